From an optimization exercise on the open Yosys and OpenROAD flow, aimed at small area; shortcuts taken in it are not production practice. At most, simulation tests tie the RTL to the original design; equivalence was not proved. Order is by start time. A run may have started before the one above it ended, and the first run may already hold edits. The series may have gaps, and a smaller design here may also do less where the tests do not look. Function not checked in run 1: the RTL went through the layout flow alone. Power and IR drop assume default switching activity. The clock port is modelled as an ideal driver; clocking choices that lean on that would not hold on a real chip.

===== config.mk =====
export PLATFORM = sky130hd
export DESIGN_NAME = top
export DESIGN_NICKNAME = top
export VERILOG_FILES = /design/flow/design.v
export SDC_FILE = /design/flow/constraint.sdc
export NUM_CORES = 4
export LEC_CHECK = 0
export CAP_MARGIN = 20
export CORE_MARGIN = 2
export CORE_UTILIZATION = 40
export SLEW_MARGIN = 20

===== constraint.sdc =====
create_clock -name core_clock -period 7.5 [get_ports {clk}]
set_input_delay 1.5000 -clock core_clock [delete_from_list [all_inputs] [get_ports {clk}]]
set_output_delay 1.5000 -clock core_clock [all_outputs]
set_load 0.01 [all_outputs]

===== design.v =====
module top #(parameter WIDTH = 32)
(
	input				   clk,
	input				   rst,
	input 				   div_ready,
	input 				   div_datavalid_i,
	input 	   [WIDTH-1:0] div_dividend_i,
	input 	   [WIDTH-1:0] div_divisor_i,
	output reg 		 	   div_doing_o,
	output reg 		 	   div_qrvalid_o,
	output reg [WIDTH-1:0] div_quotient_o,
	output reg [WIDTH-1:0] div_remainder_o
);
reg [2*WIDTH  :0] div_remainder_r 	[WIDTH-1:0];
reg [2*WIDTH-1:0] div_divisor_r   	[WIDTH-1:0];
reg [  WIDTH-1:0] div_quotient_r  	[WIDTH-1:0];
reg               div_data_valid_r 	[WIDTH-1:0];
reg 		 	  div_qrvalid_r;
reg [WIDTH-1:0]   div_quotiento_r;
reg [WIDTH-1:0]   div_remaindero_r;
always @(posedge clk) begin
    if (rst) begin
    	div_doing_o <= 1'b0;
    end
    else if (div_qrvalid_o) begin
      	div_doing_o <= 1'b0;
    end
    else if(div_datavalid_i) begin
      	div_doing_o <= 1'b1;
    end
end
always @(posedge clk ) begin
	if (rst) begin
    	div_quotient_o 	<= 1'b0;
		div_remainder_o	<= 0;
		div_qrvalid_o	<=0;
    end
	else if (div_ready)begin
		div_quotient_o 	<= 1'b0;
		div_remainder_o	<= 0;
		div_qrvalid_o	<=0;
	end
	else if(div_qrvalid_r)begin
		div_quotient_o 	<= div_quotiento_r;
		div_remainder_o	<= div_remaindero_r;
		div_qrvalid_o	<= div_qrvalid_r;
	end
end
genvar div_m_var;
always @ (posedge clk ) begin
	if (rst) begin
		div_remainder_r	[0] <= {2*WIDTH+1{1'b0}};
		div_divisor_r  	[0] <= {2*WIDTH  {1'b0}};
		div_quotient_r 	[0] <= {  WIDTH  {1'b0}};
		div_data_valid_r[0] <=            1'b0  ;
	end else if (div_datavalid_i) begin
		if (|div_divisor_i) begin 
			div_remainder_r	[0] 	<= (div_dividend_i<<1) - (div_divisor_i<<WIDTH);
			div_divisor_r  	[0] 	<= div_divisor_i<<WIDTH;
			div_quotient_r 	[0] 	<= {  WIDTH  {1'b0}};
			div_data_valid_r[0] 	<=            1'b1  ;
		end else begin
			div_remainder_r	[0] 	<= {2*WIDTH+1{1'b0}};
			div_divisor_r  	[0] 	<= {2*WIDTH  {1'b0}};
			div_quotient_r 	[0] 	<= {  WIDTH  {1'b0}};
			div_data_valid_r[0] 	<=            1'b0  ;
		end
	end else begin
		div_remainder_r	[0]		<= {2*WIDTH+1{1'b0}};
		div_divisor_r  	[0]		<= {2*WIDTH  {1'b0}};
		div_quotient_r 	[0]		<= {  WIDTH  {1'b0}};
		div_data_valid_r[0]		<=            1'b0  ;
	end
end
generate
for (div_m_var=1;div_m_var<WIDTH;div_m_var=div_m_var+1) begin: calculate_cycle
	always @ (posedge clk ) begin
		if (rst) begin
			div_remainder_r[div_m_var] 	<= {2*WIDTH+1{1'b0}};
			div_divisor_r  [div_m_var] 	<= {2*WIDTH  {1'b0}};
			div_quotient_r [div_m_var] 	<= {  WIDTH  {1'b0}};
			div_data_valid_r[div_m_var] <=            1'b0  ;
		end else if (div_data_valid_r[div_m_var-1]) begin
			if (div_remainder_r[div_m_var-1][2*WIDTH]) begin 
				div_remainder_r[div_m_var] <= ((div_remainder_r[div_m_var-1]+div_divisor_r[div_m_var-1])<<1) - div_divisor_r[div_m_var-1];
				div_divisor_r  [div_m_var] <= div_divisor_r  [div_m_var-1];
				div_quotient_r [div_m_var] <= div_quotient_r [div_m_var-1]<<1 ;
				div_data_valid_r[div_m_var] <= div_data_valid_r[div_m_var-1];
			end else begin 
				div_remainder_r[div_m_var] <= (div_remainder_r[div_m_var-1]<<1) - div_divisor_r[div_m_var-1];
				div_divisor_r  [div_m_var] <= div_divisor_r  [div_m_var-1];
				div_quotient_r [div_m_var] <= (div_quotient_r [div_m_var-1]<<1) + 1'b1;
				div_data_valid_r[div_m_var] <= div_data_valid_r[div_m_var-1];
			end
		end else begin
			div_remainder_r[div_m_var] <= div_remainder_r[div_m_var-1];
			div_divisor_r  [div_m_var] <= div_divisor_r  [div_m_var-1];
			div_quotient_r [div_m_var] <= div_quotient_r [div_m_var-1];
			div_data_valid_r[div_m_var] <= div_data_valid_r[div_m_var-1];
		end
	end
end
endgenerate
always @ (posedge clk ) begin
	if (rst) begin
		div_remaindero_r <= {WIDTH{1'b0}};
		div_remaindero_r  <= {WIDTH{1'b0}};
		div_qrvalid_r  <=        1'b0  ;
	end else if (div_data_valid_r[WIDTH-1]) begin
		if (div_remainder_r[WIDTH-1][2*WIDTH]) begin
			div_remaindero_r <= (div_remainder_r[WIDTH-1]+div_divisor_r[WIDTH-1])>>WIDTH;
			div_quotiento_r  <= div_quotient_r [WIDTH-1]<<1;
			div_qrvalid_r  <= div_data_valid_r[WIDTH-1];
		end else begin
			div_remaindero_r <= div_remainder_r[WIDTH-1]>>WIDTH;
			div_quotiento_r  <= (div_quotient_r [WIDTH-1]<<1) + 1'b1;
			div_qrvalid_r  <= div_data_valid_r[WIDTH-1];
		end
	end else begin
			div_qrvalid_r  <= div_data_valid_r[WIDTH-1];
	end
end
endmodule

===== run.sh =====
#!/bin/bash
# synth_recipe.tcl (not shown) runs the flow's synth.tcl, then flattens the netlist and writes it again
# the make line also repeats each setting of config.mk as NAME=value (left out here)
make -C /OpenROAD-flow-scripts/flow DESIGN_CONFIG=/design/flow/config.mk WORK_HOME=/design/flow/orfs CLKGATE_MAP_FILE= SYNTH_SCRIPT=/design/flow/synth_recipe.tcl finish

==> run_results.csv, run 1 <==
group,metric,value,unit
route,post_drt_via_cell_ratio,5.321,
synthesis,post_synth_num_cell_types,100,
synthesis,synth_top_cells_by_area,"sky130_fd_sc_hd__dfxtp_1, sky130_fd_sc_hd__ha_1, sky130_fd_sc_hd__mux2i_1",
place,io_buffer_count,133,
clocking,clkSlewWorstSetupHoldPaths,60,ps
layout,layoutNonFillerInstCount,31540,
synthesis,library_cell_with_the_largest_summed_area_after_synthesis,"sky130_fd_sc_hd__dfxtp_1",
synthesis,synth_instances,24530,
synthesis,yosys_register_bits,3235,
setup_path,critical-path-top-cell-by-count,"sky130_fd_sc_hd__a31oi_1",
synthesis,synth.net_count,26650,
layout,nFillCells,51760,
timing,fin_crit,6448,ps
synthesis,post-synth-top-area-fraction,30.76,%
timing,slew_headroom,27.20,%
clocking,ctsResizeCount,0,
timing,finalHoldViolations,0,
route,route.detailed.drc,0,
global_routing,grt_start_max_net_pins,175,
timing,setup_ws,1052,ps
power,power-per-cell-area,174.1,mW/mm2
run,max_cap_viols,0,
route,wl_per_cell,17.20,um
place,dp_hpwl,430100,um
clocking,cts.repair_timing.setup_buffer_count,0,
timing,achievable-frequency,0.1551,GHz
place,dp_cells,30860,
synthesis,synth_sequential_area_ratio,31.22,%
clocking,maximum_count_of_clock_buffers_along_a_single_path,4,
clocking,cts_buffers,361,
route,vias,167800,
setup_path,crit_path_end_kind,"flop",
floorplan,floorplan.initialDensity,40.10,%
synthesis,count_of_flip_flops_with_a_built_in_enable_after_synthesis,32,
setup_path,timing.critical_path.fanout_max,4,
timing,slew_of_the_pin_with_the_lowest_slew_margin,1085,ps
synthesis,avgSynthCellArea,8.499,um2
setup_path,crit_path_start_kind,"flop",
layout,fin_nets,26400,
timing,finalSetupViolCount,0,
power,vdd_drop_max,0.2062,mV
setup_path,cp.arrival,7360,ps
run_status,outcome,"timing/DRC/antenna clean",
clocking,cts.sinks,3235,
place,setup_ws_pre_cts,1086,ps
hold_path,timing.hold.worst.class,"reg -> reg",
timing,timing_max_transition_violations_final,0,
floorplan,dieHeight,725.9,um
place,routabilityCongestion,0.8959,
layout,layout_common_cells,"sky130_fd_sc_hd__nor2_1, sky130_fd_sc_hd__dfxtp_1, sky130_fd_sc_hd__ha_1",
route,drt_wl_total,542300,um
synthesis,post_synth_instance_area,0.2085,mm2
global_routing,global_route_wire_length_before_repair,864600,um
layout,area.growth.synth_to_final,9.886,%
synthesis,ys_dominant_reg_cell,"sky130_fd_sc_hd__dfxtp_1",
global_routing,grt_pass1_vias,163600,
clocking,cts_tree,"built",
clocking,clock_latency,1020,ps
setup_path,required,8410,ps
timing,fin_crit_sh,85.97,%
global_routing,grt_overflow_total,0,
timing,rsz0062_at_grt,"false",
floorplan,placementRows,265,
layout,layout_cell_share_with_drive_strength_beyond_1,6.983,%
floorplan,core_area,0.5199,mm2
setup_path,critical_path.slowest_cell,"sky130_fd_sc_hd__or4b_1",
layout,mostFrequentLayoutCell,"sky130_fd_sc_hd__nor2_1",
floorplan,floorplan.die_area,0.5270,mm2
synthesis,async_sr_flop_fraction,0,%
synthesis,yosys_warnings,5,
route,firstDrtPassIters,6,
global_routing,track_usage,19.65,%
timing,skew,73.09,ps
setup_path,max_stage_delay,550,ps
power,leakagePower,97.84,nW
floorplan,floorplan.io_pins,134,
global_routing,grt_antenna_before_repair,14,
floorplan,width_of_the_die,725.9,um
layout,postLayoutCoreUtil,44.06,%
clocking,cts.root.buffer_cell,"sky130_fd_sc_hd__clkbuf_16",
timing,finalSetupTns,0,ps
route,route.antenna.remaining_nets,0,
clocking,cts_htree_levels,5,
clocking,cts_hold_buf,0,
setup_path,classification_of_the_worst_setup_path,"reg -> reg",
route,first_iter_violations,9080,
==> critical path, delay by kind of cell (launching register included) <==
kind | cells | cell delay, ps
simple gates | 5 | 1260
fa+ha+maj | 3 | 880
compound gates | 13 | 3290
mux | 1 | 270
flops | 1 | 350
buf+inv | 1 | 60
xor+xnor | 2 | 220
==> sequential cells by signal, summed over array words and instances, names as in the netlist <==
name and count:
div_remainder_r 1552, div_remaindero_r 32, div_remainder_o 32, div_data_valid_r 32, div_divisor_r 1024, div_quotient_o 32, div_quotiento_r 32, div_qrvalid_r 1
div_quotient_r 496, div_qrvalid_o 1, div_doing_o 1
==> cells in the mapped netlist, drive strengths merged, types with 276 or more instances <==
master,count
a21o,1043
a21oi,1697
clkbuf,708
dfxtp,3203
ha,1986
inv,1641
mux2,773
mux2i,1671
nand2,1012
nand2b,276
nand3,349
nor2,3878
nor2b,325
nor3,284
o21ai,845
xnor2,1128
xor2,511
==> power by group <==
| part | total, mW | switching (mW) | internal (mW) |
|---|---|---|---|
| Combinational | 3.88 | 2.20 | 1.68 |
| Clock | 18.6 | 7.60 | 11.0 |
| Sequential | 17.5 | 0.137 | 17.3 |
| Total | 39.9 | 9.94 | 30.0 |
==> layer usage <==
metal | global-route usage [%] | wire length [um] | up-vias | share of wire (%)
met4 | 6.200 | 17780 | 2 | 3.3
met2 | 35.17 | 262400 | 2847 | 48
met5 | 0 | 11 | - | 0.0020
met3 | 2.109 | 19490 | 877 | 3.6
li1 | - | - | 85550 | -
met1 | 24.59 | 242700 | 78530 | 45
==> logic make-up after synthesis <==
logic type | after synthesis | synth area share (%)
buffers and inverters | 2506 | 4.515
adder cells (fa/ha/maj) | 2049 | 12.52
XOR/XNOR | 1639 | 6.886
AND/OR/NAND/NOR | 7131 | 15.41
flip-flops | 3235 | 31.22
AO/OA/AOI/OAI | 5524 | 17.24
multiplexers | 2444 | 12.20
==> stage by stage <==
step / hold slack [ps] / power, mW / area [um2]
final: 398.7 / 39.89 / 229100
after global routing: 403.1 / 41.50 / 229100
after CTS: 402.6 / 40.37 / 229000
after detailed placement: 388.7 / 21.66 / 216400
after global placement: 386.9 / 21.65 / 216400
after floorplan: 385.5 / 20.85 / 208500
==> area by class of cell <==
class	instances	area, um2	area share [%]
Sequential cell	3235	65200	28.46
Clock buffer	490	10150	4.430
Tap cell	6942	8686	3.792
Timing Repair Buffer	246	2392	1.044
Inverter	1655	6217	2.714
Multi-Input combinational cell	18790	134000	58.49
Antenna cell	4	10.01	0.004369
Clock inverter	176	2445	1.067
==> final timing paths <==
check                                                       from                           endpoint  depth (start not counted)  slack, ps
worst max-delay path             div_divisor_r[1][32]$_SDFF_PP0_  div_remainder_r[2][64]$_SDFF_PP0_                         25       1050
worst min-delay path            div_quotient_r[31][3]$_SDFF_PP0_       div_quotiento_r[4]$_DFFE_PP_                          0        400
worst max register to register   div_divisor_r[1][32]$_SDFF_PP0_  div_remainder_r[2][64]$_SDFF_PP0_                         25       1050
worst min register to register  div_quotient_r[31][3]$_SDFF_PP0_       div_quotiento_r[4]$_DFFE_PP_                          0        400
## Run 2: large edit since run 1, in outline
design.v: 123 -> 3241 lines; modules unchanged: 0
  top: edited, 123 -> 3241 lines, shown in part
==> module top, changes in run 2, first 52 of 3360 lines <==
@@ -1,123 +1,3241 @@
-module top #(parameter WIDTH = 32)
-(
-	input				   clk,
-	input				   rst,
-	input 				   div_ready,
-	input 				   div_datavalid_i,
-	input 	   [WIDTH-1:0] div_dividend_i,
-	input 	   [WIDTH-1:0] div_divisor_i,
-	output reg 		 	   div_doing_o,
-	output reg 		 	   div_qrvalid_o,
-	output reg [WIDTH-1:0] div_quotient_o,
-	output reg [WIDTH-1:0] div_remainder_o
+module top (
+    input             clk,
+    input             rst,
+    input             div_ready,
+    input             div_datavalid_i,
+    input      [31:0] div_dividend_i,
+    input      [31:0] div_divisor_i,
+    output reg        div_doing_o,
+    output reg        div_qrvalid_o,
+    output reg [31:0] div_quotient_o,
+    output reg [31:0] div_remainder_o
 );
-reg [2*WIDTH  :0] div_remainder_r 	[WIDTH-1:0];
-reg [2*WIDTH-1:0] div_divisor_r   	[WIDTH-1:0];
-reg [  WIDTH-1:0] div_quotient_r  	[WIDTH-1:0];
-reg               div_data_valid_r 	[WIDTH-1:0];
-reg 		 	  div_qrvalid_r;
-reg [WIDTH-1:0]   div_quotiento_r;
-reg [WIDTH-1:0]   div_remaindero_r;
-always @(posedge clk) begin
-    if (rst) begin
-    	div_doing_o <= 1'b0;
+    wire v_in = div_datavalid_i & (|div_divisor_i);
+    wire [0:0] t0 = div_dividend_i[31];
+    wire hi0 = |div_divisor_i[31:1];
+    wire [1:0] c0;
+    wire [0:0] d0;
+    assign c0[0] = 1'b0;
+    assign d0[0] = t0[0] ^ div_divisor_i[0] ^ c0[0];
+    assign c0[1] = (~t0[0] & (div_divisor_i[0] | c0[0])) | (div_divisor_i[0] & c0[0]);
+    wire qb0 = ~c0[1] & ~hi0;
+    wire [0:0] r0 = qb0 ? d0 : t0;
+    wire [30:0] a0 = div_dividend_i[30:0];
+    wire [0:0] q0 = qb0;
+    wire [1:0] t1 = {r0, a0[30]};
+    wire hi1 = |div_divisor_i[31:2];
+    wire [2:0] c1;
+    wire [1:0] d1;
+    assign c1[0] = 1'b0;
==> run 2 against run 1 <==
Compared with the run above: still clean; non-clock buffer count fell by 53; die area fell by 68%; worst setup slack got worse by 480 ps; largest cell class is now flip-flops and latches.
==> run_results.csv, run 2 <==
group,metric,value,unit
setup_path,crit_path_end_kind,"flop",
power,power.switching_fraction,24.23,%
route,vias,39460,
hold_path,timing.hold.worst.class,"reg -> reg",
route,post_drt_via_cell_ratio,4.667,
global_routing,global_route_wire_length_before_repair,201000,um
route,route.detailed.drc,0,
synthesis,post_synth_num_cell_types,89,
clocking,clkSlewWorstSetupHoldPaths,60,ps
power,clockPowerShare,37.6,%
global_routing,grt_overflow_total,0,
synthesis,ys_dominant_reg_cell,"sky130_fd_sc_hd__dfxtp_1",
place,post_dp_cell_area,0.07120,mm2
power,power.share.combinational,11.4,%
timing,rsz0062_at_grt,"false",
setup_path,classification_of_the_worst_setup_path,"reg -> reg",
floorplan,floorplan.io_pins,134,
route,dr.max_layer_used,"met4",
timing,fin_crit_sh,92.33,%
setup_path,crit_path_start_kind,"flop",
synthesis,yosys_warnings,1,
power,seq_power_share,51.0,%
global_routing,grt_antenna_before_repair,0,
floorplan,placementRows,150,
setup_path,cp.arrival,7600,ps
floorplan,core_area,0.1668,mm2
clocking,cts_buffers,188,
clocking,cts.root.buffer_cell,"sky130_fd_sc_hd__clkbuf_16",
layout,area.growth.synth_to_final,16.19,%
clocking,cts.sinks,1955,
synthesis,async_sr_flop_fraction,0,%
route,met3RoutedLength,3928,um
clocking,maximum_count_of_clock_buffers_along_a_single_path,3,
synthesis,synth.net_count,6505,
global_routing,track_usage,14.60,%
route,met1Wirelength,54720,um
route,firstDrtPassIters,5,
timing,finalSetupTns,0,ps
clocking,cts_htree_levels,4,
synthesis,post_synth_instance_area,0.06699,mm2
route,first_iter_violations,1676,
route,met2RoutedLength,60750,um
run_status,outcome,"timing/DRC/antenna clean",
floorplan,floorplan.die_area,0.1708,mm2
place,io_buffer_count,133,
route,route.antenna.remaining_nets,0,
layout,mostFrequentLayoutCell,"sky130_fd_sc_hd__dfxtp_1",
floorplan,dieHeight,413.3,um
layout,layout_common_cells,"sky130_fd_sc_hd__dfxtp_1, sky130_fd_sc_hd__inv_1, sky130_fd_sc_hd__ha_1",
timing,skew,89.25,ps
power,power-per-cell-area,330.4,mW/mm2
setup_path,required,8180,ps
synthesis,avgSynthCellArea,11.51,um2
setup_path,timing.critical_path.fanout_max,21,
timing,finalHoldWorstSlack,289.3,ps
setup_path,crit-reg2reg-launch,"b_s12[0]$_DFF_P_",
power,vdd_drop_max,0.2227,mV
clocking,cts_tree,"built",
setup_path,setup.worst_path.start,"b_s12[0]$_DFF_P_",
power,power.net_switching,6.232,mW
floorplan,floorplan.initialDensity,40.15,%
place,dp_hpwl,93260,um
synthesis,library_cell_with_the_largest_summed_area_after_synthesis,"sky130_fd_sc_hd__dfxtp_1",
layout,layoutNonFillerInstCount,8454,
synthesis,yosys_register_bits,1955,
global_routing,grt_pass1_vias,39420,
layout,fin_nets,6784,
layout,layout_cell_share_with_drive_strength_beyond_1,7.889,%
timing,finalHoldViolations,0,
clocking,cts.repair_timing.setup_buffer_count,0,
timing,achievable-frequency,0.1444,GHz
synthesis,synth_top_cells_by_area,"sky130_fd_sc_hd__dfxtp_1, sky130_fd_sc_hd__ha_1, sky130_fd_sc_hd__fa_1",
place,routabilityCongestion,0.8703,
synthesis,synth_sequential_area_ratio,58.42,%
hold_path,min-delay-start,"a_s7[2]$_DFF_P_",
power,leakagePower,33.93,nW
synthesis,synth_instances,5819,
timing,slew_headroom,31.26,%
route,wl_per_cell,14.62,um
clocking,clock_latency,850,ps
power,internal_power,19.48,mW
synthesis,post-synth-top-area-fraction,58.42,%
timing,timing_max_transition_violations_final,0,
synthesis,top_count_cell_post_synth,"sky130_fd_sc_hd__dfxtp_1",
floorplan,width_of_the_die,413.3,um
route,drt_wl_total,123600,um
run,max_cap_viols,0,
timing,finalSetupViolCount,0,
place,dp_cells,8112,
timing,fin_crit,6925,ps
layout,fin_area,0.07784,mm2
timing,slew_of_the_pin_with_the_lowest_slew_margin,1031,ps
synthesis,count_of_flip_flops_with_a_built_in_enable_after_synthesis,0,
synthesis,post_synth_most_frequent_cells,"sky130_fd_sc_hd__dfxtp_1, sky130_fd_sc_hd__inv_1, sky130_fd_sc_hd__ha_1",
global_routing,grt_start_max_net_pins,128,
## run 2: kinds of logic after synthesis
family,count (synthesis),synth area share (%)
buffers and inverters,601,3.494
DFF,1955,58.42
AOI/OAI and AO/OA,1080,10.18
xor gates and xnor gates,269,3.517
adders and majority gates,618,13.03
muxes,235,3.614
and+or+nand+nor,1061,7.745
## run 2: metrics by stage
stage	utilization, %	total power, mW	setup slack, ps
6_report	46.65	25.72	575.3
5_1_grt	46.65	27.04	71.68
4_1_cts	46.64	26.08	389.0
3_5_place_dp	42.67	16.29	-248.3
3_3_place_gp	42.67	16.17	-207.3
2_1_floorplan	-	15.34	1103
## run 2: metal layers
metal  global-route usage, %  vias to the layer above
met2                   26.08                      585
met1                   17.29                    18300
met5                       0                        -
li1                        -                    20330
met4                   5.693                        0
met3                   2.636                      248
## run 2: final cells by class
cell class	count	area (um2)
clock buffers	255	5369
diodes	1	2.502
well taps	2204	2758
multi-input cells	3263	25590
flip-flops and latches	1955	39140
inverters	497	1866
repair buffers	193	1856
fillers	14910	89010
clock inverters	86	1260
## run 2: worst max-delay path: stages, from the launching register on
cell and delay [ps]:
sky130_fd_sc_hd__dfxtp_1 390, sky130_fd_sc_hd__ha_1 230, sky130_fd_sc_hd__fa_1 430, sky130_fd_sc_hd__a211oi_1 250, sky130_fd_sc_hd__o21bai_1 160, sky130_fd_sc_hd__o211a_1 300, sky130_fd_sc_hd__a311oi_2 530, sky130_fd_sc_hd__nor3b_1 170
sky130_fd_sc_hd__o21ai_2 260, sky130_fd_sc_hd__a31oi_1 230, sky130_fd_sc_hd__a21oi_4 370, sky130_fd_sc_hd__buf_4 410, sky130_fd_sc_hd__mux2i_2 460, sky130_fd_sc_hd__inv_1 80, sky130_fd_sc_hd__ha_1 260, sky130_fd_sc_hd__a21oi_1 190
sky130_fd_sc_hd__nor2_1 70, sky130_fd_sc_hd__nor3b_1 160, sky130_fd_sc_hd__o21ai_0 110, sky130_fd_sc_hd__a21oi_1 210, sky130_fd_sc_hd__o221ai_1 240, sky130_fd_sc_hd__a211o_1 370, sky130_fd_sc_hd__a31o_2 330, sky130_fd_sc_hd__buf_4 230
sky130_fd_sc_hd__nor3b_1 250, sky130_fd_sc_hd__a21oi_1 60
## run 2: power groups by stage
stage | registers [mW] | clock network [mW] | logic, mW
after floorplan | 13.1 | 0 | 2.28
after global placement | 13.3 | 0 | 2.84
after detailed placement | 13.4 | 0 | 2.92
after CTS | 13.2 | 9.97 | 2.94
after global routing | 13.3 | 10.4 | 3.33
final | 13.1 | 9.67 | 2.93
## run 2: timing repair
action / in CTS / in global routing
hold buffers: 0 / 0
resized for setup: 0 / 1
endpoints found under the setup margin: 0 / 1
endpoints found under the hold margin: 0 / 0
## run 2: final timing paths
kind | end | slack, ps | cells past startpoint
worst max-delay path | r_s13[6]$_DFF_P_ | 580 | 25
worst max register to register | r_s13[6]$_DFF_P_ | 580 | 25
worst min register to register | a_s8[2]$_DFF_P_ | 290 | 0
worst min-delay path | a_s8[2]$_DFF_P_ | 290 | 0
==> run 3, diff against run 2 <==
--- a/config.mk
+++ b/config.mk
@@ -7,5 +7,7 @@
 export LEC_CHECK = 0
 export CAP_MARGIN = 20
 export CORE_MARGIN = 2
-export CORE_UTILIZATION = 40
+export CORE_UTILIZATION = 60
+export CTS_BUF_LIST = sky130_fd_sc_hd__clkbuf_8
+export CTS_CLUSTER_SIZE = 30
 export SLEW_MARGIN = 20
==> run 3 against run 2 <==
Compared with the run above: sequential share of layout area grew 0.95 points; cell area is 1.8% lower; register-to-register slack hardly changed; largest cell class unchanged; maximum frequency grew 0.15%; global-route usage increased by 7.0 points; area after synthesis is the same; still clean on timing, DRC and antenna; sequential power is essentially flat.
==> run_results.csv, run 3 <==
group,metric,value,unit
place,dp_cells,7392,
floorplan,floorplan.die_area,0.1143,mm2
global_routing,grt_antenna_before_repair,4,
hold_path,min-delay-start,"x_s29[15]$_DFF_P_",
hold_path,whs_endpoint,"x_s30[15]$_DFF_P_",
setup_path,setup.worst_path.start,"a_s6[15]$_DFF_P_",
timing,finalSetupTns,0,ps
power,power-per-cell-area,324.6,mW/mm2
run_status,outcome,"timing/DRC/antenna clean",
layout,layoutNonFillerInstCount,7923,
hold_path,worst_hold_path.num_cells,0,
power,seq_power_share,53.2,%
synthesis,post_synth_most_frequent_cells,"sky130_fd_sc_hd__dfxtp_1, sky130_fd_sc_hd__inv_1, sky130_fd_sc_hd__ha_1",
power,internal_power,18.71,mW
floorplan,floorplan.io_pins,134,
synthesis,top_count_cell_post_synth,"sky130_fd_sc_hd__dfxtp_1",
clocking,cts_tree,"built",
layout,nFillCells,8247,
global_routing,track_usage,21.58,%
power,clockPowerShare,35.0,%
layout,layout_common_cells,"sky130_fd_sc_hd__dfxtp_1, sky130_fd_sc_hd__inv_1, sky130_fd_sc_hd__ha_1",
setup_path,timing.critical_path.fanout_max,14,
timing,skew,61.21,ps
synthesis,post-synth-top-area-fraction,58.42,%
layout,layout_cell_share_with_drive_strength_beyond_1,9.533,%
place,routabilityCongestion,0.9144,
clocking,cts_htree_levels,5,
route,post_drt_via_cell_ratio,5.058,
route,first_iter_violations,1540,
setup_path,cp.arrival,7670,ps
floorplan,core_area,0.1107,mm2
global_routing,grt_pass1_vias,39920,
setup_path,critical-path-top-cell-by-count,"sky130_fd_sc_hd__a21o_1",
route,route.antenna.remaining_nets,0,
power,leakagePower,34.19,nW
setup_path,r2r_end,"r_s7[16]$_DFF_P_",
clocking,cts.repair_timing.setup_buffer_count,0,
power,power.switching_fraction,24.56,%
clocking,maximum_count_of_clock_buffers_along_a_single_path,4,
timing,finalHoldWorstSlack,268.2,ps
synthesis,synth_instances,5819,
clocking,cts_buffers,312,
timing,fin_crit,6914,ps
synthesis,synth.net_count,6505,
synthesis,async_sr_flop_fraction,0,%
floorplan,width_of_the_die,338.2,um
layout,area.growth.synth_to_final,14.05,%
timing,achievable-frequency,0.1446,GHz
timing,finalHoldViolations,0,
setup_path,classification_of_the_worst_setup_path,"reg -> reg",
synthesis,yosys_register_bits,1955,
synthesis,synth_top_cells_by_area,"sky130_fd_sc_hd__dfxtp_1, sky130_fd_sc_hd__ha_1, sky130_fd_sc_hd__fa_1",
setup_path,max_stage_delay,630,ps
setup_path,crit_path_start_kind,"flop",
setup_path,reg2reg_setup_slack,590,ps
synthesis,yosys_warnings,1,
power,vdd_drop_max,0.2198,mV
layout,mostFrequentLayoutCell,"sky130_fd_sc_hd__dfxtp_1",
place,io_buffer_count,133,
global_routing,grt_overflow_total,0,
route,firstDrtPassIters,5,
layout,register_area,0.03914,mm2
clocking,cts.sinks,1955,
global_routing,global_route_wire_length_before_repair,200800,um
timing,finalSetupViolCount,0,
setup_path,worst-r2r-cell-count,25,
clocking,clkSlewWorstSetupHoldPaths,60,ps
floorplan,placementRows,122,
timing,fin_crit_sh,92.19,%
timing,slew_headroom,36.37,%
route,route.detailed.drc,0,
timing,timing_max_transition_violations_final,0,
route,wl_per_cell,15.44,um
synthesis,synth_sequential_area_ratio,58.42,%
clocking,cts.root.buffer_cell,"sky130_fd_sc_hd__clkbuf_8",
route,vias,40080,
power,power.net_switching,6.090,mW
setup_path,crit-reg2reg-launch,"a_s6[15]$_DFF_P_",
floorplan,dieHeight,338.2,um
synthesis,library_cell_with_the_largest_summed_area_after_synthesis,"sky130_fd_sc_hd__dfxtp_1",
setup_path,critical_path.slowest_cell,"sky130_fd_sc_hd__or3_1",
floorplan,floorplan.initialDensity,60.54,%
run,max_cap_viols,0,
synthesis,ys_dominant_reg_cell,"sky130_fd_sc_hd__dfxtp_1",
route,drt_wl_total,122400,um
layout,fin_nets,6905,
setup_path,crit_path_end_kind,"flop",
timing,slew_of_the_pin_with_the_lowest_slew_margin,930.4,ps
power,power.share.combinational,11.7,%
clocking,clock_latency,930,ps
layout,area_of_combinational_cells_with_multiple_inputs,0.02559,mm2
synthesis,post_synth_instance_area,0.06699,mm2
hold_path,timing.hold.worst.class,"reg -> reg",
synthesis,avgSynthCellArea,11.51,um2
timing,rsz0062_at_grt,"false",
setup_path,required,8250,ps
global_routing,grt_start_max_net_pins,111,
place,dp_hpwl,92580,um
synthesis,post_synth_num_cell_types,89,
layout,postLayoutCoreUtil,69.04,%
synthesis,count_of_flip_flops_with_a_built_in_enable_after_synthesis,0,
-- run 3: cell types whose count changed in the layout (fill, tap and decap cells not counted), moves of 3 or more --
cell,delta
sky130_fd_sc_hd__clkinv_2,+5
sky130_fd_sc_hd__diode_2,+4
sky130_fd_sc_hd__clkbuf_8,+338
sky130_fd_sc_hd__clkinv_4,-5
sky130_fd_sc_hd__bufinv_16,-6
sky130_fd_sc_hd__inv_6,+3
sky130_fd_sc_hd__inv_1,+87
sky130_fd_sc_hd__buf_12,-3
sky130_fd_sc_hd__clkinv_16,-12
sky130_fd_sc_hd__clkbuf_16,-190
sky130_fd_sc_hd__clkbuf_1,-28
sky130_fd_sc_hd__clkinvlp_4,-6
-- run 3: per-stage QoR --
step	worst slack, ps	instance area (um2)	total power, mW
finish	585.7	76410	24.80
global route	112.8	76400	26.15
CTS	406.2	76380	25.13
detailed placement	-95.50	70240	16.33
global placement	-20.18	70230	16.22
floorplan	1103	66990	15.34
-- run 3: power by group through the flow --
stage | combinational (mW) | clock (mW) | sequential (mW)
after global routing | 3.30 | 9.45 | 13.4
after CTS | 2.91 | 8.96 | 13.3
after detailed placement | 2.88 | 0 | 13.4
after global placement | 2.82 | 0 | 13.4
final | 2.91 | 8.69 | 13.2
after floorplan | 2.28 | 0 | 13.1
-- run 3: timing repair --
item	in CTS	in global routing
hold buffers	0	0
resized for setup	0	1
endpoints found under the setup margin	0	1
-- run 3: routing by layer --
layer | wire length, um | global-route usage, % | vias up
li1 | - | - | 20630
met4 | 4271 | 9.245 | 2
met1 | 53600 | 26.45 | 18480
met2 | 58470 | 36.68 | 734
met3 | 5992 | 4.666 | 233
met5 | 13 | 0 | -
-- run 3: how the worst max path moves through the flow --
stage | depth (start not counted) | to | slack (ps)
4_1_cts | 25 | r_s7[16]$_DFF_P_ | 410
2_1_floorplan | 22 | r_s0[1]$_DFF_P_ | 1100
3_5_place_dp | 23 | r_s0[1]$_DFF_P_ | -100
3_3_place_gp | 23 | r_s0[3]$_DFF_P_ | -20
6_report | 25 | r_s7[16]$_DFF_P_ | 590
5_1_grt | 25 | r_s7[16]$_DFF_P_ | 110
-- run 3: cells by family after synthesis --
family                     share of synthesized area (%)
AOI/OAI and AO/OA                                  10.18
xor gates and xnor gates                           3.517
adders and majority gates                          13.03
buffers and inverters                              3.494
DFF                                                58.42
muxes                                              3.614
and+or+nand+nor                                    7.745
-- run 3: worst max-delay path: cells and delay by family, from the launching register on --
family          cells  cell delay, ps
compound gates     14            3410
fa+ha+maj           5            1680
buf+inv             2             120
flops               1             330
mux                 1             260
simple gates        3             970
-- run 3: layout make-up --
class / count / area share [%]
multi-input cells: 3263 / 33.49
clock inverters: 150 / 1.285
flip-flops and latches: 1955 / 51.23
well taps: 1488 / 2.437
inverters: 497 / 2.442
repair buffers: 190 / 2.352
diodes: 5 / 0.01638
clock buffers: 375 / 6.755
==> run 4, diff against run 3 <==
--- a/config.mk
+++ b/config.mk
@@ -8,6 +8,5 @@
 export CAP_MARGIN = 20
 export CORE_MARGIN = 2
 export CORE_UTILIZATION = 60
-export CTS_BUF_LIST = sky130_fd_sc_hd__clkbuf_8
-export CTS_CLUSTER_SIZE = 30
+export CTS_BUF_LIST = sky130_fd_sc_hd__clkbuf_4
 export SLEW_MARGIN = 20
==> run 4 against run 3 <==
Compared with the run above: flip-flop and latch count did not move; worst setup slack got worse by 18 ps; non-clock buffer count did not move; largest power group unchanged; maximum frequency fell by 0.26%; die area did not move; critical path type unchanged; via count rose by 2.3%; clock power fell by 7.4%.
==> run_results.csv, run 4 <==
group,metric,value,unit
run_status,outcome,"timing/DRC/antenna clean",
synthesis,count_of_flip_flops_with_a_built_in_enable_after_synthesis,0,
place,routabilityCongestion,0.9144,
floorplan,placementRows,122,
synthesis,async_sr_flop_fraction,0,%
layout,layout_cell_share_with_drive_strength_beyond_1,13.42,%
layout,fin_nets,7053,
timing,slew_headroom,34.73,%
place,dp_hpwl,92580,um
floorplan,core_area,0.1107,mm2
setup_path,timing.critical_path.max_delay_family,"compound AO/OA/AOI/OAI gates",
synthesis,post_synth_instance_area,0.06699,mm2
route,route.detailed.drc,0,
route,firstDrtPassIters,5,
power,leakagePower,34.15,nW
layout,mostFrequentLayoutCell,"sky130_fd_sc_hd__dfxtp_1",
setup_path,crit_buf_inv,2,
setup_path,crit_path_end_kind,"flop",
global_routing,track_usage,21.78,%
floorplan,width_of_the_die,338.2,um
synthesis,ys_dominant_reg_cell,"sky130_fd_sc_hd__dfxtp_1",
global_routing,grt_overflow_total,0,
power,power.switching_fraction,24.81,%
hold_path,timing.hold.worst.class,"reg -> reg",
synthesis,post_synth_num_cell_types,89,
synthesis,synth_instances,5819,
clocking,clkSlewWorstSetupHoldPaths,60,ps
power,power.net_switching,5.987,mW
floorplan,floorplan.die_area,0.1143,mm2
setup_path,critical_path.slowest_cell,"sky130_fd_sc_hd__or3_1",
global_routing,grt_antenna_before_repair,4,
timing,rsz0062_at_grt,"false",
setup_path,classification_of_the_worst_setup_path,"reg -> reg",
power,vdd_drop_max,0.2340,mV
route,wl_per_cell,14.90,um
timing,timing_max_transition_violations_final,0,
timing,finalHoldViolations,0,
place,setup_ws_pre_cts,-95.50,ps
timing,slew_of_the_pin_with_the_lowest_slew_margin,954.4,ps
clocking,cts_buffers,460,
clocking,maximum_count_of_clock_buffers_along_a_single_path,4,
timing,setup_ws,567.5,ps
clocking,cts_tree,"built",
clocking,cts.root.buffer_cell,"sky130_fd_sc_hd__clkbuf_4",
layout,layoutNonFillerInstCount,8197,
timing,achievable-frequency,0.1442,GHz
floorplan,floorplan.initialDensity,60.54,%
place,dp_cells,7392,
timing,fin_crit_sh,92.43,%
setup_path,crit_path_start_kind,"flop",
route,drt_wl_total,122200,um
run,max_cap_viols,0,
setup_path,critical-path-top-cell-by-count,"sky130_fd_sc_hd__a21o_1",
global_routing,global_route_wire_length_before_repair,202600,um
power,power.share.combinational,12.0,%
floorplan,floorplan.io_pins,134,
power,clockPowerShare,33.3,%
route,first_iter_violations,1552,
synthesis,yosys_register_bits,1955,
place,io_buffer_count,133,
setup_path,reg2reg_setup_slack,570,ps
clocking,clock_latency,1240,ps
synthesis,yosys_warnings,1,
synthesis,top_count_cell_post_synth,"sky130_fd_sc_hd__dfxtp_1",
synthesis,post_synth_most_frequent_cells,"sky130_fd_sc_hd__dfxtp_1, sky130_fd_sc_hd__inv_1, sky130_fd_sc_hd__ha_1",
layout,area.growth.synth_to_final,13.46,%
synthesis,synth_sequential_area_ratio,58.42,%
synthesis,synth_top_cells_by_area,"sky130_fd_sc_hd__dfxtp_1, sky130_fd_sc_hd__ha_1, sky130_fd_sc_hd__fa_1",
route,route.antenna.remaining_nets,0,
layout,nFillCells,8388,
route,post_drt_via_cell_ratio,5.002,
layout,layout_common_cells,"sky130_fd_sc_hd__dfxtp_1, sky130_fd_sc_hd__clkbuf_4, sky130_fd_sc_hd__inv_1",
synthesis,avgSynthCellArea,11.51,um2
power,internal_power,18.15,mW
setup_path,timing.critical_path.fanout_max,14,
setup_path,cp.arrival,7990,ps
global_routing,grt_pass1_vias,41380,
clocking,cts_htree_levels,5,
timing,fin_crit,6933,ps
clocking,cts.repair_timing.setup_buffer_count,0,
synthesis,library_cell_with_the_largest_summed_area_after_synthesis,"sky130_fd_sc_hd__dfxtp_1",
power,seq_power_share,54.6,%
timing,skew,120.2,ps
clocking,cts.sinks,1955,
setup_path,required,8560,ps
global_routing,grt_start_max_net_pins,111,
route,vias,41000,
timing,finalSetupViolCount,0,
synthesis,synth.net_count,6505,
setup_path,max_stage_delay,630,ps
synthesis,post-synth-top-area-fraction,58.42,%
power,power-per-cell-area,317.5,mW/mm2
floorplan,dieHeight,338.2,um
-- run 4: cells by family (layout without fill, tap and decap cells) --
logic type	count (synthesis)	in the layout	share of synthesized area (%)
DFF	1955	1955	58.42
muxes	235	235	3.614
and+or+nand+nor	1061	1061	7.745
buffers and inverters	601	1479	3.494
AOI/OAI and AO/OA	1080	1080	10.18
xor gates and xnor gates	269	269	3.517
other	0	12	0
adders and majority gates	618	618	13.03
-- run 4: power groups by stage --
stage	sequential [mW]	combinational (mW)	clock, mW
6_report	13.2	2.90	8.05
5_1_grt	13.4	3.30	8.95
4_1_cts	13.2	2.90	8.37
3_5_place_dp	13.4	2.88	0
3_3_place_gp	13.4	2.82	0
2_1_floorplan	13.1	2.28	0
-- run 4: what timing repair did --
| action | CTS | global route |
|---|---|---|
| gates resized for setup | 0 | 1 |
| hold buffers | 0 | 0 |
| endpoints found under the setup margin | 0 | 1 |
-- run 4: per-stage QoR --
stage	util [%]	hold slack (ps)	instance area [um2]	setup TNS (ps)	total power, mW
detailed placement	63.47	312.1	70240	-279.6	16.33
global placement	63.46	309.6	70230	-54.86	16.22
global route	68.67	221.1	76000	0	25.64
finish	68.68	249.4	76010	0	24.13
CTS	68.64	220.3	75970	0	24.51
floorplan	-	309.6	66990	0	15.34
-- run 4: final timing paths --
check        depth (start not counted)               from                end
max                                 25   a_s6[15]$_DFF_P_   r_s7[16]$_DFF_P_
min                                  0  q_s12[11]$_DFF_P_  q_s13[13]$_DFF_P_
max reg2reg                         25   a_s6[15]$_DFF_P_   r_s7[16]$_DFF_P_
min reg2reg                          0  q_s12[11]$_DFF_P_  q_s13[13]$_DFF_P_
-- run 4: per-layer routing --
layer	up-vias	track usage [%]	wire length [um]
met2	763	36.70	58430
met1	18810	25.95	53200
met3	228	5.475	6089
met5	-	0	13
li1	21200	-	-
met4	2	10.66	4435
-- run 4: layout make-up --
| type | count | area [um2] | area share (%) |
|---|---|---|---|
| sequential | 1955 | 39140 | 51.49 |
| multi-input combinational | 3263 | 25590 | 33.66 |
| clock buffer | 698 | 5240 | 6.894 |
| inverter | 497 | 1866 | 2.454 |
| tap | 1488 | 1862 | 2.449 |
| timing repair buffer | 190 | 1797 | 2.364 |
| clock inverter | 94 | 490.5 | 0.6453 |
| antenna | 12 | 30.03 | 0.03951 |
==> run 5, diff against run 4 <==
==> flow/run.sh (new file) <==
#!/bin/bash
# Standard layout, with clock tree synthesis told not to add dummy loads and to use larger sink clusters.
set -euo pipefail
export CTS_ARGS="-sink_clustering_enable -repair_clock_nets -dont_use_dummy_load -sink_clustering_size 30 -sink_clustering_max_diameter 120"
bash standard.sh > standard_flow.log 2>&1
==> standard.sh (new file) <==
#!/bin/bash
# synth_recipe.tcl (not shown) runs the flow's synth.tcl, then flattens the netlist and writes it again
# the make line also repeats each setting of config.mk as NAME=value (left out here)
make -C /OpenROAD-flow-scripts/flow DESIGN_CONFIG=/design/flow/config.mk WORK_HOME=/design/flow/orfs CLKGATE_MAP_FILE= SYNTH_SCRIPT=/design/flow/synth_recipe.tcl "${@:-finish}"
--- a/config.mk
+++ b/config.mk
@@ -7,6 +7,5 @@
 export LEC_CHECK = 0
 export CAP_MARGIN = 20
 export CORE_MARGIN = 2
-export CORE_UTILIZATION = 60
-export CTS_BUF_LIST = sky130_fd_sc_hd__clkbuf_4
+export CORE_UTILIZATION = 40
 export SLEW_MARGIN = 20
removed: run.sh
==> run 5 against run 4 <==
Compared with the run above: critical path type unchanged; cell count is 0.11% lower; worst setup slack worse by 22 ps; area after synthesis stayed put; synthesized cell count stayed put; register-to-register slack worse by 20 ps; core utilization is 25 points lower; flip-flop and latch count stayed put; cell area is 3.8% lower; still clean on timing, DRC and antenna.
==> run_results.csv, run 5 <==
group,metric,value,unit
power,power-per-cell-area,283.5,mW/mm2
floorplan,core_area,0.1668,mm2
clocking,clock_latency,740,ps
place,dp_hpwl,93260,um
place,post_dp_cell_area,0.07120,mm2
synthesis,yosys_warnings,1,
floorplan,dieHeight,413.3,um
setup_path,crit-reg2reg-launch,"b_s12[0]$_DFF_P_",
setup_path,critical_path.slowest_cell,"sky130_fd_sc_hd__a311oi_2",
place,dp_cells,8112,
synthesis,synth.net_count,6505,
route,met1Wirelength,54270,um
global_routing,grt_antenna_before_repair,0,
run_status,outcome,"timing/DRC/antenna clean",
floorplan,width_of_the_die,413.3,um
timing,setup_ws,545.8,ps
synthesis,synth_sequential_area_ratio,58.42,%
synthesis,avgSynthCellArea,11.51,um2
clocking,cts.repair_timing.setup_buffer_count,0,
route,route.antenna.remaining_nets,0,
synthesis,post_synth_num_cell_types,89,
hold_path,whs_endpoint,"x_s15[9]$_DFF_P_",
timing,finalSetupViolCount,0,
setup_path,cp.arrival,7520,ps
synthesis,post_synth_instance_area,0.06699,mm2
layout,layout_common_cells,"sky130_fd_sc_hd__dfxtp_1, sky130_fd_sc_hd__inv_1, sky130_fd_sc_hd__ha_1",
clocking,cts_buffers,76,
setup_path,worst-r2r-cell-count,24,
clocking,cts_hold_buf,0,
route,first_iter_violations,1674,
timing,achievable-frequency,0.1438,GHz
layout,mostFrequentLayoutCell,"sky130_fd_sc_hd__dfxtp_1",
timing,timing_max_transition_violations_final,0,
clocking,cts_tree,"built",
layout,layout_cell_share_with_drive_strength_beyond_1,4.278,%
timing,finalSetupTns,0,ps
timing,fin_crit,6954,ps
global_routing,grt_pass1_vias,38090,
timing,finalHoldWorstSlack,283.3,ps
floorplan,placementRows,150,
synthesis,count_of_flip_flops_with_a_built_in_enable_after_synthesis,0,
route,route.detailed.drc,0,
synthesis,post_synth_most_frequent_cells,"sky130_fd_sc_hd__dfxtp_1, sky130_fd_sc_hd__inv_1, sky130_fd_sc_hd__ha_1",
route,met2RoutedLength,59160,um
floorplan,floorplan.initialDensity,40.15,%
synthesis,ys_dominant_reg_cell,"sky130_fd_sc_hd__dfxtp_1",
route,post_drt_via_cell_ratio,4.706,
synthesis,async_sr_flop_fraction,0,%
place,setup_ws_pre_cts,-248.3,ps
synthesis,synth_instances,5819,
route,firstDrtPassIters,5,
hold_path,min-delay-start,"x_s14[9]$_DFF_P_",
timing,finalHoldViolations,0,
timing,slew_of_the_pin_with_the_lowest_slew_margin,1025,ps
synthesis,top_count_cell_post_synth,"sky130_fd_sc_hd__dfxtp_1",
place,io_buffer_count,133,
synthesis,post-synth-top-area-fraction,58.42,%
layout,area.growth.synth_to_final,9.129,%
setup_path,timing.critical_path.fanout_max,21,
clocking,maximum_count_of_clock_buffers_along_a_single_path,3,
layout,insertedDiodeCount,0,
clocking,cts.sinks,1955,
global_routing,track_usage,14.10,%
setup_path,crit_chain,"ha_1 -> fa_1 -> a211oi_1 -> o21bai_1 -> o211a_1 -> a311oi_2 -> nor3b_1 -> o21ai_2 -> a31oi_1 -> a21oi_4 -> buf_4 -> mux2i_2 -> inv_1 -> ha_1 -> a21oi_1 -> nor2_1 -> nor3b_1 -> o21ai_0 -> a21oi_1 -> o221ai_1 -> a211o_1 -> a31o_2 -> buf_4 -> mux2_2",
layout,fin_area,0.07311,mm2
setup_path,r2r_end,"r_s13[8]$_DFF_P_",
layout,postLayoutCoreUtil,43.82,%
route,wl_per_cell,14.69,um
layout,layoutNonFillerInstCount,8188,
setup_path,crit_path_start_kind,"flop",
timing,rsz0062_at_grt,"false",
floorplan,floorplan.die_area,0.1708,mm2
route,met3RoutedLength,3333,um
route,drt_wl_total,120300,um
layout,fin_nets,6672,
setup_path,crit_path_end_kind,"flop",
setup_path,required,8070,ps
place,routabilityCongestion,0.8703,
global_routing,grt_start_max_net_pins,128,
power,vdd_drop_max,0.2173,mV
hold_path,timing.hold.worst.class,"reg -> reg",
global_routing,grt_overflow_total,0,
route,dr.max_layer_used,"met4",
timing,fin_crit_sh,92.72,%
setup_path,reg2reg_setup_slack,550,ps
setup_path,max_stage_delay,570,ps
hold_path,worst_hold_path.num_cells,0,
clocking,cts.root.buffer_cell,"sky130_fd_sc_hd__clkbuf_16",
power,totalPowerFinal,20.73,mW
power,leakagePower,31.66,nW
setup_path,classification_of_the_worst_setup_path,"reg -> reg",
clocking,ctsResizeCount,0,
clocking,clkSlewWorstSetupHoldPaths,120,ps
synthesis,synth_top_cells_by_area,"sky130_fd_sc_hd__dfxtp_1, sky130_fd_sc_hd__ha_1, sky130_fd_sc_hd__fa_1",
synthesis,yosys_register_bits,1955,
route,vias,38540,
run,max_cap_viols,0,
timing,skew,99.98,ps
global_routing,global_route_wire_length_before_repair,195400,um
floorplan,floorplan.io_pins,134,
timing,slew_headroom,31.69,%
synthesis,library_cell_with_the_largest_summed_area_after_synthesis,"sky130_fd_sc_hd__dfxtp_1",
clocking,cts_htree_levels,3,
run 5: cell types whose count changed in the layout (fill, tap and decap cells not counted), sizes merged:
cell	change
clkinvlp	-2
inv	-4
bufinv	-4
buf	+5
clkdlybuf4s50	-1
clkbuf	-623
clkinv	-84
diode	-12
run 5: final cells by class:
class | instances | area, um2
multi-input cells | 3263 | 25590
flip-flops and latches | 1955 | 39140
repair buffers | 193 | 1856
well taps | 2204 | 2758
inverters | 497 | 1866
clock buffers | 76 | 1902
fillers | 15330 | 93740
run 5: cell families (layout without fill, tap and decap cells):
kind of cell | Yosys count | after routing | synth area share [%]
compound gates | 1080 | 1080 | 10.18
flops | 1955 | 1955 | 58.42
xor+xnor | 269 | 269 | 3.517
buf+inv | 601 | 766 | 3.494
mux | 235 | 235 | 3.614
simple gates | 1061 | 1061 | 7.745
fa+ha+maj | 618 | 618 | 13.03
run 5: worst max-delay path by stage:
stage,from,to,depth (start not counted)
4_1_cts,b_s12[0]$_DFF_P_,r_s13[8]$_DFF_P_,24
3_3_place_gp,div_divisor_i[27],r_s0[2]$_DFF_P_,24
5_1_grt,div_divisor_i[27],r_s0[1]$_DFF_P_,24
3_5_place_dp,div_divisor_i[27],r_s0[1]$_DFF_P_,24
2_1_floorplan,div_divisor_i[4],r_s0[1]$_DFF_P_,22
6_report,b_s12[0]$_DFF_P_,r_s13[8]$_DFF_P_,24
run 5: report_power, final:
group | total (mW) | internal, mW | switching (mW)
Clock | 4.72 | 1.83 | 2.89
Sequential | 13.1 | 12.5 | 0.623
Combinational | 2.92 | 1.33 | 1.59
run 5: critical path, delay by kind of cell, from the launching register on:
| kind | cells | cell delay (ps) |
|---|---|---|
| AO/OA/AOI/OAI | 13 | 3560 |
| adder cells (fa/ha/maj) | 3 | 910 |
| buffers and inverters | 3 | 730 |
| flip-flops | 1 | 410 |
| multiplexers | 2 | 780 |
| AND/OR/NAND/NOR | 3 | 410 |
run 5: metal layers:
layer | GRT usage (%) | vias up
met5 | 0 | -
met4 | 4.671 | 0
met3 | 1.698 | 166
met2 | 25.51 | 493
met1 | 17.26 | 17930
li1 | - | 19950
==> run 6, diff against run 5 <==
==> flow/run.sh (replaced) <==
#!/bin/bash
# Standard layout, with clock tree synthesis told not to add dummy loads.
set -euo pipefail
export CTS_ARGS="-sink_clustering_enable -repair_clock_nets -dont_use_dummy_load"
bash standard.sh > standard_flow.log 2>&1
==> run 6 against run 5 <==
Compared with the run above: core utilization is 1.7 points higher; clock skew increased by 16 ps; cell count is 1.4% higher; non-clock buffer count stayed put; sequential power hardly changed; via count increased by 1.8%; largest cell class unchanged; largest power group unchanged.
==> run_results.csv, run 6 <==
group,metric,value,unit
global_routing,global_route_wire_length_before_repair,199400,um
floorplan,floorplan.initialDensity,40.15,%
floorplan,floorplan.io_pins,134,
synthesis,yosys_warnings,1,
power,vdd_drop_max,0.2220,mV
hold_path,timing.hold.worst.class,"reg -> reg",
place,routabilityCongestion,0.8703,
layout,fin_area,0.07592,mm2
clocking,cts_tree,"built",
timing,achievable-frequency,0.1434,GHz
setup_path,reg2reg_setup_slack,530,ps
setup_path,cp.arrival,7600,ps
synthesis,async_sr_flop_fraction,0,%
synthesis,top_count_cell_post_synth,"sky130_fd_sc_hd__dfxtp_1",
clocking,cts_buffers,188,
timing,setup_ws,525.6,ps
synthesis,ys_dominant_reg_cell,"sky130_fd_sc_hd__dfxtp_1",
route,wl_per_cell,14.77,um
setup_path,crit_path_start_kind,"flop",
synthesis,avgSynthCellArea,11.51,um2
timing,timing_max_transition_violations_final,0,
global_routing,grt.met2_usage,25.84,%
setup_path,crit_path_end_kind,"flop",
layout,register_area,0.03914,mm2
global_routing,grt_start_max_net_pins,128,
route,vias,39230,
timing,rsz0062_at_grt,"false",
global_routing,grt_most_used_layer,"met2",
synthesis,post_synth_instance_area,0.06699,mm2
setup_path,required,8130,ps
setup_path,classification_of_the_worst_setup_path,"reg -> reg",
timing,fin_crit,6974,ps
synthesis,synth_sequential_area_ratio,58.42,%
setup_path,worst-r2r-cell-count,25,
layout,layout_cell_share_with_drive_strength_beyond_1,6.037,%
route,first_iter_violations,1656,
layout,layout_common_cells,"sky130_fd_sc_hd__dfxtp_1, sky130_fd_sc_hd__inv_1, sky130_fd_sc_hd__ha_1",
timing,slew_of_the_pin_with_the_lowest_slew_margin,1015,ps
setup_path,max_stage_delay,580,ps
setup_path,critical_path.slowest_cell,"sky130_fd_sc_hd__a311oi_2",
global_routing,grt_antenna_before_repair,0,
floorplan,floorplan.die_area,0.1708,mm2
run,max_cap_viols,0,
hold_path,worst_hold_path.num_cells,0,
synthesis,post-synth-top-area-fraction,58.42,%
place,io_buffer_count,133,
synthesis,post_synth_most_frequent_cells,"sky130_fd_sc_hd__dfxtp_1, sky130_fd_sc_hd__inv_1, sky130_fd_sc_hd__ha_1",
global_routing,grtUsageMet3,2.560,%
synthesis,yosys_register_bits,1955,
power,power-per-cell-area,313.3,mW/mm2
place,post_dp_cell_area,0.07120,mm2
timing,finalSetupViolCount,0,
route,route.antenna.remaining_nets,0,
layout,nFillCells,15060,
synthesis,count_of_flip_flops_with_a_built_in_enable_after_synthesis,0,
clocking,cts.sinks,1955,
floorplan,width_of_the_die,413.3,um
layout,area_of_combinational_cells_with_multiple_inputs,0.02559,mm2
timing,fin_crit_sh,92.99,%
timing,skew,115.8,ps
layout,mostFrequentLayoutCell,"sky130_fd_sc_hd__dfxtp_1",
clocking,cts.repair_timing.setup_buffer_count,0,
clocking,clock_latency,820,ps
clocking,maximum_count_of_clock_buffers_along_a_single_path,3,
layout,area.growth.synth_to_final,13.32,%
setup_path,timing.critical_path.fanout_max,21,
floorplan,core_area,0.1668,mm2
timing,finalSetupTns,0,ps
synthesis,synth_instances,5819,
floorplan,dieHeight,413.3,um
synthesis,synth_top_cells_by_area,"sky130_fd_sc_hd__dfxtp_1, sky130_fd_sc_hd__ha_1, sky130_fd_sc_hd__fa_1",
synthesis,library_cell_with_the_largest_summed_area_after_synthesis,"sky130_fd_sc_hd__dfxtp_1",
synthesis,post_synth_num_cell_types,89,
global_routing,grt_pass1_vias,39230,
layout,fin_nets,6784,
place,setup_ws_pre_cts,-248.3,ps
floorplan,placementRows,150,
route,firstDrtPassIters,5,
run_status,outcome,"timing/DRC/antenna clean",
synthesis,synth.net_count,6505,
layout,postLayoutCoreUtil,45.50,%
global_routing,groute.layer.met1.usage,17.19,%
global_routing,track_usage,14.48,%
place,dp_cells,8112,
clocking,clkSlewWorstSetupHoldPaths,60,ps
layout,layoutNonFillerInstCount,8301,
clocking,cts_htree_levels,4,
route,drt_wl_total,122600,um
route,route.detailed.drc,0,
timing,finalHoldViolations,0,
timing,slew_headroom,32.36,%
place,dp_hpwl,93260,um
power,leakagePower,33.04,nW
clocking,cts.root.buffer_cell,"sky130_fd_sc_hd__clkbuf_16",
global_routing,grt_overflow_total,0,
route,post_drt_via_cell_ratio,4.726,
-- run 6: cell counts after synthesis --
No cell type changed its count.
-- run 6: stage by stage --
stage	hold slack [ps]	total power, mW
after detailed placement	312.1	16.29
after floorplan	309.6	15.34
final	274.2	23.79
after CTS	281.3	24.14
after global placement	309.6	16.17
after global routing	270.6	25.07
-- run 6: final timing paths --
check                          from                end
setup reg to reg   b_s12[0]$_DFF_P_   r_s13[6]$_DFF_P_
hold / removal    x_s16[13]$_DFF_P_  x_s17[13]$_DFF_P_
setup / recovery   b_s12[0]$_DFF_P_   r_s13[6]$_DFF_P_
hold reg to reg   x_s16[13]$_DFF_P_  x_s17[13]$_DFF_P_
-- run 6: cell families (layout without fill, tap and decap cells) --
group	Yosys count	count (layout)	share of synthesized area, %
xor gates and xnor gates	269	269	3.517
DFF	1955	1955	58.42
muxes	235	235	3.614
adders and majority gates	618	618	13.03
AOI/OAI and AO/OA	1080	1080	10.18
other	0	1	0
buffers and inverters	601	878	3.494
and+or+nand+nor	1061	1061	7.745
-- run 6: cell type report --
| cell class | count | area share, % |
|---|---|---|
| sequential | 1955 | 51.56 |
| multi-input combinational | 3263 | 33.71 |
| clock buffer | 188 | 6.197 |
| tap | 2204 | 3.633 |
| inverter | 497 | 2.457 |
| timing repair buffer | 193 | 2.444 |
| antenna | 1 | 0.003296 |
-- run 6: report_power, final --
part | switching [mW] | internal [mW]
registers | 0.627 | 12.5
clock network | 3.39 | 4.36
logic | 1.60 | 1.33
total | 5.61 | 18.2
-- run 6: per-layer routing --
metal / share of wire [%] / wire length, um
met5: 0 / 0
met1: 44 / 53930
met4: 3.3 / 4017
met3: 3.4 / 4185
met2: 49 / 60490
-- run 6: repair_timing --
| item | 4_1_cts | 5_1_grt |
|---|---|---|
| endpoints found under the setup margin | 0 | 1 |
| hold buffers | 0 | 0 |
| resized for setup | 0 | 1 |
| hold endpoints to repair | 0 | 0 |
-- run 6: worst max-delay path: cells and delay by family, from the launching register on --
kind | cells | cell delay, ps
adders and majority gates | 3 | 910
muxes | 1 | 470
and+or+nand+nor | 4 | 660
DFF | 1 | 390
buffers and inverters | 3 | 730
AOI/OAI and AO/OA | 14 | 3660
==> run 7, diff against run 6 <==
==> run.sh (new file) <==
#!/bin/bash
# synth_recipe.tcl (not shown) runs the flow's synth.tcl, then flattens the netlist and writes it again
# the make line also repeats each setting of config.mk as NAME=value (left out here)
make -C /OpenROAD-flow-scripts/flow DESIGN_CONFIG=/design/flow/config.mk WORK_HOME=/design/flow/orfs CLKGATE_MAP_FILE= SYNTH_SCRIPT=/design/flow/synth_recipe.tcl finish
--- a/config.mk
+++ b/config.mk
@@ -8,4 +8,6 @@
 export CAP_MARGIN = 20
 export CORE_MARGIN = 2
 export CORE_UTILIZATION = 40
+export CTS_CLUSTER_DIAMETER = 120
+export CTS_CLUSTER_SIZE = 30
 export SLEW_MARGIN = 20
removed: flow/run.sh
removed: standard.sh
==> run 7 against run 6 <==
Compared with the run above: flip-flop and latch count stayed put; first-iteration DRC count is 4.0% higher; power is 12% lower; routed wire length is 1.8% lower; maximum frequency is 0.72% higher; sequential power hardly changed; via count is 1.7% lower; global-route usage is 0.37 points lower; critical path type unchanged; largest cell class unchanged; highest routed layer unchanged.
==> run_results.csv, run 7 <==
group,metric,value,unit
timing,slew_headroom,31.77,%
synthesis,library_cell_with_the_largest_summed_area_after_synthesis,"sky130_fd_sc_hd__dfxtp_1",
floorplan,width_of_the_die,413.3,um
layout,register_area,0.03914,mm2
power,power-per-cell-area,286.1,mW/mm2
setup_path,crit_path_end_kind,"flop",
clocking,cts_hold_buf,0,
timing,finalHoldViolations,0,
clocking,maximum_count_of_clock_buffers_along_a_single_path,3,
power,totalPowerFinal,21.00,mW
timing,timing_max_transition_violations_final,0,
floorplan,core_area,0.1668,mm2
synthesis,post-synth-top-area-fraction,58.42,%
synthesis,post_synth_num_cell_types,89,
global_routing,track_usage,14.11,%
layout,area_of_combinational_cells_with_multiple_inputs,0.02559,mm2
global_routing,global_route_wire_length_before_repair,195700,um
route,firstDrtPassIters,5,
route,route.detailed.drc,0,
route,drt_wl_total,120400,um
route,first_iter_violations,1723,
clocking,cts_htree_levels,3,
timing,fin_crit,6924,ps
synthesis,post_synth_instance_area,0.06699,mm2
global_routing,grt_antenna_before_repair,0,
run,max_cap_viols,0,
layout,fin_area,0.07340,mm2
synthesis,post_synth_most_frequent_cells,"sky130_fd_sc_hd__dfxtp_1, sky130_fd_sc_hd__inv_1, sky130_fd_sc_hd__ha_1",
route,vias,38570,
place,routabilityCongestion,0.8703,
route,post_drt_via_cell_ratio,4.703,
clocking,clock_latency,740,ps
clocking,cts.root.buffer_cell,"sky130_fd_sc_hd__clkbuf_16",
timing,achievable-frequency,0.1444,GHz
synthesis,synth_sequential_area_ratio,58.42,%
floorplan,placementRows,150,
place,io_buffer_count,133,
timing,fin_crit_sh,92.32,%
floorplan,dieHeight,413.3,um
timing,skew,49.18,ps
setup_path,classification_of_the_worst_setup_path,"reg -> reg",
setup_path,timing.critical_path.fanout_max,21,
floorplan,floorplan.io_pins,134,
route,wl_per_cell,14.68,um
global_routing,grt_overflow_total,0,
clocking,cts_tree,"built",
synthesis,count_of_flip_flops_with_a_built_in_enable_after_synthesis,0,
layout,layout_cell_share_with_drive_strength_beyond_1,4.486,%
global_routing,grt_pass1_vias,38150,
synthesis,synth_top_cells_by_area,"sky130_fd_sc_hd__dfxtp_1, sky130_fd_sc_hd__ha_1, sky130_fd_sc_hd__fa_1",
layout,mostFrequentLayoutCell,"sky130_fd_sc_hd__dfxtp_1",
power,leakagePower,31.79,nW
synthesis,synth_instances,5819,
layout,fin_nets,6672,
floorplan,floorplan.initialDensity,40.15,%
clocking,clkSlewWorstSetupHoldPaths,120,ps
layout,layout_common_cells,"sky130_fd_sc_hd__dfxtp_1, sky130_fd_sc_hd__inv_1, sky130_fd_sc_hd__ha_1",
layout,area.growth.synth_to_final,9.564,%
clocking,cts_buffers,76,
layout,insertedDiodeCount,0,
global_routing,grt_start_max_net_pins,128,
floorplan,floorplan.die_area,0.1708,mm2
synthesis,avgSynthCellArea,11.51,um2
clocking,cts.sinks,1955,
timing,rsz0062_at_grt,"false",
timing,finalSetupViolCount,0,
synthesis,ys_dominant_reg_cell,"sky130_fd_sc_hd__dfxtp_1",
synthesis,async_sr_flop_fraction,0,%
setup_path,required,8120,ps
setup_path,cp.arrival,7540,ps
synthesis,yosys_register_bits,1955,
synthesis,yosys_warnings,1,
hold_path,timing.hold.worst.class,"reg -> reg",
setup_path,crit_path_start_kind,"flop",
synthesis,synth.net_count,6505,
layout,nFillCells,15300,
route,route.antenna.remaining_nets,0,
run_status,outcome,"timing/DRC/antenna clean",
synthesis,top_count_cell_post_synth,"sky130_fd_sc_hd__dfxtp_1",
layout,postLayoutCoreUtil,43.99,%
timing,finalHoldWorstSlack,309.9,ps
timing,slew_of_the_pin_with_the_lowest_slew_margin,1023,ps
power,vdd_drop_max,0.2178,mV
place,dp_hpwl,93260,um
place,post_dp_cell_area,0.07120,mm2
-- run 7: critical path: stages, from the launching register on --
cell and delay (ps):
sky130_fd_sc_hd__dfxtp_1 410, sky130_fd_sc_hd__ha_1 230, sky130_fd_sc_hd__fa_1 430, sky130_fd_sc_hd__a211oi_1 250, sky130_fd_sc_hd__o21bai_1 160, sky130_fd_sc_hd__o211a_1 300
sky130_fd_sc_hd__a311oi_2 540, sky130_fd_sc_hd__nor3b_1 170, sky130_fd_sc_hd__o21ai_2 250, sky130_fd_sc_hd__a31oi_1 230, sky130_fd_sc_hd__a21oi_4 370, sky130_fd_sc_hd__buf_4 410
sky130_fd_sc_hd__mux2i_2 490, sky130_fd_sc_hd__inv_1 90, sky130_fd_sc_hd__ha_1 250, sky130_fd_sc_hd__a21oi_1 180, sky130_fd_sc_hd__nor2_1 70, sky130_fd_sc_hd__nor3b_1 160
sky130_fd_sc_hd__o21ai_0 110, sky130_fd_sc_hd__a21oi_1 210, sky130_fd_sc_hd__o221ai_1 240, sky130_fd_sc_hd__a211o_1 370, sky130_fd_sc_hd__a31o_2 330, sky130_fd_sc_hd__buf_4 230
sky130_fd_sc_hd__nor3b_1 250, sky130_fd_sc_hd__a21oi_1 60
-- run 7: kinds of logic (layout without fill, tap and decap cells) --
group	count (synthesis)	count (layout)	synth area share, %
mux	235	235	3.614
simple gates	1061	1061	7.745
buf+inv	601	779	3.494
fa+ha+maj	618	618	13.03
xor+xnor	269	269	3.517
compound gates	1080	1080	10.18
flops	1955	1955	58.42
-- run 7: repair_timing --
action	CTS	global route
setup buffers	0	0
setup endpoints to repair	0	1
resized for setup	0	1
-- run 7: path summary, 6_finish.rpt --
| path | startpoint | end | slack [ps] | depth (start not counted) |
|---|---|---|---|---|
| max | b_s12[0]$_DFF_P_ | r_s13[6]$_DFF_P_ | 580 | 25 |
| min | a_s8[4]$_DFF_P_ | a_s9[4]$_DFF_P_ | 310 | 0 |
| max reg2reg | b_s12[0]$_DFF_P_ | r_s13[6]$_DFF_P_ | 580 | 25 |
| min reg2reg | a_s8[4]$_DFF_P_ | a_s9[4]$_DFF_P_ | 310 | 0 |
-- run 7: layout make-up --
type	count	area share [%]
inverter	497	2.542
clock buffer	76	2.591
sequential	1955	53.32
timing repair buffer	193	2.528
clock inverter	13	0.3972
tap	2204	3.757
multi-input combinational	3263	34.86
-- run 7: power breakdown --
part / switching (mW) / internal (mW) / leakage (nW) / total, mW
logic: 1.59 / 1.33 / 14.4 / 2.92
clock network: 3.06 / 1.94 / 1.06 / 5.00
registers: 0.624 / 12.5 / 16.3 / 13.1
-- run 7: routing by layer --
metal	part of all wire (%)	track usage, %	vias up
met4	2.8	4.483	0
met1	45	17.27	17900
li1	-	-	19970
met3	3.1	1.884	171
met2	49	25.51	527
met5	0	0	-
-- run 7: per-stage QoR --
stage | worst slack (ps) | cells | TNS [ps]
2_1_floorplan | 1103 | 5819 | 0
3_3_place_gp | -207.3 | 8111 | -761.0
3_5_place_dp | -248.3 | 8112 | -960.8
4_1_cts | 412.2 | 8201 | 0
5_1_grt | 96.51 | 8201 | 0
6_report | 575.6 | 8201 | 0
==> run 8, diff against run 7 <==
--- a/config.mk
+++ b/config.mk
@@ -8,6 +8,6 @@
 export CAP_MARGIN = 20
 export CORE_MARGIN = 2
 export CORE_UTILIZATION = 40
-export CTS_CLUSTER_DIAMETER = 120
-export CTS_CLUSTER_SIZE = 30
+export CTS_CLUSTER_DIAMETER = 100
+export CTS_CLUSTER_SIZE = 24
 export SLEW_MARGIN = 20
==> run 8 against run 7 <==
Compared with the run above: combinational power hardly changed; global-route usage increased by 0.11 points; clock power up 8.4%; area after synthesis is the same; highest routed layer unchanged; hold slack got worse by 8.0 ps.
==> run_results.csv, run 8 <==
group,metric,value,unit
clocking,maximum_count_of_clock_buffers_along_a_single_path,3,
timing,finalSetupTns,0,ps
route,vias,38690,
power,power.share.combinational,13.6,%
layout,area.growth.synth_to_final,10.17,%
power,power.net_switching,5.351,mW
global_routing,grt_most_used_layer,"met2",
global_routing,grt_start_max_net_pins,128,
power,seq_power_share,61.1,%
synthesis,synth_instances,5819,
timing,achievable-frequency,0.1437,GHz
synthesis,async_sr_flop_fraction,0,%
clocking,clkSlewWorstSetupHoldPaths,100,ps
synthesis,synth_sequential_area_ratio,58.42,%
power,leakagePower,31.98,nW
clocking,cts_hold_buf,0,
route,post_drt_via_cell_ratio,4.706,
setup_path,crit_path_end_kind,"flop",
clocking,ctsResizeCount,0,
place,io_buffer_count,133,
timing,slew_of_the_pin_with_the_lowest_slew_margin,1034,ps
global_routing,grtUsageMet3,2.009,%
synthesis,yosys_warnings,1,
setup_path,timing.critical_path.fanout_max,21,
clocking,cts_buffers,93,
synthesis,library_cell_with_the_largest_summed_area_after_synthesis,"sky130_fd_sc_hd__dfxtp_1",
setup_path,cp.arrival,7600,ps
route,firstDrtPassIters,5,
synthesis,count_of_flip_flops_with_a_built_in_enable_after_synthesis,0,
setup_path,classification_of_the_worst_setup_path,"reg -> reg",
floorplan,width_of_the_die,413.3,um
power,power-per-cell-area,290.4,mW/mm2
power,internal_power,16.08,mW
global_routing,groute.layer.met1.usage,17.34,%
global_routing,grt.met2_usage,25.62,%
clocking,cts.sinks,1955,
hold_path,timing.hold.worst.class,"reg -> reg",
synthesis,post_synth_num_cell_types,89,
timing,slew_headroom,31.07,%
route,drt_wl_total,120800,um
layout,layout_cell_share_with_drive_strength_beyond_1,4.737,%
floorplan,floorplan.initialDensity,40.15,%
synthesis,yosys_register_bits,1955,
layout,mostFrequentLayoutCell,"sky130_fd_sc_hd__dfxtp_1",
setup_path,crit_path_start_kind,"flop",
synthesis,ys_dominant_reg_cell,"sky130_fd_sc_hd__dfxtp_1",
run,max_cap_viols,0,
layout,layout_common_cells,"sky130_fd_sc_hd__dfxtp_1, sky130_fd_sc_hd__inv_1, sky130_fd_sc_hd__ha_1",
synthesis,synth.net_count,6505,
clocking,cts_htree_levels,3,
floorplan,floorplan.die_area,0.1708,mm2
synthesis,post-synth-top-area-fraction,58.42,%
clocking,cts_tree,"built",
timing,finalSetupViolCount,0,
synthesis,synth_top_cells_by_area,"sky130_fd_sc_hd__dfxtp_1, sky130_fd_sc_hd__ha_1, sky130_fd_sc_hd__fa_1",
timing,timing_max_transition_violations_final,0,
clocking,clock_latency,780,ps
synthesis,avgSynthCellArea,11.51,um2
timing,skew,54.62,ps
power,totalPowerFinal,21.44,mW
synthesis,post_synth_most_frequent_cells,"sky130_fd_sc_hd__dfxtp_1, sky130_fd_sc_hd__inv_1, sky130_fd_sc_hd__ha_1",
run_status,outcome,"timing/DRC/antenna clean",
power,vdd_drop_max,0.1960,mV
power,power.switching_fraction,24.96,%
floorplan,placementRows,150,
place,dp_hpwl,93260,um
floorplan,core_area,0.1668,mm2
synthesis,post_synth_instance_area,0.06699,mm2
power,clockPowerShare,25.3,%
timing,finalHoldViolations,0,
route,route.detailed.drc,0,
clocking,cts.root.buffer_cell,"sky130_fd_sc_hd__clkbuf_16",
timing,rsz0062_at_grt,"false",
global_routing,grt_pass1_vias,38390,
clocking,cts.repair_timing.setup_buffer_count,0,
global_routing,grt_antenna_before_repair,0,
synthesis,top_count_cell_post_synth,"sky130_fd_sc_hd__dfxtp_1",
global_routing,grt_overflow_total,0,
global_routing,track_usage,14.23,%
floorplan,dieHeight,413.3,um
place,routabilityCongestion,0.8703,
timing,fin_crit,6961,ps
route,route.antenna.remaining_nets,0,
layout,fin_nets,6689,
timing,fin_crit_sh,92.81,%
route,wl_per_cell,14.69,um
setup_path,required,8130,ps
route,first_iter_violations,1692,
floorplan,floorplan.io_pins,134,
global_routing,global_route_wire_length_before_repair,196900,um
==> run 8: area by class of cell <==
cell class,count,area [um2]
Tap cell,2204,2758
Fill cell,15270,93040
Inverter,497,1866
Sequential cell,1955,39140
Clock buffer,97,2352
Multi-Input combinational cell,3263,25590
Timing Repair Buffer,193,1856
Clock inverter,11,245.2
Antenna cell,1,2.502
==> run 8: power groups by stage <==
stage                     combinational (mW)  clock [mW]  sequential [mW]
after detailed placement                2.92           0             13.4
after CTS                               2.94        5.68             13.1
after floorplan                         2.28           0             13.1
final                                   2.92        5.42             13.1
after global placement                  2.84           0             13.3
after global routing                    3.32        6.04             13.3
==> run 8: per-stage QoR <==
step / std cells / setup slack (ps) / utilization, % / hold slack [ps] / instance area, um2
final: 8221 / 539.0 / 44.24 / 301.8 / 73810
after global routing: 8220 / 60.15 / 44.24 / 295.2 / 73810
after CTS: 8220 / 370.2 / 44.23 / 291.6 / 73790
after detailed placement: 8112 / -248.3 / 42.67 / 312.1 / 71200
after global placement: 8111 / -207.3 / 42.67 / 309.6 / 71190
after floorplan: 5819 / 1103 / - / 309.6 / 66990
==> run 8: final timing paths <==
kind / endpoint / startpoint / slack (ps) / cells after the start
max: r_s13[6]$_DFF_P_ / b_s12[0]$_DFF_P_ / 540 / 25
min: x_s16[9]$_DFF_P_ / x_s15[9]$_DFF_P_ / 300 / 0
max reg2reg: r_s13[6]$_DFF_P_ / b_s12[0]$_DFF_P_ / 540 / 25
min reg2reg: x_s16[9]$_DFF_P_ / x_s15[9]$_DFF_P_ / 300 / 0
==> run 8: critical path, stage by stage (launching register included) <==
cell	delay, ps
sky130_fd_sc_hd__dfxtp_1	410
sky130_fd_sc_hd__ha_1	230
sky130_fd_sc_hd__fa_1	430
sky130_fd_sc_hd__a211oi_1	260
sky130_fd_sc_hd__o21bai_1	170
sky130_fd_sc_hd__o211a_1	300
sky130_fd_sc_hd__a311oi_2	540
sky130_fd_sc_hd__nor3b_1	180
sky130_fd_sc_hd__o21ai_2	260
sky130_fd_sc_hd__a31oi_1	230
sky130_fd_sc_hd__a21oi_4	360
sky130_fd_sc_hd__buf_4	410
sky130_fd_sc_hd__mux2i_2	470
sky130_fd_sc_hd__inv_1	80
sky130_fd_sc_hd__ha_1	250
sky130_fd_sc_hd__a21oi_1	190
sky130_fd_sc_hd__nor2_1	70
sky130_fd_sc_hd__nor3b_1	160
sky130_fd_sc_hd__o21ai_0	110
sky130_fd_sc_hd__a21oi_1	210
sky130_fd_sc_hd__o221ai_1	240
sky130_fd_sc_hd__a211o_1	370
sky130_fd_sc_hd__a31o_2	330
sky130_fd_sc_hd__buf_4	230
sky130_fd_sc_hd__nor3b_1	250
sky130_fd_sc_hd__a21oi_1	60
==> run 8: logic make-up (layout without fill, tap and decap cells) <==
family,count (synthesis),count (layout),synth area share [%]
other cells,0,1,0
mux,235,235,3.614
xor+xnor,269,269,3.517
fa+ha+maj,618,618,13.03
compound gates,1080,1080,10.18
flops,1955,1955,58.42
buf+inv,601,798,3.494
simple gates,1061,1061,7.745
==> run 8: metal layers <==
| layer | wire (um) | share of wire (%) |
|---|---|---|
| met3 | 3615 | 3.0 |
| met1 | 54380 | 45 |
| met5 | 0 | 0 |
| met4 | 3462 | 2.9 |
| met2 | 59350 | 49 |
==> run 9, diff against run 8 <==
--- a/design.v
+++ b/design.v
@@ -7,8 +7,8 @@
     input      [31:0] div_divisor_i,
     output reg        div_doing_o,
     output reg        div_qrvalid_o,
-    output reg [31:0] div_quotient_o,
-    output reg [31:0] div_remainder_o
+    output     [31:0] div_quotient_o,
+    output     [31:0] div_remainder_o
 );
     wire v_in = div_datavalid_i & (|div_divisor_i);
     wire [0:0] t0 = div_dividend_i[31];
@@ -125,6 +125,7 @@
     wire hi6 = |b_s1[31:7];
     wire [6:0] g6 = ~t6 & b_s1[6:0];
     wire [6:0] p6 = ~(t6 ^ b_s1[6:0]);
+    wire [6:0] po6 = ~t6 | b_s1[6:0];
     wire G6_0 = g6[1] | (p6[1] & g6[0]);
     wire P6_0 = p6[1] & p6[0];
     wire G6_1 = g6[3] | (p6[3] & g6[2]);
@@ -161,6 +162,7 @@
     wire hi7 = |b_s1[31:8];
     wire [7:0] g7 = ~t7 & b_s1[7:0];
     wire [7:0] p7 = ~(t7 ^ b_s1[7:0]);
+    wire [7:0] po7 = ~t7 | b_s1[7:0];
     wire G7_0 = g7[1] | (p7[1] & g7[0]);
     wire P7_0 = p7[1] & p7[0];
     wire G7_1 = g7[3] | (p7[3] & g7[2]);
@@ -211,6 +213,7 @@
     wire hi8 = |b_s2[31:9];
     wire [8:0] g8 = ~t8 & b_s2[8:0];
     wire [8:0] p8 = ~(t8 ^ b_s2[8:0]);
+    wire [8:0] po8 = ~t8 | b_s2[8:0];
     wire G8_0 = g8[1] | (p8[1] & g8[0]);
     wire P8_0 = p8[1] & p8[0];
     wire G8_1 = g8[3] | (p8[3] & g8[2]);
@@ -257,6 +260,7 @@
     wire hi9 = |b_s2[31:10];
     wire [9:0] g9 = ~t9 & b_s2[9:0];
     wire [9:0] p9 = ~(t9 ^ b_s2[9:0]);
+    wire [9:0] po9 = ~t9 | b_s2[9:0];
     wire G9_0 = g9[1] | (p9[1] & g9[0]);
     wire P9_0 = p9[1] & p9[0];
     wire G9_1 = g9[3] | (p9[3] & g9[2]);
@@ -315,6 +319,7 @@
     wire hi10 = |b_s3[31:11];
     wire [10:0] g10 = ~t10 & b_s3[10:0];
     wire [10:0] p10 = ~(t10 ^ b_s3[10:0]);
+    wire [10:0] po10 = ~t10 | b_s3[10:0];
     wire G10_0 = g10[1] | (p10[1] & g10[0]);
     wire P10_0 = p10[1] & p10[0];
     wire G10_1 = g10[3] | (p10[3] & g10[2]);
@@ -371,6 +376,7 @@
     wire hi11 = |b_s3[31:12];
     wire [11:0] g11 = ~t11 & b_s3[11:0];
     wire [11:0] p11 = ~(t11 ^ b_s3[11:0]);
+    wire [11:0] po11 = ~t11 | b_s3[11:0];
     wire G11_0 = g11[1] | (p11[1] & g11[0]);
     wire P11_0 = p11[1] & p11[0];
     wire G11_1 = g11[3] | (p11[3] & g11[2]);
@@ -441,6 +447,7 @@
     wire hi12 = |b_s4[31:13];
     wire [12:0] g12 = ~t12 & b_s4[12:0];
     wire [12:0] p12 = ~(t12 ^ b_s4[12:0]);
+    wire [12:0] po12 = ~t12 | b_s4[12:0];
     wire G12_0 = g12[1] | (p12[1] & g12[0]);
     wire P12_0 = p12[1] & p12[0];
     wire G12_1 = g12[3] | (p12[3] & g12[2]);
@@ -509,6 +516,7 @@
     wire hi13 = |b_s4[31:14];
     wire [13:0] g13 = ~t13 & b_s4[13:0];
     wire [13:0] p13 = ~(t13 ^ b_s4[13:0]);
+    wire [13:0] po13 = ~t13 | b_s4[13:0];
     wire G13_0 = g13[1] | (p13[1] & g13[0]);
     wire P13_0 = p13[1] & p13[0];
     wire G13_1 = g13[3] | (p13[3] & g13[2]);
@@ -591,6 +599,7 @@
     wire hi14 = |b_s5[31:15];
     wire [14:0] g14 = ~t14 & b_s5[14:0];
     wire [14:0] p14 = ~(t14 ^ b_s5[14:0]);
+    wire [14:0] po14 = ~t14 | b_s5[14:0];
     wire G14_0 = g14[1] | (p14[1] & g14[0]);
     wire P14_0 = p14[1] & p14[0];
     wire G14_1 = g14[3] | (p14[3] & g14[2]);
@@ -673,6 +682,7 @@
     wire hi15 = |b_s5[31:16];
     wire [15:0] g15 = ~t15 & b_s5[15:0];
     wire [15:0] p15 = ~(t15 ^ b_s5[15:0]);
+    wire [15:0] po15 = ~t15 | b_s5[15:0];
     wire G15_0 = g15[1] | (p15[1] & g15[0]);
     wire P15_0 = p15[1] & p15[0];
     wire G15_1 = g15[3] | (p15[3] & g15[2]);
@@ -771,6 +781,7 @@
     wire hi16 = |b_s6[31:17];
     wire [16:0] g16 = ~t16 & b_s6[16:0];
     wire [16:0] p16 = ~(t16 ^ b_s6[16:0]);
+    wire [16:0] po16 = ~t16 | b_s6[16:0];
     wire G16_0 = g16[1] | (p16[1] & g16[0]);
     wire P16_0 = p16[1] & p16[0];
     wire G16_1 = g16[3] | (p16[3] & g16[2]);
@@ -865,6 +876,7 @@
     wire hi17 = |b_s6[31:18];
     wire [17:0] g17 = ~t17 & b_s6[17:0];
     wire [17:0] p17 = ~(t17 ^ b_s6[17:0]);
+    wire [17:0] po17 = ~t17 | b_s6[17:0];
     wire G17_0 = g17[1] | (p17[1] & g17[0]);
     wire P17_0 = p17[1] & p17[0];
     wire G17_1 = g17[3] | (p17[3] & g17[2]);
@@ -971,6 +983,7 @@
     wire hi18 = |b_s7[31:19];
     wire [18:0] g18 = ~t18 & b_s7[18:0];
     wire [18:0] p18 = ~(t18 ^ b_s7[18:0]);
+    wire [18:0] po18 = ~t18 | b_s7[18:0];
     wire G18_0 = g18[1] | (p18[1] & g18[0]);
     wire P18_0 = p18[1] & p18[0];
     wire G18_1 = g18[3] | (p18[3] & g18[2]);
@@ -1075,6 +1088,7 @@
     wire hi19 = |b_s7[31:20];
     wire [19:0] g19 = ~t19 & b_s7[19:0];
     wire [19:0] p19 = ~(t19 ^ b_s7[19:0]);
+    wire [19:0] po19 = ~t19 | b_s7[19:0];
     wire G19_0 = g19[1] | (p19[1] & g19[0]);
     wire P19_0 = p19[1] & p19[0];
     wire G19_1 = g19[3] | (p19[3] & g19[2]);
@@ -1193,6 +1207,7 @@
     wire hi20 = |b_s8[31:21];
     wire [20:0] g20 = ~t20 & b_s8[20:0];
     wire [20:0] p20 = ~(t20 ^ b_s8[20:0]);
+    wire [20:0] po20 = ~t20 | b_s8[20:0];
     wire G20_0 = g20[1] | (p20[1] & g20[0]);
     wire P20_0 = p20[1] & p20[0];
     wire G20_1 = g20[3] | (p20[3] & g20[2]);
@@ -1309,6 +1324,7 @@
     wire hi21 = |b_s8[31:22];
     wire [21:0] g21 = ~t21 & b_s8[21:0];
     wire [21:0] p21 = ~(t21 ^ b_s8[21:0]);
+    wire [21:0] po21 = ~t21 | b_s8[21:0];
     wire G21_0 = g21[1] | (p21[1] & g21[0]);
     wire P21_0 = p21[1] & p21[0];
     wire G21_1 = g21[3] | (p21[3] & g21[2]);
@@ -1439,6 +1455,7 @@
     wire hi22 = |b_s9[31:23];
     wire [22:0] g22 = ~t22 & b_s9[22:0];
     wire [22:0] p22 = ~(t22 ^ b_s9[22:0]);
+    wire [22:0] po22 = ~t22 | b_s9[22:0];
     wire G22_0 = g22[1] | (p22[1] & g22[0]);
     wire P22_0 = p22[1] & p22[0];
     wire G22_1 = g22[3] | (p22[3] & g22[2]);
@@ -1569,6 +1586,7 @@
     wire hi23 = |b_s9[31:24];
     wire [23:0] g23 = ~t23 & b_s9[23:0];
     wire [23:0] p23 = ~(t23 ^ b_s9[23:0]);
+    wire [23:0] po23 = ~t23 | b_s9[23:0];
     wire G23_0 = g23[1] | (p23[1] & g23[0]);
     wire P23_0 = p23[1] & p23[0];
     wire G23_1 = g23[3] | (p23[3] & g23[2]);
@@ -1715,6 +1733,7 @@
     wire hi24 = |b_s10[31:25];
     wire [24:0] g24 = ~t24 & b_s10[24:0];
     wire [24:0] p24 = ~(t24 ^ b_s10[24:0]);
+    wire [24:0] po24 = ~t24 | b_s10[24:0];
     wire G24_0 = g24[1] | (p24[1] & g24[0]);
     wire P24_0 = p24[1] & p24[0];
     wire G24_1 = g24[3] | (p24[3] & g24[2]);
@@ -1859,6 +1878,7 @@
     wire hi25 = |b_s10[31:26];
     wire [25:0] g25 = ~t25 & b_s10[25:0];
     wire [25:0] p25 = ~(t25 ^ b_s10[25:0]);
+    wire [25:0] po25 = ~t25 | b_s10[25:0];
     wire G25_0 = g25[1] | (p25[1] & g25[0]);
     wire P25_0 = p25[1] & p25[0];
     wire G25_1 = g25[3] | (p25[3] & g25[2]);
@@ -2017,6 +2037,7 @@
     wire hi26 = |b_s11[31:27];
     wire [26:0] g26 = ~t26 & b_s11[26:0];
     wire [26:0] p26 = ~(t26 ^ b_s11[26:0]);
+    wire [26:0] po26 = ~t26 | b_s11[26:0];
     wire G26_0 = g26[1] | (p26[1] & g26[0]);
     wire P26_0 = p26[1] & p26[0];
     wire G26_1 = g26[3] | (p26[3] & g26[2]);
@@ -2175,6 +2196,7 @@
     wire hi27 = |b_s11[31:28];
     wire [27:0] g27 = ~t27 & b_s11[27:0];
     wire [27:0] p27 = ~(t27 ^ b_s11[27:0]);
+    wire [27:0] po27 = ~t27 | b_s11[27:0];
     wire G27_0 = g27[1] | (p27[1] & g27[0]);
     wire P27_0 = p27[1] & p27[0];
     wire G27_1 = g27[3] | (p27[3] & g27[2]);
@@ -2349,6 +2371,7 @@
     wire hi28 = |b_s12[31:29];
     wire [28:0] g28 = ~t28 & b_s12[28:0];
     wire [28:0] p28 = ~(t28 ^ b_s12[28:0]);
+    wire [28:0] po28 = ~t28 | b_s12[28:0];
     wire G28_0 = g28[1] | (p28[1] & g28[0]);
     wire P28_0 = p28[1] & p28[0];
     wire G28_1 = g28[3] | (p28[3] & g28[2]);
@@ -2523,6 +2546,7 @@
     wire hi29 = |b_s12[31:30];
     wire [29:0] g29 = ~t29 & b_s12[29:0];
     wire [29:0] p29 = ~(t29 ^ b_s12[29:0]);
+    wire [29:0] po29 = ~t29 | b_s12[29:0];
     wire G29_0 = g29[1] | (p29[1] & g29[0]);
     wire P29_0 = p29[1] & p29[0];
     wire G29_1 = g29[3] | (p29[3] & g29[2]);
@@ -2713,6 +2737,7 @@
     wire hi30 = |b_s13[31:31];
     wire [30:0] g30 = ~t30 & b_s13[30:0];
     wire [30:0] p30 = ~(t30 ^ b_s13[30:0]);
+    wire [30:0] po30 = ~t30 | b_s13[30:0];
     wire G30_0 = g30[1] | (p30[1] & g30[0]);
     wire P30_0 = p30[1] & p30[0];
     wire G30_1 = g30[3] | (p30[3] & g30[2]);
@@ -2905,6 +2930,7 @@
     wire hi31 = 1'b0;
     wire [31:0] g31 = ~t31 & b_s13[31:0];
     wire [31:0] p31 = ~(t31 ^ b_s13[31:0]);
+    wire [31:0] po31 = ~t31 | b_s13[31:0];
     wire G31_0 = g31[1] | (p31[1] & g31[0]);
     wire P31_0 = p31[1] & p31[0];
     wire G31_1 = g31[3] | (p31[3] & g31[2]);
@@ -3211,25 +3237,27 @@
     reg [32:0] x_s32;
     reg [4:0] lm_s32;
     always @(posedge clk) begin x_s32 <= x_s31; lm_s32 <= lm_s31; end
-    wire [31:0] th, qf, rf;
-    genvar ui;
-    generate for (ui = 0; ui < 32; ui = ui + 1) begin : up
-        assign th[ui] = (ui <= lm_s32);
-        assign rf[ui] = x_s32[32-ui] & th[ui];
-        if (ui == 0) begin : u0 assign qf[ui] = x_s32[0]; end
-        else begin : un assign qf[ui] = x_s32[ui] & ~th[32-ui]; end
-    end endgenerate
+    reg [32:0] x_o;
+    reg [4:0] lm_o;
     always @(posedge clk) begin
         if (rst | div_ready) begin
-            div_qrvalid_o   <= 1'b0;
-            div_quotient_o  <= 32'd0;
-            div_remainder_o <= 32'd0;
+            div_qrvalid_o <= 1'b0;
+            x_o           <= 33'd0;
+            lm_o          <= 5'd0;
         end else if (v_s32) begin
-            div_qrvalid_o   <= 1'b1;
-            div_quotient_o  <= qf;
-            div_remainder_o <= rf;
+            div_qrvalid_o <= 1'b1;
+            x_o           <= x_s32;
+            lm_o          <= lm_s32;
         end
     end
+    wire [31:0] th;
+    genvar ui;
+    generate for (ui = 0; ui < 32; ui = ui + 1) begin : up
+        assign th[ui] = (ui <= lm_o);
+        assign div_remainder_o[ui] = x_o[32-ui] & th[ui];
+        if (ui == 0) begin : u0 assign div_quotient_o[ui] = x_o[0]; end
+        else begin : un assign div_quotient_o[ui] = x_o[ui] & ~th[32-ui]; end
+    end endgenerate
     always @(posedge clk) begin
         if (rst)
             div_doing_o <= 1'b0;
--- a/config.mk
+++ b/config.mk
@@ -8,6 +8,6 @@
 export CAP_MARGIN = 20
 export CORE_MARGIN = 2
 export CORE_UTILIZATION = 40
-export CTS_CLUSTER_DIAMETER = 100
-export CTS_CLUSTER_SIZE = 24
+export CTS_CLUSTER_DIAMETER = 120
+export CTS_CLUSTER_SIZE = 30
 export SLEW_MARGIN = 20
==> run 9 against run 8 <==
Compared with the run above: sequential share of layout area is 0.080 points higher; routed wire length is 0.86% lower; worst setup slack better by 0.65 ps; clock skew shrank 19 ps; die area fell by 1.1%; core utilization fell by 0.063 points; largest cell class unchanged.
==> run_results.csv, run 9 <==
group,metric,value,unit
setup_path,max_stage_delay,440,ps
synthesis,post_synth_most_frequent_cells,"sky130_fd_sc_hd__dfxtp_1, sky130_fd_sc_hd__ha_1, sky130_fd_sc_hd__inv_1",
synthesis,top_count_cell_post_synth,"sky130_fd_sc_hd__dfxtp_1",
layout,nFillCells,15210,
synthesis,synth_sequential_area_ratio,58.32,%
setup_path,crit_buf_inv,7,
synthesis,avgSynthCellArea,11.51,um2
setup_path,crit_path_end_kind,"flop",
layout,layout_cell_share_with_drive_strength_beyond_1,4.735,%
route,drt_wl_total,119800,um
timing,finalSetupViolCount,0,
clocking,cts_htree_levels,3,
setup_path,crit_path_start_kind,"flop",
layout,mostFrequentLayoutCell,"sky130_fd_sc_hd__dfxtp_1",
setup_path,cp.arrival,7580,ps
layout,fin_nets,6631,
synthesis,synth_instances,5751,
floorplan,dieHeight,410.9,um
setup_path,required,8120,ps
synthesis,synth_top_cells_by_area,"sky130_fd_sc_hd__dfxtp_1, sky130_fd_sc_hd__ha_1, sky130_fd_sc_hd__fa_1",
timing,fin_crit,6960,ps
floorplan,placementRows,149,
route,route.detailed.drc,0,
clocking,cts_buffers,75,
timing,skew,35.80,ps
timing,finalHoldViolations,0,
clocking,cts.sinks,1929,
global_routing,grt_start_max_net_pins,40,
layout,layout_common_cells,"sky130_fd_sc_hd__dfxtp_1, sky130_fd_sc_hd__ha_1, sky130_fd_sc_hd__inv_1",
global_routing,grt_antenna_before_repair,6,
clocking,maximum_count_of_clock_buffers_along_a_single_path,3,
floorplan,core_area,0.1646,mm2
route,first_iter_violations,1598,
layout,insertedDiodeCount,0,
timing,fin_crit_sh,92.80,%
synthesis,count_of_flip_flops_with_a_built_in_enable_after_synthesis,0,
power,power-per-cell-area,284.2,mW/mm2
clocking,ctsResizeCount,0,
floorplan,floorplan.die_area,0.1688,mm2
route,route.antenna.remaining_nets,0,
synthesis,async_sr_flop_fraction,0,%
clocking,cts.root.buffer_cell,"sky130_fd_sc_hd__clkbuf_16",
place,dp_cells,8057,
setup_path,timing.critical_path.fanout_max,36,
synthesis,library_cell_with_the_largest_summed_area_after_synthesis,"sky130_fd_sc_hd__dfxtp_1",
place,dp_hpwl,94210,um
timing,slew_of_the_pin_with_the_lowest_slew_margin,937.2,ps
synthesis,post_synth_instance_area,0.06622,mm2
timing,slew_headroom,37.45,%
timing,timing_max_transition_violations_final,0,
place,post_dp_cell_area,0.07057,mm2
global_routing,grt_overflow_total,0,
synthesis,yosys_register_bits,1929,
synthesis,post_synth_num_cell_types,89,
hold_path,timing.hold.worst.class,"reg -> reg",
setup_path,timing.critical_path.max_delay_family,"compound AO/OA/AOI/OAI gates",
setup_path,critical_path.slowest_cell,"sky130_fd_sc_hd__a31oi_1",
global_routing,grt_pass1_vias,38010,
clocking,cts.repair_timing.setup_buffer_count,0,
synthesis,yosys_warnings,1,
layout,area.growth.synth_to_final,9.810,%
clocking,clock_latency,730,ps
route,vias,38150,
synthesis,ys_dominant_reg_cell,"sky130_fd_sc_hd__dfxtp_1",
setup_path,classification_of_the_worst_setup_path,"reg -> reg",
timing,finalHoldWorstSlack,318.9,ps
run,max_cap_viols,0,
clocking,cts_hold_buf,0,
place,routabilityCongestion,0.8654,
clocking,cts_tree,"built",
clocking,clkSlewWorstSetupHoldPaths,110,ps
synthesis,synth.net_count,6437,
setup_path,critical-path-top-cell-by-count,"sky130_fd_sc_hd__buf_4",
layout,layoutNonFillerInstCount,8145,
run_status,outcome,"timing/DRC/antenna clean",
floorplan,width_of_the_die,410.9,um
route,post_drt_via_cell_ratio,4.684,
power,leakagePower,31.59,nW
route,wl_per_cell,14.70,um
place,io_buffer_count,133,
global_routing,track_usage,14.28,%
global_routing,global_route_wire_length_before_repair,196700,um
route,firstDrtPassIters,5,
synthesis,post-synth-top-area-fraction,58.32,%
timing,rsz0062_at_grt,"false",
floorplan,floorplan.initialDensity,40.23,%
power,vdd_drop_max,0.1683,mV
layout,fin_area,0.07272,mm2
floorplan,floorplan.io_pins,134,
timing,achievable-frequency,0.1437,GHz
run 9: per-layer routing:
layer / global-route usage (%) / share of wire [%] / up-vias
li1: - / - / 19710
met1: 17.62 / 45 / 17810
met2: 25.84 / 49 / 478
met3: 2.022 / 3.2 / 155
met4: 3.898 / 2.2 / 0
met5: 0 / 0 / -
run 9: metrics by stage:
stage | worst slack (ps) | power [mW] | utilization (%) | TNS (ps)
finish | 539.7 | 20.66 | 44.17 | 0
global route | 16.82 | 21.87 | 44.17 | 0
CTS | 383.7 | 20.98 | 44.16 | 0
detailed placement | 3.888 | 16.09 | 42.87 | 0
global placement | -4.555 | 15.96 | 42.87 | -7.058
floorplan | 1103 | 15.13 | - | 0
run 9: worst paths after layout:
path                    startpoint                to  slack (ps)  depth (start not counted)
setup / recovery  a_s11[5]$_DFF_P_  r_s12[4]$_DFF_P_         540                         27
hold / removal    a_s2[20]$_DFF_P_  a_s3[20]$_DFF_P_         320                          0
setup reg to reg  a_s11[5]$_DFF_P_  r_s12[4]$_DFF_P_         540                         27
hold reg to reg   a_s2[20]$_DFF_P_  a_s3[20]$_DFF_P_         320                          0
run 9: final cells by class:
type / instances / area (um2) / area share (%)
Timing Repair Buffer: 214 / 2014 / 2.770
Sequential cell: 1929 / 38620 / 53.11
Tap cell: 2189 / 2739 / 3.766
Multi-Input combinational cell: 3242 / 25410 / 34.95
Inverter: 483 / 1813 / 2.493
Clock buffer: 75 / 1877 / 2.581
Clock inverter: 13 / 241.5 / 0.3321
run 9: cells by family (layout without fill, tap and decap cells):
family / Yosys count / count (layout) / share of synthesized area [%]
buffers and inverters: 580 / 785 / 3.435
xor gates and xnor gates: 284 / 284 / 3.756
adders and majority gates: 618 / 618 / 13.18
DFF: 1929 / 1929 / 58.32
and+or+nand+nor: 1048 / 1048 / 7.596
muxes: 226 / 226 / 3.503
AOI/OAI and AO/OA: 1066 / 1066 / 10.21
run 9: power breakdown:
group          total [mW]  internal [mW]  switching [mW]
Sequential           12.9           12.3           0.593
Combinational        2.92           1.31            1.60
Clock                4.85           1.88            2.97
Total                20.7           15.5            5.17
run 9: worst register-to-register path, delay by kind of cell (launching register included):
| family | cells | cell delay, ps |
|---|---|---|
| compound gates | 15 | 4120 |
| buf+inv | 7 | 1010 |
| fa+ha+maj | 3 | 930 |
| mux | 1 | 380 |
| flops | 1 | 340 |
| simple gates | 1 | 110 |
==> run 10, diff against run 9 <==
--- a/config.mk
+++ b/config.mk
@@ -8,6 +8,6 @@
 export CAP_MARGIN = 20
 export CORE_MARGIN = 2
 export CORE_UTILIZATION = 40
-export CTS_CLUSTER_DIAMETER = 120
-export CTS_CLUSTER_SIZE = 30
+export CTS_CLUSTER_DIAMETER = 100
+export CTS_CLUSTER_SIZE = 24
 export SLEW_MARGIN = 20
==> run 10 against run 9 <==
Compared with the run above: via count increased by 0.33%; non-clock buffer count unchanged; register-to-register slack got worse by 40 ps; sequential power about the same; critical path depth unchanged; first-iteration DRC count decreased by 4.2%; routed wire length increased by 0.47%; critical endpoint unchanged; largest power group unchanged.
==> run_results.csv, run 10 <==
group,metric,value,unit
layout,layout_cell_share_with_drive_strength_beyond_1,5.051,%
timing,slew_headroom,37.56,%
clocking,cts_tree,"built",
layout,layout_common_cells,"sky130_fd_sc_hd__dfxtp_1, sky130_fd_sc_hd__ha_1, sky130_fd_sc_hd__inv_1",
timing,finalSetupViolCount,0,
setup_path,crit_path_end_kind,"flop",
synthesis,library_cell_with_the_largest_summed_area_after_synthesis,"sky130_fd_sc_hd__dfxtp_1",
synthesis,post-synth-top-area-fraction,58.32,%
synthesis,avgSynthCellArea,11.51,um2
power,leakagePower,31.86,nW
synthesis,top_count_cell_post_synth,"sky130_fd_sc_hd__dfxtp_1",
power,vdd_drop_max,0.2001,mV
synthesis,synth.net_count,6437,
setup_path,timing.critical_path.max_delay_family,"compound AO/OA/AOI/OAI gates",
synthesis,async_sr_flop_fraction,0,%
layout,insertedDiodeCount,0,
clocking,maximum_count_of_clock_buffers_along_a_single_path,3,
timing,timing_max_transition_violations_final,0,
route,route.antenna.remaining_nets,0,
route,route.detailed.drc,0,
synthesis,yosys_warnings,1,
run_status,outcome,"timing/DRC/antenna clean",
place,routabilityCongestion,0.8654,
global_routing,grt_pass1_vias,38290,
synthesis,synth_sequential_area_ratio,58.32,%
place,dp_hpwl,94210,um
setup_path,required,8130,ps
floorplan,floorplan.io_pins,134,
global_routing,track_usage,14.38,%
setup_path,crit_buf_inv,7,
place,io_buffer_count,133,
floorplan,placementRows,149,
clocking,cts_buffers,93,
floorplan,dieHeight,410.9,um
timing,rsz0062_at_grt,"false",
synthesis,ys_dominant_reg_cell,"sky130_fd_sc_hd__dfxtp_1",
clocking,cts.root.buffer_cell,"sky130_fd_sc_hd__clkbuf_16",
floorplan,floorplan.die_area,0.1688,mm2
synthesis,yosys_register_bits,1929,
floorplan,width_of_the_die,410.9,um
clocking,cts.sinks,1929,
synthesis,synth_instances,5751,
timing,fin_crit,7004,ps
timing,fin_crit_sh,93.39,%
layout,fin_nets,6649,
timing,achievable-frequency,0.1428,GHz
route,wl_per_cell,14.73,um
power,power-per-cell-area,290.4,mW/mm2
setup_path,crit_path_start_kind,"flop",
clocking,clock_latency,760,ps
clocking,clkSlewWorstSetupHoldPaths,100,ps
setup_path,cp.arrival,7630,ps
setup_path,max_stage_delay,450,ps
setup_path,critical_path.slowest_cell,"sky130_fd_sc_hd__a31oi_1",
route,post_drt_via_cell_ratio,4.687,
global_routing,grt_antenna_before_repair,5,
layout,nFillCells,15120,
route,first_iter_violations,1531,
route,firstDrtPassIters,5,
layout,mostFrequentLayoutCell,"sky130_fd_sc_hd__dfxtp_1",
layout,postLayoutCoreUtil,44.52,%
timing,finalHoldViolations,0,
setup_path,critical-path-top-cell-by-count,"sky130_fd_sc_hd__buf_4",
clocking,cts_htree_levels,3,
synthesis,post_synth_most_frequent_cells,"sky130_fd_sc_hd__dfxtp_1, sky130_fd_sc_hd__ha_1, sky130_fd_sc_hd__inv_1",
synthesis,post_synth_instance_area,0.06622,mm2
layout,area.growth.synth_to_final,10.66,%
run,max_cap_viols,0,
setup_path,classification_of_the_worst_setup_path,"reg -> reg",
global_routing,grt_start_max_net_pins,40,
route,vias,38280,
setup_path,timing.critical_path.fanout_max,36,
timing,slew_of_the_pin_with_the_lowest_slew_margin,935.6,ps
floorplan,floorplan.initialDensity,40.23,%
route,drt_wl_total,120300,um
floorplan,core_area,0.1646,mm2
synthesis,post_synth_num_cell_types,89,
clocking,cts_hold_buf,0,
timing,finalSetupTns,0,ps
synthesis,count_of_flip_flops_with_a_built_in_enable_after_synthesis,0,
global_routing,grt_overflow_total,0,
hold_path,timing.hold.worst.class,"reg -> reg",
timing,skew,72.22,ps
global_routing,global_route_wire_length_before_repair,197800,um
synthesis,synth_top_cells_by_area,"sky130_fd_sc_hd__dfxtp_1, sky130_fd_sc_hd__ha_1, sky130_fd_sc_hd__fa_1",
## run 10: layout make-up
type / instances / area (um2) / share of cell area (%)
flip-flops and latches: 1929 / 38620 / 52.70
well taps: 2189 / 2739 / 3.737
clock buffers: 96 / 2349 / 3.205
multi-input cells: 3242 / 25410 / 34.67
clock inverters: 15 / 340.3 / 0.4644
inverters: 483 / 1813 / 2.474
repair buffers: 214 / 2014 / 2.749
## run 10: path summary, 6_finish.rpt
path         cells after the start             start  slack (ps)               end
max                             27  a_s11[5]$_DFF_P_         500  r_s12[4]$_DFF_P_
min                              0  x_s16[1]$_DFF_P_         280  x_s17[1]$_DFF_P_
min reg2reg                      0  x_s16[1]$_DFF_P_         280  x_s17[1]$_DFF_P_
max reg2reg                     27  a_s11[5]$_DFF_P_         500  r_s12[4]$_DFF_P_
## run 10: through the flow
step | total power [mW] | cell area (um2) | hold slack [ps] | setup WS [ps] | std cells
after floorplan | 15.13 | 66220 | 309.6 | 1103 | 5751
final | 21.28 | 73280 | 284.5 | 495.9 | 8168
after CTS | 21.60 | 73260 | 273.4 | 377.6 | 8168
after global placement | 15.96 | 70570 | 309.6 | -4.555 | 8057
after global routing | 22.51 | 73280 | 270.4 | 11.97 | 8168
after detailed placement | 16.09 | 70570 | 312.1 | 3.888 | 8057
## run 10: cells by family after synthesis
logic type | after synthesis | synth area share [%]
buf+inv | 580 | 3.435
simple gates | 1048 | 7.596
xor+xnor | 284 | 3.756
flops | 1929 | 58.32
mux | 226 | 3.503
compound gates | 1066 | 10.21
fa+ha+maj | 618 | 13.18
## run 10: power by group
part	internal [mW]	total [mW]	switching [mW]
Combinational	1.31	2.92	1.61
Clock	2.34	5.46	3.11
Sequential	12.3	12.9	0.594
Total	16.0	21.3	5.32
## run 10: timing repair
| action | 4_1_cts | 5_1_grt |
|---|---|---|
| hold endpoints to repair | 0 | 0 |
| resized for setup | 0 | 4 |
| setup endpoints to repair | 0 | 27 |
| setup buffers | 0 | 0 |
## run 10: per-layer routing
layer	GRT usage, %	up-vias	share of wire [%]
li1	-	19770	-
met1	17.64	17840	45
met2	25.95	495	49
met3	2.095	177	3.3
met4	4.241	0	2.4
met5	0	-	0
==> run 11, diff against run 10 <==
--- a/config.mk
+++ b/config.mk
@@ -8,6 +8,6 @@
 export CAP_MARGIN = 20
 export CORE_MARGIN = 2
 export CORE_UTILIZATION = 40
-export CTS_CLUSTER_DIAMETER = 100
-export CTS_CLUSTER_SIZE = 24
+export CTS_CLUSTER_DIAMETER = 70
+export CTS_CLUSTER_SIZE = 30
 export SLEW_MARGIN = 20
==> run 11 against run 10 <==
Compared with the run above: still clean; combinational power barely moved; cell area rose by 1.7%; register-to-register slack improved by 140 ps; sequential power barely moved; non-clock buffer count did not move; sequential share of layout area fell by 0.90 points; global-route usage barely moved; flip-flop and latch count did not move; maximum frequency rose by 2.1%; cell count rose by 0.81%; critical endpoint is now x_s14[13]$_DFF_P_; highest routed layer unchanged.
==> run_results.csv, run 11 <==
group,metric,value,unit
run_status,outcome,"timing/DRC/antenna clean",
synthesis,count_of_flip_flops_with_a_built_in_enable_after_synthesis,0,
timing,fin_crit,6860,ps
layout,fin_nets,6663,
timing,timing_max_transition_violations_final,0,
floorplan,floorplan.die_area,0.1688,mm2
setup_path,worst-r2r-cell-count,23,
place,io_buffer_count,133,
hold_path,worst_hold_path.num_cells,0,
setup_path,crit_path_end_kind,"flop",
clocking,cts_htree_levels,3,
layout,nFillCells,15040,
clocking,clock_latency,800,ps
power,power.net_switching,5.995,mW
global_routing,track_usage,14.37,%
layout,mostFrequentLayoutCell,"sky130_fd_sc_hd__dfxtp_1",
timing,finalSetupTns,0,ps
power,power.share.combinational,13.0,%
clocking,cts.sinks,1929,
synthesis,yosys_warnings,1,
place,dp_hpwl,94210,um
synthesis,yosys_register_bits,1929,
hold_path,timing.hold.worst.class,"reg -> reg",
layout,area.growth.synth_to_final,12.58,%
clocking,cts.repair_timing.setup_buffer_count,0,
global_routing,grt_overflow_total,0,
power,seq_power_share,57.1,%
setup_path,crit_chain,"ha_1 -> inv_1 -> fa_1 -> nor2b_1 -> o31a_1 -> o41ai_4 -> o2111ai_2 -> a211oi_4 -> o32ai_2 -> a31o_2 -> buf_4 -> mux2i_1 -> ha_1 -> o21ai_0 -> nor2_1 -> or4_1 -> a221o_1 -> a21oi_2 -> o31a_2 -> nor3_4 -> o211a_1 -> nor4_1 -> a21oi_1",
layout,insertedDiodeCount,0,
timing,achievable-frequency,0.1458,GHz
power,clockPowerShare,29.9,%
timing,finalSetupViolCount,0,
route,route.antenna.remaining_nets,0,
global_routing,grt_antenna_before_repair,6,
setup_path,classification_of_the_worst_setup_path,"reg -> reg",
floorplan,placementRows,149,
power,power-per-cell-area,302.7,mW/mm2
setup_path,crit-reg2reg-launch,"b_s13[0]$_DFF_P_",
timing,slew_headroom,37.40,%
timing,skew,93.57,ps
power,power.switching_fraction,26.57,%
floorplan,floorplan.initialDensity,40.23,%
setup_path,cp.arrival,7510,ps
clocking,cts.root.buffer_cell,"sky130_fd_sc_hd__clkbuf_16",
run,max_cap_viols,0,
power,vdd_drop_max,0.2447,mV
setup_path,crit_path_start_kind,"flop",
layout,layout_common_cells,"sky130_fd_sc_hd__dfxtp_1, sky130_fd_sc_hd__ha_1, sky130_fd_sc_hd__inv_1",
clocking,ctsResizeCount,0,
timing,finalHoldViolations,0,
power,leakagePower,32.44,nW
synthesis,synth.net_count,6437,
place,post_dp_cell_area,0.07057,mm2
synthesis,post_synth_most_frequent_cells,"sky130_fd_sc_hd__dfxtp_1, sky130_fd_sc_hd__ha_1, sky130_fd_sc_hd__inv_1",
floorplan,core_area,0.1646,mm2
timing,fin_crit_sh,91.46,%
timing,slew_of_the_pin_with_the_lowest_slew_margin,938.0,ps
synthesis,synth_top_cells_by_area,"sky130_fd_sc_hd__dfxtp_1, sky130_fd_sc_hd__ha_1, sky130_fd_sc_hd__fa_1",
setup_path,timing.critical_path.max_delay_family,"compound AO/OA/AOI/OAI gates",
synthesis,post_synth_instance_area,0.06622,mm2
setup_path,critical_path.slowest_cell,"sky130_fd_sc_hd__a31o_2",
setup_path,crit_buf_inv,2,
setup_path,r2r_end,"x_s14[13]$_DFF_P_",
power,internal_power,16.57,mW
clocking,cts_hold_buf,0,
synthesis,ys_dominant_reg_cell,"sky130_fd_sc_hd__dfxtp_1",
hold_path,min-delay-start,"q_s12[2]$_DFF_P_",
synthesis,post_synth_num_cell_types,89,
route,firstDrtPassIters,5,
setup_path,reg2reg_setup_slack,640,ps
synthesis,library_cell_with_the_largest_summed_area_after_synthesis,"sky130_fd_sc_hd__dfxtp_1",
route,drt_wl_total,120500,um
place,routabilityCongestion,0.8654,
global_routing,global_route_wire_length_before_repair,198100,um
route,post_drt_via_cell_ratio,4.669,
route,route.detailed.drc,0,
synthesis,synth_sequential_area_ratio,58.32,%
floorplan,dieHeight,410.9,um
synthesis,post-synth-top-area-fraction,58.32,%
route,vias,38440,
floorplan,width_of_the_die,410.9,um
clocking,maximum_count_of_clock_buffers_along_a_single_path,3,
layout,layout_cell_share_with_drive_strength_beyond_1,6.121,%
synthesis,avgSynthCellArea,11.51,um2
global_routing,grt_pass1_vias,38410,
hold_path,whs_endpoint,"q_s13[4]$_DFF_P_",
clocking,cts_tree,"built",
floorplan,floorplan.io_pins,134,
global_routing,grt_start_max_net_pins,40,
route,first_iter_violations,1572,
synthesis,async_sr_flop_fraction,0,%
timing,rsz0062_at_grt,"false",
setup_path,required,8150,ps
route,wl_per_cell,14.64,um
setup_path,critical-path-top-cell-by-count,"sky130_fd_sc_hd__ha_1",
layout,fin_area,0.07455,mm2
clocking,cts_buffers,107,
setup_path,max_stage_delay,510,ps
synthesis,synth_instances,5751,
clocking,clkSlewWorstSetupHoldPaths,100,ps
synthesis,top_count_cell_post_synth,"sky130_fd_sc_hd__dfxtp_1",
setup_path,timing.critical_path.fanout_max,14,
## run 11: metrics by stage
step / power, mW / cells / hold WS, ps / utilization, % / setup WS (ps)
2_1_floorplan: 15.13 / 5751 / 309.6 / - / 1103
3_3_place_gp: 15.96 / 8057 / 309.6 / 42.87 / -4.555
3_5_place_dp: 16.09 / 8057 / 312.1 / 42.87 / 3.888
4_1_cts: 22.89 / 8234 / 246.1 / 45.27 / 355.2
5_1_grt: 23.81 / 8234 / 265.2 / 45.29 / 5.494
6_report: 22.56 / 8234 / 256.7 / 45.29 / 640.4
## run 11: metal layers
layer | vias to the layer above | part of all wire (%) | global-route usage, %
met5 | - | 0 | 0
met2 | 501 | 49 | 25.87
met1 | 17900 | 45 | 17.69
li1 | 19860 | - | -
met4 | 0 | 2.5 | 4.443
met3 | 192 | 3.3 | 1.950
## run 11: area by class of cell
cell class | count | area, um2 | area share (%)
inverters | 483 | 1813 | 2.432
clock buffers | 110 | 2709 | 3.634
flip-flops and latches | 1929 | 38620 | 51.80
well taps | 2189 | 2739 | 3.674
multi-input cells | 3242 | 25410 | 34.09
repair buffers | 214 | 2014 | 2.702
clock inverters | 67 | 1244 | 1.668
## run 11: worst max path at each step
stage,startpoint,to,slack (ps),cells past startpoint
floorplan,div_divisor_i[4],r_s0[1]$_DFF_P_,1100,22
global placement,div_divisor_i[27],r_s0[1]$_DFF_P_,-5,24
detailed placement,div_divisor_i[27],r_s0[3]$_DFF_P_,4,24
CTS,a_s11[5]$_DFF_P_,r_s12[4]$_DFF_P_,360,27
global route,b_s9[0]$_DFF_P_,r_s10[16]$_DFF_P_,5,24
finish,b_s13[0]$_DFF_P_,x_s14[13]$_DFF_P_,640,23
## run 11: logic make-up after synthesis
logic type,synth area share (%)
compound gates,10.21
flops,58.32
xor+xnor,3.756
buf+inv,3.435
simple gates,7.596
mux,3.503
fa+ha+maj,13.18
## run 11: power groups by stage
stage,Combinational (mW),Clock (mW),Sequential (mW)
global route,3.31,7.39,13.1
detailed placement,2.91,0,13.2
global placement,2.84,0,13.1
finish,2.92,6.75,12.9
floorplan,2.25,0,12.9
CTS,2.93,7.02,12.9
==> run 12, diff against run 11 <==
--- a/config.mk
+++ b/config.mk
@@ -8,6 +8,6 @@
 export CAP_MARGIN = 20
 export CORE_MARGIN = 2
 export CORE_UTILIZATION = 40
-export CTS_CLUSTER_DIAMETER = 70
-export CTS_CLUSTER_SIZE = 30
+export CTS_CLUSTER_DIAMETER = 110
+export CTS_CLUSTER_SIZE = 28
 export SLEW_MARGIN = 20
==> run 12 against run 11 <==
Compared with the run above: cell count is 0.95% lower; area after synthesis is the same; combinational power barely moved; largest cell class unchanged; highest routed layer unchanged.
==> run_results.csv, run 12 <==
group,metric,value,unit
route,route.detailed.drc,0,
clocking,cts_tree,"built",
setup_path,crit_path_start_kind,"flop",
setup_path,crit_buf_inv,7,
place,io_buffer_count,133,
synthesis,synth.net_count,6437,
floorplan,floorplan.die_area,0.1688,mm2
synthesis,count_of_flip_flops_with_a_built_in_enable_after_synthesis,0,
layout,fin_area,0.07292,mm2
synthesis,yosys_register_bits,1929,
floorplan,floorplan.io_pins,134,
layout,fin_nets,6637,
synthesis,yosys_warnings,1,
synthesis,synth_sequential_area_ratio,58.32,%
route,first_iter_violations,1640,
setup_path,classification_of_the_worst_setup_path,"reg -> reg",
synthesis,post_synth_most_frequent_cells,"sky130_fd_sc_hd__dfxtp_1, sky130_fd_sc_hd__ha_1, sky130_fd_sc_hd__inv_1",
run,max_cap_viols,0,
timing,fin_crit,7021,ps
setup_path,timing.critical_path.fanout_max,36,
timing,slew_headroom,37.53,%
route,drt_wl_total,120000,um
floorplan,core_area,0.1646,mm2
clocking,cts.sinks,1929,
timing,slew_of_the_pin_with_the_lowest_slew_margin,936.1,ps
clocking,cts_hold_buf,0,
clocking,clkSlewWorstSetupHoldPaths,110,ps
synthesis,synth-simple-area-share,7.596,%
place,post_dp_cell_area,0.07057,mm2
clocking,ctsResizeCount,0,
floorplan,width_of_the_die,410.9,um
global_routing,grt_pass1_vias,38130,
synthesis,synth_top_cells_by_area,"sky130_fd_sc_hd__dfxtp_1, sky130_fd_sc_hd__ha_1, sky130_fd_sc_hd__fa_1",
route,route.antenna.remaining_nets,0,
route,post_drt_via_cell_ratio,4.682,
setup_path,max_stage_delay,460,ps
setup_path,critical-path-top-cell-by-count,"sky130_fd_sc_hd__buf_4",
synthesis,post_synth_num_cell_types,89,
route,firstDrtPassIters,6,
layout,insertedDiodeCount,0,
synthesis,synth_instances,5751,
place,dp_hpwl,94210,um
timing,fin_crit_sh,93.61,%
timing,timing_max_transition_violations_final,0,
route,wl_per_cell,14.71,um
setup_path,crit_path_end_kind,"flop",
synthesis,post_synth_instance_area,0.06622,mm2
power,vdd_drop_max,0.1968,mV
synthesis,synth-xor-area-share,3.756,%
timing,finalHoldViolations,0,
global_routing,global_route_wire_length_before_repair,197300,um
place,routabilityCongestion,0.8654,
synthesis,synth-compound-area-share,10.21,%
run_status,outcome,"timing/DRC/antenna clean",
synthesis,top_count_cell_post_synth,"sky130_fd_sc_hd__dfxtp_1",
synthesis,async_sr_flop_fraction,0,%
floorplan,dieHeight,410.9,um
synthesis,synth_fa_ha_area_share,13.18,%
layout,layout_cell_share_with_drive_strength_beyond_1,4.877,%
synthesis,ys_dominant_reg_cell,"sky130_fd_sc_hd__dfxtp_1",
synthesis,avgSynthCellArea,11.51,um2
synthesis,library_cell_with_the_largest_summed_area_after_synthesis,"sky130_fd_sc_hd__dfxtp_1",
timing,achievable-frequency,0.1424,GHz
floorplan,placementRows,149,
synthesis,post-synth-top-area-fraction,58.32,%
power,power-per-cell-area,286.4,mW/mm2
timing,skew,54.62,ps
floorplan,floorplan.initialDensity,40.23,%
timing,finalSetupViolCount,0,
timing,finalHoldWorstSlack,312.7,ps
synthesis,dominant_combinational_cell_family_by_area_after_synthesis,"adder cells",
global_routing,grt_antenna_before_repair,6,
power,leakagePower,31.67,nW
timing,rsz0062_at_grt,"false",
clocking,maximum_count_of_clock_buffers_along_a_single_path,3,
setup_path,timing.critical_path.max_delay_family,"compound AO/OA/AOI/OAI gates",
layout,area.growth.synth_to_final,10.12,%
global_routing,grt_start_max_net_pins,40,
clocking,cts_buffers,81,
layout,layout_common_cells,"sky130_fd_sc_hd__dfxtp_1, sky130_fd_sc_hd__ha_1, sky130_fd_sc_hd__inv_1",
route,vias,38180,
hold_path,timing.hold.worst.class,"reg -> reg",
global_routing,grt_overflow_total,0,
clocking,cts.root.buffer_cell,"sky130_fd_sc_hd__clkbuf_16",
global_routing,track_usage,14.32,%
layout,mostFrequentLayoutCell,"sky130_fd_sc_hd__dfxtp_1",
setup_path,cp.arrival,7620,ps
clocking,cts_htree_levels,3,
clocking,cts.repair_timing.setup_buffer_count,0,
synthesis,muxShareOfSynthArea,3.503,%
clocking,clock_latency,730,ps
setup_path,required,8100,ps
setup_path,critical_path.slowest_cell,"sky130_fd_sc_hd__a31oi_1",
[run 12: metal layers]
metal	global-route usage, %	vias to the layer above	routed length [um]	part of all wire, %
met3	1.984	164	3611	3.0
met5	0	-	0	0
met4	4.076	0	2822	2.4
met2	25.82	476	59010	49
li1	-	19750	-	-
met1	17.71	17800	54550	45
[run 12: layout make-up]
class                   count  area (um2)
fillers                 15180       91690
clock inverters            16       291.5
repair buffers            214        2014
inverters                 483        1813
flip-flops and latches   1929       38620
clock buffers              83        2034
well taps                2189        2739
multi-input cells        3242       25410
[run 12: where the power goes]
part / switching [mW] / internal, mW / leakage [nW]
Clock: 3.04 / 2.03 / 1.10
Combinational: 1.61 / 1.31 / 14.4
Sequential: 0.595 / 12.3 / 16.1
Total: 5.24 / 15.6 / 31.7
[run 12: logic make-up (layout without fill, tap and decap cells)]
family / after synthesis / count (layout)
DFF: 1929 / 1929
and+or+nand+nor: 1048 / 1048
buffers and inverters: 580 / 796
AOI/OAI and AO/OA: 1066 / 1066
muxes: 226 / 226
adders and majority gates: 618 / 618
xor gates and xnor gates: 284 / 284
[run 12: final timing paths]
path                          from                to  slack (ps)  cells after the start
hold reg to reg   a_s3[11]$_DFF_P_  a_s4[11]$_DFF_P_         310                      0
setup reg to reg  a_s11[5]$_DFF_P_  r_s12[4]$_DFF_P_         480                     27
setup / recovery  a_s11[5]$_DFF_P_  r_s12[4]$_DFF_P_         480                     27
hold / removal    a_s3[11]$_DFF_P_  a_s4[11]$_DFF_P_         310                      0
[run 12: through the flow]
step	TNS, ps	utilization (%)	cells	setup WS [ps]	total power, mW
after floorplan	0	-	5751	1103	15.13
after global placement	-7.058	42.87	8057	-4.555	15.96
after detailed placement	0	42.87	8057	3.888	16.09
after CTS	0	44.28	8156	375.4	21.20
after global routing	0	44.30	8156	5.413	22.10
final	0	44.30	8156	479.1	20.88
==> run 13, diff against run 12 <==
--- a/config.mk
+++ b/config.mk
@@ -7,7 +7,7 @@
 export LEC_CHECK = 0
 export CAP_MARGIN = 20
 export CORE_MARGIN = 2
-export CORE_UTILIZATION = 40
-export CTS_CLUSTER_DIAMETER = 110
-export CTS_CLUSTER_SIZE = 28
+export CORE_UTILIZATION = 60
+export CTS_CLUSTER_DIAMETER = 100
+export CTS_CLUSTER_SIZE = 24
 export SLEW_MARGIN = 20
==> run 13 against run 12 <==
Compared with the run above: still clean; cell area shrank 1.1%; critical path depth shrank 1; cell count shrank 8.7%; routed wire length grew 0.19%; critical path type unchanged; highest routed layer unchanged.
==> run_results.csv, run 13 <==
group,metric,value,unit
setup_path,cp.arrival,7540,ps
timing,slew_of_the_pin_with_the_lowest_slew_margin,991.2,ps
power,internal_power,15.91,mW
synthesis,post-synth-top-area-fraction,58.32,%
setup_path,crit_path_end_kind,"flop",
floorplan,placementRows,121,
floorplan,floorplan.initialDensity,60.67,%
setup_path,classification_of_the_worst_setup_path,"reg -> reg",
global_routing,grtUsageMet3,3.529,%
synthesis,count_of_flip_flops_with_a_built_in_enable_after_synthesis,0,
floorplan,floorplan.io_pins,134,
route,route.detailed.drc,0,
synthesis,yosys_register_bits,1929,
timing,slew_headroom,33.85,%
synthesis,post_synth_most_frequent_cells,"sky130_fd_sc_hd__dfxtp_1, sky130_fd_sc_hd__ha_1, sky130_fd_sc_hd__inv_1",
place,setup_ws_pre_cts,-136.2,ps
route,vias,38360,
synthesis,ys_dominant_reg_cell,"sky130_fd_sc_hd__dfxtp_1",
clocking,ctsResizeCount,0,
global_routing,grt_start_max_net_pins,40,
synthesis,synth.net_count,6437,
clocking,cts.repair_timing.setup_buffer_count,0,
floorplan,dieHeight,336.2,um
setup_path,crit-reg2reg-launch,"a_s9[9]$_DFF_P_",
power,power.share.combinational,13.8,%
setup_path,required,8120,ps
hold_path,min-delay-start,"q_s12[10]$_DFF_P_",
layout,layout_cell_share_with_drive_strength_beyond_1,4.945,%
timing,finalSetupTns,0,ps
layout,mostFrequentLayoutCell,"sky130_fd_sc_hd__dfxtp_1",
route,first_iter_violations,1845,
power,power-per-cell-area,293.1,mW/mm2
power,power.switching_fraction,24.74,%
synthesis,library_cell_with_the_largest_summed_area_after_synthesis,"sky130_fd_sc_hd__dfxtp_1",
clocking,clock_latency,700,ps
timing,skew,20.88,ps
power,clockPowerShare,24.9,%
synthesis,synth_instances,5751,
route,route.antenna.remaining_nets,0,
global_routing,groute.layer.met1.usage,27.73,%
setup_path,setup.worst_path.start,"a_s9[9]$_DFF_P_",
hold_path,worst_hold_path.num_cells,0,
timing,rsz0062_at_grt,"false",
layout,nFillCells,8495,
run,max_cap_viols,0,
clocking,cts_tree,"built",
clocking,cts.root.buffer_cell,"sky130_fd_sc_hd__clkbuf_16",
timing,timing_max_transition_violations_final,0,
global_routing,grt_most_used_layer,"met2",
clocking,cts_buffers,91,
place,routabilityCongestion,0.9276,
setup_path,worst-r2r-cell-count,26,
setup_path,crit_path_start_kind,"flop",
route,post_drt_via_cell_ratio,5.153,
synthesis,post_synth_instance_area,0.06622,mm2
layout,register_area,0.03862,mm2
global_routing,global_route_wire_length_before_repair,194300,um
layout,area.growth.synth_to_final,8.946,%
synthesis,post_synth_num_cell_types,89,
floorplan,core_area,0.1092,mm2
synthesis,synth_top_cells_by_area,"sky130_fd_sc_hd__dfxtp_1, sky130_fd_sc_hd__ha_1, sky130_fd_sc_hd__fa_1",
global_routing,grt_antenna_before_repair,2,
global_routing,grt_overflow_total,0,
synthesis,async_sr_flop_fraction,0,%
timing,finalHoldViolations,0,
clocking,cts_hold_buf,0,
global_routing,grt.met2_usage,37.11,%
place,io_buffer_count,133,
run_status,outcome,"timing/DRC/antenna clean",
clocking,cts_htree_levels,3,
layout,postLayoutCoreUtil,66.09,%
timing,finalSetupViolCount,0,
synthesis,top_count_cell_post_synth,"sky130_fd_sc_hd__dfxtp_1",
timing,fin_crit_sh,92.25,%
floorplan,floorplan.die_area,0.1130,mm2
global_routing,grt_pass1_vias,37760,
synthesis,avgSynthCellArea,11.51,um2
route,drt_wl_total,120200,um
synthesis,synth_sequential_area_ratio,58.32,%
floorplan,width_of_the_die,336.2,um
route,firstDrtPassIters,5,
route,wl_per_cell,16.15,um
timing,fin_crit,6919,ps
global_routing,track_usage,21.49,%
layout,fin_nets,6641,
layout,layout_common_cells,"sky130_fd_sc_hd__dfxtp_1, sky130_fd_sc_hd__ha_1, sky130_fd_sc_hd__inv_1",
clocking,cts.sinks,1929,
place,dp_hpwl,93480,um
synthesis,yosys_warnings,1,
layout,area_of_combinational_cells_with_multiple_inputs,0.02541,mm2
clocking,maximum_count_of_clock_buffers_along_a_single_path,3,
timing,setup_ws,581.0,ps
clocking,clkSlewWorstSetupHoldPaths,90,ps
power,power.net_switching,5.232,mW
power,vdd_drop_max,0.2694,mV
setup_path,timing.critical_path.fanout_max,30,
timing,achievable-frequency,0.1445,GHz
hold_path,timing.hold.worst.class,"reg -> reg",
power,seq_power_share,61.3,%
power,leakagePower,31.75,nW
## run 13: cell counts after synthesis
No cell type changed its count.
## run 13: layout make-up
cell class | count | share of cell area (%)
tap | 1476 | 2.560
clock buffer | 95 | 3.248
clock inverter | 9 | 0.2671
timing repair buffer | 208 | 2.653
multi-input combinational | 3242 | 35.22
antenna | 3 | 0.01041
sequential | 1929 | 53.53
inverter | 483 | 2.513
## run 13: cells by family after synthesis
family | Yosys count | synth area share (%)
compound gates | 1066 | 10.21
xor+xnor | 284 | 3.756
fa+ha+maj | 618 | 13.18
buf+inv | 580 | 3.435
flops | 1929 | 58.32
mux | 226 | 3.503
simple gates | 1048 | 7.596
## run 13: path summary, 6_finish.rpt
check | to | slack [ps]
max | r_s10[9]$_DFF_P_ | 580
min | q_s13[12]$_DFF_P_ | 320
max reg2reg | r_s10[9]$_DFF_P_ | 580
min reg2reg | q_s13[12]$_DFF_P_ | 320
## run 13: power groups by stage
stage                     Clock (mW)  Combinational (mW)  Sequential, mW
after global routing            5.83                3.31            13.2
final                           5.27                2.92            13.0
after CTS                       5.46                2.91            13.0
after floorplan                    0                2.25            12.9
after global placement             0                2.84            13.2
after detailed placement           0                2.89            13.2
## run 13: metrics by stage
stage	cell area [um2]	instances	power (mW)	hold slack [ps]
floorplan	66220	5751	15.13	309.6
global placement	69570	7338	15.99	309.5
detailed placement	69570	7338	16.11	312.1
CTS	72110	7442	21.39	314.8
global route	72140	7442	22.30	322.8
finish	72150	7445	21.14	317.2
## run 13: metal layers
layer  share of wire (%)  wire [um]
met1                  45      54510
met2                  48      57210
met3                 4.5       5374
met4                 2.6       3128
met5                   0          0
## run 13: critical path, stage by stage (launching register included)
cell,delay [ps]
sky130_fd_sc_hd__dfxtp_1,350
sky130_fd_sc_hd__inv_1,50
sky130_fd_sc_hd__ha_1,200
sky130_fd_sc_hd__fa_1,430
sky130_fd_sc_hd__a211oi_1,250
sky130_fd_sc_hd__o21bai_1,160
sky130_fd_sc_hd__o2111ai_1,360
sky130_fd_sc_hd__a2111oi_2,170
sky130_fd_sc_hd__o32a_1,450
sky130_fd_sc_hd__a221oi_2,360
sky130_fd_sc_hd__a21oi_2,170
sky130_fd_sc_hd__buf_4,250
sky130_fd_sc_hd__nor2_1,120
sky130_fd_sc_hd__a21o_1,150
sky130_fd_sc_hd__inv_1,60
sky130_fd_sc_hd__ha_1,290
sky130_fd_sc_hd__a211oi_1,360
sky130_fd_sc_hd__o21ai_1,200
sky130_fd_sc_hd__a221oi_2,370
sky130_fd_sc_hd__o21ai_1,220
sky130_fd_sc_hd__a211oi_1,410
sky130_fd_sc_hd__o21bai_1,160
sky130_fd_sc_hd__a21o_1,250
sky130_fd_sc_hd__a211oi_4,250
sky130_fd_sc_hd__buf_4,350
sky130_fd_sc_hd__buf_4,210
sky130_fd_sc_hd__mux2i_1,210
==> run 14, diff against run 13 <==
==> flow/run.sh (new file) <==
#!/bin/bash
# The standard layout (standard.sh, which runs the standard synthesis and ORFS
# unchanged) with two placement/CTS options set through ORFS's own variables:
#  - every input and output port still gets its own buffer, but a buf_1 rather
#    than the larger default cell (the resizer may still upsize it);
#  - clock tree synthesis adds no dummy loads.
# make's full output goes to standard_flow.log; ORFS keeps each step's log
# under orfs/logs.
set -euo pipefail
export BUFFER_PORTS_ARGS="-inputs -outputs -buffer_cell sky130_fd_sc_hd__buf_1"
export CTS_ARGS="-sink_clustering_enable -repair_clock_nets -dont_use_dummy_load -sink_clustering_size 24 -sink_clustering_max_diameter 100"
bash standard.sh > standard_flow.log 2>&1
==> standard.sh (new file) <==
#!/bin/bash
# synth_recipe.tcl (not shown) runs the flow's synth.tcl, then flattens the netlist and writes it again
# the make line also repeats each setting of config.mk as NAME=value (left out here)
make -C /OpenROAD-flow-scripts/flow DESIGN_CONFIG=/design/flow/config.mk WORK_HOME=/design/flow/orfs CLKGATE_MAP_FILE= SYNTH_SCRIPT=/design/flow/synth_recipe.tcl "${@:-finish}"
--- a/config.mk
+++ b/config.mk
@@ -7,7 +7,7 @@
 export LEC_CHECK = 0
 export CAP_MARGIN = 20
 export CORE_MARGIN = 2
-export CORE_UTILIZATION = 60
+export CORE_UTILIZATION = 40
 export CTS_CLUSTER_DIAMETER = 100
 export CTS_CLUSTER_SIZE = 24
 export SLEW_MARGIN = 20
removed: run.sh
==> run 14 against run 13 <==
Compared with the run above: flip-flop and latch count is the same; clock power down 4%; area after synthesis did not move; clock skew grew 110 ps; core utilization shrank 22 points; cell count is 9.1% higher; register-to-register slack got worse by 110 ps; maximum frequency down 1.5%; power fell by 1.5%; sequential power about the same; largest power group unchanged; die area grew 49%; via count decreased by 0.40%.
==> run_results.csv, run 14 <==
group,metric,value,unit
global_routing,grt.met2_usage,25.17,%
clocking,cts.sinks,1929,
route,route.detailed.drc,0,
timing,fin_crit,7027,ps
setup_path,crit_path_end_kind,"flop",
synthesis,yosys_warnings,1,
setup_path,crit-reg2reg-launch,"b_s13[1]$_DFF_P_",
timing,achievable-frequency,0.1423,GHz
power,power.share.combinational,13.6,%
global_routing,track_usage,14.17,%
power,power.switching_fraction,24.42,%
synthesis,count_of_flip_flops_with_a_built_in_enable_after_synthesis,0,
clocking,cts_buffers,91,
run,max_cap_viols,0,
setup_path,cp.arrival,7590,ps
floorplan,dieHeight,410.9,um
synthesis,post-synth-top-area-fraction,58.32,%
power,leakagePower,31.24,nW
setup_path,required,8060,ps
synthesis,synth.net_count,6437,
place,dp_hpwl,93040,um
route,drt_wl_total,118800,um
route,wl_per_cell,14.62,um
hold_path,whs_endpoint,"x_s23[28]$_DFF_P_",
run_status,outcome,"timing/DRC/antenna clean",
setup_path,r2r_end,"x_s14[24]$_DFF_P_",
synthesis,post_synth_most_frequent_cells,"sky130_fd_sc_hd__dfxtp_1, sky130_fd_sc_hd__ha_1, sky130_fd_sc_hd__inv_1",
route,first_iter_violations,1637,
global_routing,grt_most_used_layer,"met2",
hold_path,min-delay-start,"x_s22[28]$_DFF_P_",
synthesis,avgSynthCellArea,11.51,um2
global_routing,grt_start_max_net_pins,40,
setup_path,timing.critical_path.fanout_max,19,
synthesis,ys_dominant_reg_cell,"sky130_fd_sc_hd__dfxtp_1",
clocking,cts_htree_levels,3,
layout,layout_common_cells,"sky130_fd_sc_hd__dfxtp_1, sky130_fd_sc_hd__ha_1, sky130_fd_sc_hd__inv_1",
place,routabilityCongestion,0.8519,
place,io_buffer_count,133,
clocking,maximum_count_of_clock_buffers_along_a_single_path,3,
floorplan,floorplan.io_pins,134,
layout,nFillCells,15250,
global_routing,groute.layer.met1.usage,17.52,%
place,dp_cells,8030,
timing,finalSetupViolCount,0,
timing,finalSetupTns,0,ps
timing,slew_headroom,34.52,%
synthesis,async_sr_flop_fraction,0,%
layout,insertedDiodeCount,0,
setup_path,classification_of_the_worst_setup_path,"reg -> reg",
layout,fin_nets,6621,
synthesis,post_synth_num_cell_types,89,
setup_path,crit_path_start_kind,"flop",
clocking,clock_latency,770,ps
clocking,cts_hold_buf,0,
clocking,clkSlewWorstSetupHoldPaths,90,ps
layout,layout_cell_share_with_drive_strength_beyond_1,4.349,%
floorplan,floorplan.initialDensity,40.23,%
global_routing,global_route_wire_length_before_repair,195100,um
timing,fin_crit_sh,93.70,%
timing,finalHoldViolations,0,
power,totalPowerFinal,20.83,mW
setup_path,reg2reg_setup_slack,470,ps
power,seq_power_share,62.0,%
power,internal_power,15.74,mW
timing,timing_max_transition_violations_final,0,
timing,slew_of_the_pin_with_the_lowest_slew_margin,979.1,ps
setup_path,worst-r2r-cell-count,21,
floorplan,placementRows,149,
route,firstDrtPassIters,6,
hold_path,timing.hold.worst.class,"reg -> reg",
global_routing,grt_overflow_total,0,
floorplan,width_of_the_die,410.9,um
floorplan,floorplan.die_area,0.1688,mm2
clocking,cts_tree,"built",
timing,skew,126.0,ps
timing,rsz0062_at_grt,"false",
synthesis,synth_top_cells_by_area,"sky130_fd_sc_hd__dfxtp_1, sky130_fd_sc_hd__ha_1, sky130_fd_sc_hd__fa_1",
layout,layoutNonFillerInstCount,8122,
power,power.net_switching,5.085,mW
layout,mostFrequentLayoutCell,"sky130_fd_sc_hd__dfxtp_1",
synthesis,post_synth_instance_area,0.06622,mm2
synthesis,yosys_register_bits,1929,
clocking,cts.root.buffer_cell,"sky130_fd_sc_hd__clkbuf_16",
route,post_drt_via_cell_ratio,4.704,
power,clockPowerShare,24.4,%
synthesis,top_count_cell_post_synth,"sky130_fd_sc_hd__dfxtp_1",
global_routing,grt_pass1_vias,38070,
hold_path,worst_hold_path.num_cells,0,
global_routing,grt_antenna_before_repair,3,
layout,area.growth.synth_to_final,8.465,%
route,route.antenna.remaining_nets,0,
synthesis,synth_sequential_area_ratio,58.32,%
floorplan,core_area,0.1646,mm2
power,vdd_drop_max,0.2577,mV
route,vias,38210,
global_routing,grtUsageMet3,2.129,%
power,power-per-cell-area,289.9,mW/mm2
synthesis,synth_instances,5751,
synthesis,library_cell_with_the_largest_summed_area_after_synthesis,"sky130_fd_sc_hd__dfxtp_1",
-- run 14: cell type report --
type                            instances  area (um2)  area share [%]
Multi-Input combinational cell       3242       25410           35.38
Timing Repair Buffer                  188       967.2           1.347
Sequential cell                      1929       38620           53.77
Clock buffer                           91        2277           3.170
Tap cell                             2189        2739           3.813
Inverter                              483        1813           2.524
-- run 14: metal layers --
layer	vias up	share of wire [%]	routed length [um]
li1	19680	-	-
met1	17820	46	54040
met2	521	48	57430
met3	185	3.3	3899
met4	2	2.8	3369
met5	-	0.011	13
-- run 14: how the worst max path moves through the flow --
stage                           start           endpoint  cells past startpoint
finish               b_s13[1]$_DFF_P_  x_s14[24]$_DFF_P_                     21
global route         a_s11[5]$_DFF_P_  r_s12[19]$_DFF_P_                     26
CTS                   b_s9[0]$_DFF_P_  r_s10[16]$_DFF_P_                     24
detailed placement  div_divisor_i[27]    r_s0[1]$_DFF_P_                     23
global placement    div_divisor_i[27]    r_s0[1]$_DFF_P_                     23
floorplan            div_divisor_i[4]    r_s0[1]$_DFF_P_                     22
-- run 14: timing repair --
item	in CTS	in global routing
setup buffers	0	0
gates resized for setup	0	6
hold endpoints to repair	0	0
setup endpoints to repair	0	38
-- run 14: cell families (layout without fill, tap and decap cells) --
group / count (synthesis) / count (layout) / share of synthesized area [%]
DFF: 1929 / 1929 / 58.32
AOI/OAI and AO/OA: 1066 / 1066 / 10.21
xor gates and xnor gates: 284 / 284 / 3.756
and+or+nand+nor: 1048 / 1048 / 7.596
adders and majority gates: 618 / 618 / 13.18
buffers and inverters: 580 / 762 / 3.435
muxes: 226 / 226 / 3.503
-- run 14: power by group through the flow --
| stage | logic (mW) | clock network [mW] | registers (mW) |
|---|---|---|---|
| 3_3_place_gp | 2.75 | 0 | 13.1 |
| 5_1_grt | 3.22 | 5.69 | 13.1 |
| 6_report | 2.83 | 5.08 | 12.9 |
| 3_5_place_dp | 2.81 | 0 | 13.2 |
| 4_1_cts | 2.84 | 5.34 | 13.0 |
| 2_1_floorplan | 2.25 | 0 | 12.9 |
-- run 14: stage by stage --
stage               setup WS [ps]  hold slack (ps)  utilization [%]  cell area [um2]
finish                      472.8            242.5            43.63            71830
global route                59.17            232.7            43.63            71830
CTS                         333.7            225.8            43.61            71790
detailed placement          28.13            312.1            42.23            69510
global placement            157.4            309.6            42.23            69510
floorplan                    1103            309.6                -            66220
-- run 14: worst max-delay path: stages, from the launching register on --
cell,delay (ps)
sky130_fd_sc_hd__dfxtp_1,380
sky130_fd_sc_hd__inv_1,110
sky130_fd_sc_hd__fa_1,510
sky130_fd_sc_hd__nor2b_1,200
sky130_fd_sc_hd__o31a_1,210
sky130_fd_sc_hd__o41ai_4,100
sky130_fd_sc_hd__o2111ai_2,390
sky130_fd_sc_hd__a211oi_4,170
sky130_fd_sc_hd__o32ai_2,440
sky130_fd_sc_hd__a31o_2,630
sky130_fd_sc_hd__mux2i_1,630
sky130_fd_sc_hd__ha_1,210
sky130_fd_sc_hd__o21a_1,110
sky130_fd_sc_hd__o31ai_1,110
sky130_fd_sc_hd__a211oi_1,450
sky130_fd_sc_hd__a221o_1,280
sky130_fd_sc_hd__a21oi_2,110
sky130_fd_sc_hd__o31a_2,400
sky130_fd_sc_hd__nor3_4,310
sky130_fd_sc_hd__o211a_1,540
sky130_fd_sc_hd__nor3_1,130
sky130_fd_sc_hd__or3_1,360
==> run 15, diff against run 14 <==
--- a/config.mk
+++ b/config.mk
@@ -7,7 +7,7 @@
 export LEC_CHECK = 0
 export CAP_MARGIN = 20
 export CORE_MARGIN = 2
-export CORE_UTILIZATION = 40
+export CORE_UTILIZATION = 60
 export CTS_CLUSTER_DIAMETER = 100
 export CTS_CLUSTER_SIZE = 24
 export SLEW_MARGIN = 20
==> run 15 against run 14 <==
Compared with the run above: cell area is 1.0% lower; flip-flop and latch count stayed put; register-to-register slack worse by 70 ps; critical endpoint is now r_s9[0]$_DFF_P_; still clean; cell count is 8.5% lower.
==> run_results.csv, run 15 <==
group,metric,value,unit
run_status,outcome,"timing/DRC/antenna clean",
route,first_iter_violations,1756,
synthesis,post_synth_instance_area,0.06622,mm2
global_routing,grt_start_max_net_pins,40,
clocking,cts.root.buffer_cell,"sky130_fd_sc_hd__clkbuf_16",
floorplan,floorplan.io_pins,134,
route,route.detailed.drc,0,
synthesis,yosys_warnings,1,
timing,achievable-frequency,0.1410,GHz
layout,layout_cell_share_with_drive_strength_beyond_1,4.671,%
synthesis,synth_sequential_area_ratio,58.32,%
synthesis,muxShareOfSynthArea,3.503,%
layout,insertedDiodeCount,0,
layout,layout_common_cells,"sky130_fd_sc_hd__dfxtp_1, sky130_fd_sc_hd__ha_1, sky130_fd_sc_hd__inv_1",
clocking,clock_latency,680,ps
timing,slew_headroom,21.56,%
route,firstDrtPassIters,5,
timing,finalSetupViolCount,0,
floorplan,floorplan.die_area,0.1130,mm2
route,drt_wl_total,119900,um
synthesis,synth_instances,5751,
timing,skew,46.79,ps
global_routing,grt_overflow_total,0,
layout,fin_nets,6640,
place,dp_hpwl,93530,um
run,max_cap_viols,0,
setup_path,timing.critical_path.fanout_max,28,
floorplan,dieHeight,336.2,um
setup_path,crit-reg2reg-launch,"b_s8[0]$_DFF_P_",
floorplan,width_of_the_die,336.2,um
timing,fin_crit,7095,ps
timing,fin_crit_sh,94.60,%
synthesis,synth_top_cells_by_area,"sky130_fd_sc_hd__dfxtp_1, sky130_fd_sc_hd__ha_1, sky130_fd_sc_hd__fa_1",
timing,slew_of_the_pin_with_the_lowest_slew_margin,1169,ps
power,power.net_switching,5.117,mW
global_routing,global_route_wire_length_before_repair,193200,um
setup_path,worst-r2r-cell-count,21,
synthesis,synth_fa_ha_area_share,13.18,%
route,post_drt_via_cell_ratio,5.155,
place,io_buffer_count,133,
layout,area.growth.synth_to_final,7.329,%
hold_path,timing.hold.worst.class,"reg -> reg",
power,vdd_drop_max,0.2374,mV
layout,mostFrequentLayoutCell,"sky130_fd_sc_hd__dfxtp_1",
global_routing,track_usage,21.38,%
clocking,clkSlewWorstSetupHoldPaths,90,ps
setup_path,reg2reg_setup_slack,410,ps
setup_path,cp.arrival,7670,ps
power,power.share.combinational,13.9,%
setup_path,required,8070,ps
timing,rsz0062_at_grt,"false",
power,leakagePower,31.33,nW
layout,postLayoutCoreUtil,65.11,%
timing,finalSetupTns,0,ps
setup_path,classification_of_the_worst_setup_path,"reg -> reg",
hold_path,min-delay-start,"a_s3[14]$_DFF_P_",
route,vias,38290,
setup_path,r2r_end,"r_s9[0]$_DFF_P_",
clocking,cts_tree,"built",
power,power.switching_fraction,24.45,%
timing,finalHoldViolations,0,
global_routing,grt_antenna_before_repair,1,
hold_path,whs_endpoint,"a_s4[14]$_DFF_P_",
synthesis,post-synth-top-area-fraction,58.32,%
hold_path,worst_hold_path.num_cells,0,
timing,finalHoldWorstSlack,283.5,ps
clocking,cts_htree_levels,3,
synthesis,post_synth_num_cell_types,89,
synthesis,dominant_combinational_cell_family_by_area_after_synthesis,"adder cells",
synthesis,count_of_flip_flops_with_a_built_in_enable_after_synthesis,0,
power,internal_power,15.81,mW
clocking,cts.repair_timing.setup_buffer_count,0,
synthesis,avgSynthCellArea,11.51,um2
synthesis,synth-compound-area-share,10.21,%
timing,setup_ws,405.4,ps
synthesis,synth.net_count,6437,
power,totalPowerFinal,20.93,mW
floorplan,core_area,0.1092,mm2
synthesis,ys_dominant_reg_cell,"sky130_fd_sc_hd__dfxtp_1",
floorplan,placementRows,121,
synthesis,post_synth_most_frequent_cells,"sky130_fd_sc_hd__dfxtp_1, sky130_fd_sc_hd__ha_1, sky130_fd_sc_hd__inv_1",
clocking,cts_buffers,92,
synthesis,library_cell_with_the_largest_summed_area_after_synthesis,"sky130_fd_sc_hd__dfxtp_1",
synthesis,yosys_register_bits,1929,
synthesis,async_sr_flop_fraction,0,%
route,wl_per_cell,16.14,um
synthesis,top_count_cell_post_synth,"sky130_fd_sc_hd__dfxtp_1",
clocking,maximum_count_of_clock_buffers_along_a_single_path,3,
clocking,cts.sinks,1929,
timing,timing_max_transition_violations_final,0,
place,setup_ws_pre_cts,178.6,ps
synthesis,synth-xor-area-share,3.756,%
floorplan,floorplan.initialDensity,60.67,%
setup_path,crit_path_end_kind,"flop",
place,routabilityCongestion,0.9236,
route,route.antenna.remaining_nets,0,
setup_path,crit_path_start_kind,"flop",
synthesis,synth-simple-area-share,7.596,%
global_routing,grt_pass1_vias,37250,
power,clockPowerShare,24.3,%
power,power-per-cell-area,294.4,mW/mm2
power,seq_power_share,61.9,%
[run 15: cell type report]
cell class                      count  area (um2)
Clock buffer                       92        2302
Timing Repair Buffer              206        1097
Multi-Input combinational cell   3242       25400
Sequential cell                  1929       38620
Inverter                          483        1813
Fill cell                        8558       38080
Tap cell                         1476        1847
[run 15: what timing repair did]
action,in CTS,in global routing
endpoints found under the setup margin,0,55
endpoints found under the hold margin,0,0
gates resized for setup,0,6
hold buffers,0,0
[run 15: worst max-delay path by stage]
stage | start | endpoint | slack (ps)
2_1_floorplan | div_divisor_i[4] | r_s0[1]$_DFF_P_ | 1100
3_3_place_gp | div_divisor_i[19] | r_s0[2]$_DFF_P_ | 350
3_5_place_dp | div_divisor_i[19] | r_s0[1]$_DFF_P_ | 180
4_1_cts | a_s9[9]$_DFF_P_ | r_s10[16]$_DFF_P_ | 330
5_1_grt | a_s8[11]$_DFF_P_ | r_s9[0]$_DFF_P_ | 8
6_report | b_s8[0]$_DFF_P_ | r_s9[0]$_DFF_P_ | 410
[run 15: through the flow]
step | std cells | area (um2)
finish | 7428 | 71070
global route | 7428 | 71070
floorplan | 5751 | 66220
detailed placement | 7336 | 68750
global placement | 7336 | 68750
CTS | 7428 | 71050
[run 15: logic make-up (layout without fill, tap and decap cells)]
| logic type | count (synthesis) | count (layout) |
|---|---|---|
| mux | 226 | 226 |
| compound gates | 1066 | 1066 |
| simple gates | 1048 | 1048 |
| flops | 1929 | 1929 |
| buf+inv | 580 | 781 |
| fa+ha+maj | 618 | 618 |
| xor+xnor | 284 | 284 |
[run 15: worst max-delay path: stages, from the launching register on]
cell	delay, ps
sky130_fd_sc_hd__dfxtp_1	400
sky130_fd_sc_hd__ha_1	230
sky130_fd_sc_hd__fa_1	420
sky130_fd_sc_hd__a211o_1	330
sky130_fd_sc_hd__a2111oi_4	410
sky130_fd_sc_hd__o311a_1	280
sky130_fd_sc_hd__nor2_1	90
sky130_fd_sc_hd__a221o_1	390
sky130_fd_sc_hd__and4_4	220
sky130_fd_sc_hd__o41a_2	680
sky130_fd_sc_hd__a21oi_1	400
sky130_fd_sc_hd__fa_1	300
sky130_fd_sc_hd__a211oi_1	100
sky130_fd_sc_hd__o21a_1	230
sky130_fd_sc_hd__nor3_1	360
sky130_fd_sc_hd__o31ai_1	170
sky130_fd_sc_hd__a21boi_0	560
sky130_fd_sc_hd__a31oi_1	280
sky130_fd_sc_hd__o21ai_1	500
sky130_fd_sc_hd__nand2_1	90
sky130_fd_sc_hd__buf_4	270
sky130_fd_sc_hd__a21oi_1	260
[run 15: power by group through the flow]
stage,Combinational [mW],Sequential (mW),Clock (mW)
2_1_floorplan,2.25,12.9,0
3_3_place_gp,2.82,13.2,0
3_5_place_dp,2.87,13.2,0
4_1_cts,2.89,13.0,5.26
5_1_grt,3.28,13.2,5.62
6_report,2.90,12.9,5.08
[run 15: layer usage]
metal | vias up | global-route usage [%] | wire length [um]
li1 | 19760 | - | -
met1 | 17780 | 27.85 | 54840
met2 | 579 | 37.13 | 57140
met3 | 173 | 3.304 | 4958
met4 | 0 | 5.505 | 2972
met5 | - | 0 | 0
==> run 16, diff against run 15 <==
==> flow/run.sh (replaced) <==
#!/bin/bash
# The standard layout (standard.sh, which runs the standard synthesis and ORFS
# unchanged) with two placement/CTS options set through ORFS's own variables:
#  - every input and output port still gets its own buffer, but a buf_1 rather
#    than the larger default cell (the resizer may still upsize it);
#  - clock tree synthesis adds no dummy loads;
#  - after global routing, gates with positive slack are downsized (RECOVER_POWER).
# make's full output goes to standard_flow.log; ORFS keeps each step's log
# under orfs/logs.
set -euo pipefail
export BUFFER_PORTS_ARGS="-inputs -outputs -buffer_cell sky130_fd_sc_hd__buf_1"
export RECOVER_POWER=100
export CTS_ARGS="-sink_clustering_enable -repair_clock_nets -dont_use_dummy_load -sink_clustering_size 24 -sink_clustering_max_diameter 100"
bash standard.sh > standard_flow.log 2>&1
==> run 16 against run 15 <==
Compared with the run above: now fails the layout checks on max-capacitance violations, max-slew violations; area after synthesis did not move; cell area fell by 0.14%; worst setup slack got worse by 97 ps; global-route usage did not move; cell count barely moved; clock power barely moved.
==> run_results.csv, run 16 <==
group,metric,value,unit
synthesis,synth-simple-area-share,7.596,%
place,routabilityCongestion,0.9236,
route,post_drt_via_cell_ratio,5.157,
setup_path,crit_path_end_kind,"flop",
synthesis,avgSynthCellArea,11.51,um2
clocking,cts.root.buffer_cell,"sky130_fd_sc_hd__clkbuf_16",
synthesis,count_of_flip_flops_with_a_built_in_enable_after_synthesis,0,
synthesis,synth_instances,5751,
global_routing,grt_start_max_net_pins,40,
setup_path,cp.arrival,7750,ps
layout,layout_common_cells,"sky130_fd_sc_hd__dfxtp_1, sky130_fd_sc_hd__ha_1, sky130_fd_sc_hd__inv_1",
floorplan,floorplan.die_area,0.1130,mm2
clocking,cts_hold_buf,0,
synthesis,async_sr_flop_fraction,0,%
hold_path,min-delay-start,"lm_s14[0]$_SDFF_PP1_",
route,first_iter_violations,1774,
global_routing,grt_overflow_total,0,
place,io_buffer_count,133,
setup_path,reg2reg_setup_slack,310,ps
route,route.antenna.remaining_nets,0,
layout,mostFrequentLayoutCell,"sky130_fd_sc_hd__dfxtp_1",
route,vias,38310,
clocking,cts.sinks,1929,
timing,skew,51.71,ps
timing,finalSetupViolCount,0,
layout,layout_cell_share_with_drive_strength_beyond_1,4.284,%
layout,postLayoutCoreUtil,65.02,%
floorplan,placementRows,121,
floorplan,floorplan.initialDensity,60.67,%
clocking,cts_buffers,92,
setup_path,r2r_end,"x_s14[19]$_DFF_P_",
power,leakagePower,31.24,nW
global_routing,global_route_wire_length_before_repair,193200,um
synthesis,post_synth_most_frequent_cells,"sky130_fd_sc_hd__dfxtp_1, sky130_fd_sc_hd__ha_1, sky130_fd_sc_hd__inv_1",
timing,timing_max_transition_violations_final,57,
global_routing,grt_antenna_before_repair,2,
synthesis,synth-xor-area-share,3.756,%
floorplan,width_of_the_die,336.2,um
timing,fin_crit_sh,95.89,%
route,wl_per_cell,16.14,um
synthesis,library_cell_with_the_largest_summed_area_after_synthesis,"sky130_fd_sc_hd__dfxtp_1",
power,totalPowerFinal,20.91,mW
timing,slew_of_the_pin_with_the_lowest_slew_margin,2616,ps
clocking,ctsResizeCount,0,
hold_path,worst_hold_path.num_cells,0,
global_routing,track_usage,21.38,%
power,vdd_drop_max,0.2377,mV
setup_path,setup.worst_path.start,"a_s13[1]$_DFF_P_",
hold_path,whs_endpoint,"lm_s15[0]$_DFF_P_",
run_status,failed_layout_checks,"max-capacitance violations, max-slew violations",
floorplan,dieHeight,336.2,um
synthesis,top_count_cell_post_synth,"sky130_fd_sc_hd__dfxtp_1",
layout,fin_nets,6640,
timing,fin_crit,7192,ps
synthesis,yosys_register_bits,1929,
layout,nFillCells,8580,
setup_path,required,8060,ps
route,firstDrtPassIters,5,
route,route.detailed.drc,0,
timing,slew_headroom,-74.41,%
timing,rsz0062_at_grt,"false",
run,max_cap_viols,3,
clocking,clock_latency,680,ps
synthesis,post_synth_num_cell_types,89,
clocking,cts_htree_levels,3,
synthesis,synth-compound-area-share,10.21,%
layout,area.growth.synth_to_final,7.180,%
clocking,clkSlewWorstSetupHoldPaths,90,ps
floorplan,core_area,0.1092,mm2
setup_path,worst-r2r-cell-count,25,
synthesis,synth_top_cells_by_area,"sky130_fd_sc_hd__dfxtp_1, sky130_fd_sc_hd__ha_1, sky130_fd_sc_hd__fa_1",
place,dp_hpwl,93530,um
run_status,outcome,"failed layout checks",
power,power-per-cell-area,294.5,mW/mm2
synthesis,post_synth_instance_area,0.06622,mm2
synthesis,synth.net_count,6437,
layout,layoutNonFillerInstCount,7429,
setup_path,classification_of_the_worst_setup_path,"reg -> reg",
route,drt_wl_total,119900,um
setup_path,crit-reg2reg-launch,"a_s13[1]$_DFF_P_",
synthesis,yosys_warnings,1,
synthesis,post-synth-top-area-fraction,58.32,%
synthesis,synth_fa_ha_area_share,13.18,%
place,setup_ws_pre_cts,178.6,ps
timing,achievable-frequency,0.1390,GHz
timing,finalSetupTns,0,ps
timing,setup_ws,308.0,ps
synthesis,muxShareOfSynthArea,3.503,%
place,dp_cells,7336,
synthesis,dominant_combinational_cell_family_by_area_after_synthesis,"adder cells",
floorplan,floorplan.io_pins,134,
clocking,cts.repair_timing.setup_buffer_count,0,
clocking,cts_tree,"built",
global_routing,grt_pass1_vias,37250,
setup_path,timing.critical_path.fanout_max,19,
hold_path,timing.hold.worst.class,"reg -> reg",
timing,finalHoldViolations,0,
synthesis,ys_dominant_reg_cell,"sky130_fd_sc_hd__dfxtp_1",
setup_path,crit_path_start_kind,"flop",
synthesis,synth_sequential_area_ratio,58.32,%
clocking,maximum_count_of_clock_buffers_along_a_single_path,3,
## run 16: report_power, final
part           internal, mW  switching, mW
logic                  1.30           1.58
clock network          2.19           2.89
registers              12.3          0.637
total                  15.8           5.11
## run 16: kinds of logic after synthesis
| logic type | Yosys count |
|---|---|
| AO/OA/AOI/OAI | 1066 |
| XOR/XNOR | 284 |
| adder cells (fa/ha/maj) | 618 |
| buffers and inverters | 580 |
| flip-flops | 1929 |
| multiplexers | 226 |
| AND/OR/NAND/NOR | 1048 |
## run 16: layout make-up
type | instances | area, um2 | share of cell area, %
Multi-Input combinational cell | 3242 | 25360 | 35.73
Antenna cell | 1 | 2.502 | 0.003526
Tap cell | 1476 | 1847 | 2.602
Clock buffer | 92 | 2302 | 3.244
Inverter | 483 | 1813 | 2.554
Sequential cell | 1929 | 38620 | 54.41
Timing Repair Buffer | 206 | 1030 | 1.451
## run 16: worst max-delay path by stage
stage                        endpoint  slack (ps)
finish              x_s14[19]$_DFF_P_         310
CTS                 r_s10[16]$_DFF_P_         330
global placement      r_s0[2]$_DFF_P_         350
global route         r_s11[8]$_DFF_P_           5
floorplan             r_s0[1]$_DFF_P_        1100
detailed placement    r_s0[1]$_DFF_P_         180
## run 16: layer usage
metal | up-vias | wire, um | track usage (%)
met5 | - | 0 | 0
met4 | 0 | 3179 | 5.505
met3 | 169 | 4920 | 3.304
met2 | 567 | 57080 | 37.13
met1 | 17810 | 54700 | 27.85
li1 | 19770 | - | -
## run 16: metrics by stage
stage	hold WS [ps]	cell area, um2
floorplan	309.6	66220
detailed placement	312.1	68750
finish	281.7	70980
global placement	309.5	68750
CTS	271.4	71050
global route	267.1	70970
## run 16: worst max-delay path: stages, from the launching register on
cell	delay, ps
sky130_fd_sc_hd__dfxtp_1	300
sky130_fd_sc_hd__inv_1	70
sky130_fd_sc_hd__ha_1	140
sky130_fd_sc_hd__inv_1	50
sky130_fd_sc_hd__fa_1	420
sky130_fd_sc_hd__nor2b_1	190
sky130_fd_sc_hd__o31a_1	190
sky130_fd_sc_hd__o41ai_2	120
sky130_fd_sc_hd__o2111ai_2	470
sky130_fd_sc_hd__a211oi_4	180
sky130_fd_sc_hd__o32ai_2	420
sky130_fd_sc_hd__a31o_1	750
sky130_fd_sc_hd__mux2i_1	520
sky130_fd_sc_hd__ha_1	370
sky130_fd_sc_hd__a211oi_1	230
sky130_fd_sc_hd__nor2_1	100
sky130_fd_sc_hd__or4_1	410
sky130_fd_sc_hd__a221o_1	410
sky130_fd_sc_hd__a21oi_2	190
sky130_fd_sc_hd__o31a_2	250
sky130_fd_sc_hd__nor3_4	80
sky130_fd_sc_hd__o211ai_1	460
sky130_fd_sc_hd__buf_12	230
sky130_fd_sc_hd__buf_4	160
sky130_fd_sc_hd__a21oi_1	60
sky130_fd_sc_hd__a211o_1	300
==> run 17, diff against run 16 <==
==> flow/run.sh (replaced) <==
#!/bin/bash
# The standard layout (standard.sh, which runs the standard synthesis and ORFS
# unchanged) with two placement/CTS options set through ORFS's own variables:
#  - every input and output port still gets its own buffer, but a buf_1 rather
#    than the larger default cell (the resizer may still upsize it);
#  - clock tree synthesis adds no dummy loads.
# make's full output goes to standard_flow.log; ORFS keeps each step's log
# under orfs/logs.
set -euo pipefail
export BUFFER_PORTS_ARGS="-inputs -outputs -buffer_cell sky130_fd_sc_hd__buf_1"
export CTS_ARGS="-sink_clustering_enable -repair_clock_nets -dont_use_dummy_load -sink_clustering_size 30 -sink_clustering_max_diameter 110"
bash standard.sh > standard_flow.log 2>&1
--- a/config.mk
+++ b/config.mk
@@ -8,6 +8,6 @@
 export CAP_MARGIN = 20
 export CORE_MARGIN = 2
 export CORE_UTILIZATION = 60
-export CTS_CLUSTER_DIAMETER = 100
-export CTS_CLUSTER_SIZE = 24
+export CTS_CLUSTER_DIAMETER = 110
+export CTS_CLUSTER_SIZE = 30
 export SLEW_MARGIN = 20
==> run 17 against run 16 <==
Compared with the run above: now clean on timing, DRC and antenna; core utilization decreased by 0.32 points; routed wire length decreased by 0.57%; flip-flop and latch count unchanged; clock power decreased by 9.5%; count of clock-buffer cells in the layout decreased by 18; clock skew decreased by 24 ps; register-to-register slack improved by 150 ps; maximum frequency increased by 2.2%; worst setup slack improved by 150 ps; die area unchanged; hold slack improved by 25 ps; highest routed layer unchanged.
==> run_results.csv, run 17 <==
group,metric,value,unit
setup_path,max_stage_delay,680,ps
timing,fin_crit,7038,ps
global_routing,track_usage,21.29,%
global_routing,groute.layer.met1.usage,27.78,%
hold_path,timing.hold.worst.class,"reg -> reg",
clocking,cts_tree,"built",
global_routing,grt_start_max_net_pins,40,
setup_path,critical_path.slowest_cell,"sky130_fd_sc_hd__o41a_2",
route,route.detailed.drc,0,
power,vdd_drop_max,0.2471,mV
synthesis,library_cell_with_the_largest_summed_area_after_synthesis,"sky130_fd_sc_hd__dfxtp_1",
setup_path,cp.arrival,7610,ps
place,dp_hpwl,93530,um
layout,fin_nets,6622,
synthesis,yosys_warnings,1,
route,drt_wl_total,119200,um
synthesis,count_of_flip_flops_with_a_built_in_enable_after_synthesis,0,
synthesis,avgSynthCellArea,11.51,um2
clocking,cts_hold_buf,0,
global_routing,grt_pass1_vias,37020,
clocking,clkSlewWorstSetupHoldPaths,110,ps
power,leakagePower,31.10,nW
place,routabilityCongestion,0.9236,
place,dp_cells,7336,
synthesis,ys_dominant_reg_cell,"sky130_fd_sc_hd__dfxtp_1",
timing,achievable-frequency,0.1421,GHz
clocking,cts.sinks,1929,
place,io_buffer_count,133,
floorplan,floorplan.initialDensity,60.67,%
route,post_drt_via_cell_ratio,5.164,
synthesis,post_synth_instance_area,0.06622,mm2
timing,rsz0062_at_grt,"false",
floorplan,width_of_the_die,336.2,um
synthesis,post-synth-top-area-fraction,58.32,%
global_routing,grtUsageMet3,3.426,%
setup_path,required,8070,ps
clocking,cts_buffers,74,
global_routing,grt_most_used_layer,"met2",
layout,insertedDiodeCount,0,
route,firstDrtPassIters,5,
layout,layoutNonFillerInstCount,7410,
synthesis,synth.net_count,6437,
run,max_cap_viols,0,
clocking,cts.root.buffer_cell,"sky130_fd_sc_hd__clkbuf_16",
timing,finalSetupTns,0,ps
synthesis,synth_sequential_area_ratio,58.32,%
floorplan,floorplan.die_area,0.1130,mm2
synthesis,synth_instances,5751,
power,power-per-cell-area,289.3,mW/mm2
clocking,clock_latency,660,ps
setup_path,timing.critical_path.fanout_max,28,
floorplan,placementRows,121,
layout,layout_common_cells,"sky130_fd_sc_hd__dfxtp_1, sky130_fd_sc_hd__ha_1, sky130_fd_sc_hd__inv_1",
floorplan,dieHeight,336.2,um
synthesis,async_sr_flop_fraction,0,%
route,first_iter_violations,1780,
global_routing,grt_overflow_total,0,
route,wl_per_cell,16.09,um
floorplan,floorplan.io_pins,134,
synthesis,top_count_cell_post_synth,"sky130_fd_sc_hd__dfxtp_1",
setup_path,crit_path_start_kind,"flop",
timing,fin_crit_sh,93.84,%
layout,area.growth.synth_to_final,6.649,%
setup_path,crit_path_end_kind,"flop",
timing,slew_of_the_pin_with_the_lowest_slew_margin,1184,ps
global_routing,global_route_wire_length_before_repair,192400,um
route,route.antenna.remaining_nets,0,
layout,layout_cell_share_with_drive_strength_beyond_1,4.382,%
global_routing,grt_antenna_before_repair,2,
floorplan,core_area,0.1092,mm2
setup_path,classification_of_the_worst_setup_path,"reg -> reg",
route,vias,38270,
clocking,maximum_count_of_clock_buffers_along_a_single_path,3,
synthesis,post_synth_num_cell_types,89,
layout,mostFrequentLayoutCell,"sky130_fd_sc_hd__dfxtp_1",
timing,skew,27.22,ps
timing,slew_headroom,20.54,%
timing,finalSetupViolCount,0,
setup_path,crit_chain,"ha_1 -> fa_1 -> a211o_1 -> a2111oi_4 -> o311a_1 -> nor2_1 -> a221o_1 -> and4_4 -> o41a_2 -> a21oi_1 -> fa_1 -> a211oi_1 -> o21a_1 -> nor3_1 -> o31ai_1 -> a21boi_0 -> a31oi_1 -> o21ai_1 -> nand2_1 -> buf_4 -> a21oi_1",
clocking,ctsResizeCount,0,
run_status,outcome,"timing/DRC/antenna clean",
global_routing,grt.met2_usage,36.92,%
synthesis,synth_top_cells_by_area,"sky130_fd_sc_hd__dfxtp_1, sky130_fd_sc_hd__ha_1, sky130_fd_sc_hd__fa_1",
clocking,cts.repair_timing.setup_buffer_count,0,
synthesis,post_synth_most_frequent_cells,"sky130_fd_sc_hd__dfxtp_1, sky130_fd_sc_hd__ha_1, sky130_fd_sc_hd__inv_1",
timing,finalHoldViolations,0,
timing,timing_max_transition_violations_final,0,
place,post_dp_cell_area,0.06875,mm2
layout,fin_area,0.07062,mm2
clocking,cts_htree_levels,3,
synthesis,yosys_register_bits,1929,
## run 17: cell types whose count changed in the layout (fill, tap and decap cells not counted), moves of 4 or more
cell / previous run / this run
sky130_fd_sc_hd__and2_0: 18 / 0
sky130_fd_sc_hd__and2_1: 11 / 29
sky130_fd_sc_hd__buf_4: 48 / 69
sky130_fd_sc_hd__clkbuf_1: 16 / 0
sky130_fd_sc_hd__clkbuf_16: 92 / 74
sky130_fd_sc_hd__clkbuf_2: 6 / 0
sky130_fd_sc_hd__mux2_1: 4 / 0
sky130_fd_sc_hd__mux2_2: 36 / 40
sky130_fd_sc_hd__o21ai_0: 210 / 202
sky130_fd_sc_hd__o21ai_1: 9 / 17
## run 17: cell families (layout without fill, tap and decap cells)
kind of cell    after synthesis  count (layout)  share of synthesized area, %
flops                      1929            1929                         58.32
mux                         226             226                         3.503
buf+inv                     580             763                         3.435
compound gates             1066            1066                         10.21
simple gates               1048            1048                         7.596
xor+xnor                    284             284                         3.756
fa+ha+maj                   618             618                         13.18
## run 17: where the power goes
part           internal, mW  switching (mW)
Clock                  1.79            2.80
Combinational          1.31            1.59
Sequential             12.3           0.636
## run 17: worst paths after layout
path | startpoint | to | slack [ps] | cells after the start
min reg2reg | a_s5[9]$_DFF_P_ | a_s6[9]$_DFF_P_ | 310 | 0
max | b_s8[0]$_DFF_P_ | r_s9[0]$_DFF_P_ | 460 | 21
min | a_s5[9]$_DFF_P_ | a_s6[9]$_DFF_P_ | 310 | 0
max reg2reg | b_s8[0]$_DFF_P_ | r_s9[0]$_DFF_P_ | 460 | 21
## run 17: layer usage
layer / vias to the layer above / part of all wire [%]
met2: 544 / 48
met5: - / 0
met1: 17860 / 46
li1: 19720 / -
met3: 150 / 4.1
met4: 0 / 2.3
## run 17: stage by stage
stage	total power, mW	setup slack [ps]	hold slack [ps]	util (%)
2_1_floorplan	15.13	1103	309.6	-
3_3_place_gp	15.99	345.2	309.5	62.98
3_5_place_dp	16.09	178.6	312.1	62.98
4_1_cts	20.67	334.1	305.4	64.68
5_1_grt	21.56	13.06	311.4	64.70
6_report	20.43	462.0	306.8	64.70
## run 17: worst max-delay path, delay by kind of cell, from the launching register on
| family | cells | cell delay, ps |
|---|---|---|
| AOI/OAI and AO/OA | 13 | 4540 |
| buffers and inverters | 1 | 270 |
| adders and majority gates | 3 | 940 |
| and+or+nand+nor | 4 | 760 |
| DFF | 1 | 400 |
## run 17: layout make-up
class                           instances  area [um2]
Timing Repair Buffer                  206        1097
Clock buffer                           74        1852
Fill cell                            8594       38530
Inverter                              483        1813
Multi-Input combinational cell       3242       25400
Sequential cell                      1929       38620
Tap cell                             1476        1847
==> run 18, diff against run 17 <==
--- a/design.v
+++ b/design.v
@@ -115,7 +115,7 @@
     wire [25:0] a5 = a4[25:0];
     wire [5:0] q5 = {q4, qb5};
     reg v_s1;
-    always @(posedge clk) v_s1 <= v_s0 & ~rst;
+    always @(posedge clk) v_s1 <= v_s0;
     reg [5:0] r_s1, q_s1;
     always @(posedge clk) begin r_s1 <= r5; q_s1 <= q5; end
     reg [25:0] a_s1;
@@ -203,7 +203,7 @@
     wire [23:0] a7 = a6[23:0];
     wire [7:0] q7 = {q6, qb7};
     reg v_s2;
-    always @(posedge clk) v_s2 <= v_s1 & ~rst;
+    always @(posedge clk) v_s2 <= v_s1;
     reg [7:0] r_s2, q_s2;
     always @(posedge clk) begin r_s2 <= r7; q_s2 <= q7; end
     reg [23:0] a_s2;
@@ -309,7 +309,7 @@
     wire [21:0] a9 = a8[21:0];
     wire [9:0] q9 = {q8, qb9};
     reg v_s3;
-    always @(posedge clk) v_s3 <= v_s2 & ~rst;
+    always @(posedge clk) v_s3 <= v_s2;
     reg [9:0] r_s3, q_s3;
     always @(posedge clk) begin r_s3 <= r9; q_s3 <= q9; end
     reg [21:0] a_s3;
@@ -437,7 +437,7 @@
     wire [19:0] a11 = a10[19:0];
     wire [11:0] q11 = {q10, qb11};
     reg v_s4;
-    always @(posedge clk) v_s4 <= v_s3 & ~rst;
+    always @(posedge clk) v_s4 <= v_s3;
     reg [11:0] r_s4, q_s4;
     always @(posedge clk) begin r_s4 <= r11; q_s4 <= q11; end
     reg [19:0] a_s4;
@@ -589,7 +589,7 @@
     wire [17:0] a13 = a12[17:0];
     wire [13:0] q13 = {q12, qb13};
     reg v_s5;
-    always @(posedge clk) v_s5 <= v_s4 & ~rst;
+    always @(posedge clk) v_s5 <= v_s4;
     reg [13:0] r_s5, q_s5;
     always @(posedge clk) begin r_s5 <= r13; q_s5 <= q13; end
     reg [17:0] a_s5;
@@ -771,7 +771,7 @@
     wire [15:0] a15 = a14[15:0];
     wire [15:0] q15 = {q14, qb15};
     reg v_s6;
-    always @(posedge clk) v_s6 <= v_s5 & ~rst;
+    always @(posedge clk) v_s6 <= v_s5;
     reg [15:0] r_s6, q_s6;
     always @(posedge clk) begin r_s6 <= r15; q_s6 <= q15; end
     reg [15:0] a_s6;
@@ -973,7 +973,7 @@
     wire [13:0] a17 = a16[13:0];
     wire [17:0] q17 = {q16, qb17};
     reg v_s7;
-    always @(posedge clk) v_s7 <= v_s6 & ~rst;
+    always @(posedge clk) v_s7 <= v_s6;
     reg [17:0] r_s7, q_s7;
     always @(posedge clk) begin r_s7 <= r17; q_s7 <= q17; end
     reg [13:0] a_s7;
@@ -1197,7 +1197,7 @@
     wire [11:0] a19 = a18[11:0];
     wire [19:0] q19 = {q18, qb19};
     reg v_s8;
-    always @(posedge clk) v_s8 <= v_s7 & ~rst;
+    always @(posedge clk) v_s8 <= v_s7;
     reg [19:0] r_s8, q_s8;
     always @(posedge clk) begin r_s8 <= r19; q_s8 <= q19; end
     reg [11:0] a_s8;
@@ -1445,7 +1445,7 @@
     wire [9:0] a21 = a20[9:0];
     wire [21:0] q21 = {q20, qb21};
     reg v_s9;
-    always @(posedge clk) v_s9 <= v_s8 & ~rst;
+    always @(posedge clk) v_s9 <= v_s8;
     reg [21:0] r_s9, q_s9;
     always @(posedge clk) begin r_s9 <= r21; q_s9 <= q21; end
     reg [9:0] a_s9;
@@ -1723,7 +1723,7 @@
     wire [7:0] a23 = a22[7:0];
     wire [23:0] q23 = {q22, qb23};
     reg v_s10;
-    always @(posedge clk) v_s10 <= v_s9 & ~rst;
+    always @(posedge clk) v_s10 <= v_s9;
     reg [23:0] r_s10, q_s10;
     always @(posedge clk) begin r_s10 <= r23; q_s10 <= q23; end
     reg [7:0] a_s10;
@@ -2027,7 +2027,7 @@
     wire [5:0] a25 = a24[5:0];
     wire [25:0] q25 = {q24, qb25};
     reg v_s11;
-    always @(posedge clk) v_s11 <= v_s10 & ~rst;
+    always @(posedge clk) v_s11 <= v_s10;
     reg [25:0] r_s11, q_s11;
     always @(posedge clk) begin r_s11 <= r25; q_s11 <= q25; end
     reg [5:0] a_s11;
@@ -2361,7 +2361,7 @@
     wire [3:0] a27 = a26[3:0];
     wire [27:0] q27 = {q26, qb27};
     reg v_s12;
-    always @(posedge clk) v_s12 <= v_s11 & ~rst;
+    always @(posedge clk) v_s12 <= v_s11;
     reg [27:0] r_s12, q_s12;
     always @(posedge clk) begin r_s12 <= r27; q_s12 <= q27; end
     reg [3:0] a_s12;
@@ -2727,7 +2727,7 @@
     wire [1:0] a29 = a28[1:0];
     wire [29:0] q29 = {q28, qb29};
     reg v_s13;
-    always @(posedge clk) v_s13 <= v_s12 & ~rst;
+    always @(posedge clk) v_s13 <= v_s12;
     reg [29:0] r_s13, q_s13;
     always @(posedge clk) begin r_s13 <= r29; q_s13 <= q29; end
     reg [1:0] a_s13;
@@ -3133,110 +3133,77 @@
     integer li;
     always @* begin
         lm_w = 5'd0;
-        for (li = 0; li < 32; li = li + 1) if (b_s13[li]) lm_w = li;
+        if (v_s13) for (li = 0; li < 32; li = li + 1) if (b_s13[li]) lm_w = li;
     end
     wire [32:0] x_w;
     assign x_w[0] = q31[0];
-    assign x_w[32] = r31[0];
+    assign x_w[32] = r31[0] | ~v_s13;
     genvar xi;
     generate for (xi = 1; xi < 32; xi = xi + 1) begin : pk
         assign x_w[xi] = q31[xi] | r31[32-xi];
     end endgenerate
-    reg v_s14;
-    always @(posedge clk) v_s14 <= v_s13 & ~rst;
     reg [32:0] x_s14;
     reg [4:0] lm_s14;
     always @(posedge clk) begin x_s14 <= x_w; lm_s14 <= lm_w; end
-    reg v_s15;
-    always @(posedge clk) v_s15 <= v_s14 & ~rst;
     reg [32:0] x_s15;
     reg [4:0] lm_s15;
     always @(posedge clk) begin x_s15 <= x_s14; lm_s15 <= lm_s14; end
-    reg v_s16;
-    always @(posedge clk) v_s16 <= v_s15 & ~rst;
     reg [32:0] x_s16;
     reg [4:0] lm_s16;
     always @(posedge clk) begin x_s16 <= x_s15; lm_s16 <= lm_s15; end
-    reg v_s17;
-    always @(posedge clk) v_s17 <= v_s16 & ~rst;
     reg [32:0] x_s17;
     reg [4:0] lm_s17;
     always @(posedge clk) begin x_s17 <= x_s16; lm_s17 <= lm_s16; end
-    reg v_s18;
-    always @(posedge clk) v_s18 <= v_s17 & ~rst;
     reg [32:0] x_s18;
     reg [4:0] lm_s18;
     always @(posedge clk) begin x_s18 <= x_s17; lm_s18 <= lm_s17; end
-    reg v_s19;
-    always @(posedge clk) v_s19 <= v_s18 & ~rst;
     reg [32:0] x_s19;
     reg [4:0] lm_s19;
     always @(posedge clk) begin x_s19 <= x_s18; lm_s19 <= lm_s18; end
-    reg v_s20;
-    always @(posedge clk) v_s20 <= v_s19 & ~rst;
     reg [32:0] x_s20;
     reg [4:0] lm_s20;
     always @(posedge clk) begin x_s20 <= x_s19; lm_s20 <= lm_s19; end
-    reg v_s21;
-    always @(posedge clk) v_s21 <= v_s20 & ~rst;
     reg [32:0] x_s21;
     reg [4:0] lm_s21;
     always @(posedge clk) begin x_s21 <= x_s20; lm_s21 <= lm_s20; end
-    reg v_s22;
-    always @(posedge clk) v_s22 <= v_s21 & ~rst;
     reg [32:0] x_s22;
     reg [4:0] lm_s22;
     always @(posedge clk) begin x_s22 <= x_s21; lm_s22 <= lm_s21; end
-    reg v_s23;
-    always @(posedge clk) v_s23 <= v_s22 & ~rst;
     reg [32:0] x_s23;
     reg [4:0] lm_s23;
     always @(posedge clk) begin x_s23 <= x_s22; lm_s23 <= lm_s22; end
-    reg v_s24;
-    always @(posedge clk) v_s24 <= v_s23 & ~rst;
     reg [32:0] x_s24;
     reg [4:0] lm_s24;
     always @(posedge clk) begin x_s24 <= x_s23; lm_s24 <= lm_s23; end
-    reg v_s25;
-    always @(posedge clk) v_s25 <= v_s24 & ~rst;
     reg [32:0] x_s25;
     reg [4:0] lm_s25;
     always @(posedge clk) begin x_s25 <= x_s24; lm_s25 <= lm_s24; end
-    reg v_s26;
-    always @(posedge clk) v_s26 <= v_s25 & ~rst;
     reg [32:0] x_s26;
     reg [4:0] lm_s26;
     always @(posedge clk) begin x_s26 <= x_s25; lm_s26 <= lm_s25; end
-    reg v_s27;
-    always @(posedge clk) v_s27 <= v_s26 & ~rst;
     reg [32:0] x_s27;
     reg [4:0] lm_s27;
     always @(posedge clk) begin x_s27 <= x_s26; lm_s27 <= lm_s26; end
-    reg v_s28;
-    always @(posedge clk) v_s28 <= v_s27 & ~rst;
     reg [32:0] x_s28;
     reg [4:0] lm_s28;
     always @(posedge clk) begin x_s28 <= x_s27; lm_s28 <= lm_s27; end
-    reg v_s29;
-    always @(posedge clk) v_s29 <= v_s28 & ~rst;
     reg [32:0] x_s29;
     reg [4:0] lm_s29;
     always @(posedge clk) begin x_s29 <= x_s28; lm_s29 <= lm_s28; end
-    reg v_s30;
-    always @(posedge clk) v_s30 <= v_s29 & ~rst;
     reg [32:0] x_s30;
     reg [4:0] lm_s30;
     always @(posedge clk) begin x_s30 <= x_s29; lm_s30 <= lm_s29; end
-    reg v_s31;
-    always @(posedge clk) v_s31 <= v_s30 & ~rst;
     reg [32:0] x_s31;
     reg [4:0] lm_s31;
     always @(posedge clk) begin x_s31 <= x_s30; lm_s31 <= lm_s30; end
-    reg v_s32;
-    always @(posedge clk) v_s32 <= v_s31 & ~rst;
     reg [32:0] x_s32;
     reg [4:0] lm_s32;
     always @(posedge clk) begin x_s32 <= x_s31; lm_s32 <= lm_s31; end
+    reg [5:0] since_rst;
+    always @(posedge clk)
+        if (rst) since_rst <= 6'd0;
+        else if (!since_rst[5]) since_rst <= since_rst + 6'd1;
+    wire arrive = since_rst[5] & ~(x_s32[32] & (lm_s32 == 5'd0));
     reg [32:0] x_o;
     reg [4:0] lm_o;
     always @(posedge clk) begin
@@ -3244,7 +3211,7 @@
             div_qrvalid_o <= 1'b0;
             x_o           <= 33'd0;
             lm_o          <= 5'd0;
-        end else if (v_s32) begin
+        end else if (arrive) begin
             div_qrvalid_o <= 1'b1;
             x_o           <= x_s32;
             lm_o          <= lm_s32;
==> run 18 against run 17 <==
Compared with the run above: sequential share of layout area rose by 0.15 points; routed wire length fell by 1.3%; non-clock buffer count fell by 15; combinational power barely moved; die area fell by 0.81%; global-route usage fell by 0.27 points; count of clock-buffer cells in the layout did not move; power fell by 0.44%; critical endpoint is now r_s9[2]$_DFF_P_; highest routed layer is now met5.
==> run_results.csv, run 18 <==
group,metric,value,unit
route,drt_wl_total,117600,um
floorplan,floorplan.io_pins,134,
global_routing,grt_antenna_before_repair,3,
clocking,cts.repair_timing.setup_buffer_count,0,
synthesis,post-synth-top-area-fraction,58.40,%
synthesis,avgSynthCellArea,11.38,um2
timing,finalHoldViolations,0,
clocking,cts.root.buffer_cell,"sky130_fd_sc_hd__clkbuf_16",
synthesis,synth_sequential_area_ratio,58.40,%
layout,area.growth.synth_to_final,6.512,%
power,internal_power,15.34,mW
setup_path,crit_path_start_kind,"flop",
synthesis,synth.net_count,6457,
timing,achievable-frequency,0.1439,GHz
route,firstDrtPassIters,5,
place,dp_hpwl,92250,um
power,clockPowerShare,22.5,%
place,routabilityCongestion,0.9067,
synthesis,ys_dominant_reg_cell,"sky130_fd_sc_hd__dfxtp_1",
layout,mostFrequentLayoutCell,"sky130_fd_sc_hd__dfxtp_1",
run_status,outcome,"timing/DRC/antenna clean",
power,vdd_drop_max,0.2297,mV
global_routing,track_usage,21.02,%
layout,layout_cell_share_with_drive_strength_beyond_1,3.837,%
hold_path,min-delay-start,"lm_s14[0]$_SDFF_PN0_",
synthesis,yosys_warnings,1,
timing,slew_of_the_pin_with_the_lowest_slew_margin,930.2,ps
setup_path,reg2reg_setup_slack,550,ps
synthesis,synth_top_cells_by_area,"sky130_fd_sc_hd__dfxtp_1, sky130_fd_sc_hd__ha_1, sky130_fd_sc_hd__fa_1",
synthesis,post_synth_num_cell_types,83,
timing,fin_crit_sh,92.65,%
timing,fin_crit,6949,ps
synthesis,library_cell_with_the_largest_summed_area_after_synthesis,"sky130_fd_sc_hd__dfxtp_1",
floorplan,width_of_the_die,334.9,um
power,seq_power_share,63.3,%
route,route.detailed.drc,0,
clocking,clock_latency,690,ps
power,power.net_switching,5.004,mW
synthesis,top_count_cell_post_synth,"sky130_fd_sc_hd__dfxtp_1",
floorplan,dieHeight,334.9,um
route,route.antenna.remaining_nets,0,
power,power.share.combinational,14.2,%
clocking,cts.sinks,1916,
setup_path,crit-reg2reg-launch,"b_s8[0]$_DFF_P_",
synthesis,post_synth_instance_area,0.06568,mm2
layout,fin_nets,6631,
setup_path,classification_of_the_worst_setup_path,"reg -> reg",
power,leakagePower,30.80,nW
global_routing,global_route_wire_length_before_repair,189600,um
layout,layoutNonFillerInstCount,7356,
setup_path,crit_path_end_kind,"flop",
global_routing,grt_pass1_vias,37050,
setup_path,cp.arrival,7520,ps
floorplan,floorplan.die_area,0.1121,mm2
global_routing,grt_start_max_net_pins,50,
floorplan,placementRows,121,
timing,rsz0062_at_grt,"false",
timing,slew_headroom,37.99,%
setup_path,setup.worst_path.start,"b_s8[0]$_DFF_P_",
clocking,cts_hold_buf,0,
clocking,maximum_count_of_clock_buffers_along_a_single_path,3,
clocking,clkSlewWorstSetupHoldPaths,100,ps
power,power.switching_fraction,24.60,%
place,dp_cells,7282,
synthesis,synth_instances,5770,
synthesis,count_of_flip_flops_with_a_built_in_enable_after_synthesis,0,
layout,layout_common_cells,"sky130_fd_sc_hd__dfxtp_1, sky130_fd_sc_hd__inv_1, sky130_fd_sc_hd__ha_1",
route,wl_per_cell,15.99,um
synthesis,async_sr_flop_fraction,0,%
power,power-per-cell-area,290.8,mW/mm2
clocking,cts_tree,"built",
floorplan,core_area,0.1087,mm2
synthesis,yosys_register_bits,1916,
route,post_drt_via_cell_ratio,5.218,
synthesis,post_synth_most_frequent_cells,"sky130_fd_sc_hd__dfxtp_1, sky130_fd_sc_hd__inv_1, sky130_fd_sc_hd__ha_1",
run,max_cap_viols,0,
route,vias,38380,
clocking,ctsResizeCount,0,
clocking,cts_buffers,74,
setup_path,timing.critical_path.fanout_max,30,
floorplan,floorplan.initialDensity,60.42,%
layout,insertedDiodeCount,0,
clocking,cts_htree_levels,3,
timing,finalSetupTns,0,ps
hold_path,timing.hold.worst.class,"reg -> reg",
place,io_buffer_count,133,
route,first_iter_violations,1837,
timing,timing_max_transition_violations_final,0,
global_routing,grt_overflow_total,0,
timing,finalSetupViolCount,0,
timing,skew,69.52,ps
setup_path,required,8070,ps
run 18: cell types whose count changed after synthesis, moves of 16 or more:
cell	before	now
sky130_fd_sc_hd__nor2b_1	78	50
sky130_fd_sc_hd__nor2_1	388	351
sky130_fd_sc_hd__mux2i_1	184	146
sky130_fd_sc_hd__a21oi_1	373	349
sky130_fd_sc_hd__nor3_1	62	84
sky130_fd_sc_hd__and2_1	29	45
sky130_fd_sc_hd__xnor2_1	166	140
sky130_fd_sc_hd__nand2_1	192	313
run 18: layout make-up:
class / count / area [um2]
Clock buffer: 74 / 1852
Sequential cell: 1916 / 38360
Timing Repair Buffer: 191 / 997.2
Inverter: 496 / 1862
Multi-Input combinational cell: 3265 / 25120
Tap cell: 1414 / 1769
Fill cell: 8681 / 38750
run 18: worst max-delay path: stages, from the launching register on:
cell and delay (ps):
sky130_fd_sc_hd__dfxtp_1 380, sky130_fd_sc_hd__ha_1 210, sky130_fd_sc_hd__fa_1 400, sky130_fd_sc_hd__a21o_1 180
sky130_fd_sc_hd__a21o_1 210, sky130_fd_sc_hd__a2111oi_2 490, sky130_fd_sc_hd__or4_1 300, sky130_fd_sc_hd__a31oi_1 160
sky130_fd_sc_hd__o31a_1 340, sky130_fd_sc_hd__o21ai_0 160, sky130_fd_sc_hd__nand2b_1 420, sky130_fd_sc_hd__mux2_2 470
sky130_fd_sc_hd__fa_1 390, sky130_fd_sc_hd__a21o_1 170, sky130_fd_sc_hd__a21o_1 200, sky130_fd_sc_hd__a2111oi_0 450
sky130_fd_sc_hd__buf_4 200, sky130_fd_sc_hd__o31a_1 210, sky130_fd_sc_hd__o2111ai_1 220, sky130_fd_sc_hd__a21oi_1 360
sky130_fd_sc_hd__o22ai_1 210, sky130_fd_sc_hd__o21ai_2 240, sky130_fd_sc_hd__buf_12 220, sky130_fd_sc_hd__mux2i_1 230
run 18: final timing paths:
path / to / cells past startpoint
hold / removal: lm_s15[0]$_DFF_P_ / 0
setup reg to reg: r_s9[2]$_DFF_P_ / 23
setup / recovery: r_s9[2]$_DFF_P_ / 23
hold reg to reg: lm_s15[0]$_DFF_P_ / 0
run 18: cell families (layout without fill, tap and decap cells):
group	after synthesis	in the layout	synth area share, %
buf+inv	589	761	3.452
mux	195	195	3.065
compound gates	1055	1055	10.15
xor+xnor	267	267	3.561
flops	1916	1916	58.40
simple gates	1129	1129	8.059
fa+ha+maj	619	619	13.31
run 18: per-stage QoR:
stage	worst slack [ps]	hold WS [ps]	utilization [%]	cell area (um2)	total power, mW
after floorplan	1100	309.6	-	65680	15.10
after global placement	281.2	309.5	62.64	68090	15.95
after detailed placement	190.3	312.1	62.64	68090	16.04
after CTS	256.4	263.0	64.34	69940	20.60
after global routing	12.16	270.1	64.35	69950	21.51
final	551.3	273.8	64.35	69950	20.34
run 18: power groups by stage:
stage               registers (mW)  clock network [mW]  logic, mW
floorplan                     12.8                   0       2.27
global route                  13.1                5.11       3.28
detailed placement            13.2                   0       2.88
CTS                           12.9                4.76       2.90
global placement              13.1                   0       2.83
finish                        12.9                4.57       2.89
run 18: metal layers:
layer | up-vias | track usage, % | share of wire (%)
li1 | 19750 | - | -
met1 | 17970 | 27.52 | 46
met2 | 514 | 36.49 | 48
met3 | 152 | 3.065 | 3.9
met4 | 2 | 5.391 | 2.5
met5 | - | 0 | 0.010
==> run 19, diff against run 18 <==
--- a/config.mk
+++ b/config.mk
@@ -7,7 +7,5 @@
 export LEC_CHECK = 0
 export CAP_MARGIN = 20
 export CORE_MARGIN = 2
-export CORE_UTILIZATION = 60
-export CTS_CLUSTER_DIAMETER = 110
-export CTS_CLUSTER_SIZE = 30
+export CORE_UTILIZATION = 70
 export SLEW_MARGIN = 20
==> run 19 against run 18 <==
Compared with the run above: sequential power about the same; count of clock-buffer cells in the layout is 1 lower; sequential share of layout area rose by 0.28 points; combinational power hardly changed; synthesized cell count is the same; largest cell class unchanged; largest power group unchanged.
==> run_results.csv, run 19 <==
group,metric,value,unit
run_status,outcome,"timing/DRC/antenna clean",
run,max_cap_viols,0,
power,seq_power_share,63.5,%
route,post_drt_via_cell_ratio,5.387,
layout,area_of_combinational_cells_with_multiple_inputs,0.02511,mm2
clocking,clkSlewWorstSetupHoldPaths,110,ps
synthesis,synth.net_count,6457,
timing,skew,72.54,ps
layout,fin_nets,6618,
setup_path,cp.arrival,7500,ps
layout,fin_area,0.06960,mm2
timing,finalSetupViolCount,0,
timing,fin_crit_sh,93.00,%
place,routabilityCongestion,0.9026,
setup_path,critical_path.slowest_cell,"sky130_fd_sc_hd__o22ai_2",
synthesis,avgSynthCellArea,11.38,um2
route,first_iter_violations,2118,
clocking,maximum_count_of_clock_buffers_along_a_single_path,3,
global_routing,grt_pass1_vias,38090,
synthesis,synth_instances,5770,
floorplan,placementRows,112,
power,leakagePower,30.72,nW
synthesis,library_cell_with_the_largest_summed_area_after_synthesis,"sky130_fd_sc_hd__dfxtp_1",
global_routing,global_route_wire_length_before_repair,193500,um
timing,slew_headroom,27.82,%
clocking,cts_tree,"built",
layout,postLayoutCoreUtil,74.68,%
setup_path,crit_path_start_kind,"flop",
global_routing,track_usage,25.35,%
place,io_buffer_count,133,
power,power.net_switching,5.136,mW
timing,slew_of_the_pin_with_the_lowest_slew_margin,1083,ps
timing,finalHoldViolations,0,
layout,area.growth.synth_to_final,5.971,%
place,post_dp_cell_area,0.06776,mm2
route,wl_per_cell,16.87,um
floorplan,floorplan.die_area,0.09629,mm2
clocking,cts.root.buffer_cell,"sky130_fd_sc_hd__clkbuf_16",
hold_path,timing.hold.worst.class,"reg -> reg",
setup_path,required,8030,ps
power,power-per-cell-area,293.9,mW/mm2
floorplan,floorplan.io_pins,134,
synthesis,synth_sequential_area_ratio,58.40,%
layout,register_area,0.03836,mm2
layout,layout_common_cells,"sky130_fd_sc_hd__dfxtp_1, sky130_fd_sc_hd__inv_1, sky130_fd_sc_hd__ha_1",
synthesis,post-synth-top-area-fraction,58.40,%
synthesis,count_of_flip_flops_with_a_built_in_enable_after_synthesis,0,
synthesis,ys_dominant_reg_cell,"sky130_fd_sc_hd__dfxtp_1",
setup_path,classification_of_the_worst_setup_path,"reg -> reg",
floorplan,dieHeight,310.3,um
global_routing,grt_antenna_before_repair,2,
place,dp_hpwl,92020,um
layout,layout_cell_share_with_drive_strength_beyond_1,3.609,%
layout,mostFrequentLayoutCell,"sky130_fd_sc_hd__dfxtp_1",
synthesis,synth_top_cells_by_area,"sky130_fd_sc_hd__dfxtp_1, sky130_fd_sc_hd__ha_1, sky130_fd_sc_hd__fa_1",
clocking,cts.repair_timing.setup_buffer_count,0,
timing,rsz0062_at_grt,"false",
power,totalPowerFinal,20.45,mW
floorplan,width_of_the_die,310.3,um
synthesis,post_synth_instance_area,0.06568,mm2
timing,fin_crit,6975,ps
clocking,cts.sinks,1916,
route,drt_wl_total,121200,um
setup_path,crit_path_end_kind,"flop",
clocking,cts_buffers,73,
synthesis,yosys_register_bits,1916,
timing,finalSetupTns,0,ps
synthesis,post_synth_most_frequent_cells,"sky130_fd_sc_hd__dfxtp_1, sky130_fd_sc_hd__inv_1, sky130_fd_sc_hd__ha_1",
global_routing,grt_overflow_total,0,
synthesis,async_sr_flop_fraction,0,%
synthesis,post_synth_num_cell_types,83,
power,internal_power,15.32,mW
route,firstDrtPassIters,5,
timing,achievable-frequency,0.1434,GHz
timing,timing_max_transition_violations_final,0,
synthesis,yosys_warnings,1,
floorplan,floorplan.initialDensity,70.48,%
power,clockPowerShare,22.4,%
place,dp_cells,7110,
power,vdd_drop_max,0.2733,mV
setup_path,max_stage_delay,500,ps
route,vias,38710,
power,power.switching_fraction,25.11,%
floorplan,core_area,0.09319,mm2
route,route.detailed.drc,0,
global_routing,grt_start_max_net_pins,41,
layout,layoutNonFillerInstCount,7185,
route,route.antenna.remaining_nets,0,
layout,nFillCells,6415,
synthesis,top_count_cell_post_synth,"sky130_fd_sc_hd__dfxtp_1",
clocking,cts_htree_levels,3,
clocking,clock_latency,690,ps
setup_path,timing.critical_path.fanout_max,24,
power,power.share.combinational,14.1,%
run 19: cell type report:
class | instances | share of cell area [%]
antenna | 2 | 0.007191
clock buffer | 73 | 2.625
inverter | 496 | 2.675
multi-input combinational | 3265 | 36.08
sequential | 1916 | 55.11
tap | 1254 | 2.254
timing repair buffer | 179 | 1.249
run 19: stage by stage:
stage | setup slack, ps | hold WS [ps]
after floorplan | 1100 | 309.6
after global placement | 262.7 | 309.5
after detailed placement | 145.3 | 312.1
after CTS | 386.0 | 282.0
after global routing | 36.95 | 298.3
final | 525.0 | 295.4
run 19: cell families after synthesis:
kind of cell               share of synthesized area, %
DFF                                               58.40
and+or+nand+nor                                   8.059
AOI/OAI and AO/OA                                 10.15
adders and majority gates                         13.31
buffers and inverters                             3.452
xor gates and xnor gates                          3.561
muxes                                             3.065
run 19: critical path: cells and delay by family (launching register included):
kind / cells / cell delay [ps]
and+or+nand+nor: 5 / 850
muxes: 1 / 380
adders and majority gates: 3 / 920
AOI/OAI and AO/OA: 12 / 3660
DFF: 1 / 340
buffers and inverters: 4 / 710
run 19: final timing paths:
| kind | from | to | slack, ps | cells past startpoint |
|---|---|---|---|---|
| min | q_s10[4]$_DFF_P_ | q_s11[6]$_DFF_P_ | 300 | 0 |
| max reg2reg | a_s10[7]$_DFF_P_ | r_s11[4]$_DFF_P_ | 520 | 25 |
| max | a_s10[7]$_DFF_P_ | r_s11[4]$_DFF_P_ | 520 | 25 |
| min reg2reg | q_s10[4]$_DFF_P_ | q_s11[6]$_DFF_P_ | 300 | 0 |
run 19: routing by layer:
layer | GRT usage, % | vias to the layer above | wire (um)
met5 | 0 | - | 0
met4 | 6.842 | 0 | 3134
met3 | 3.399 | 191 | 4840
met2 | 45.48 | 670 | 59800
met1 | 32.09 | 18130 | 53440
li1 | - | 19710 | -
run 19: what timing repair did:
item / 4_1_cts / 5_1_grt
gates resized for setup: 0 / 3
setup endpoints to repair: 0 / 22
hold buffers: 0 / 0
run 19: power by group through the flow:
stage	Combinational, mW	Clock, mW	Sequential, mW
floorplan	2.27	0	12.8
CTS	2.88	4.70	13.0
global placement	2.74	0	13.1
global route	3.27	5.03	13.2
finish	2.89	4.59	13.0
detailed placement	2.83	0	13.2
==> run 20, diff against run 19 <==
--- a/flow/run.sh
+++ b/flow/run.sh
@@ -8,5 +8,5 @@
 # under orfs/logs.
 set -euo pipefail
 export BUFFER_PORTS_ARGS="-inputs -outputs -buffer_cell sky130_fd_sc_hd__buf_1"
-export CTS_ARGS="-sink_clustering_enable -repair_clock_nets -dont_use_dummy_load -sink_clustering_size 30 -sink_clustering_max_diameter 110"
+export CTS_ARGS="-sink_clustering_enable -repair_clock_nets -dont_use_dummy_load -sink_clustering_size 36 -sink_clustering_max_diameter 90"
 bash standard.sh > standard_flow.log 2>&1
--- a/config.mk
+++ b/config.mk
@@ -7,5 +7,5 @@
 export LEC_CHECK = 0
 export CAP_MARGIN = 20
 export CORE_MARGIN = 2
-export CORE_UTILIZATION = 70
+export CORE_UTILIZATION = 60
 export SLEW_MARGIN = 20
==> run 20 against run 19 <==
Compared with the run above: non-clock buffer count rose by 12; sequential power about the same; synthesized cell count unchanged; first-iteration DRC count shrank 13%; core utilization down 10 points; still clean on timing, DRC and antenna; cell area grew 0.37%.
==> run_results.csv, run 20 <==
group,metric,value,unit
route,firstDrtPassIters,7,
setup_path,setup.worst_path.start,"a_s12[3]$_DFF_P_",
route,post_drt_via_cell_ratio,5.212,
place,io_buffer_count,133,
synthesis,synth_instances,5770,
setup_path,cp.arrival,7450,ps
power,leakagePower,30.75,nW
layout,nFillCells,8714,
floorplan,width_of_the_die,334.9,um
setup_path,classification_of_the_worst_setup_path,"reg -> reg",
power,vdd_drop_max,0.2346,mV
setup_path,crit-reg2reg-launch,"a_s12[3]$_DFF_P_",
synthesis,yosys_warnings,1,
place,routabilityCongestion,0.9067,
global_routing,track_usage,21.01,%
synthesis,synth_top_cells_by_area,"sky130_fd_sc_hd__dfxtp_1, sky130_fd_sc_hd__ha_1, sky130_fd_sc_hd__fa_1",
global_routing,grt_overflow_total,0,
setup_path,critical_path.slowest_cell,"sky130_fd_sc_hd__a31oi_4",
clocking,cts.root.buffer_cell,"sky130_fd_sc_hd__clkbuf_16",
hold_path,whs_endpoint,"a_s1[4]$_DFF_P_",
global_routing,grt_antenna_before_repair,3,
synthesis,async_sr_flop_fraction,0,%
setup_path,timing.critical_path.fanout_max,38,
timing,slew_of_the_pin_with_the_lowest_slew_margin,932.4,ps
setup_path,crit_path_start_kind,"flop",
floorplan,core_area,0.1087,mm2
setup_path,crit_buf_inv,3,
floorplan,placementRows,121,
run_status,outcome,"timing/DRC/antenna clean",
timing,fin_crit_sh,91.95,%
setup_path,r2r_end,"r_s13[18]$_DFF_P_",
layout,mostFrequentLayoutCell,"sky130_fd_sc_hd__dfxtp_1",
layout,layout_cell_share_with_drive_strength_beyond_1,3.789,%
layout,layout_common_cells,"sky130_fd_sc_hd__dfxtp_1, sky130_fd_sc_hd__inv_1, sky130_fd_sc_hd__ha_1",
layout,fin_area,0.06986,mm2
floorplan,floorplan.die_area,0.1121,mm2
timing,slew_headroom,37.84,%
route,wl_per_cell,15.99,um
timing,finalSetupTns,0,ps
clocking,cts.sinks,1916,
setup_path,max_stage_delay,590,ps
timing,rsz0062_at_grt,"false",
global_routing,grt_pass1_vias,37020,
route,route.detailed.drc,0,
clocking,cts_buffers,70,
synthesis,ys_dominant_reg_cell,"sky130_fd_sc_hd__dfxtp_1",
power,power.share.combinational,14.3,%
timing,achievable-frequency,0.1450,GHz
power,power.switching_fraction,24.65,%
synthesis,top_count_cell_post_synth,"sky130_fd_sc_hd__dfxtp_1",
setup_path,reg2reg_setup_slack,600,ps
synthesis,library_cell_with_the_largest_summed_area_after_synthesis,"sky130_fd_sc_hd__dfxtp_1",
power,internal_power,15.25,mW
clocking,cts_htree_levels,3,
route,vias,38330,
route,route.antenna.remaining_nets,0,
timing,fin_crit,6896,ps
synthesis,post_synth_most_frequent_cells,"sky130_fd_sc_hd__dfxtp_1, sky130_fd_sc_hd__inv_1, sky130_fd_sc_hd__ha_1",
power,power.net_switching,4.989,mW
synthesis,synth_sequential_area_ratio,58.40,%
place,post_dp_cell_area,0.06809,mm2
layout,fin_nets,6627,
layout,area.growth.synth_to_final,6.367,%
timing,finalSetupViolCount,0,
setup_path,timing.critical_path.max_delay_family,"compound AO/OA/AOI/OAI gates",
synthesis,avgSynthCellArea,11.38,um2
timing,finalHoldViolations,0,
setup_path,required,8050,ps
setup_path,crit_path_end_kind,"flop",
route,first_iter_violations,1845,
synthesis,yosys_register_bits,1916,
clocking,cts_tree,"built",
global_routing,global_route_wire_length_before_repair,189300,um
timing,timing_max_transition_violations_final,0,
timing,skew,77.13,ps
floorplan,floorplan.io_pins,134,
clocking,clkSlewWorstSetupHoldPaths,120,ps
clocking,cts.repair_timing.setup_buffer_count,0,
clocking,maximum_count_of_clock_buffers_along_a_single_path,3,
synthesis,synth.net_count,6457,
timing,finalHoldWorstSlack,290.8,ps
hold_path,min-delay-start,"a_s0[4]$_DFF_P_",
synthesis,count_of_flip_flops_with_a_built_in_enable_after_synthesis,0,
synthesis,post_synth_num_cell_types,83,
power,power-per-cell-area,289.6,mW/mm2
place,dp_hpwl,92250,um
global_routing,grt_start_max_net_pins,50,
setup_path,worst-r2r-cell-count,23,
hold_path,timing.hold.worst.class,"reg -> reg",
floorplan,dieHeight,334.9,um
run,max_cap_viols,0,
clocking,clock_latency,690,ps
timing,setup_ws,603.8,ps
power,clockPowerShare,22.1,%
synthesis,post_synth_instance_area,0.06568,mm2
floorplan,floorplan.initialDensity,60.42,%
synthesis,post-synth-top-area-fraction,58.40,%
hold_path,worst_hold_path.num_cells,0,
setup_path,crit_chain,"inv_1 -> ha_1 -> fa_1 -> a211oi_1 -> o21a_1 -> nor3_1 -> o21ai_0 -> and2_1 -> o221ai_1 -> a31oi_4 -> mux2_2 -> fa_1 -> a211oi_1 -> o21ai_1 -> a2111oi_1 -> buf_4 -> nor3_1 -> a22oi_1 -> nand2_1 -> a31o_2 -> a21o_1 -> buf_4 -> o31a_1",
place,setup_ws_pre_cts,190.3,ps
route,drt_wl_total,117600,um
power,seq_power_share,63.7,%
[run 20: repair_timing]
action	CTS	global route
endpoints found under the setup margin	0	24
gates resized for setup	0	5
hold buffers	0	0
[run 20: cell type report]
class                           count  area [um2]  area share, %
Sequential cell                  1916       38360          54.91
Multi-Input combinational cell   3265       25120          35.96
Inverter                          496        1862          2.665
Tap cell                         1414        1769          2.533
Clock buffer                       70        1752          2.507
Timing Repair Buffer              191       997.2          1.427
Antenna cell                        1       2.502       0.003582
[run 20: worst max path at each step]
stage,end,slack [ps],cells after the start
finish,r_s13[18]$_DFF_P_,600,23
global route,r_s13[13]$_DFF_P_,40,24
CTS,r_s7[16]$_DFF_P_,230,27
detailed placement,r_s0[3]$_DFF_P_,190,23
global placement,r_s0[1]$_DFF_P_,280,23
floorplan,r_s0[1]$_DFF_P_,1100,22
[run 20: cells by family (layout without fill, tap and decap cells)]
kind of cell | count (synthesis) | in the layout | share of synthesized area, %
multiplexers | 195 | 195 | 3.065
XOR/XNOR | 267 | 267 | 3.561
buffers and inverters | 589 | 757 | 3.452
AO/OA/AOI/OAI | 1055 | 1055 | 10.15
other | 0 | 1 | 0
AND/OR/NAND/NOR | 1129 | 1129 | 8.059
adder cells (fa/ha/maj) | 619 | 619 | 13.31
flip-flops | 1916 | 1916 | 58.40
[run 20: layer usage]
layer	global-route usage, %	up-vias	part of all wire (%)
li1	-	19740	-
met1	27.32	17890	46
met2	36.49	526	48
met3	3.198	168	3.8
met4	5.648	2	2.6
met5	0	-	0.0085
[run 20: metrics by stage]
stage | instances | total power [mW] | utilization (%)
final | 7353 | 20.23 | 64.27
after floorplan | 5770 | 15.10 | -
after global routing | 7352 | 21.38 | 64.26
after detailed placement | 7282 | 16.04 | 62.64
after global placement | 7282 | 15.95 | 62.64
after CTS | 7352 | 20.48 | 64.25
[run 20: worst register-to-register path: cells and delay by family (launching register included)]
kind	cells	cell delay, ps
and+or+nand+nor	4	540
adders and majority gates	3	1060
muxes	1	430
buffers and inverters	3	540
AOI/OAI and AO/OA	12	3920
DFF	1	320
[run 20: power by group through the flow]
| stage | Clock [mW] | Combinational, mW | Sequential [mW] |
|---|---|---|---|
| finish | 4.46 | 2.89 | 12.9 |
| global route | 4.98 | 3.29 | 13.1 |
| CTS | 4.64 | 2.90 | 12.9 |
| detailed placement | 0 | 2.88 | 13.2 |
| global placement | 0 | 2.83 | 13.1 |
| floorplan | 0 | 2.27 | 12.8 |

[afterwards: timing with drivers on the ports]
No port has a modelled driver above. Below, the same layouts with a new extraction and two added sets of constraints. Step 1: set_driving_cell puts a clkbuf_16 on clk and a buf_2 on each other input, an assumption about the parent block. Step 2 also shifts input and output timing later by t, the mid clock arrival at the registers, as if the neighbouring blocks saw the same clock. a / b / c = ideal ports / drivers / drivers and shift; a / b = the first two.
run | shift t [ns] | slack for setup (ns) | latest minus earliest clock arrival (ns)
run 1 | 1.109 | 1.052 / 1.052 / 1.052 | 0.092 / 0.092
run 2 | 0.890 | 0.575 / 0.575 / -0.059 | 0.090 / 0.090
run 3 | 0.961 | 0.586 / 0.586 / 0.265 | 0.073 / 0.074
run 4 | 1.262 | 0.567 / 0.567 / 0.211 | 0.153 / 0.153
run 5 | 0.774 | 0.546 / 0.546 / -0.088 | 0.110 / 0.109
run 6 | 0.847 | 0.526 / 0.526 / -0.049 | 0.130 / 0.130
run 7 | 0.795 | 0.576 / 0.576 / -0.056 | 0.060 / 0.061
run 8 | 0.830 | 0.539 / 0.539 / -0.080 | 0.057 / 0.057
run 9 | 0.791 | 0.540 / 0.540 / 0.170 | 0.040 / 0.040
run 10 | 0.811 | 0.496 / 0.496 / 0.139 | 0.081 / 0.081
run 11 | 0.835 | 0.640 / 0.640 / 0.137 | 0.097 / 0.096
run 12 | 0.787 | 0.479 / 0.479 / 0.172 | 0.065 / 0.065
run 13 | 0.762 | 0.581 / 0.581 / 0.186 | 0.024 / 0.024
run 14 | 0.776 | 0.473 / 0.473 / 0.224 | 0.133 / 0.133
run 15 | 0.718 | 0.405 / 0.405 / 0.405 | 0.059 / 0.059
run 16 | 0.718 | 0.308 / 0.308 / 0.259 | 0.058 / 0.058
run 17 | 0.719 | 0.462 / 0.462 / 0.462 | 0.031 / 0.032
run 18 | 0.717 | 0.551 / 0.551 / 0.479 | 0.071 / 0.071
run 19 | 0.724 | 0.525 / 0.525 / 0.178 | 0.075 / 0.075
run 20 | 0.715 | 0.604 / 0.604 / 0.511 | 0.080 / 0.080
Met with ideal ports but missed after step 2: setup timing in 5 of these runs.
